This is an optimization exercise on Yosys and OpenROAD, whose aim is small area, not a production implementation. RTL that was checked went through simulation tests only; none was proved equivalent to the original. The runs stand in the order in which they began. Some may have run side by side, so a run need not build on the results above it, and the first need not be the original design. Not every run is shown, and edits may drop behaviour that the tests do not exercise. For runs 3 to 5, only the layout was checked, not whether the RTL still works.

==> flow/design.v <==
module scankeyboard_debounce(clk,rst_n,r,c,keyvalue,keyfinish);
input              clk;
input              rst_n; 
input        [4:1] c;                   
output  reg  [4:1] r;                   
output  reg  [4:0] keyvalue;            
output             keyfinish;           
reg		    [25:0]	time_cnt;			 
reg		    [25:0]	time_cnt_n;			 
reg          [ 1:0]  q;                 
reg          [ 1:0]  q_n;               
reg          [ 4:1]  r_n;               
reg          [ 4:1]  c1;                
reg          [ 4:1]  c2;                
reg          [ 4:1]  c3;                
reg          [ 4:1]  c4;                
reg          [ 4:1]  c1_n;              
reg          [ 4:1]  c2_n;              
reg          [ 4:1]  c3_n;              
reg          [ 4:1]  c4_n;              
wire         [ 4:1]  c1_tmp;            
wire         [ 4:1]  c2_tmp;            
wire         [ 4:1]  c3_tmp;            
wire         [ 4:1]  c4_tmp;            
reg          [ 3:0]  keyflag;           
reg          [ 3:0]  keyflag_n;         
reg          [ 4:0]  keyvalue_n;        
parameter SET_TIME = 26'd4;  
always @ (posedge clk or negedge rst_n)  
begin
	if(!rst_n)									 
		time_cnt <= 26'h0;					 
	else
		time_cnt <= time_cnt_n;				 
end
always @ (*)  
begin
	if(time_cnt == SET_TIME-1)			    
		time_cnt_n = 26'h0;					 
	else
		time_cnt_n = time_cnt + 26'h1;	 
end
always @ (posedge clk or negedge rst_n)  
begin
	if(!rst_n)								    
		q <= 2'b0;					          
	else
		q <= q_n;				             
end
always @ (*)  
begin
	if(time_cnt == SET_TIME-1)           
		q_n = q+1'b1;                     
	else
	   q_n = q;                          
end
always @ (posedge clk or negedge rst_n)  
begin
	if(!rst_n)								    
		r <= 4'b1110;					       
	else
		r <= r_n;				             
end
always @ (*)  
begin
	case(q)
	  0:r_n=4'b1110;
	  1:r_n=4'b1101;
	  2:r_n=4'b1011;
	  3:r_n=4'b0111;
	endcase                        
end
always @ (posedge clk or negedge rst_n)
begin
	if(!rst_n) begin
		c1 <= 4'b1111; c1_n <= 4'b1111;
		c2 <= 4'b1111; c2_n <= 4'b1111;
		c3 <= 4'b1111; c3_n <= 4'b1111;
		c4 <= 4'b1111; c4_n <= 4'b1111;
	end
	else begin
		if(r_n[1] & ~r[1]) begin c1 <= c; c1_n <= c1; end
		if(r_n[2] & ~r[2]) begin c2 <= c; c2_n <= c2; end
		if(r_n[3] & ~r[3]) begin c3 <= c; c3_n <= c3; end
		if(r_n[4] & ~r[4]) begin c4 <= c; c4_n <= c4; end
	end
end
assign c1_tmp=c1|c1_n;
assign c2_tmp=c2|c2_n;
assign c3_tmp=c3|c3_n;
assign c4_tmp=c4|c4_n;
always @ (posedge clk or negedge rst_n)  
begin
	if(!rst_n)								    
		keyflag <= 4'b1111;					 
	else
		keyflag <= keyflag_n;				 
end
always @ (*)  
begin
	case(r)
	  4'b1110:if (c1_tmp==4'b1111)
					keyflag_n={keyflag[3:1],1'b1};
				 else
					keyflag_n={keyflag[3:1],1'b0};	 
	  4'b1101:if (c2_tmp==4'b1111)
					keyflag_n={keyflag[3:2],1'b1,keyflag[0]};
				 else
					keyflag_n={keyflag[3:2],1'b0,keyflag[0]};
	  4'b1011:if (c3_tmp==4'b1111)
					keyflag_n={keyflag[3],1'b1,keyflag[1:0]};
				 else
					keyflag_n={keyflag[3],1'b0,keyflag[1:0]}; 
	  4'b0111:if (c4_tmp==4'b1111)
					keyflag_n={1'b1,keyflag[2:0]}; 
				 else
					keyflag_n={1'b0,keyflag[2:0]}; 	 
	  default: keyflag_n=keyflag;	
	endcase                         
end
always @ (posedge clk or negedge rst_n)  
begin
	if(!rst_n)								    
		keyvalue <= 5'b10000;				 
	else
		keyvalue <= keyvalue_n;				 
end
always @ (*)  
begin	
   case(keyflag)
	4'b1110:
	  case(c1_tmp)
		  4'b1110:keyvalue_n= 5'b00000;
		  4'b1101:keyvalue_n= 5'b00001;
		  4'b1011:keyvalue_n= 5'b00010;
		  4'b0111:keyvalue_n= 5'b00011;
		  default:keyvalue_n= keyvalue;
	  endcase
	4'b1101:
	  case(c2_tmp)
		  4'b1110:keyvalue_n= 5'b00100;
		  4'b1101:keyvalue_n= 5'b00101;
		  4'b1011:keyvalue_n= 5'b00110;
		  4'b0111:keyvalue_n= 5'b00111;
		  default:keyvalue_n= keyvalue;
	  endcase	
	4'b1011:
	  case(c3_tmp)
		  4'b1110:keyvalue_n= 5'b01000;
		  4'b1101:keyvalue_n= 5'b01001;
		  4'b1011:keyvalue_n= 5'b01010;
		  4'b0111:keyvalue_n= 5'b01011;
		  default:keyvalue_n= keyvalue;
	  endcase
	4'b0111:
	  case(c4_tmp)
		  4'b1110:keyvalue_n= 5'b01100;
		  4'b1101:keyvalue_n= 5'b01101;
		  4'b1011:keyvalue_n= 5'b01110;
		  4'b0111:keyvalue_n= 5'b01111;
		  default:keyvalue_n= keyvalue;
	  endcase
	4'b1111: keyvalue_n= 5'b10000;
	default: keyvalue_n= keyvalue;
	endcase
end
assign keyfinish=&keyflag;      
endmodule
module smart_pill_box_ctl(
    input                   clk    ,         
    input                   rst_n  ,         
	input        [4:0]      keyvalue,        
	input                   keyfinish,       
	output	reg  [23:0]     time_din,        
	output  reg  [27:0]     pill_box_din,    
    output	reg  [63:0] 	r_dis  ,         
    output	reg  [63:0]     g_dis,           
	output	wire            beep,             
	output  wire [3:0]      mode_out,
	output  wire [3:0]      index_out         
    );
reg  [15:0] key,key_n1,key_n2;
wire [15:0] key_fin;
reg  [31:0] time1s_cnt;
reg  clk_1hz;
reg  [31:0] time500ms_cnt;
reg  clk_2hz;
reg  [31:0] time250ms_cnt;
reg  clk_4hz;
reg [7:0] hour; 
reg [7:0] min; 
reg [7:0] sec; 
wire [3:0] hour_bcd0;
wire [3:0] hour_bcd1;
wire [3:0] min_bcd0;
wire [3:0] min_bcd1;
wire [3:0] sec_bcd0;
wire [3:0] sec_bcd1;
reg [7:0] pill_box1_hour[2:0]; 
reg [7:0] pill_box1_min[2:0]; 
reg [7:0] pill_box1_sec[2:0]; 
reg pill_box1_on_flag[2:0]; 
reg pill_box1_alarm_flag[2:0]; 
wire [3:0] pill_box1_hour_bcd0[2:0];
wire [3:0] pill_box1_hour_bcd1[2:0];
wire [3:0] pill_box1_min_bcd0[2:0];
wire [3:0] pill_box1_min_bcd1[2:0];
wire [3:0] pill_box1_sec_bcd0[2:0];
wire [3:0] pill_box1_sec_bcd1[2:0];
reg [7:0] pill_box2_hour[2:0]; 
reg [7:0] pill_box2_min[2:0]; 
reg [7:0] pill_box2_sec[2:0]; 
reg pill_box2_on_flag[2:0]; 
reg pill_box2_alarm_flag[2:0]; 
wire [3:0] pill_box2_hour_bcd0[2:0];
wire [3:0] pill_box2_hour_bcd1[2:0];
wire [3:0] pill_box2_min_bcd0[2:0];
wire [3:0] pill_box2_min_bcd1[2:0];
wire [3:0] pill_box2_sec_bcd0[2:0];
wire [3:0] pill_box2_sec_bcd1[2:0];
reg [7:0] pill_box3_hour[2:0]; 
reg [7:0] pill_box3_min[2:0]; 
reg [7:0] pill_box3_sec[2:0]; 
reg pill_box3_on_flag[2:0]; 
reg pill_box3_alarm_flag[2:0]; 
wire [3:0] pill_box3_hour_bcd0[2:0];
wire [3:0] pill_box3_hour_bcd1[2:0];
wire [3:0] pill_box3_min_bcd0[2:0];
wire [3:0] pill_box3_min_bcd1[2:0];
wire [3:0] pill_box3_sec_bcd0[2:0];
wire [3:0] pill_box3_sec_bcd1[2:0];
reg  [7:0] recent_hour;
reg  [7:0] recent_min;
reg  [7:0] recent_sec;
wire [3:0] recent_hour_bcd0;
wire [3:0] recent_hour_bcd1;
wire [3:0] recent_min_bcd0;
wire [3:0] recent_min_bcd1;
wire [3:0] recent_sec_bcd0;
wire [3:0] recent_sec_bcd1;
reg  [2:0] box_flag_abc; 
reg [3:0] mode; 
reg [3:0] change; 
reg [3:0] index; 
reg beep_ctl; 
reg [31:0] beep_cnt; 
wire alarm_ctl;
parameter  FRE = 32'd16;  
parameter SET_TIME_1MS = 16'd50_000;
parameter SET_TIME_1S = 32'd1000;  
parameter SET_TIME_500MS = 32'd500;  
parameter SET_TIME_250MS = 32'd250;  
parameter TIME = 4'd0; 
parameter PILL_BOX1 = 4'd1;
parameter PILL_BOX2 = 4'd2;
parameter PILL_BOX3 = 4'd3;
assign mode_out=mode;
assign index_out=index;
always @ (posedge clk or negedge rst_n)  
begin
	if(!rst_n) begin						
		beep_ctl<=1'b0;
		beep_cnt<=0;
	end
	else begin
		if(beep_cnt>FRE) begin
			beep_ctl<=~ beep_ctl;
			beep_cnt<=0;
		end
		else begin
			beep_cnt<=beep_cnt+1'b1;
		end
	end	
end
assign   beep =~ (beep_ctl & alarm_ctl);
always @ (posedge clk or negedge rst_n)  
begin
	if(!rst_n) begin						
		pill_box1_alarm_flag[0]<=1'b0;
		pill_box1_alarm_flag[1]<=1'b0;
		pill_box1_alarm_flag[2]<=1'b0;
		pill_box2_alarm_flag[0]<=1'b0;
		pill_box2_alarm_flag[1]<=1'b0;
		pill_box2_alarm_flag[2]<=1'b0;
		pill_box3_alarm_flag[0]<=1'b0;
		pill_box3_alarm_flag[1]<=1'b0;
		pill_box3_alarm_flag[2]<=1'b0;
	end
	else begin
		if(pill_box1_alarm_flag[0]==1'b1) begin 
			if(key_fin[5]) begin
				pill_box1_alarm_flag[0]<=1'b0;
			end
		end
		else begin
			if(mode==PILL_BOX1 && index==4'd0 && change!=4'd0) begin 
				pill_box1_alarm_flag[0]<=1'b0;
			end
			else begin 
				if(pill_box1_on_flag[0]) begin 
					if(pill_box1_hour[0]==hour && pill_box1_min[0]==min && pill_box1_sec[0]==sec && time1s_cnt==0) begin
						pill_box1_alarm_flag[0]<=1'b1;
					end
					else begin
						pill_box1_alarm_flag[0]<=1'b0;
					end
				end
				else begin 
					pill_box1_alarm_flag[0]<=1'b0;
				end
			end
		end
		if(pill_box1_alarm_flag[1]==1'b1) begin 
			if(key_fin[5]) begin
				pill_box1_alarm_flag[1]<=1'b0;
			end
		end
		else begin
			if(mode==PILL_BOX1 && index==4'd1 && change!=4'd0) begin 
				pill_box1_alarm_flag[1]<=1'b0;
			end
			else begin 
				if(pill_box1_on_flag[1]) begin 
					if(pill_box1_hour[1]==hour && pill_box1_min[1]==min && pill_box1_sec[1]==sec && time1s_cnt==0) begin
						pill_box1_alarm_flag[1]<=1'b1;
					end
					else begin
						pill_box1_alarm_flag[1]<=1'b0;
					end
				end
				else begin 
					pill_box1_alarm_flag[1]<=1'b0;
				end
			end
		end
		if(pill_box1_alarm_flag[2]==1'b1) begin 
			if(key_fin[5]) begin
				pill_box1_alarm_flag[2]<=1'b0;
			end
		end
		else begin
			if(mode==PILL_BOX1 && index==4'd2 && change!=4'd0) begin 
				pill_box1_alarm_flag[2]<=1'b0;
			end
			else begin 
				if(pill_box1_on_flag[2]) begin 
					if(pill_box1_hour[2]==hour && pill_box1_min[2]==min && pill_box1_sec[2]==sec && time1s_cnt==0) begin
						pill_box1_alarm_flag[2]<=1'b1;
					end
					else begin
						pill_box1_alarm_flag[2]<=1'b0;
					end
				end
				else begin 
					pill_box1_alarm_flag[2]<=1'b0;
				end
			end
		end
		if(pill_box2_alarm_flag[0]==1'b1) begin 
			if(key_fin[5]) begin
				pill_box2_alarm_flag[0]<=1'b0;
			end
		end
		else begin
			if(mode==PILL_BOX2 && index==4'd0 && change!=4'd0) begin 
				pill_box2_alarm_flag[0]<=1'b0;
			end
			else begin 
				if(pill_box2_on_flag[0]) begin 
					if(pill_box2_hour[0]==hour && pill_box2_min[0]==min && pill_box2_sec[0]==sec && time1s_cnt==0) begin
						pill_box2_alarm_flag[0]<=1'b1;
					end
					else begin
						pill_box2_alarm_flag[0]<=1'b0;
					end
				end
				else begin 
					pill_box2_alarm_flag[0]<=1'b0;
				end
			end
		end
		if(pill_box2_alarm_flag[1]==1'b1) begin 
			if(key_fin[5]) begin
				pill_box2_alarm_flag[1]<=1'b0;
			end
		end
		else begin
			if(mode==PILL_BOX2 && index==4'd1 && change!=4'd0) begin 
				pill_box2_alarm_flag[1]<=1'b0;
			end
			else begin 
				if(pill_box2_on_flag[1]) begin 
					if(pill_box2_hour[1]==hour && pill_box2_min[1]==min && pill_box2_sec[1]==sec && time1s_cnt==0) begin
						pill_box2_alarm_flag[1]<=1'b1;
					end
					else begin
						pill_box2_alarm_flag[1]<=1'b0;
					end
				end
				else begin 
					pill_box2_alarm_flag[1]<=1'b0;
				end
			end
		end
		if(pill_box2_alarm_flag[2]==1'b1) begin 
			if(key_fin[5]) begin
				pill_box2_alarm_flag[2]<=1'b0;
			end
		end
		else begin
			if(mode==PILL_BOX2 && index==4'd2 && change!=4'd0) begin 
				pill_box2_alarm_flag[2]<=1'b0;
			end
			else begin 
				if(pill_box2_on_flag[2]) begin 
					if(pill_box2_hour[2]==hour && pill_box2_min[2]==min && pill_box2_sec[2]==sec && time1s_cnt==0) begin
						pill_box2_alarm_flag[2]<=1'b1;
					end
					else begin
						pill_box2_alarm_flag[2]<=1'b0;
					end
				end
				else begin 
					pill_box2_alarm_flag[2]<=1'b0;
				end
			end
		end
		if(pill_box3_alarm_flag[0]==1'b1) begin 
			if(key_fin[5]) begin
				pill_box3_alarm_flag[0]<=1'b0;
			end
		end
		else begin
			if(mode==PILL_BOX3 && index==4'd0 && change!=4'd0) begin 
				pill_box3_alarm_flag[0]<=1'b0;
			end
			else begin 
				if(pill_box3_on_flag[0]) begin 
					if(pill_box3_hour[0]==hour && pill_box3_min[0]==min && pill_box3_sec[0]==sec && time1s_cnt==0) begin
						pill_box3_alarm_flag[0]<=1'b1;
					end
					else begin
						pill_box3_alarm_flag[0]<=1'b0;
					end
				end
				else begin 
					pill_box3_alarm_flag[0]<=1'b0;
				end
			end
		end
		if(pill_box3_alarm_flag[1]==1'b1) begin 
			if(key_fin[5]) begin
				pill_box3_alarm_flag[1]<=1'b0;
			end
		end
		else begin
			if(mode==PILL_BOX3 && index==4'd1 && change!=4'd0) begin 
				pill_box3_alarm_flag[1]<=1'b0;
			end
			else begin 
				if(pill_box3_on_flag[1]) begin 
					if(pill_box3_hour[1]==hour && pill_box3_min[1]==min && pill_box3_sec[1]==sec && time1s_cnt==0) begin
						pill_box3_alarm_flag[1]<=1'b1;
					end
					else begin
						pill_box3_alarm_flag[1]<=1'b0;
					end
				end
				else begin 
					pill_box3_alarm_flag[1]<=1'b0;
				end
			end
		end
		if(pill_box3_alarm_flag[2]==1'b1) begin 
			if(key_fin[5]) begin
				pill_box3_alarm_flag[2]<=1'b0;
			end
		end
		else begin
			if(mode==PILL_BOX3 && index==4'd2 && change!=4'd0) begin 
				pill_box3_alarm_flag[2]<=1'b0;
			end
			else begin 
				if(pill_box3_on_flag[2]) begin 
					if(pill_box3_hour[2]==hour && pill_box3_min[2]==min && pill_box3_sec[2]==sec && time1s_cnt==0) begin
						pill_box3_alarm_flag[2]<=1'b1;
					end
					else begin
						pill_box3_alarm_flag[2]<=1'b0;
					end
				end
				else begin 
					pill_box3_alarm_flag[2]<=1'b0;
				end
			end
		end
	end	
end
assign alarm_ctl=pill_box1_alarm_flag[0]|pill_box1_alarm_flag[1]|pill_box1_alarm_flag[2]|
		pill_box2_alarm_flag[0]|pill_box2_alarm_flag[1]|pill_box2_alarm_flag[2]|
		pill_box3_alarm_flag[0]|pill_box3_alarm_flag[1]|pill_box3_alarm_flag[2];
always @ (posedge clk or negedge rst_n)  
begin
	if(!rst_n) begin						
		r_dis<=64'h00000000000000000;
		g_dis<=64'h00000000000000000;
	end
	else begin
		if(box_flag_abc[0]==1'b1) begin
			r_dis<=64'h0042427e42241800;
		end
		else if(box_flag_abc[1]==1'b1) begin
			r_dis<=64'h1C24241C24241C00;
		end
		else if(box_flag_abc[2]==1'b1) begin
			r_dis<=64'h001C220202221C00;
		end
		else if(mode==PILL_BOX1 && change!=4'd0) begin
			g_dis<=64'h00000000000000000; 
			if(clk_2hz) begin
				if(r_dis==64'h00000000000000000) begin
					r_dis<=64'h003c3c3c24183C00;
				end
				else begin
					r_dis<=64'h00000000000000000;	
				end
			end	
		end
		else if(mode==PILL_BOX2 && change!=4'd0) begin
			r_dis<=64'h00000000000000000; 
			if(clk_2hz) begin
				if(g_dis==64'h00000000000000000) begin
					g_dis<=64'h003c3c3c24183C00;
				end
				else begin
					g_dis<=64'h00000000000000000;	
				end
			end	
		end
		else if(mode==PILL_BOX3 && change!=4'd0) begin
			if(clk_2hz) begin
				if(g_dis==64'h00000000000000000) begin
					g_dis<=64'h003c3c3c24183C00;
					r_dis<=64'h003c3c3c24183C00;
				end
				else begin
					g_dis<=64'h00000000000000000;	
					r_dis<=64'h00000000000000000;
				end
			end	
		end
		else if(change==4'd0) begin 
			if(pill_box1_alarm_flag[0]|pill_box1_alarm_flag[1]|pill_box1_alarm_flag[2]) begin
				g_dis<=64'h00000000000000000; 
				if(clk_4hz) begin
					if(r_dis==64'h00000000000000000) begin
						r_dis<=64'h003c3c3c24183C00;
					end
					else begin
						r_dis<=64'h00000000000000000;	
					end
				end
			end
			else if(pill_box2_alarm_flag[0]|pill_box2_alarm_flag[1]|pill_box2_alarm_flag[2]) begin
				r_dis<=64'h00000000000000000; 
				if(clk_4hz) begin
					if(g_dis==64'h00000000000000000) begin
						g_dis<=64'h003c3c3c24183C00;
					end
					else begin
						g_dis<=64'h00000000000000000;	
					end
				end
			end
			else if(pill_box3_alarm_flag[0]|pill_box3_alarm_flag[1]|pill_box3_alarm_flag[2]) begin
				if(clk_4hz) begin
					if(g_dis==64'h00000000000000000) begin
						g_dis<=64'h003c3c3c24183C00;
						r_dis<=64'h003c3c3c24183C00;
					end
					else begin
						g_dis<=64'h00000000000000000;	
						r_dis<=64'h00000000000000000;
					end
				end
			end
			else begin
				r_dis<=64'h00000000000000000;
				g_dis<=64'h00000000000000000;
			end
		end
		else begin
			r_dis<=64'h00000000000000000;
			g_dis<=64'h00000000000000000;
		end
	end	
end
always @ (posedge clk or negedge rst_n)  
begin
	if(!rst_n) begin						
		key <= 16'b0000000000000000;
	end
	else begin
		case(keyvalue)
			5'b00000:key<=16'b0000000000000001;	 
			5'b00001:key<=16'b0000000000000010;		
			5'b00010:key<=16'b0000000000000100;	
			5'b00011:key<=16'b0000000000001000;		
			5'b00100:key<=16'b0000000000010000;	
			5'b00101:key<=16'b0000000000100000;		
			5'b00110:key<=16'b0000000001000000;		
			5'b00111:key<=16'b0000000010000000;	
			5'b01000:key<=16'b0000000100000000;		
			5'b01001:key<=16'b0000001000000000;		
			5'b01010:key<=16'b0000010000000000;		
			5'b01011:key<=16'b0000100000000000;		
			5'b01100:key<=16'b0001000000000000;		
			5'b01101:key<=16'b0010000000000000;		
			5'b01110:key<=16'b0100000000000000;	
			5'b01111:key<=16'b1000000000000000;	
			5'b10000:key<=16'b0000000000000000;
			default:key<=16'b0000000000000000;	 
		endcase         	 		 
	end	
end
always @ (posedge clk or negedge rst_n)  
begin
	if(!rst_n) begin						
		key_n1<=16'b0000000000000000;
		key_n2<=16'b0000000000000000;
	end
	else begin
		key_n1<=key;
		key_n2<=key_n1;
	end	
end
assign key_fin=key_n1 & (~ key_n2);  
always @ (posedge clk or negedge rst_n)  
begin
	if(!rst_n) begin						
		time1s_cnt<=0;
        clk_1hz<=1'b0;
	end
	else begin
		if((mode==TIME && change==4'd0) || mode==PILL_BOX1 || mode==PILL_BOX2 || mode==PILL_BOX3) begin
			if(time1s_cnt == SET_TIME_1S-1'b1) begin
				time1s_cnt<=0;
				clk_1hz<=1'b1;
			end
			else begin
				time1s_cnt<=time1s_cnt+1;
				clk_1hz<=1'b0;
			end
		end
		else begin
			time1s_cnt<=0;
			clk_1hz<=1'b0;
		end 
	end	
end
always @ (posedge clk or negedge rst_n)  
begin
	if(!rst_n) begin						
		time500ms_cnt<=0;
        clk_2hz<=1'b0;
	end
	else begin
		if(change!=4'd0) begin
			if(time500ms_cnt == SET_TIME_500MS-1'b1) begin
				time500ms_cnt<=0;
				clk_2hz<=1'b1;
			end
			else begin
				time500ms_cnt<=time500ms_cnt+1;
				clk_2hz<=1'b0;
			end
		end
		else begin
			time500ms_cnt<=0;
			clk_2hz<=1'b0;
		end 
	end	
end
always @ (posedge clk or negedge rst_n)  
begin
	if(!rst_n) begin						
		time250ms_cnt<=0;
        clk_4hz<=1'b0;
	end
	else begin
		if(mode==TIME && alarm_ctl==1'b1) begin
			if(time250ms_cnt == SET_TIME_250MS-1'b1) begin
				time250ms_cnt<=0;
				clk_4hz<=1'b1;
			end
			else begin
				time250ms_cnt<=time250ms_cnt+1;
				clk_4hz<=1'b0;
			end
		end
		else begin
			time250ms_cnt<=0;
			clk_4hz<=1'b0;
		end 
	end	
end
assign hour_bcd1 = hour/4'd10%4'd10; 
assign hour_bcd0 = hour%4'd10;
assign min_bcd1  = min/4'd10%4'd10;
assign min_bcd0  = min%4'd10;  
assign sec_bcd1  = sec/4'd10%4'd10;
assign sec_bcd0  = sec%4'd10;   
assign pill_box1_hour_bcd1[0] = pill_box1_hour[0]/4'd10%4'd10; 
assign pill_box1_hour_bcd0[0] = pill_box1_hour[0]%4'd10;
assign pill_box1_min_bcd1[0]  = pill_box1_min[0]/4'd10%4'd10;
assign pill_box1_min_bcd0[0]  = pill_box1_min[0]%4'd10;  
assign pill_box1_sec_bcd1[0]  = pill_box1_sec[0]/4'd10%4'd10;
assign pill_box1_sec_bcd0[0]  = pill_box1_sec[0]%4'd10;   
assign pill_box1_hour_bcd1[1] = pill_box1_hour[1]/4'd10%4'd10; 
assign pill_box1_hour_bcd0[1] = pill_box1_hour[1]%4'd10;
assign pill_box1_min_bcd1[1]  = pill_box1_min[1]/4'd10%4'd10;
assign pill_box1_min_bcd0[1]  = pill_box1_min[1]%4'd10;  
assign pill_box1_sec_bcd1[1]  = pill_box1_sec[1]/4'd10%4'd10;
assign pill_box1_sec_bcd0[1]  = pill_box1_sec[1]%4'd10;   
assign pill_box1_hour_bcd1[2] = pill_box1_hour[2]/4'd10%4'd10; 
assign pill_box1_hour_bcd0[2] = pill_box1_hour[2]%4'd10;
assign pill_box1_min_bcd1[2]  = pill_box1_min[2]/4'd10%4'd10;
assign pill_box1_min_bcd0[2]  = pill_box1_min[2]%4'd10;  
assign pill_box1_sec_bcd1[2]  = pill_box1_sec[2]/4'd10%4'd10;
assign pill_box1_sec_bcd0[2]  = pill_box1_sec[2]%4'd10;   
assign pill_box2_hour_bcd1[0] = pill_box2_hour[0]/4'd10%4'd10; 
assign pill_box2_hour_bcd0[0] = pill_box2_hour[0]%4'd10;
assign pill_box2_min_bcd1[0]  = pill_box2_min[0]/4'd10%4'd10;
assign pill_box2_min_bcd0[0]  = pill_box2_min[0]%4'd10;  
assign pill_box2_sec_bcd1[0]  = pill_box2_sec[0]/4'd10%4'd10;
assign pill_box2_sec_bcd0[0]  = pill_box2_sec[0]%4'd10;   
assign pill_box2_hour_bcd1[1] = pill_box2_hour[1]/4'd10%4'd10; 
assign pill_box2_hour_bcd0[1] = pill_box2_hour[1]%4'd10;
assign pill_box2_min_bcd1[1]  = pill_box2_min[1]/4'd10%4'd10;
assign pill_box2_min_bcd0[1]  = pill_box2_min[1]%4'd10;  
assign pill_box2_sec_bcd1[1]  = pill_box2_sec[1]/4'd10%4'd10;
assign pill_box2_sec_bcd0[1]  = pill_box2_sec[1]%4'd10;   
assign pill_box2_hour_bcd1[2] = pill_box2_hour[2]/4'd10%4'd10; 
assign pill_box2_hour_bcd0[2] = pill_box2_hour[2]%4'd10;
assign pill_box2_min_bcd1[2]  = pill_box2_min[2]/4'd10%4'd10;
assign pill_box2_min_bcd0[2]  = pill_box2_min[2]%4'd10;  
assign pill_box2_sec_bcd1[2]  = pill_box2_sec[2]/4'd10%4'd10;
assign pill_box2_sec_bcd0[2]  = pill_box2_sec[2]%4'd10;
assign pill_box3_hour_bcd1[0] = pill_box3_hour[0]/4'd10%4'd10; 
assign pill_box3_hour_bcd0[0] = pill_box3_hour[0]%4'd10;
assign pill_box3_min_bcd1[0]  = pill_box3_min[0]/4'd10%4'd10;
assign pill_box3_min_bcd0[0]  = pill_box3_min[0]%4'd10;  
assign pill_box3_sec_bcd1[0]  = pill_box3_sec[0]/4'd10%4'd10;
assign pill_box3_sec_bcd0[0]  = pill_box3_sec[0]%4'd10;   
assign pill_box3_hour_bcd1[1] = pill_box3_hour[1]/4'd10%4'd10; 
assign pill_box3_hour_bcd0[1] = pill_box3_hour[1]%4'd10;
assign pill_box3_min_bcd1[1]  = pill_box3_min[1]/4'd10%4'd10;
assign pill_box3_min_bcd0[1]  = pill_box3_min[1]%4'd10;  
assign pill_box3_sec_bcd1[1]  = pill_box3_sec[1]/4'd10%4'd10;
assign pill_box3_sec_bcd0[1]  = pill_box3_sec[1]%4'd10;   
assign pill_box3_hour_bcd1[2] = pill_box3_hour[2]/4'd10%4'd10; 
assign pill_box3_hour_bcd0[2] = pill_box3_hour[2]%4'd10;
assign pill_box3_min_bcd1[2]  = pill_box3_min[2]/4'd10%4'd10;
assign pill_box3_min_bcd0[2]  = pill_box3_min[2]%4'd10;  
assign pill_box3_sec_bcd1[2]  = pill_box3_sec[2]/4'd10%4'd10;
assign pill_box3_sec_bcd0[2]  = pill_box3_sec[2]%4'd10;
assign recent_hour_bcd1 = recent_hour/4'd10%4'd10; 
assign recent_hour_bcd0 = recent_hour%4'd10;
assign recent_min_bcd1  = recent_min/4'd10%4'd10;
assign recent_min_bcd0  = recent_min%4'd10;  
assign recent_sec_bcd1  = recent_sec/4'd10%4'd10;
assign recent_sec_bcd0  = recent_sec%4'd10;
always @ (posedge clk or negedge rst_n)  
begin
	if(!rst_n) begin						
		hour<=8'd0;
		min<=8'd0;
		sec<=8'd0;
		mode<=TIME; 
		change<=4'd0; 
		index<=4'd0; 
		pill_box1_hour[0]<=8'd0;
		pill_box1_min[0]<=8'd0;
		pill_box1_sec[0]<=8'd0;
		pill_box1_hour[1]<=8'd0;
		pill_box1_min[1]<=8'd0;
		pill_box1_sec[1]<=8'd0;
		pill_box1_hour[2]<=8'd0;
		pill_box1_min[2]<=8'd0;
		pill_box1_sec[2]<=8'd0;
		pill_box2_hour[0]<=8'd0;
		pill_box2_min[0]<=8'd0;
		pill_box2_sec[0]<=8'd0;
		pill_box2_hour[1]<=8'd0;
		pill_box2_min[1]<=8'd0;
		pill_box2_sec[1]<=8'd0;
		pill_box2_hour[2]<=8'd0;
		pill_box2_min[2]<=8'd0;
		pill_box2_sec[2]<=8'd0;
		pill_box3_hour[0]<=8'd0;
		pill_box3_min[0]<=8'd0;
		pill_box3_sec[0]<=8'd0;
		pill_box3_hour[1]<=8'd0;
		pill_box3_min[1]<=8'd0;
		pill_box3_sec[1]<=8'd0;
		pill_box3_hour[2]<=8'd0;
		pill_box3_min[2]<=8'd0;
		pill_box3_sec[2]<=8'd0;
		pill_box1_on_flag[0]<=1'b0;
		pill_box1_on_flag[1]<=1'b0;
		pill_box1_on_flag[2]<=1'b0;
		pill_box2_on_flag[0]<=1'b0;
		pill_box2_on_flag[1]<=1'b0;
		pill_box2_on_flag[2]<=1'b0;
		pill_box3_on_flag[0]<=1'b0;
		pill_box3_on_flag[1]<=1'b0;
		pill_box3_on_flag[2]<=1'b0;
	end
	else begin
		if(mode==TIME) begin 
			index<=4'd0;
			if(key_fin[0]==1'b1) begin
				if(change==4'd3) begin
					change<=4'd0;
				end
				else begin
					change<=change+1'b1;
				end
			end
			else if(key_fin[1]==1'b1) begin
				if(change==4'd1) begin
					if(hour==8'd23) hour<=8'd0;
					else hour<=hour+1'd1;
				end
				else if(change==4'd2) begin
					if(min==8'd59) min<=8'd0;
					else min<=min+1'd1;
				end
				else if(change==4'd3) begin
					if(sec==8'd59) sec<=8'd0;
					else sec<=sec+1'd1;
				end
			end
			else if(key_fin[2]==1'b1) begin
				if(change==4'd1) begin
					if(hour==8'd0) hour<=8'd23;
					else hour<=hour-1'd1;
				end
				else if(change==4'd2) begin
					if(min==8'd0) min<=8'd59;
					else min<=min-1'd1;
				end
				else if(change==4'd3) begin
					if(sec==8'd0) sec<=8'd59;
					else sec<=sec-1'd1;
				end
			end
			else if(key_fin[3]==1'b1) begin
				if(change==4'd0) begin
					mode<=PILL_BOX1;
				end
			end
		end
		else if(mode==PILL_BOX1) begin
			if(key_fin[0]==1'b1) begin
				if(change==4'd4) begin
					change<=4'd0;
				end
				else begin
					change<=change+1'b1;
				end
			end
			else if(key_fin[1]==1'b1) begin
				if(change==4'd1) begin
					if(pill_box1_hour[index]==8'd23) pill_box1_hour[index]<=8'd0;
					else pill_box1_hour[index]<=pill_box1_hour[index]+1'd1;
				end
				else if(change==4'd2) begin
					if(pill_box1_min[index]==8'd59) pill_box1_min[index]<=8'd0;
					else pill_box1_min[index]<=pill_box1_min[index]+1'd1;
				end
				else if(change==4'd3) begin
					if(pill_box1_sec[index]==8'd59) pill_box1_sec[index]<=8'd0;
					else pill_box1_sec[index]<=pill_box1_sec[index]+1'd1;
				end
				else if(change==4'd4) begin
					pill_box1_on_flag[index]<=~pill_box1_on_flag[index];
				end
			end
			else if(key_fin[2]==1'b1) begin
				if(change==4'd1) begin
					if(pill_box1_hour[index]==8'd0) pill_box1_hour[index]<=8'd23;
					else pill_box1_hour[index]<=pill_box1_hour[index]-1'd1;
				end
				else if(change==4'd2) begin
					if(pill_box1_min[index]==8'd0) pill_box1_min[index]<=8'd59;
					else pill_box1_min[index]<=pill_box1_min[index]-1'd1;
				end
				else if(change==4'd3) begin
					if(pill_box1_sec[index]==8'd0) pill_box1_sec[index]<=8'd59;
					else pill_box1_sec[index]<=pill_box1_sec[index]-1'd1;
				end
				else if(change==4'd4) begin
					pill_box1_on_flag[index]<=~pill_box1_on_flag[index];
				end
			end
			else if(key_fin[3]==1'b1) begin
				if(change==4'd0) begin
					mode<=PILL_BOX2;
					index<=4'd0;
				end
			end
			else if(key_fin[4]==1'b1) begin 
				if(change==4'd0) begin
					if(index==4'd2) begin
						index<=4'd0;
					end
					else begin
						index<=index+1'b1;
					end
				end
			end
		end
		else if(mode==PILL_BOX2) begin
			if(key_fin[0]==1'b1) begin
				if(change==4'd4) begin
					change<=4'd0;
				end
				else begin
					change<=change+1'b1;
				end
			end
			else if(key_fin[1]==1'b1) begin
				if(change==4'd1) begin
					if(pill_box2_hour[index]==8'd23) pill_box2_hour[index]<=8'd0;
					else pill_box2_hour[index]<=pill_box2_hour[index]+1'd1;
				end
				else if(change==4'd2) begin
					if(pill_box2_min[index]==8'd59) pill_box2_min[index]<=8'd0;
					else pill_box2_min[index]<=pill_box2_min[index]+1'd1;
				end
				else if(change==4'd3) begin
					if(pill_box2_sec[index]==8'd59) pill_box2_sec[index]<=8'd0;
					else pill_box2_sec[index]<=pill_box2_sec[index]+1'd1;
				end
				else if(change==4'd4) begin
					pill_box2_on_flag[index]<=~pill_box2_on_flag[index];
				end
			end
			else if(key_fin[2]==1'b1) begin
				if(change==4'd1) begin
					if(pill_box2_hour[index]==8'd0) pill_box2_hour[index]<=8'd23;
					else pill_box2_hour[index]<=pill_box2_hour[index]-1'd1;
				end
				else if(change==4'd2) begin
					if(pill_box2_min[index]==8'd0) pill_box2_min[index]<=8'd59;
					else pill_box2_min[index]<=pill_box2_min[index]-1'd1;
				end
				else if(change==4'd3) begin
					if(pill_box2_sec[index]==8'd0) pill_box2_sec[index]<=8'd59;
					else pill_box2_sec[index]<=pill_box2_sec[index]-1'd1;
				end
				else if(change==4'd4) begin
					pill_box2_on_flag[index]<=~pill_box2_on_flag[index];
				end
			end
			else if(key_fin[3]==1'b1) begin
				if(change==4'd0) begin
					mode<=PILL_BOX3;
					index<=4'd0;
				end
			end
			else if(key_fin[4]==1'b1) begin 
				if(change==4'd0) begin
					if(index==4'd2) begin
						index<=4'd0;
					end
					else begin
						index<=index+1'b1;
					end
				end
			end
		end
		else if(mode==PILL_BOX3) begin
			if(key_fin[0]==1'b1) begin
				if(change==4'd4) begin
					change<=4'd0;
				end
				else begin
					change<=change+1'b1;
				end
			end
			else if(key_fin[1]==1'b1) begin
				if(change==4'd1) begin
					if(pill_box3_hour[index]==8'd23) pill_box3_hour[index]<=8'd0;
					else pill_box3_hour[index]<=pill_box3_hour[index]+1'd1;
				end
				else if(change==4'd2) begin
					if(pill_box3_min[index]==8'd59) pill_box3_min[index]<=8'd0;
					else pill_box3_min[index]<=pill_box3_min[index]+1'd1;
				end
				else if(change==4'd3) begin
					if(pill_box3_sec[index]==8'd59) pill_box3_sec[index]<=8'd0;
					else pill_box3_sec[index]<=pill_box3_sec[index]+1'd1;
				end
				else if(change==4'd4) begin
					pill_box3_on_flag[index]<=~pill_box3_on_flag[index];
				end
			end
			else if(key_fin[2]==1'b1) begin
				if(change==4'd1) begin
					if(pill_box3_hour[index]==8'd0) pill_box3_hour[index]<=8'd23;
					else pill_box3_hour[index]<=pill_box3_hour[index]-1'd1;
				end
				else if(change==4'd2) begin
					if(pill_box3_min[index]==8'd0) pill_box3_min[index]<=8'd59;
					else pill_box3_min[index]<=pill_box3_min[index]-1'd1;
				end
				else if(change==4'd3) begin
					if(pill_box3_sec[index]==8'd0) pill_box3_sec[index]<=8'd59;
					else pill_box3_sec[index]<=pill_box3_sec[index]-1'd1;
				end
				else if(change==4'd4) begin
					pill_box3_on_flag[index]<=~pill_box3_on_flag[index];
				end
			end
			else if(key_fin[3]==1'b1) begin
				if(change==4'd0) begin
					mode<=TIME;
					index<=4'd0;
				end
			end
			else if(key_fin[4]==1'b1) begin 
				if(change==4'd0) begin
					if(index==4'd2) begin
						index<=4'd0;
					end
					else begin
						index<=index+1'b1;
					end
				end
			end		
		end
		if(((change==4'd0&&mode==TIME))||mode==PILL_BOX1||mode==PILL_BOX2||mode==PILL_BOX3) begin
			if(clk_1hz==1'b1) begin
				if(sec==8'd59) begin
					sec<=8'd0;
					if(min==8'd59)begin
						min<=8'd0;
						if (hour==8'd23) begin
							hour<=8'd0;
						end
						else begin
							hour<=hour+1'b1;
						end 
					end
					else begin
						min<=min+1'b1;
					end 
				end	
				else begin
					sec<=sec+1'b1;
				end
			end	
		end
	end	
end
always @ (posedge clk or negedge rst_n)  
begin
	if(!rst_n) begin						
		time_din<=24'h000000;
	end
	else begin
		if(mode==TIME) begin
			if(change==4'd0) begin
				time_din<={hour_bcd1,hour_bcd0,min_bcd1,min_bcd0,sec_bcd1,sec_bcd0};
			end
			else if(change==4'd1) begin
				time_din[7:0]<={sec_bcd1,sec_bcd0};
				time_din[15:8]<={min_bcd1,min_bcd0};
				if(clk_2hz==1'b1) begin
					if(time_din[23:16]==8'hff) begin
						time_din[23:16]<={hour_bcd1,hour_bcd0};
					end
					else begin
						time_din[23:16]<=8'hff;
					end
				end
			end
			else if(change==4'd2) begin
				time_din[7:0]<={sec_bcd1,sec_bcd0};
				time_din[23:16]<={hour_bcd1,hour_bcd0};
				if(clk_2hz==1'b1) begin
					if(time_din[15:8]==8'hff) begin
						time_din[15:8]<={min_bcd1,min_bcd0};
					end
					else begin
						time_din[15:8]<=8'hff;
					end
				end
			end
			else if(change==4'd3) begin
				time_din[15:8]<={min_bcd1,min_bcd0};
				time_din[23:16]<={hour_bcd1,hour_bcd0};
				if(clk_2hz==1'b1) begin
					if(time_din[7:0]==8'hff) begin
						time_din[7:0]<={sec_bcd1,sec_bcd0};
					end
					else begin
						time_din[7:0]<=8'hff;
					end
				end
			end
		end 
		else begin
			time_din<={hour_bcd1,hour_bcd0,min_bcd1,min_bcd0,sec_bcd1,sec_bcd0};
		end
	end	
end
always @ (posedge clk or negedge rst_n)  
begin
	if(!rst_n) begin						 
		box_flag_abc<=3'b000;
	end
	else begin
		if(box_flag_abc==3'b000) begin
			if(key_fin[6]==1'b1) begin
				box_flag_abc<=3'b001;
			end
			else if(key_fin[7]==1'b1) begin
				box_flag_abc<=3'b010;
			end
			else if(key_fin[8]==1'b1) begin
				box_flag_abc<=3'b100;
			end
		end
		else if(box_flag_abc==3'b001) begin
			if(key_fin[6]==1'b1) begin
				box_flag_abc<=3'b000;
			end
			else if(key_fin[7]==1'b1) begin
				box_flag_abc<=3'b010;
			end
			else if(key_fin[8]==1'b1) begin
				box_flag_abc<=3'b100;
			end
		end
		else if(box_flag_abc==3'b010) begin
			if(key_fin[6]==1'b1) begin
				box_flag_abc<=3'b001;
			end
			else if(key_fin[7]==1'b1) begin
				box_flag_abc<=3'b000;
			end
			else if(key_fin[8]==1'b1) begin
				box_flag_abc<=3'b100;
			end
		end
		else if(box_flag_abc==3'b100) begin
			if(key_fin[6]==1'b1) begin
				box_flag_abc<=3'b001;
			end
			else if(key_fin[7]==1'b1) begin
				box_flag_abc<=3'b010;
			end
			else if(key_fin[8]==1'b1) begin
				box_flag_abc<=3'b000;
			end
		end
	end	
end
always @ (posedge clk or negedge rst_n)  
begin
	if(!rst_n) begin						
		pill_box_din<=28'h0000000;
	end
	else begin
		if(mode==TIME) begin 
			pill_box_din<=28'hFFFFFF;
		end
		else if(mode==PILL_BOX1) begin
			if(change==4'd0) begin
				pill_box_din[27:4]<={pill_box1_hour_bcd1[index],pill_box1_hour_bcd0[index],pill_box1_min_bcd1[index],pill_box1_min_bcd0[index],pill_box1_sec_bcd1[index],pill_box1_sec_bcd0[index]};
				pill_box_din[3:0]<={3'b000,pill_box1_on_flag[index]};
			end
			else if(change==4'd1) begin
				pill_box_din[19:4]<={pill_box1_min_bcd1[index],pill_box1_min_bcd0[index],pill_box1_sec_bcd1[index],pill_box1_sec_bcd0[index]};
				pill_box_din[3:0]<={3'b000,pill_box1_on_flag[index]};
				if(clk_2hz==1'b1) begin
					if(pill_box_din[27:20]==8'hff) begin
						pill_box_din[27:20]<={pill_box1_hour_bcd1[index],pill_box1_hour_bcd0[index]};
					end
					else begin
						pill_box_din[27:20]<=8'hff;
					end
				end
			end
			else if(change==4'd2) begin
				pill_box_din[27:20]<={pill_box1_hour_bcd1[index],pill_box1_hour_bcd0[index]};
				pill_box_din[11:4]<={pill_box1_sec_bcd1[index],pill_box1_sec_bcd0[index]};
				pill_box_din[3:0]<={3'b000,pill_box1_on_flag[index]};
				if(clk_2hz==1'b1) begin
					if(pill_box_din[19:12]==8'hff) begin
						pill_box_din[19:12]<={pill_box1_min_bcd1[index],pill_box1_min_bcd0[index]};
					end
					else begin
						pill_box_din[19:12]<=8'hff;
					end
				end
			end
			else if(change==4'd3) begin
				pill_box_din[27:12]<={pill_box1_hour_bcd1[index],pill_box1_hour_bcd0[index],pill_box1_min_bcd1[index],pill_box1_min_bcd0[index]};
				pill_box_din[3:0]<={3'b000,pill_box1_on_flag[index]};
				if(clk_2hz==1'b1) begin
					if(pill_box_din[11:4]==8'hff) begin
						pill_box_din[11:4]<={pill_box1_sec_bcd1[index],pill_box1_sec_bcd0[index]};
					end
					else begin
						pill_box_din[11:4]<=8'hff;
					end
				end
			end
			else if(change==4'd4) begin
				pill_box_din[27:4]<={pill_box1_hour_bcd1[index],pill_box1_hour_bcd0[index],pill_box1_min_bcd1[index],pill_box1_min_bcd0[index],pill_box1_sec_bcd1[index],pill_box1_sec_bcd0[index]};
				if(clk_2hz==1'b1) begin
					if(pill_box_din[3:0]==4'hf) begin
						pill_box_din[3:0]<={3'b000,pill_box1_on_flag[index]};
					end
					else begin
						pill_box_din[3:0]<=4'hf;
					end
				end		
			end
		end
		else if(mode==PILL_BOX2) begin
			if(change==4'd0) begin
				pill_box_din[27:4]<={pill_box2_hour_bcd1[index],pill_box2_hour_bcd0[index],pill_box2_min_bcd1[index],pill_box2_min_bcd0[index],pill_box2_sec_bcd1[index],pill_box2_sec_bcd0[index]};
				pill_box_din[3:0]<={3'b000,pill_box2_on_flag[index]};
			end
			else if(change==4'd1) begin
				pill_box_din[19:4]<={pill_box2_min_bcd1[index],pill_box2_min_bcd0[index],pill_box2_sec_bcd1[index],pill_box2_sec_bcd0[index]};
				pill_box_din[3:0]<={3'b000,pill_box2_on_flag[index]};
				if(clk_2hz==1'b1) begin
					if(pill_box_din[27:20]==8'hff) begin
						pill_box_din[27:20]<={pill_box2_hour_bcd1[index],pill_box2_hour_bcd0[index]};
					end
					else begin
						pill_box_din[27:20]<=8'hff;
					end
				end
			end
			else if(change==4'd2) begin
				pill_box_din[27:20]<={pill_box2_hour_bcd1[index],pill_box2_hour_bcd0[index]};
				pill_box_din[11:4]<={pill_box2_sec_bcd1[index],pill_box2_sec_bcd0[index]};
				pill_box_din[3:0]<={3'b000,pill_box2_on_flag[index]};
				if(clk_2hz==1'b1) begin
					if(pill_box_din[19:12]==8'hff) begin
						pill_box_din[19:12]<={pill_box2_min_bcd1[index],pill_box2_min_bcd0[index]};
					end
					else begin
						pill_box_din[19:12]<=8'hff;
					end
				end
			end
			else if(change==4'd3) begin
				pill_box_din[27:12]<={pill_box2_hour_bcd1[index],pill_box2_hour_bcd0[index],pill_box2_min_bcd1[index],pill_box2_min_bcd0[index]};
				pill_box_din[3:0]<={3'b000,pill_box2_on_flag[index]};
				if(clk_2hz==1'b1) begin
					if(pill_box_din[11:4]==8'hff) begin
						pill_box_din[11:4]<={pill_box2_sec_bcd1[index],pill_box2_sec_bcd0[index]};
					end
					else begin
						pill_box_din[11:4]<=8'hff;
					end
				end
			end
			else if(change==4'd4) begin
				pill_box_din[27:4]<={pill_box2_hour_bcd1[index],pill_box2_hour_bcd0[index],pill_box2_min_bcd1[index],pill_box2_min_bcd0[index],pill_box2_sec_bcd1[index],pill_box2_sec_bcd0[index]};
				if(clk_2hz==1'b1) begin
					if(pill_box_din[3:0]==4'hf) begin
						pill_box_din[3:0]<={3'b000,pill_box2_on_flag[index]};
					end
					else begin
						pill_box_din[3:0]<=4'hf;
					end
				end		
			end
		end
		else if(mode==PILL_BOX3) begin
			if(change==4'd0) begin
				pill_box_din[27:4]<={pill_box3_hour_bcd1[index],pill_box3_hour_bcd0[index],pill_box3_min_bcd1[index],pill_box3_min_bcd0[index],pill_box3_sec_bcd1[index],pill_box3_sec_bcd0[index]};
				pill_box_din[3:0]<={3'b000,pill_box3_on_flag[index]};
			end
			else if(change==4'd1) begin
				pill_box_din[19:4]<={pill_box3_min_bcd1[index],pill_box3_min_bcd0[index],pill_box3_sec_bcd1[index],pill_box3_sec_bcd0[index]};
				pill_box_din[3:0]<={3'b000,pill_box3_on_flag[index]};
				if(clk_2hz==1'b1) begin
					if(pill_box_din[27:20]==8'hff) begin
						pill_box_din[27:20]<={pill_box3_hour_bcd1[index],pill_box3_hour_bcd0[index]};
					end
					else begin
						pill_box_din[27:20]<=8'hff;
					end
				end
			end
			else if(change==4'd2) begin
				pill_box_din[27:20]<={pill_box3_hour_bcd1[index],pill_box3_hour_bcd0[index]};
				pill_box_din[11:4]<={pill_box3_sec_bcd1[index],pill_box3_sec_bcd0[index]};
				pill_box_din[3:0]<={3'b000,pill_box3_on_flag[index]};
				if(clk_2hz==1'b1) begin
					if(pill_box_din[19:12]==8'hff) begin
						pill_box_din[19:12]<={pill_box3_min_bcd1[index],pill_box3_min_bcd0[index]};
					end
					else begin
						pill_box_din[19:12]<=8'hff;
					end
				end
			end
			else if(change==4'd3) begin
				pill_box_din[27:12]<={pill_box3_hour_bcd1[index],pill_box3_hour_bcd0[index],pill_box3_min_bcd1[index],pill_box3_min_bcd0[index]};
				pill_box_din[3:0]<={3'b000,pill_box3_on_flag[index]};
				if(clk_2hz==1'b1) begin
					if(pill_box_din[11:4]==8'hff) begin
						pill_box_din[11:4]<={pill_box3_sec_bcd1[index],pill_box3_sec_bcd0[index]};
					end
					else begin
						pill_box_din[11:4]<=8'hff;
					end
				end
			end
			else if(change==4'd4) begin
				pill_box_din[27:4]<={pill_box3_hour_bcd1[index],pill_box3_hour_bcd0[index],pill_box3_min_bcd1[index],pill_box3_min_bcd0[index],pill_box3_sec_bcd1[index],pill_box3_sec_bcd0[index]};
				if(clk_2hz==1'b1) begin
					if(pill_box_din[3:0]==4'hf) begin
						pill_box_din[3:0]<={3'b000,pill_box3_on_flag[index]};
					end
					else begin
						pill_box_din[3:0]<=4'hf;
					end
				end		
			end
		end
	end	
end
endmodule               
module lattic(
    input                   clk    ,         
    input                   rst_n  ,         
    input        [63:0] 	r_dis  ,         
    input        [63:0]     g_dis  ,         
    output	reg  [ 7:0]     row    ,         
    output  reg	 [ 7:0]     r_col  ,       
    output  reg	 [ 7:0]     g_col
    );
parameter SET_TIME_1MS = 16'd8;  
reg			[15:0]	time_cnt;			 
reg			[2:0]	cnt;			 
always @ (posedge clk or negedge rst_n)  
begin
	if(!rst_n) begin						 
		time_cnt <= 16'd0;					 
		cnt <= 3'd0;
	end
	else begin
		if(time_cnt==SET_TIME_1MS) begin
			time_cnt<=16'd0;
			if(cnt==3'd7) cnt<=3'd0;
			else cnt<=cnt+1'b1;
		end
		else time_cnt<=time_cnt+1'b1;
	end	
end
always @ (*)
begin
	case (cnt)  
		3'b000 : r_col = ~r_dis[ 7:0 ];  
		3'b001 : r_col = ~r_dis[15:8 ];  
		3'b010 : r_col = ~r_dis[23:16];  
		3'b011 : r_col = ~r_dis[31:24];  
		3'b100 : r_col = ~r_dis[39:32];  
		3'b101 : r_col = ~r_dis[47:40];  
		3'b110 : r_col = ~r_dis[55:48];  
		3'b111 : r_col = ~r_dis[63:56];  		
		default: r_col = ~r_dis[ 7:0 ]; 	
	endcase 	
end
always @ (*)
begin
	case (cnt)  
		3'b000 : g_col = ~g_dis[ 7:0 ];  
		3'b001 : g_col = ~g_dis[15:8 ];  
		3'b010 : g_col = ~g_dis[23:16];  
		3'b011 : g_col = ~g_dis[31:24];  
		3'b100 : g_col = ~g_dis[39:32];  
		3'b101 : g_col = ~g_dis[47:40];  
		3'b110 : g_col = ~g_dis[55:48];  
		3'b111 : g_col = ~g_dis[63:56];  		
		default: g_col = ~g_dis[ 7:0 ];  	
	endcase 	
end
always @ (*)
begin
	case (cnt)  
		3'b000 : row = ~8'b11111110; 
		3'b001 : row = ~8'b11111101; 
		3'b010 : row = ~8'b11111011; 
		3'b011 : row = ~8'b11110111; 
		3'b100 : row = ~8'b11101111; 
		3'b101 : row = ~8'b11011111; 
		3'b110 : row = ~8'b10111111; 
		3'b111 : row = ~8'b01111111; 		
		default: row = ~8'b11111110;   
	endcase 	       
end                    
endmodule               
module lcd1602_driver(
	input				clk			, 
	input				rst_n		, 
	input	[255:0]		dis_data    , 
	output	reg			lcd_rs		, 
	output	wire		lcd_rw		, 
	output	reg			lcd_en		, 
	output	reg	[7:0]	lcd_data	  
	);
parameter SET_TIME_1MS = 32'd50_000; 
parameter SET_TIME_5MS = 32'd250_000; 
parameter INIT_CMD_NUM = 4'd5; 
reg	[31:0]	cnt				; 
reg	[3:0]	state_f			; 
reg	[3:0]	state_s		    ; 
reg	[3:0]	init_cnt		; 
reg [7:0]   init_cmd[4:0]  	; 
reg [7:0]   pos_cmd[31:0]  	; 
reg [255:0] dis_cache	   	; 
reg	[4:0]	refresh_pos		; 
reg	[7:0]	refresh_date    ; 
reg	[4:0]	local_pos           ; 
localparam
INIT			= 4'd0	, 
CHECK 			= 4'd1	, 
REFRESH		    = 4'd2	;
localparam
S0			= 4'd0	, 
S1 			= 4'd1	,
S2		    = 4'd2	,
S3		    = 4'd3	, 
S4		    = 4'd4	, 
S5		    = 4'd5	; 
localparam
S0_TIME			    = 10	, 
S1_TIME	 			= 24	, 
S2_TIME			    = 10	,
S3_TIME			    = 10	,
S4_TIME			    = 24	, 
S5_TIME			    = 10	;
assign lcd_rw = 1'b0; 
always @ (posedge clk)   
begin
	init_cmd[0]<=8'h38; 
	init_cmd[1]<=8'h0c;
	init_cmd[2]<=8'h06;
	init_cmd[3]<=8'h01;
	init_cmd[4]<=8'h80;
	pos_cmd[ 0]<=8'h80+8'h00;
	pos_cmd[ 1]<=8'h80+8'h01;
	pos_cmd[ 2]<=8'h80+8'h02;
	pos_cmd[ 3]<=8'h80+8'h03;
	pos_cmd[ 4]<=8'h80+8'h04;
	pos_cmd[ 5]<=8'h80+8'h05;
	pos_cmd[ 6]<=8'h80+8'h06;
	pos_cmd[ 7]<=8'h80+8'h07;
	pos_cmd[ 8]<=8'h80+8'h08;
	pos_cmd[ 9]<=8'h80+8'h09;
	pos_cmd[10]<=8'h80+8'h0A;
	pos_cmd[11]<=8'h80+8'h0B;
	pos_cmd[12]<=8'h80+8'h0C;
	pos_cmd[13]<=8'h80+8'h0D;
	pos_cmd[14]<=8'h80+8'h0E;
	pos_cmd[15]<=8'h80+8'h0F;
	pos_cmd[16]<=8'h80+8'h40+8'h00;
	pos_cmd[17]<=8'h80+8'h40+8'h01;
	pos_cmd[18]<=8'h80+8'h40+8'h02;
	pos_cmd[19]<=8'h80+8'h40+8'h03;	
	pos_cmd[20]<=8'h80+8'h40+8'h04;
	pos_cmd[21]<=8'h80+8'h40+8'h05;
	pos_cmd[22]<=8'h80+8'h40+8'h06;
	pos_cmd[23]<=8'h80+8'h40+8'h07;
	pos_cmd[24]<=8'h80+8'h40+8'h08;
	pos_cmd[25]<=8'h80+8'h40+8'h09;
	pos_cmd[26]<=8'h80+8'h40+8'h0A;
	pos_cmd[27]<=8'h80+8'h40+8'h0B;
	pos_cmd[28]<=8'h80+8'h40+8'h0C;
	pos_cmd[29]<=8'h80+8'h40+8'h0D;
	pos_cmd[30]<=8'h80+8'h40+8'h0E;
	pos_cmd[31]<=8'h80+8'h40+8'h0F;	
end
always @ (posedge clk or negedge rst_n)  
begin
	if(!rst_n) begin	
		state_f <= INIT; 
		state_s <= S0; 
		cnt <= 0;	
		refresh_pos<=5'd0; 
		init_cnt <= 4'd0; 
		lcd_rs <= 1'b0;
		lcd_en <= 1'b0;
		lcd_data <= 8'd0;
		refresh_date<=" ";
		local_pos<=5'd0; 
		dis_cache <= "                                ";
	end
	else begin
		if(state_f==INIT) begin
			if(init_cnt<INIT_CMD_NUM) begin
				if(state_s==S0) begin
					if(cnt==S0_TIME) begin
						cnt<=0;
						state_s<=S1;
					end
					else begin  
						cnt<=cnt+1;
						lcd_rs<=1'b0;
						lcd_en <= 1'b0;
						lcd_data<=init_cmd[init_cnt];
					end
				end
				else if(state_s==S1)begin
					if(cnt==S1_TIME) begin
						cnt<=0;
						state_s<=S2;
					end
					else begin  
						cnt<=cnt+1;
						lcd_en <= 1'b1;
					end
				end
				else if(state_s==S2)begin
					if(cnt==S2_TIME) begin
						cnt<=0;
						state_s<=S0;
						init_cnt<=init_cnt+4'd1;
					end
					else begin  
						cnt<=cnt+1;
						lcd_en <= 1'b0;
					end
				end
			end
			else begin
				state_f<=CHECK;
			end
		end
		else if(state_f==CHECK) begin
			if(dis_cache[7:0]!=dis_data[7:0]) begin 
				refresh_pos<=5'd0;
				refresh_date<=dis_data[7:0];
				state_f <= REFRESH; 
				if(local_pos==5'd0) state_s <= S3;
				else state_s <= S0; 
				dis_cache[7:0]<=dis_data[7:0];
			end
			else if(dis_cache[15:8]!=dis_data[15:8]) begin
				refresh_pos<=5'd1;
				refresh_date<=dis_data[15:8];
				state_f <= REFRESH; 
				if(local_pos==5'd1) state_s <= S3;
				else state_s <= S0; 
				dis_cache[15:8]<=dis_data[15:8];
			end
			else if(dis_cache[23:16]!=dis_data[23:16]) begin
				refresh_pos<=5'd2;
				refresh_date<=dis_data[23:16];
				state_f <= REFRESH; 
				if(local_pos==5'd2) state_s <= S3;
				else state_s <= S0; 
				dis_cache[23:16]<=dis_data[23:16];
			end
			else if(dis_cache[31:24]!=dis_data[31:24]) begin
				refresh_pos<=5'd3;
				refresh_date<=dis_data[31:24];
				state_f <= REFRESH; 
				if(local_pos==5'd3) state_s <= S3;
				else state_s <= S0; 
				dis_cache[31:24]<=dis_data[31:24];
			end
			else if(dis_cache[39:32]!=dis_data[39:32]) begin
				refresh_pos<=5'd4;
				refresh_date<=dis_data[39:32];
				state_f <= REFRESH; 
				if(local_pos==5'd4) state_s <= S3;
				else state_s <= S0; 
				dis_cache[39:32]<=dis_data[39:32];
			end
			else if(dis_cache[47:40]!=dis_data[47:40]) begin
				refresh_pos<=5'd5;
				refresh_date<=dis_data[47:40];
				state_f <= REFRESH; 
				if(local_pos==5'd5) state_s <= S3;
				else state_s <= S0; 
				dis_cache[47:40]<=dis_data[47:40];
			end
			else if(dis_cache[55:48]!=dis_data[55:48]) begin
				refresh_pos<=5'd6;
				refresh_date<=dis_data[55:48];
				state_f <= REFRESH; 
				if(local_pos==5'd6) state_s <= S3;
				else state_s <= S0; 
				dis_cache[55:48]<=dis_data[55:48];
			end
			else if(dis_cache[63:56]!=dis_data[63:56]) begin
				refresh_pos<=5'd7;
				refresh_date<=dis_data[63:56];
				state_f <= REFRESH; 
				if(local_pos==5'd7) state_s <= S3;
				else state_s <= S0; 
				dis_cache[63:56]<=dis_data[63:56];
			end
			else if(dis_cache[71:64]!=dis_data[71:64]) begin
				refresh_pos<=5'd8;
				refresh_date<=dis_data[71:64];
				state_f <= REFRESH; 
				if(local_pos==5'd8) state_s <= S3;
				else state_s <= S0; 
				dis_cache[71:64]<=dis_data[71:64];
			end
			else if(dis_cache[79:72]!=dis_data[79:72]) begin
				refresh_pos<=5'd9;
				refresh_date<=dis_data[79:72];
				state_f <= REFRESH; 
				if(local_pos==5'd9) state_s <= S3;
				else state_s <= S0; 
				dis_cache[79:72]<=dis_data[79:72];
			end
			else if(dis_cache[87:80]!=dis_data[87:80]) begin
				refresh_pos<=5'd10;
				refresh_date<=dis_data[87:80];
				state_f <= REFRESH; 
				if(local_pos==5'd10) state_s <= S3;
				else state_s <= S0; 
				dis_cache[87:80]<=dis_data[87:80];
			end
			else if(dis_cache[95:88]!=dis_data[95:88]) begin
				refresh_pos<=5'd11;
				refresh_date<=dis_data[95:88];
				state_f <= REFRESH; 
				if(local_pos==5'd11) state_s <= S3;
				else state_s <= S0; 
				dis_cache[95:88]<=dis_data[95:88];
			end
			else if(dis_cache[103:96]!=dis_data[103:96]) begin
				refresh_pos<=5'd12;
				refresh_date<=dis_data[103:96];
				state_f <= REFRESH; 
				if(local_pos==5'd12) state_s <= S3;
				else state_s <= S0; 
				dis_cache[103:96]<=dis_data[103:96];
			end
			else if(dis_cache[111:104]!=dis_data[111:104]) begin
				refresh_pos<=5'd13;
				refresh_date<=dis_data[111:104];
				state_f <= REFRESH; 
				if(local_pos==5'd13) state_s <= S3;
				else state_s <= S0; 
				dis_cache[111:104]<=dis_data[111:104];
			end
			else if(dis_cache[119:112]!=dis_data[119:112]) begin
				refresh_pos<=5'd14;
				refresh_date<=dis_data[119:112];
				state_f <= REFRESH; 
				if(local_pos==5'd14) state_s <= S3;
				else state_s <= S0; 
				dis_cache[119:112]<=dis_data[119:112];
			end
			else if(dis_cache[127:120]!=dis_data[127:120]) begin
				refresh_pos<=5'd15;
				refresh_date<=dis_data[127:120];
				state_f <= REFRESH; 
				if(local_pos==5'd15) state_s <= S3;
				else state_s <= S0; 
				dis_cache[127:120]<=dis_data[127:120];
			end
			else if(dis_cache[135:128]!=dis_data[135:128]) begin
				refresh_pos<=5'd16;
				refresh_date<=dis_data[135:128];
				state_f <= REFRESH; 
				if(local_pos==5'd16) state_s <= S3;
				else state_s <= S0; 
				dis_cache[135:128]<=dis_data[135:128];
			end
			else if(dis_cache[143:136]!=dis_data[143:136]) begin
				refresh_pos<=5'd17;
				refresh_date<=dis_data[143:136];
				state_f <= REFRESH; 
				if(local_pos==5'd17) state_s <= S3;
				else state_s <= S0; 
				dis_cache[143:136]<=dis_data[143:136];
			end
			else if(dis_cache[151:144]!=dis_data[151:144]) begin
				refresh_pos<=5'd18;
				refresh_date<=dis_data[151:144];
				state_f <= REFRESH; 
				if(local_pos==5'd18) state_s <= S3;
				else state_s <= S0; 
				dis_cache[151:144]<=dis_data[151:144];
			end
			else if(dis_cache[159:152]!=dis_data[159:152]) begin
				refresh_pos<=5'd19;
				refresh_date<=dis_data[159:152];
				state_f <= REFRESH; 
				if(local_pos==5'd19) state_s <= S3;
				else state_s <= S0; 
				dis_cache[159:152]<=dis_data[159:152];
			end
			else if(dis_cache[167:160]!=dis_data[167:160]) begin
				refresh_pos<=5'd20;
				refresh_date<=dis_data[167:160];
				state_f <= REFRESH; 
				if(local_pos==5'd20) state_s <= S3;
				else state_s <= S0; 
				dis_cache[167:160]<=dis_data[167:160];
			end
			else if(dis_cache[175:168]!=dis_data[175:168]) begin
				refresh_pos<=5'd21;
				refresh_date<=dis_data[175:168];
				state_f <= REFRESH; 
				if(local_pos==5'd21) state_s <= S3;
				else state_s <= S0; 
				dis_cache[175:168]<=dis_data[175:168];
			end
			else if(dis_cache[183:176]!=dis_data[183:176]) begin
				refresh_pos<=5'd22;
				refresh_date<=dis_data[183:176];
				state_f <= REFRESH; 
				if(local_pos==5'd22) state_s <= S3;
				else state_s <= S0; 
				dis_cache[183:176]<=dis_data[183:176];
			end
			else if(dis_cache[191:184]!=dis_data[191:184]) begin
				refresh_pos<=5'd23;
				refresh_date<=dis_data[191:184];
				state_f <= REFRESH; 
				if(local_pos==5'd23) state_s <= S3;
				else state_s <= S0; 
				dis_cache[191:184]<=dis_data[191:184];
			end
			else if(dis_cache[199:192]!=dis_data[199:192]) begin
				refresh_pos<=5'd24;
				refresh_date<=dis_data[199:192];
				state_f <= REFRESH; 
				if(local_pos==5'd24) state_s <= S3;
				else state_s <= S0; 
				dis_cache[199:192]<=dis_data[199:192];
			end
			else if(dis_cache[207:200]!=dis_data[207:200]) begin
				refresh_pos<=5'd25;
				refresh_date<=dis_data[207:200];
				state_f <= REFRESH; 
				if(local_pos==5'd25) state_s <= S3;
				else state_s <= S0; 
				dis_cache[207:200]<=dis_data[207:200];
			end
			else if(dis_cache[215:208]!=dis_data[215:208]) begin
				refresh_pos<=5'd26;
				refresh_date<=dis_data[215:208];
				state_f <= REFRESH; 
				if(local_pos==5'd26) state_s <= S3;
				else state_s <= S0; 
				dis_cache[215:208]<=dis_data[215:208];
			end
			else if(dis_cache[223:216]!=dis_data[223:216]) begin
				refresh_pos<=5'd27;
				refresh_date<=dis_data[223:216];
				state_f <= REFRESH; 
				if(local_pos==5'd27) state_s <= S3;
				else state_s <= S0; 
				dis_cache[223:216]<=dis_data[223:216];
			end
			else if(dis_cache[231:224]!=dis_data[231:224]) begin
				refresh_pos<=5'd28;
				refresh_date<=dis_data[231:224];
				state_f <= REFRESH; 
				if(local_pos==5'd28) state_s <= S3;
				else state_s <= S0; 
				dis_cache[231:224]<=dis_data[231:224];
			end
			else if(dis_cache[239:232]!=dis_data[239:232]) begin
				refresh_pos<=5'd29;
				refresh_date<=dis_data[239:232];
				state_f <= REFRESH; 
				if(local_pos==5'd29) state_s <= S3;
				else state_s <= S0; 
				dis_cache[239:232]<=dis_data[239:232];
			end
			else if(dis_cache[247:240]!=dis_data[247:240]) begin
				refresh_pos<=5'd30;
				refresh_date<=dis_data[247:240];
				state_f <= REFRESH; 
				if(local_pos==5'd30) state_s <= S3;
				else state_s <= S0; 
				dis_cache[247:240]<=dis_data[247:240];
			end
			else if(dis_cache[255:248]!=dis_data[255:248]) begin
				refresh_pos<=5'd31;
				refresh_date<=dis_data[255:248];
				state_f <= REFRESH; 
				if(local_pos==5'd31) state_s <= S3;
				else state_s <= S0; 
				dis_cache[255:248]<=dis_data[255:248];
			end
			else begin
				state_f<=CHECK;
			end
		end
		else if(state_f==REFRESH) begin
			if(state_s==S0) begin
				if(cnt==S0_TIME) begin
					cnt<=0;
					state_s<=S1;
				end
				else begin  
					cnt<=cnt+1;
					lcd_rs<=1'b0;
					lcd_en <= 1'b0;
					lcd_data<=pos_cmd[refresh_pos];
				end	
			end
			else if(state_s==S1)begin
				if(cnt==S1_TIME) begin
					cnt<=0;
					state_s<=S2;
				end
				else begin  
					cnt<=cnt+1;
					lcd_en <= 1'b1;
				end
			end
			else if(state_s==S2)begin
				if(cnt==S2_TIME) begin
					cnt<=0;
					state_s<=S3;
				end
				else begin  
					cnt<=cnt+1;
					lcd_en <= 1'b0;
				end
			end
			else if(state_s==S3) begin
				if(cnt==S3_TIME) begin
					cnt<=0;
					state_s<=S4;
				end
				else begin  
					cnt<=cnt+1;
					lcd_rs<=1'b1;
					lcd_en <= 1'b0;
					lcd_data<=refresh_date;
				end	
			end
			else if(state_s==S4)begin
				if(cnt==S4_TIME) begin
					cnt<=0;
					state_s<=S5;
				end
				else begin  
					cnt<=cnt+1;
					lcd_en <= 1'b1;
				end
			end
			else if(state_s==S5)begin
				if(cnt==S5_TIME) begin
					cnt<=0;
					state_s<=S0;
					state_f<=CHECK;
					local_pos<=refresh_pos+1'b1;
				end
				else begin  
					cnt<=cnt+1;
					lcd_en <= 1'b0;
				end
			end
		end
	end	
end
endmodule
module lcd1602_display(
	input				clk			, 
	input				rst_n		, 
	input   [3:0]       mode_out    , 
	input   [3:0]       index_out    , 
    input	[23:0]      time_din,        
	input   [27:0]      pill_box_din,    
	output	reg [255:0]		dis_data    
	); 
parameter TIME = 4'd0; 
parameter PILL_BOX1 = 4'd1;
parameter PILL_BOX2 = 4'd2;
parameter PILL_BOX3 = 4'd3;
always @ (posedge clk or negedge rst_n)  
begin
	if(!rst_n) begin						
		dis_data <= "                                ";					
	end
	else begin
		if(mode_out==TIME) begin
			dis_data[ 7: 0]<=" "; 
			dis_data[15: 8]<="s";
			dis_data[23:16]<="m";
			dis_data[31:24]<="a";
			dis_data[39:32]<="r";
			dis_data[47:40]<="t";
			dis_data[55:48]<=" ";
			dis_data[63:56]<="p";
			dis_data[71:64]<="i";
			dis_data[79:72]<="l";
			dis_data[87:80]<="l";
			dis_data[95:88]<=" ";
			dis_data[103:96]<="b";
			dis_data[111:104]<="o";
			dis_data[119:112]<="x";
			dis_data[127:120]<=" ";
			dis_data[135:128]<=" "; 
			dis_data[143:136]<=" ";
			dis_data[151:144]<=" ";
			dis_data[159:152]<=" ";
			dis_data[167:160]<=to_char(time_din[23:20]);
			dis_data[175:168]<=to_char(time_din[19:16]);
			dis_data[183:176]<=":";
			dis_data[192:184]<=to_char(time_din[15:12]);
			dis_data[199:192]<=to_char(time_din[11: 8]);
			dis_data[207:200]<=":";
			dis_data[215:208]<=to_char(time_din[ 7: 4]);
			dis_data[223:216]<=to_char(time_din[ 3: 0]);	
			dis_data[231:224]<=" ";
			dis_data[239:232]<=" ";
			dis_data[247:240]<=" ";
			dis_data[255:248]<=" ";
		end
		else if(mode_out==PILL_BOX1||mode_out==PILL_BOX2||mode_out==PILL_BOX3) begin
			dis_data[ 7: 0]<=" "; 
			dis_data[15: 8]<=" ";
			dis_data[23:16]<=" ";
			dis_data[31:24]<=" ";
			dis_data[39:32]<=" ";
			dis_data[47:40]<="b";
			dis_data[55:48]<="o";
			dis_data[63:56]<="x";
			dis_data[71:64]<=to_char(mode_out);
			dis_data[79:72]<=":";
			dis_data[87:80]<=to_char(index_out)+"1"-"0";
			dis_data[95:88]<=" ";
			dis_data[103:96]<=" ";
			dis_data[111:104]<=" ";
			dis_data[119:112]<=" ";
			dis_data[127:120]<=" ";
			dis_data[135:128]<=" ";
			dis_data[143:136]<=" ";
			dis_data[151:144]<=" ";
			dis_data[159:152]<=" ";
			dis_data[167:160]<=to_char(pill_box_din[27:24]);
			dis_data[175:168]<=to_char(pill_box_din[23:20]);
			dis_data[183:176]<=":";
			dis_data[192:184]<=to_char(pill_box_din[19:16]);
			dis_data[199:192]<=to_char(pill_box_din[15: 12]);
			dis_data[207:200]<=":";
			dis_data[215:208]<=to_char(pill_box_din[ 11: 8]);
			dis_data[223:216]<=to_char(pill_box_din[ 7: 4]);
			dis_data[231:224]<=" ";
			if(pill_box_din[3:0]==4'd1) begin
				dis_data[239:232]<="o";
				dis_data[247:240]<="n";
				dis_data[255:248]<=" ";
			end
			else if(pill_box_din[3:0]==4'd0) begin
				dis_data[239:232]<="o";
				dis_data[247:240]<="f";
				dis_data[255:248]<="f";
			end
			else begin
				dis_data[239:232]<=" ";
				dis_data[247:240]<=" ";
				dis_data[255:248]<=" ";
			end
		end
	end	
end	
function [7:0] to_char; 
    input [3:0] char;
		begin
			case (char)  
				4'b0000 : to_char = "0";	
				4'b0001 : to_char = "1";
				4'b0010 : to_char = "2";	
				4'b0011 : to_char = "3";	
				4'b0100 : to_char = "4";	
				4'b0101 : to_char = "5";		
				4'b0110 : to_char = "6";	
				4'b0111 : to_char = "7";	
				4'b1000 : to_char = "8";	
				4'b1001 : to_char = "9";	
			default:  to_char =" "; 
			endcase	
		end
	endfunction
endmodule
module smart_pill_box(
    input                   clk    ,         
    input                   rst_n  ,         
	input        [4:1] 		c,                   
	output       [4:1] 		r,                   
	output				    lcd_rs		, 
	output			        lcd_rw		, 
	output				    lcd_en		, 
	output		  [7:0]	    lcd_data,	  
	output                  beep,
	output	     [ 7:0]     row    ,         
    output   	 [ 7:0]     r_col  ,       
    output   	 [ 7:0]     g_col
    );
wire      	[4:0]       keyvalue;           
wire             		keyfinish;          
wire        [63:0] 	    r_dis;         
wire        [63:0]      g_dis;         
wire        [3:0]       mode_out;
wire  		[23:0]      time_din;       
wire  		[27:0]      pill_box_din;    
wire	    [255:0]		dis_data    ; 
wire        [3:0]       index_out;         
scankeyboard_debounce scankeyboard_debounce_inst(
	.clk(clk),
	.rst_n(rst_n),
	.r(r),
	.c(c),
	.keyvalue(keyvalue),
	.keyfinish(keyfinish)
	);	
smart_pill_box_ctl smart_pill_box_ctl_inst(
    .clk(clk)    ,         
    .rst_n(rst_n)  ,         
	.keyvalue(keyvalue),        
	.keyfinish(keyfinish),       
	.time_din(time_din),        
	.pill_box_din(pill_box_din),    
    .r_dis(r_dis)  ,         
    .g_dis(g_dis),           
	.beep(beep),             
	.mode_out(mode_out),
	.index_out(index_out)
    );	
lattic lattic_inst(
    .clk(clk)    ,         
    .rst_n(rst_n)  ,         
    .r_dis(r_dis)  ,         
    .g_dis(g_dis)  ,         
    .row(row)    ,         
    .r_col(r_col)  ,       
    .g_col(g_col)
    );
lcd1602_driver lcd1602_driver_inst(
	.clk(clk)			, 
	.rst_n(rst_n)		, 
	.dis_data(dis_data)    , 
	.lcd_rs(lcd_rs)		, 
	.lcd_rw(lcd_rw)		, 
	.lcd_en(lcd_en)		, 
	.lcd_data(lcd_data)	  
	);
lcd1602_display lcd1602_display_inst(
	.clk(clk)			, 
	.rst_n(rst_n)		, 
	.mode_out(mode_out)    , 
	.index_out(index_out)    , 
    .time_din(time_din),        
	.pill_box_din(pill_box_din),    
	.dis_data(dis_data)     
	); 
endmodule
==> flow/run.sh <==
#!/bin/bash
# synth_recipe.tcl (not shown) runs the flow's synth.tcl, then flattens the netlist and writes it again
# the make line also repeats each setting of config.mk as NAME=value (left out here)
make -C /OpenROAD-flow-scripts/flow DESIGN_CONFIG=/design/flow/config.mk WORK_HOME=/design/flow/orfs CLKGATE_MAP_FILE= SYNTH_SCRIPT=/design/flow/synth_recipe.tcl finish
==> flow/config.mk <==
export PLATFORM = sky130hd
export DESIGN_NAME = smart_pill_box
export DESIGN_NICKNAME = smart_pill_box
export VERILOG_FILES = /design/flow/design.v
export SDC_FILE = /design/flow/constraint.sdc
export NUM_CORES = 4
export LEC_CHECK = 0
export CAP_MARGIN = 20
export CORE_MARGIN = 2
export CORE_UTILIZATION = 30
export SLEW_MARGIN = 20
==> flow/constraint.sdc <==
create_clock -name core_clock -period 12.0 [get_ports {clk}]
set_input_delay 2.4000 -clock core_clock [delete_from_list [all_inputs] [get_ports {clk}]]
set_output_delay 2.4000 -clock core_clock [all_outputs]
set_load 0.01 [all_outputs]
==> flow_summary_export.csv, run 1 <==
group,metric,value,unit
job,maxCapViolCount,0,
setup_path,critPathLaunchType,"register",
setup_path,slowest_stage,"a21oi_2",
grt,grt_overflow_total,0,
min_path,hp-class,"register to register",
setup_path,worstPathArrival,6.66,ns
clock_network,cts_buffers,94,
floorplan,dieArea,187000,um^2
finish,flow.area_growth_from_synthesis,10.8,%
finish,nets,6331,
timing,min_period,6.03,ns
timing,fin_setup_tns,0,ns
grt,grt_pass1_vias,46000,
route,drc,0,
setup_path,crit_fanout,37,
route,first_iter_violations,4911,
floorplan,die_y,432,um
timing,maxSlewHeadroom,26.4,%
yosys,synth_async_sr_flop_share,100,%
placed_design,dp_hpwl,124000,um
route,drt-pass1-iter-count,8,
clock_network,post_cts_resized,0,
floorplan,initial_core_util,30.1,%
clock_network,clock-sinks,826,
outcome,status,"complete, no violations",
timing,finalCritPeriodShare,50.3,%
yosys,ys_ff_latch,826,
floorplan,die_width,432,um
grt,grt_pass1_wl,271000,um
timing,tightest_slew,1.10,ns
setup_path,path_buf_inv,3,
route,routed-via-count,48600,
floorplan,core-area,182000,um^2
clock_network,root_buffer,"clkbuf_16",
clock_network,clk_pin_slew,0.06,ns
yosys,synth_top_area_cell,"dfrtp_1",
clock_network,post-cts-setup-buffer-count,0,
timing,rsz0062_at_grt,"no",
timing,clock_skew,0.0326,ns
clock_network,cts.htree.levels,3,
timing,timing.fmax,166,MHz
yosys,avgSynthCellArea,8.76,um^2
route,wl_per_cell,20.1,um
clock_network,cts_tree,"yes",
route,via_per_inst,5.63,
placed_design,portBuffers,42,
yosys,yosysSeqAreaShare,37.7,%
yosys,yosysMostFrequentCell,"dfrtp_1",
setup_path,crit_required,12.63,ns
yosys,synth_area_leaders,"dfrtp_1 (36%), xnor2_1 (5.1%), mux2_2 (5.0%), nor2_1 (4.9%), nand2_1 (3.8%)",
finish,drive_gt1_share,10.6,%
timing,hold_viol_final,0,
placed_design,place_congestion,0.971,
yosys,synth_flop_cell,"dfrtp_1",
floorplan,io-pin-count,46,
timing,setup_violations,0,
clock_network,clk_latency,0.72,ns
yosys,syn-instance-count,6269,
yosys,synth_cell_type_count,110,
setup_path,crit_chain,"inv_1, ha_4, buf_4, buf_4, a22oi_1, a21oi_2, nand2_1, nor3b_1, a211oi_2, ha_1, nand2_1, a311oi_1, o221ai_1, o21ai_1, xnor2_1, ha_1, or3_1, a31o_1, a31oi_1",
timing,slew_violations,0,
yosys,synth_warnings,22,
yosys,synth_edf_count,0,
setup_path,crit_family,"compound AO/OA/AOI/OAI gates",
floorplan,rows,157,
setup_path,setup.worst_path.class,"register to register",
yosys,yosysTopAreaCellShare,35.7,%
clock_network,holdBufCountCts,0,
grt,grt_usage,18.1,%
grt,grt_max_degree,178,
route,routed_wl,173000,um
setup_path,cpPeakStageDelay,0.63,ns
finish,fillers,18700,
setup_path,endpoint_kind,"register",
grt,antenna_found_initial,0,
clock_network,cts_buffer_depth,3,
yosys,synth_commonest_cells,"dfrtp_1 (783), nor2_1 (719), nand2_1 (562)",
yosys,netlist_area,54900,um^2
route,postRouteAntennaNets,0,
[path summary, 6_finish.rpt]
path / startpoint / end / slack (ns) / cells after the start
worst max-delay path: smart_pill_box_ctl_inst.index[0] / smart_pill_box_ctl_inst.pill_box_din[10] / 5.97 / 19
worst min-delay path: smart_pill_box_ctl_inst.key[0] / smart_pill_box_ctl_inst.key_n1[0] / 0.35 / 0
worst max register to register: smart_pill_box_ctl_inst.index[0] / smart_pill_box_ctl_inst.pill_box_din[10] / 5.97 / 19
worst min register to register: smart_pill_box_ctl_inst.key[0] / smart_pill_box_ctl_inst.key_n1[0] / 0.35 / 0
max in group asynchronous: rst_n / smart_pill_box_ctl_inst.time1s_cnt[20] / 7.95 / 3
min in group asynchronous: rst_n / lcd1602_driver_inst.cnt[31] / 1.66 / 1
[logic make-up (layout without fill, tap and decap cells)]
group,Yosys count,count (layout),synth area share (%)
buffers and inverters,512,470,4.12
and+or+nand+nor,2287,2287,19.7
DFF,826,826,37.7
AOI/OAI and AO/OA,1627,1627,20.0
adders and majority gates,157,157,3.52
xor gates and xnor gates,547,547,8.72
muxes,311,311,6.22
other,2,31,0.0137
[layer usage]
metal  GRT usage (%)  share of wire (%)  vias to the layer above  wire length (um)
li1                -                  -                    22500                 -
met1            24.6                 44                    23800             75900
met2            27.9                 45                     1892             77200
met3            3.15                7.0                      362             12100
met4            7.82                4.7                        0              8170
met5               0                  0                        -                 0
[layout make-up]
| class | instances | area, um^2 | share of cell area (%) |
|---|---|---|---|
| clock buffers | 133 | 2730 | 4.49 |
| inverters | 174 | 653 | 1.07 |
| clock inverters | 37 | 528 | 0.867 |
| flip-flops and latches | 826 | 20700 | 34.0 |
| multi-input cells | 4959 | 32200 | 52.8 |
| diodes | 1 | 2.50 | 0.00411 |
| repair buffers | 126 | 1090 | 1.79 |
| well taps | 2385 | 2980 | 4.90 |
[per-stage QoR]
step / utilization, % / hold WS, ns / setup slack, ns / instance area, um^2 / std cells
finish: 33.4 / 0.349 / 5.97 / 60900 / 8641
floorplan: - / 0.331 / 7.67 / 55000 / 6297
detailed placement: 31.6 / 0.336 / 6.11 / 57600 / 8470
CTS: 33.3 / 0.349 / 5.89 / 60900 / 8640
global route: 33.4 / 0.359 / 5.60 / 60900 / 8640
global placement: 31.6 / 0.333 / 6.22 / 57600 / 8469
[worst reg2reg max path: cells and delay by family (launching register included)]
kind	cells	cell delay, ns
AOI/OAI and AO/OA	8	2.27
buffers and inverters	3	1.25
and+or+nand+nor	4	0.92
adders and majority gates	3	0.87
DFF	1	0.48
xor gates and xnor gates	1	0.18
[layout by cell type (no fill, tap or decap), types with 22 or more instances in the layout]
| master | instances |
|---|---|
| dfstp_2 | 43 |
| dfrtp_1 | 781 |
| clkbuf_16 | 96 |
| o22ai_1 | 82 |
| nand3_1 | 217 |
| mux2i_1 | 67 |
| nor2b_1 | 43 |
| o21ai_1 | 25 |
| xnor2_1 | 318 |
| xor2_1 | 229 |
| nor3_1 | 169 |
| buf_4 | 80 |
| and3_1 | 67 |
| ha_1 | 138 |
| or3_1 | 41 |
| mux2_2 | 242 |
| a221oi_1 | 30 |
| a21oi_2 | 28 |
| a32oi_1 | 23 |
| nand4_1 | 117 |
| o21ai_0 | 336 |
| o31ai_1 | 42 |
| clkdlybuf4s50_1 | 41 |
| conb_1 | 30 |
| a22oi_1 | 81 |
| a31oi_1 | 78 |
| nand2b_1 | 38 |
| a211oi_1 | 45 |
| inv_1 | 162 |
| o22a_1 | 35 |
| o211ai_1 | 40 |
| and2_1 | 80 |
| nor2_1 | 719 |
| a21oi_1 | 367 |
| nor4_1 | 117 |
| a21o_1 | 105 |
| o21bai_1 | 22 |
| nand2_1 | 561 |
[registers in the layout (all words and copies together), names as in the netlist, 13 cells and up]
register and count:
lattic_inst.time_cnt 16, lcd1602_display_inst.dis_data 45, lcd1602_driver_inst.cnt 32, lcd1602_driver_inst.dis_cache 63, scankeyboard_debounce_inst.time_cnt 26, smart_pill_box_ctl_inst.beep_cnt 32
smart_pill_box_ctl_inst.g_dis 64, smart_pill_box_ctl_inst.pill_box1_hour 24, smart_pill_box_ctl_inst.pill_box1_min 24, smart_pill_box_ctl_inst.pill_box1_sec 24, smart_pill_box_ctl_inst.pill_box2_hour 24, smart_pill_box_ctl_inst.pill_box2_min 24
smart_pill_box_ctl_inst.pill_box2_sec 24, smart_pill_box_ctl_inst.pill_box3_hour 24, smart_pill_box_ctl_inst.pill_box3_min 24, smart_pill_box_ctl_inst.pill_box3_sec 24, smart_pill_box_ctl_inst.pill_box_din 26, smart_pill_box_ctl_inst.r_dis 13
smart_pill_box_ctl_inst.time1s_cnt 32, smart_pill_box_ctl_inst.time250ms_cnt 32, smart_pill_box_ctl_inst.time500ms_cnt 32, smart_pill_box_ctl_inst.time_din 24
Power of run 1 is not shown: the default activity estimate is doubtful for this run.
==> inputs of run 2 (changes only) <==
==> flow/design.v (replaced) <==
module scankeyboard_debounce(
	input              clk,
	input              rst_n,
	output reg  [4:1]  r,
	input       [4:1]  c,
	output reg  [3:0]  kcode,
	output             kev
	);
reg  [3:0] cnt;           
reg  [4:1] c1, c2, c3, c4;
reg  [4:1] c1_n, c2_n, c3_n, c4_n;
reg  [3:0] keyflag;
reg  [2:0] ch;            
wire [4:1] r_n = ~(4'b0001 << cnt[3:2]);
wire [4:1] c1_tmp = c1 | c1_n;
wire [4:1] c2_tmp = c2 | c2_n;
wire [4:1] c3_tmp = c3 | c3_n;
wire [4:1] c4_tmp = c4 | c4_n;
always @(posedge clk or negedge rst_n)
	if (!rst_n) begin
		cnt <= 4'd0;
		r <= 4'b1110;
	end else begin
		cnt <= cnt + 4'd1;
		r <= r_n;
	end
always @(posedge clk or negedge rst_n)
	if (!rst_n) begin
		c1 <= 4'b1111; c1_n <= 4'b1111;
		c2 <= 4'b1111; c2_n <= 4'b1111;
		c3 <= 4'b1111; c3_n <= 4'b1111;
		c4 <= 4'b1111; c4_n <= 4'b1111;
	end else begin
		if (r_n[1] & ~r[1]) begin c1 <= c; c1_n <= c1; end
		if (r_n[2] & ~r[2]) begin c2 <= c; c2_n <= c2; end
		if (r_n[3] & ~r[3]) begin c3 <= c; c3_n <= c3; end
		if (r_n[4] & ~r[4]) begin c4 <= c; c4_n <= c4; end
	end
always @(posedge clk or negedge rst_n)
	if (!rst_n)
		keyflag <= 4'b1111;
	else begin
		if (~r[1]) keyflag[0] <= &c1_tmp;
		if (~r[2]) keyflag[1] <= &c2_tmp;
		if (~r[3]) keyflag[2] <= &c3_tmp;
		if (~r[4]) keyflag[3] <= &c4_tmp;
	end
reg [3:0] kcode_n;
reg       hold;
always @(*) begin
	hold = 1'b0;
	kcode_n = 4'd15;
	case (keyflag)
	4'b1110:
		case (c1_tmp)
		4'b1110: kcode_n = 4'd0;
		4'b1101: kcode_n = 4'd1;
		4'b1011: kcode_n = 4'd2;
		4'b0111: kcode_n = 4'd3;
		default: hold = 1'b1;
		endcase
	4'b1101:
		case (c2_tmp)
		4'b1110: kcode_n = 4'd4;
		4'b1101: kcode_n = 4'd5;
		4'b1011: kcode_n = 4'd6;
		4'b0111: kcode_n = 4'd7;
		default: hold = 1'b1;
		endcase
	4'b1011:
		case (c3_tmp)
		4'b1110: kcode_n = 4'd8;
		4'b1101, 4'b1011, 4'b0111: kcode_n = 4'd15;
		default: hold = 1'b1;
		endcase
	4'b0111:
		case (c4_tmp)
		4'b1110, 4'b1101, 4'b1011, 4'b0111: kcode_n = 4'd15;
		default: hold = 1'b1;
		endcase
	4'b1111: kcode_n = 4'd15;
	default: hold = 1'b1;
	endcase
end
always @(posedge clk or negedge rst_n)
	if (!rst_n) begin
		kcode <= 4'd15;
		ch <= 3'b000;
	end else begin
		if (!hold) kcode <= kcode_n;
		ch <= {ch[1:0], ~hold & (kcode_n != kcode)};
	end
assign kev = ch[2];
endmodule
module smart_pill_box_ctl(
	input              clk,
	input              rst_n,
	input      [3:0]   kcode,
	input              kev,
	output reg [1:0]   mode,
	output reg [1:0]   index,
	output reg [19:0]  xd,        
	output reg         xd_bl,
	output reg         xd_on,
	output reg [2:0]   rstate,    
	output reg         gstate,    
	output             alarm_ctl
	);
localparam [19:0] BLANK_H = {2'd3, 4'd15};
localparam [19:0] BLANK_M = {3'd7, 4'd15};
wire [8:0] kf = {9{kev}} & (9'd1 << kcode);    
reg  [2:0] change;
reg  [4:0] hour;
reg  [5:0] min, sec;
reg  [4:0] ah [0:8];
reg  [5:0] am [0:8];
reg  [5:0] as [0:8];
reg  [8:0] on, af;
reg  [1:0] abc;
reg  [9:0] t1s;  reg clk_1hz;
reg  [8:0] t500; reg clk_2hz;
reg  [7:0] t250; reg clk_4hz;
assign alarm_ctl = |af;
wire [3:0] aidx = {2'b00, index} + (mode == 2'd2 ? 4'd3 : mode == 2'd3 ? 4'd6 : 4'd0);
wire [4:0] sel_h  = ah[aidx];
wire [5:0] sel_m  = am[aidx];
wire [5:0] sel_s  = as[aidx];
wire       sel_on = on[aidx];
wire [8:0] asel = (mode == 2'd0) ? 9'd0 : (9'd1 << aidx);
wire time_mode = (mode == 2'd0);
wire chg0 = (change == 3'd0);
wire [1:0] mode_n = (kf[3] & chg0) ? mode + 2'd1 : mode;
wire to_time = (mode_n == 2'd0);
wire [4:0] src_h = to_time ? hour : sel_h;
wire [5:0] src_m = to_time ? min  : sel_m;
wire [5:0] src_s = to_time ? sec  : sel_s;
wire [5:0] fv   = (change == 3'd1) ? {1'b0, src_h} : (change == 3'd2) ? src_m : src_s;
wire [5:0] fmax = (change == 3'd1) ? 6'd23 : 6'd59;
wire [5:0] fnew = kf[1] ? ((fv == fmax) ? 6'd0 : fv + 6'd1)
                        : ((fv == 6'd0) ? fmax : fv - 6'd1);
wire kud = kf[1] | kf[2];
wire run1s = ~time_mode | chg0;
wire tick  = run1s & clk_1hz;
integer a;
always @(posedge clk or negedge rst_n)
	if (!rst_n) begin
		mode <= 2'd0; change <= 3'd0; index <= 2'd0;
		hour <= 5'd0; min <= 6'd0; sec <= 6'd0;
		on <= 9'd0;
		for (a = 0; a < 9; a = a + 1) begin
			ah[a] <= 5'd0; am[a] <= 6'd0; as[a] <= 6'd0;
		end
	end else begin
		mode <= mode_n;
		if (kf[0])
			change <= (change == (time_mode ? 3'd3 : 3'd4)) ? 3'd0 : change + 3'd1;
		if (time_mode | (kf[3] & chg0))
			index <= 2'd0;
		else if (kf[4] & chg0)
			index <= (index == 2'd2) ? 2'd0 : index + 2'd1;
		if (time_mode & kud) begin
			if (change == 3'd1) hour <= fnew[4:0];
			if (change == 3'd2) min  <= fnew;
			if (change == 3'd3) sec  <= fnew;
		end
		if (tick) begin
			if (sec == 6'd59) begin
				sec <= 6'd0;
				if (min == 6'd59) begin
					min <= 6'd0;
					hour <= (hour == 5'd23) ? 5'd0 : hour + 5'd1;
				end else
					min <= min + 6'd1;
			end else
				sec <= sec + 6'd1;
		end
		for (a = 0; a < 9; a = a + 1)
			if (asel[a] & kud) begin
				if (change == 3'd1) ah[a] <= fnew[4:0];
				if (change == 3'd2) am[a] <= fnew;
				if (change == 3'd3) as[a] <= fnew;
				if (change == 3'd4) on[a] <= ~on[a];
			end
	end
reg [8:0] match;
always @(*)
	for (a = 0; a < 9; a = a + 1)
		match[a] = (ah[a] == hour) & (am[a] == min) & (as[a] == sec);
wire t1s0 = (t1s == 10'd0);
wire [8:0] editing = asel & {9{~chg0}};
always @(posedge clk or negedge rst_n)
	if (!rst_n)
		af <= 9'd0;
	else
		af <= (af & ~{9{kf[5]}}) | (~af & ~editing & on & match & {9{t1s0}});
always @(posedge clk or negedge rst_n)
	if (!rst_n) begin
		t1s <= 10'd0; clk_1hz <= 1'b0;
		t500 <= 9'd0; clk_2hz <= 1'b0;
		t250 <= 8'd0; clk_4hz <= 1'b0;
	end else begin
		if (run1s) begin
			clk_1hz <= (t1s == 10'd999);
			t1s <= (t1s == 10'd999) ? 10'd0 : t1s + 10'd1;
		end else begin
			clk_1hz <= 1'b0; t1s <= 10'd0;
		end
		if (!chg0) begin
			clk_2hz <= (t500 == 9'd499);
			t500 <= (t500 == 9'd499) ? 9'd0 : t500 + 9'd1;
		end else begin
			clk_2hz <= 1'b0; t500 <= 9'd0;
		end
		if (time_mode & alarm_ctl) begin
			clk_4hz <= (t250 == 8'd249);
			t250 <= (t250 == 8'd249) ? 8'd0 : t250 + 8'd1;
		end else begin
			clk_4hz <= 1'b0; t250 <= 8'd0;
		end
	end
always @(posedge clk or negedge rst_n)
	if (!rst_n)
		abc <= 2'd0;
	else if (kf[6])
		abc <= (abc == 2'd1) ? 2'd0 : 2'd1;
	else if (kf[7])
		abc <= (abc == 2'd2) ? 2'd0 : 2'd2;
	else if (kf[8])
		abc <= (abc == 2'd3) ? 2'd0 : 2'd3;
wire [2:0] r_tog = (rstate == 3'd0) ? 3'd4 : 3'd0;
always @(posedge clk or negedge rst_n)
	if (!rst_n) begin
		rstate <= 3'd0; gstate <= 1'b0;
	end else if (abc != 2'd0)
		rstate <= {1'b0, abc};
	else if (!chg0) begin
		case (mode)
		2'd1: begin gstate <= 1'b0; if (clk_2hz) rstate <= r_tog; end
		2'd2: begin rstate <= 3'd0; if (clk_2hz) gstate <= ~gstate; end
		2'd3: if (clk_2hz) begin gstate <= ~gstate; rstate <= gstate ? 3'd0 : 3'd4; end
		default: begin rstate <= 3'd0; gstate <= 1'b0; end
		endcase
	end else if (|af[2:0]) begin
		gstate <= 1'b0; if (clk_4hz) rstate <= r_tog;
	end else if (|af[5:3]) begin
		rstate <= 3'd0; if (clk_4hz) gstate <= ~gstate;
	end else if (|af[8:6]) begin
		if (clk_4hz) begin gstate <= ~gstate; rstate <= gstate ? 3'd0 : 3'd4; end
	end else begin
		rstate <= 3'd0; gstate <= 1'b0;
	end
function [5:0] bcd_h;   
	input [4:0] v;
	begin
		if (v >= 5'd20)      bcd_h = {2'd2, v[3:0] - 4'd4};
		else if (v >= 5'd10) bcd_h = {2'd1, v[3:0] - 4'd10};
		else                 bcd_h = {2'd0, v[3:0]};
	end
endfunction
function [6:0] bcd_ms;  
	input [5:0] v;
	begin
		if (v >= 6'd50)      bcd_ms = {3'd5, v[3:0] - 4'd2};
		else if (v >= 6'd40) bcd_ms = {3'd4, v[3:0] - 4'd8};
		else if (v >= 6'd30) bcd_ms = {3'd3, v[3:0] - 4'd14};
		else if (v >= 6'd20) bcd_ms = {3'd2, v[3:0] - 4'd4};
		else if (v >= 6'd10) bcd_ms = {3'd1, v[3:0] - 4'd10};
		else                 bcd_ms = {3'd0, v[3:0]};
	end
endfunction
wire [5:0] bh = bcd_h(src_h);
wire [6:0] bm = bcd_ms(src_m);
wire [6:0] bs = bcd_ms(src_s);
wire [5:0] xh = xd[19:14];
wire [6:0] xm = xd[13:7];
wire [6:0] xs = xd[6:0];
wire hbl = (xh == BLANK_H[5:0]);
wire mbl = (xm == BLANK_M[6:0]);
wire sbl = (xs == BLANK_M[6:0]);
always @(posedge clk or negedge rst_n)
	if (!rst_n) begin
		xd <= 20'd0; xd_bl <= 1'b0; xd_on <= 1'b0;
	end else if (time_mode & ~to_time) begin
		xd <= {2'd0, 4'd15, BLANK_M[6:0], BLANK_M[6:0]};
		xd_bl <= 1'b1;
	end else begin
		case (change)
		3'd0: begin xd <= {bh, bm, bs}; xd_bl <= 1'b0; xd_on <= sel_on; end
		3'd1: begin
			xd[13:0] <= {bm, bs}; xd_bl <= 1'b0; xd_on <= sel_on;
			if (clk_2hz) xd[19:14] <= hbl ? bh : BLANK_H[5:0];
		end
		3'd2: begin
			xd[19:14] <= bh; xd[6:0] <= bs; xd_bl <= 1'b0; xd_on <= sel_on;
			if (clk_2hz) xd[13:7] <= mbl ? bm : BLANK_M[6:0];
		end
		3'd3: begin
			xd[19:7] <= {bh, bm}; xd_bl <= 1'b0; xd_on <= sel_on;
			if (clk_2hz) xd[6:0] <= sbl ? bs : BLANK_M[6:0];
		end
		3'd4: begin
			xd <= {bh, bm, bs};
			if (clk_2hz) begin
				xd_bl <= ~xd_bl; xd_on <= sel_on;
			end
		end
		default: ;
		endcase
	end
endmodule
module lattic(
	input              clk,
	input              rst_n,
	input      [2:0]   rstate,
	input              gstate,
	input              alarm_ctl,
	output     [7:0]   row,
	output reg [7:0]   r_col,
	output     [7:0]   g_col,
	output             beep
	);
reg [3:0] tc;
reg [2:0] cnt;
always @(posedge clk or negedge rst_n)
	if (!rst_n) begin
		tc <= 4'd0; cnt <= 3'd0;
	end else if (tc == 4'd8) begin
		tc <= 4'd0; cnt <= cnt + 3'd1;
	end else
		tc <= tc + 4'd1;
assign beep = ~(cnt[1] & alarm_ctl);
assign row = 8'd1 << cnt;
reg [7:0] heart;
always @(*)
	case (cnt)
	3'd1: heart = 8'h3c;
	3'd2: heart = 8'h18;
	3'd3: heart = 8'h24;
	3'd4, 3'd5, 3'd6: heart = 8'h3c;
	default: heart = 8'h00;
	endcase
assign g_col = ~(gstate ? heart : 8'h00);
always @(*)
	case (rstate)
	3'd1:
		case (cnt)
		3'd1: r_col = ~8'h18;
		3'd2: r_col = ~8'h24;
		3'd3, 3'd5, 3'd6: r_col = ~8'h42;
		3'd4: r_col = ~8'h7e;
		default: r_col = ~8'h00;
		endcase
	3'd2:
		case (cnt)
		3'd0: r_col = ~8'h00;
		3'd1, 3'd4, 3'd7: r_col = ~8'h1c;
		default: r_col = ~8'h24;
		endcase
	3'd3:
		case (cnt)
		3'd1, 3'd6: r_col = ~8'h1c;
		3'd2, 3'd5: r_col = ~8'h22;
		3'd3, 3'd4: r_col = ~8'h02;
		default: r_col = ~8'h00;
		endcase
	3'd4: r_col = ~heart;
	default: r_col = ~8'h00;
	endcase
endmodule
module lcd1602_driver(
	input              clk,
	input              rst_n,
	input      [1:0]   dmode,
	input      [1:0]   didx,
	input      [19:0]  dd,
	input              dbl,
	input              don,
	output reg         lcd_rs,
	output             lcd_rw,
	output reg         lcd_en,
	output reg [7:0]   lcd_data
	);
assign lcd_rw = 1'b0;
localparam INIT = 2'd0, CHECK = 2'd1, REFRESH = 2'd2;
localparam S0 = 3'd0, S1 = 3'd1, S2 = 3'd2, S3 = 3'd3, S4 = 3'd4, S5 = 3'd5;
wire T = (dmode == 2'd0) & (didx != 2'd3);    
wire B = (dmode != 2'd0);                     
wire Z = (dmode == 2'd0) & (didx == 2'd3);    
wire onf = B & ~dbl;                          
reg [3:0] newc [0:31];
integer p;
always @(*) begin
	for (p = 0; p < 32; p = p + 1) newc[p] = 4'd0;
	newc[1] = {3'd0, T}; newc[2] = {3'd0, T}; newc[3] = {3'd0, T}; newc[4] = {3'd0, T};
	newc[5] = {2'd0, T, B};
	newc[6] = {3'd0, B};
	newc[7] = {2'd0, T, B};
	newc[8] = {1'b0, T, dmode};
	newc[9] = {2'd0, T, B};
	newc[10] = {1'b0, T, didx};
	newc[12] = {3'd0, T}; newc[13] = {3'd0, T}; newc[14] = {3'd0, T};
	newc[20] = {2'd0, dd[19:18]};
	newc[21] = dd[17:14];
	newc[22] = {3'd0, ~Z};
	newc[23] = {1'b0, dd[13:11]};
	newc[24] = dd[10:7];
	newc[25] = {3'd0, ~Z};
	newc[26] = {1'b0, dd[6:4]};
	newc[27] = dd[3:0];
	newc[29] = {3'd0, onf};
	newc[30] = {2'd0, onf & don, onf & ~don};
	newc[31] = {3'd0, onf & ~don};
end
function [7:0] digit;
	input [3:0] v;
	digit = (v >= 4'd10) ? " " : "0" + {4'd0, v};
endfunction
function [7:0] to_char;
	input [4:0] pos;
	input [3:0] c;
	case (pos)
	5'd1:  to_char = c[0] ? "s" : " ";
	5'd2:  to_char = c[0] ? "m" : " ";
	5'd3:  to_char = c[0] ? "a" : " ";
	5'd4:  to_char = c[0] ? "r" : " ";
	5'd5:  to_char = c[1] ? "t" : c[0] ? "b" : " ";
	5'd6:  to_char = c[0] ? "o" : " ";
	5'd7:  to_char = c[1] ? "p" : c[0] ? "x" : " ";
	5'd8:  to_char = c[2] ? "i" : (c[1:0] == 2'd0) ? " " : "0" + {6'd0, c[1:0]};
	5'd9:  to_char = c[1] ? "l" : c[0] ? ":" : " ";
	5'd10: to_char = c[2] ? "l" : (c[1:0] == 2'd3) ? " " : "1" + {6'd0, c[1:0]};
	5'd12: to_char = c[0] ? "b" : " ";
	5'd13: to_char = c[0] ? "o" : " ";
	5'd14: to_char = c[0] ? "x" : " ";
	5'd20: to_char = (c[1:0] == 2'd3) ? " " : "0" + {6'd0, c[1:0]};
	5'd21, 5'd24, 5'd27: to_char = digit(c);
	5'd23, 5'd26: to_char = (c[2:0] >= 3'd6) ? " " : "0" + {5'd0, c[2:0]};
	5'd22, 5'd25: to_char = c[0] ? ":" : " ";
	5'd29: to_char = c[0] ? "o" : " ";
	5'd30: to_char = c[1] ? "n" : c[0] ? "f" : " ";
	5'd31: to_char = c[0] ? "f" : " ";
	default: to_char = " ";
	endcase
endfunction
reg [1:0] state_f;
reg [2:0] state_s;
reg [4:0] cnt;
reg [4:0] refresh_pos;    
reg [4:0] local_pos;
reg [3:0] cache [0:31];
reg       found;
reg [4:0] fpos;
always @(*) begin
	found = 1'b0;
	fpos = 5'd0;
	for (p = 31; p >= 0; p = p - 1)
		if (cache[p] != newc[p]) begin
			found = 1'b1;
			fpos = p[4:0];
		end
end
reg [7:0] init_cmd;
always @(*)
	case (refresh_pos[2:0])
	3'd0: init_cmd = 8'h38;
	3'd1: init_cmd = 8'h0c;
	3'd2: init_cmd = 8'h06;
	3'd3: init_cmd = 8'h01;
	default: init_cmd = 8'h80;
	endcase
wire [4:0] tlim = (state_s == S1 || state_s == S4) ? 5'd24 : 5'd10;
wire tdone = (cnt == tlim);
always @(posedge clk or negedge rst_n)
	if (!rst_n) begin
		state_f <= INIT;
		state_s <= S0;
		cnt <= 5'd0;
		refresh_pos <= 5'd0;
		local_pos <= 5'd0;
		lcd_rs <= 1'b0;
		lcd_en <= 1'b0;
		lcd_data <= 8'd0;
		for (p = 0; p < 32; p = p + 1) cache[p] <= 4'd0;
		cache[10] <= 4'd3;
		cache[20] <= 4'd3; cache[21] <= 4'd15;
		cache[23] <= 4'd7; cache[24] <= 4'd15;
		cache[26] <= 4'd7; cache[27] <= 4'd15;
	end else begin
		case (state_f)
		INIT:
			if (refresh_pos[2:0] < 3'd5) begin
				cnt <= tdone ? 5'd0 : cnt + 5'd1;
				case (state_s)
				S0: if (tdone) state_s <= S1;
				    else begin lcd_rs <= 1'b0; lcd_en <= 1'b0; lcd_data <= init_cmd; end
				S1: if (tdone) state_s <= S2;
				    else lcd_en <= 1'b1;
				default:
				    if (tdone) begin state_s <= S0; refresh_pos <= refresh_pos + 5'd1; end
				    else lcd_en <= 1'b0;
				endcase
			end else
				state_f <= CHECK;
		CHECK:
			if (found) begin
				refresh_pos <= fpos;
				state_f <= REFRESH;
				state_s <= (local_pos == fpos) ? S3 : S0;
				cache[fpos] <= newc[fpos];
			end
		default: begin
			cnt <= tdone ? 5'd0 : cnt + 5'd1;
			case (state_s)
			S0: if (tdone) state_s <= S1;
			    else begin
			        lcd_rs <= 1'b0; lcd_en <= 1'b0;
			        lcd_data <= {1'b1, refresh_pos[4], 2'b00, refresh_pos[3:0]};
			    end
			S1: if (tdone) state_s <= S2;
			    else lcd_en <= 1'b1;
			S2: if (tdone) state_s <= S3;
			    else lcd_en <= 1'b0;
			S3: if (tdone) state_s <= S4;
			    else begin
			        lcd_rs <= 1'b1; lcd_en <= 1'b0;
			        lcd_data <= to_char(refresh_pos, cache[refresh_pos]);
			    end
			S4: if (tdone) state_s <= S5;
			    else lcd_en <= 1'b1;
			default:
			    if (tdone) begin
			        state_s <= S0; state_f <= CHECK;
			        local_pos <= refresh_pos + 5'd1;
			    end else lcd_en <= 1'b0;
			endcase
		end
		endcase
	end
endmodule
module lcd1602_display(
	input              clk,
	input              rst_n,
	input      [1:0]   mode,
	input      [1:0]   index,
	input      [19:0]  xd,
	input              xd_bl,
	input              xd_on,
	output reg [1:0]   dmode,
	output reg [1:0]   didx,
	output reg [19:0]  dd,
	output reg         dbl,
	output reg         don
	);
always @(posedge clk or negedge rst_n)
	if (!rst_n) begin
		dmode <= 2'd0;
		didx  <= 2'd3;
		dd    <= {2'd3, 4'd15, 3'd7, 4'd15, 3'd7, 4'd15};
		dbl   <= 1'b1;
		don   <= 1'b0;
	end else begin
		dmode <= mode;
		didx  <= index;
		dd    <= xd;
		dbl   <= xd_bl;
		don   <= xd_on;
	end
endmodule
module smart_pill_box(
	input              clk,
	input              rst_n,
	input      [4:1]   c,
	output     [4:1]   r,
	output             lcd_rs,
	output             lcd_rw,
	output             lcd_en,
	output     [7:0]   lcd_data,
	output             beep,
	output     [7:0]   row,
	output     [7:0]   r_col,
	output     [7:0]   g_col
	);
wire [3:0]  kcode;
wire        kev;
wire [1:0]  mode, index;
wire [19:0] xd;
wire        xd_bl, xd_on;
wire [2:0]  rstate;
wire        gstate;
wire        alarm_ctl;
wire [1:0]  dmode, didx;
wire [19:0] dd;
wire        dbl, don;
scankeyboard_debounce scankeyboard_debounce_inst(
	.clk(clk), .rst_n(rst_n), .r(r), .c(c), .kcode(kcode), .kev(kev));
smart_pill_box_ctl smart_pill_box_ctl_inst(
	.clk(clk), .rst_n(rst_n), .kcode(kcode), .kev(kev),
	.mode(mode), .index(index), .xd(xd), .xd_bl(xd_bl), .xd_on(xd_on),
	.rstate(rstate), .gstate(gstate), .alarm_ctl(alarm_ctl));
lattic lattic_inst(
	.clk(clk), .rst_n(rst_n), .rstate(rstate), .gstate(gstate),
	.alarm_ctl(alarm_ctl), .row(row), .r_col(r_col), .g_col(g_col), .beep(beep));
lcd1602_display lcd1602_display_inst(
	.clk(clk), .rst_n(rst_n), .mode(mode), .index(index), .xd(xd),
	.xd_bl(xd_bl), .xd_on(xd_on), .dmode(dmode), .didx(didx), .dd(dd),
	.dbl(dbl), .don(don));
lcd1602_driver lcd1602_driver_inst(
	.clk(clk), .rst_n(rst_n), .dmode(dmode), .didx(didx), .dd(dd),
	.dbl(dbl), .don(don), .lcd_rs(lcd_rs), .lcd_rw(lcd_rw), .lcd_en(lcd_en),
	.lcd_data(lcd_data));
endmodule
==> run 2 against run 1 <==
Net effect:
- still clean on timing, DRC and antenna
- die area decreased by 46%
- final cell count decreased by 49%
- clock-buffer cell count decreased by 65
- synthesized cell count decreased by 51%
- flip-flop and latch count decreased by 331
- worst hold slack improved by 0.0020 ns
- non-clock buffer count decreased by 29
- clock skew decreased by 0.0041 ns
- first-iteration DRC count decreased by 50%
- routed wire length decreased by 44%
- critical path depth increased by 2
- register-to-register slack got worse by 0.61 ns
==> flow_summary_export.csv, run 2 <==
group,metric,value,unit
yosys,yosysMostFrequentCell,"dfrtp_1",
setup_path,worstPathArrival,7.17,ns
floorplan,die_width,316,um
yosys,yosysTopAreaCellShare,34.8,%
clock_network,clk_pin_slew,0.06,ns
timing,hold_viol_final,0,
timing,setup_violations,0,
route,drc,0,
floorplan,die_y,316,um
outcome,status,"complete, no violations",
clock_network,cts_buffers,53,
clock_network,post_cts_resized,0,
finish,nets,3152,
finish,flow.area_growth_from_synthesis,12.7,%
floorplan,io-pin-count,46,
timing,slew_violations,0,
timing,min_period,6.64,ns
route,routed-via-count,24500,
setup_path,setup.worst_path.start,"smart_pill_box_ctl_inst.mode[0]",
clock_network,root_buffer,"clkbuf_16",
placed_design,dp_hpwl,70100,um
clock_network,holdBufCountCts,0,
route,drt-pass1-iter-count,6,
setup_path,cpPeakStageDelay,0.76,ns
timing,finalCritPeriodShare,55.3,%
grt,grt_overflow_total,0,
timing,tightest_slew,1.25,ns
route,routed_wl,97600,um
yosys,synth_flop_cell,"dfrtp_1",
yosys,syn-instance-count,3085,
finish,largest_register,"lcd1602_driver_inst.cache",
route,via_per_inst,5.57,
setup_path,critPathLaunchType,"register",
setup_path,crit_fanout,58,
floorplan,initial_core_util,30.3,%
finish,antenna_cells,0,
grt,grt_pass1_wl,149000,um
job,maxCapViolCount,0,
placed_design,portBuffers,38,
clock_network,clk_latency,0.64,ns
yosys,synth_top_area_cell,"dfrtp_1",
setup_path,crit_required,12.53,ns
timing,rsz0062_at_grt,"no",
setup_path,slowest_stage,"a21bo_2",
clock_network,clock-sinks,495,
yosys,synth_cell_type_count,93,
yosys,ys_ff_latch,495,
timing,setup_ws,5.36,ns
timing,maxSlewHeadroom,16.0,%
finish,final_common_cell,"dfrtp_1",
grt,grt_usage,19.2,%
grt,grt_pass1_vias,23600,
timing,clock_skew,0.0285,ns
setup_path,rr_startpoint,"smart_pill_box_ctl_inst.mode[0]",
clock_network,cts_buffer_depth,3,
route,wl_per_cell,22.2,um
route,postRouteAntennaNets,0,
yosys,synth_edf_count,0,
yosys,synth_warnings,10,
clock_network,post-cts-setup-buffer-count,0,
yosys,avgSynthCellArea,9.48,um^2
yosys,synth_commonest_cells,"dfrtp_1 (407), nand2_1 (309), nor2_1 (242)",
grt,grt_max_degree,158,
setup_path,endpoint_kind,"register",
yosys,yosysSeqAreaShare,42.7,%
timing,fin_setup_tns,0,ns
min_path,hp-class,"register to register",
placed_design,place_congestion,0.982,
setup_path,setup.worst_path.class,"register to register",
floorplan,dieArea,100000,um^2
yosys,synth_async_sr_flop_share,100,%
setup_path,crit_chain,"inv_1, ha_1, ha_1, inv_1, fa_2, buf_4, nor2b_1, a211oi_1, nor2_1, o22ai_1, o21ai_1, a22o_1, or2_2, inv_1, ha_1, o221a_2, nand4_4, o21ai_0, a21bo_2, o21ai_0, and2_1",
yosys,synth_area_leaders,"dfrtp_1 (35%), dfstp_2 (7.9%), mux2_2 (6.5%), xnor2_1 (5.2%), nand2_1 (4.0%)",
yosys,netlist_area,29300,um^2
finish,layout_common_cells,"dfrtp_1 (405), nand2_1 (309), nor2_1 (242)",
grt,antenna_found_initial,1,
floorplan,rows,114,
finish,largest_register_ffs,128,
finish,drive_gt1_share,14.7,%
min_path,min-delay-start,"scankeyboard_debounce_inst.ch[0]",
placed_design,dp_slack,5.46,ns
clock_network,cts.htree.levels,2,
floorplan,core-area,96700,um^2
route,first_iter_violations,2441,
clock_network,cts_tree,"yes",
timing,timing.fmax,151,MHz
finish,reg_top3,"lcd1602_driver_inst.cache (128), smart_pill_box_ctl_inst.am (54), smart_pill_box_ctl_inst.as (54)",
-- run 2: changes by cell type after synthesis, sizes merged, moves of 80 or more --
| cell | before | now |
|---|---|---|
| xnor2 | 318 | 173 |
| inv | 167 | 66 |
| nor2 | 724 | 243 |
| ha | 144 | 64 |
| nand3 | 218 | 114 |
| buf | 170 | 71 |
| nor4 | 119 | 36 |
| xor2 | 229 | 80 |
| a21oi | 402 | 121 |
| nand2 | 563 | 309 |
| o21ai | 362 | 201 |
| dfrtp | 783 | 407 |
| nor3 | 172 | 83 |
| a21o | 106 | 12 |
-- run 2: cell type report --
class                           instances  area (um^2)
Sequential cell                       495        12500
Multi-Input combinational cell       2367        15900
Clock inverter                         31          430
Timing Repair Buffer                   97          838
Clock buffer                           68         1470
Tap cell                             1276         1600
Fill cell                            9910        63700
Inverter                               67          251
-- run 2: layer usage --
layer | wire length [um] | up-vias | global-route usage [%]
li1 | - | 11100 | -
met1 | 42900 | 12100 | 26.5
met5 | 9 | - | 0
met2 | 43300 | 1001 | 29.9
met4 | 5010 | 2 | 8.92
met3 | 6350 | 268 | 2.54
-- run 2: critical path, delay by kind of cell (launching register included) --
family	cells	cell delay [ns]
compound gates	8	2.31
simple gates	5	1.68
fa+ha+maj	4	1.16
buf+inv	4	0.90
flops	1	0.43
-- run 2: worst paths after layout --
| kind | cells past startpoint | slack (ns) | endpoint |
|---|---|---|---|
| max | 21 | 5.36 | smart_pill_box_ctl_inst.hour[0] |
| min reg2reg | 0 | 0.35 | scankeyboard_debounce_inst.ch[1] |
| max reg2reg | 21 | 5.36 | smart_pill_box_ctl_inst.hour[0] |
| min | 0 | 0.35 | scankeyboard_debounce_inst.ch[1] |
| max in group asynchronous | 3 | 7.92 | smart_pill_box_ctl_inst.as[3][5] |
| min in group asynchronous | 1 | 1.78 | lcd1602_driver_inst.cnt[4] |
-- run 2: through the flow --
| step | cell area [um^2] | hold WS (ns) | util (%) | std cells |
|---|---|---|---|---|
| CTS | 33000 | 0.357 | 34.1 | 4401 |
| detailed placement | 31100 | 0.342 | 32.1 | 4302 |
| finish | 33000 | 0.351 | 34.1 | 4401 |
| global route | 33000 | 0.367 | 34.1 | 4401 |
| floorplan | 29300 | 0.331 | - | 3090 |
| global placement | 31100 | 0.334 | 32.1 | 4301 |
-- run 2: kinds of logic (layout without fill, tap and decap cells) --
family,Yosys count,in the layout,synth area share (%)
AO/OA/AOI/OAI,684,684,15.7
XOR/XNOR,253,253,7.60
adder cells (fa/ha/maj),65,65,2.81
buffers and inverters,228,263,3.21
flip-flops,495,495,42.7
multiplexers,220,220,8.59
other,2,7,0.0257
AND/OR/NAND/NOR,1138,1138,19.3
Power of run 2 is not shown: the default activity estimate is doubtful for this run.
==> inputs of run 3 (changes only) <==
--- a/flow/design.v
+++ b/flow/design.v
@@ -370,11 +370,7 @@
 module lcd1602_driver(
 	input              clk,
 	input              rst_n,
-	input      [1:0]   dmode,
-	input      [1:0]   didx,
-	input      [19:0]  dd,
-	input              dbl,
-	input              don,
+	input      [127:0] codes,
 	output reg         lcd_rs,
 	output             lcd_rw,
 	output reg         lcd_en,
@@ -383,34 +379,10 @@
 assign lcd_rw = 1'b0;
 localparam INIT = 2'd0, CHECK = 2'd1, REFRESH = 2'd2;
 localparam S0 = 3'd0, S1 = 3'd1, S2 = 3'd2, S3 = 3'd3, S4 = 3'd4, S5 = 3'd5;
-wire T = (dmode == 2'd0) & (didx != 2'd3);    
-wire B = (dmode != 2'd0);                     
-wire Z = (dmode == 2'd0) & (didx == 2'd3);    
-wire onf = B & ~dbl;                          
-reg [3:0] newc [0:31];
-integer p;
-always @(*) begin
-	for (p = 0; p < 32; p = p + 1) newc[p] = 4'd0;
-	newc[1] = {3'd0, T}; newc[2] = {3'd0, T}; newc[3] = {3'd0, T}; newc[4] = {3'd0, T};
-	newc[5] = {2'd0, T, B};
-	newc[6] = {3'd0, B};
-	newc[7] = {2'd0, T, B};
-	newc[8] = {1'b0, T, dmode};
-	newc[9] = {2'd0, T, B};
-	newc[10] = {1'b0, T, didx};
-	newc[12] = {3'd0, T}; newc[13] = {3'd0, T}; newc[14] = {3'd0, T};
-	newc[20] = {2'd0, dd[19:18]};
-	newc[21] = dd[17:14];
-	newc[22] = {3'd0, ~Z};
-	newc[23] = {1'b0, dd[13:11]};
-	newc[24] = dd[10:7];
-	newc[25] = {3'd0, ~Z};
-	newc[26] = {1'b0, dd[6:4]};
-	newc[27] = dd[3:0];
-	newc[29] = {3'd0, onf};
-	newc[30] = {2'd0, onf & don, onf & ~don};
-	newc[31] = {3'd0, onf & ~don};
-end
+localparam [127:0] SP = {4'd0, 4'd0, 4'd0, 4'd0, 4'd15, 4'd7, 4'd0, 4'd15,
+                         4'd7, 4'd0, 4'd15, 4'd3, 4'd0, 4'd0, 4'd0, 4'd0,
+                         4'd0, 4'd0, 4'd0, 4'd0, 4'd0, 4'd3, 4'd0, 4'd0,
+                         4'd0, 4'd0, 4'd0, 4'd0, 4'd0, 4'd0, 4'd0, 4'd0};
 function [7:0] digit;
 	input [3:0] v;
 	digit = (v >= 4'd10) ? " " : "0" + {4'd0, v};
@@ -442,22 +414,26 @@
 	default: to_char = " ";
 	endcase
 endfunction
-reg [1:0] state_f;
-reg [2:0] state_s;
-reg [4:0] cnt;
-reg [4:0] refresh_pos;    
-reg [4:0] local_pos;
-reg [3:0] cache [0:31];
-reg       found;
-reg [4:0] fpos;
+reg [1:0]   state_f;
+reg [2:0]   state_s;
+reg [4:0]   cnt;
+reg [4:0]   refresh_pos;    
+reg [4:0]   local_pos;
+reg [127:0] cache;
+wire [127:0] ncx = codes ^ SP;
+reg [31:0] diff, first;
+reg        found;
+reg [4:0]  fpos;
+integer p;
 always @(*) begin
-	found = 1'b0;
 	fpos = 5'd0;
-	for (p = 31; p >= 0; p = p - 1)
-		if (cache[p] != newc[p]) begin
-			found = 1'b1;
-			fpos = p[4:0];
-		end
+	found = 1'b0;
+	for (p = 0; p < 32; p = p + 1) begin
+		diff[p] = (cache[p*4 +: 4] != ncx[p*4 +: 4]);
+		first[p] = diff[p] & ~found;
+		found = found | diff[p];
+		if (first[p]) fpos = fpos | p[4:0];
+	end
 end
 reg [7:0] init_cmd;
 always @(*)
@@ -468,37 +444,51 @@
 	3'd3: init_cmd = 8'h01;
 	default: init_cmd = 8'h80;
 	endcase
+wire [3:0] rcode = cache[refresh_pos*4 +: 4] ^ SP[refresh_pos*4 +: 4];
 wire [4:0] tlim = (state_s == S1 || state_s == S4) ? 5'd24 : 5'd10;
 wire tdone = (cnt == tlim);
+wire win = (cnt != 5'd0);           
+wire init_run = (state_f == INIT) & (refresh_pos[2:0] < 3'd5);
+wire busy = init_run | (state_f == REFRESH);
+always @(posedge clk or negedge rst_n)
+	if (!rst_n) begin
+		lcd_rs <= 1'b0;
+		lcd_en <= 1'b0;
+		lcd_data <= 8'd0;
+	end else if (busy & win) begin
+		case (state_s)
+		S0: begin
+			lcd_rs <= 1'b0; lcd_en <= 1'b0;
+			lcd_data <= init_run ? init_cmd
+			                     : {1'b1, refresh_pos[4], 2'b00, refresh_pos[3:0]};
+		end
+		S1, S4: lcd_en <= 1'b1;
+		S3: begin
+			lcd_rs <= 1'b1; lcd_en <= 1'b0;
+			lcd_data <= to_char(refresh_pos, rcode);
+		end
+		default: lcd_en <= 1'b0;
+		endcase
+	end
 always @(posedge clk or negedge rst_n)
 	if (!rst_n) begin
 		state_f <= INIT;
 		state_s <= S0;
-		cnt <= 5'd0;
+		cnt <= 5'd1;
 		refresh_pos <= 5'd0;
 		local_pos <= 5'd0;
-		lcd_rs <= 1'b0;
-		lcd_en <= 1'b0;
-		lcd_data <= 8'd0;
-		for (p = 0; p < 32; p = p + 1) cache[p] <= 4'd0;
-		cache[10] <= 4'd3;
-		cache[20] <= 4'd3; cache[21] <= 4'd15;
-		cache[23] <= 4'd7; cache[24] <= 4'd15;
-		cache[26] <= 4'd7; cache[27] <= 4'd15;
+		cache <= 128'd0;
 	end else begin
 		case (state_f)
 		INIT:
-			if (refresh_pos[2:0] < 3'd5) begin
+			if (init_run) begin
 				cnt <= tdone ? 5'd0 : cnt + 5'd1;
-				case (state_s)
-				S0: if (tdone) state_s <= S1;
-				    else begin lcd_rs <= 1'b0; lcd_en <= 1'b0; lcd_data <= init_cmd; end
-				S1: if (tdone) state_s <= S2;
-				    else lcd_en <= 1'b1;
-				default:
-				    if (tdone) begin state_s <= S0; refresh_pos <= refresh_pos + 5'd1; end
-				    else lcd_en <= 1'b0;
-				endcase
+				if (tdone)
+					case (state_s)
+					S0: state_s <= S1;
+					S1: state_s <= S2;
+					default: begin state_s <= S0; refresh_pos <= refresh_pos + 5'd1; end
+					endcase
 			end else
 				state_f <= CHECK;
 		CHECK:
@@ -506,65 +496,59 @@
 				refresh_pos <= fpos;
 				state_f <= REFRESH;
 				state_s <= (local_pos == fpos) ? S3 : S0;
-				cache[fpos] <= newc[fpos];
+				for (p = 0; p < 32; p = p + 1)
+					if (first[p]) cache[p*4 +: 4] <= ncx[p*4 +: 4];
 			end
 		default: begin
 			cnt <= tdone ? 5'd0 : cnt + 5'd1;
-			case (state_s)
-			S0: if (tdone) state_s <= S1;
-			    else begin
-			        lcd_rs <= 1'b0; lcd_en <= 1'b0;
-			        lcd_data <= {1'b1, refresh_pos[4], 2'b00, refresh_pos[3:0]};
-			    end
-			S1: if (tdone) state_s <= S2;
-			    else lcd_en <= 1'b1;
-			S2: if (tdone) state_s <= S3;
-			    else lcd_en <= 1'b0;
-			S3: if (tdone) state_s <= S4;
-			    else begin
-			        lcd_rs <= 1'b1; lcd_en <= 1'b0;
-			        lcd_data <= to_char(refresh_pos, cache[refresh_pos]);
-			    end
-			S4: if (tdone) state_s <= S5;
-			    else lcd_en <= 1'b1;
-			default:
-			    if (tdone) begin
-			        state_s <= S0; state_f <= CHECK;
-			        local_pos <= refresh_pos + 5'd1;
-			    end else lcd_en <= 1'b0;
-			endcase
+			if (tdone) begin
+				if (state_s == S5) begin
+					state_s <= S0; state_f <= CHECK;
+					local_pos <= refresh_pos + 5'd1;
+				end else
+					state_s <= state_s + 3'd1;
+			end
 		end
 		endcase
 	end
 endmodule
 module lcd1602_display(
-	input              clk,
-	input              rst_n,
 	input      [1:0]   mode,
 	input      [1:0]   index,
 	input      [19:0]  xd,
 	input              xd_bl,
 	input              xd_on,
-	output reg [1:0]   dmode,
-	output reg [1:0]   didx,
-	output reg [19:0]  dd,
-	output reg         dbl,
-	output reg         don
+	output reg [127:0] codes     
 	);
-always @(posedge clk or negedge rst_n)
-	if (!rst_n) begin
-		dmode <= 2'd0;
-		didx  <= 2'd3;
-		dd    <= {2'd3, 4'd15, 3'd7, 4'd15, 3'd7, 4'd15};
-		dbl   <= 1'b1;
-		don   <= 1'b0;
-	end else begin
-		dmode <= mode;
-		didx  <= index;
-		dd    <= xd;
-		dbl   <= xd_bl;
-		don   <= xd_on;
-	end
+wire T = (mode == 2'd0);
+wire onf = ~T & ~xd_bl;
+always @(*) begin
+	codes = 128'd0;
+	codes[1*4 +: 4] = {3'd0, T};
+	codes[2*4 +: 4] = {3'd0, T};
+	codes[3*4 +: 4] = {3'd0, T};
+	codes[4*4 +: 4] = {3'd0, T};
+	codes[5*4 +: 4] = {2'd0, T, ~T};
+	codes[6*4 +: 4] = {3'd0, ~T};
+	codes[7*4 +: 4] = {2'd0, T, ~T};
+	codes[8*4 +: 4] = {1'b0, T, mode};
+	codes[9*4 +: 4] = {2'd0, T, ~T};
+	codes[10*4 +: 4] = {1'b0, T, index};
+	codes[12*4 +: 4] = {3'd0, T};
+	codes[13*4 +: 4] = {3'd0, T};
+	codes[14*4 +: 4] = {3'd0, T};
+	codes[20*4 +: 4] = {2'd0, xd[19:18]};
+	codes[21*4 +: 4] = xd[17:14];
+	codes[22*4 +: 4] = 4'd1;
+	codes[23*4 +: 4] = {1'b0, xd[13:11]};
+	codes[24*4 +: 4] = xd[10:7];
+	codes[25*4 +: 4] = 4'd1;
+	codes[26*4 +: 4] = {1'b0, xd[6:4]};
+	codes[27*4 +: 4] = xd[3:0];
+	codes[29*4 +: 4] = {3'd0, onf};
+	codes[30*4 +: 4] = {2'd0, onf & xd_on, onf & ~xd_on};
+	codes[31*4 +: 4] = {3'd0, onf & ~xd_on};
+end
 endmodule
 module smart_pill_box(
 	input              clk,
@@ -588,9 +572,7 @@
 wire [2:0]  rstate;
 wire        gstate;
 wire        alarm_ctl;
-wire [1:0]  dmode, didx;
-wire [19:0] dd;
-wire        dbl, don;
+wire [127:0] codes;
 scankeyboard_debounce scankeyboard_debounce_inst(
 	.clk(clk), .rst_n(rst_n), .r(r), .c(c), .kcode(kcode), .kev(kev));
 smart_pill_box_ctl smart_pill_box_ctl_inst(
@@ -601,11 +583,9 @@
 	.clk(clk), .rst_n(rst_n), .rstate(rstate), .gstate(gstate),
 	.alarm_ctl(alarm_ctl), .row(row), .r_col(r_col), .g_col(g_col), .beep(beep));
 lcd1602_display lcd1602_display_inst(
-	.clk(clk), .rst_n(rst_n), .mode(mode), .index(index), .xd(xd),
-	.xd_bl(xd_bl), .xd_on(xd_on), .dmode(dmode), .didx(didx), .dd(dd),
-	.dbl(dbl), .don(don));
+	.mode(mode), .index(index), .xd(xd), .xd_bl(xd_bl), .xd_on(xd_on),
+	.codes(codes));
 lcd1602_driver lcd1602_driver_inst(
-	.clk(clk), .rst_n(rst_n), .dmode(dmode), .didx(didx), .dd(dd),
-	.dbl(dbl), .don(don), .lcd_rs(lcd_rs), .lcd_rw(lcd_rw), .lcd_en(lcd_en),
+	.clk(clk), .rst_n(rst_n), .codes(codes), .lcd_rs(lcd_rs), .lcd_rw(lcd_rw), .lcd_en(lcd_en),
 	.lcd_data(lcd_data));
 endmodule
--- a/flow/config.mk
+++ b/flow/config.mk
@@ -5,6 +5,7 @@
 export SDC_FILE = /design/flow/constraint.sdc
 export NUM_CORES = 4
 export LEC_CHECK = 0
+export ABC_AREA = 1
 export CAP_MARGIN = 20
 export CORE_MARGIN = 2
 export CORE_UTILIZATION = 30
==> run 3 against run 2 <==
Net effect:
- critical endpoint is now smart_pill_box_ctl_inst.min[5]
- die area is 17% lower
- critical path depth increased by 7
- flip-flop and latch count shrank 108
- routed wire length down 24%
- first-iteration DRC count is 10% lower
==> flow_summary_export.csv, run 3 <==
group,metric,value,unit
finish,nets,3301,
route,highest_layer,"met4",
finish,drive_gt1_share,7.85,%
clock_network,holdBufCountCts,0,
route,met1_length,32900,um
route,met2_length,32600,um
placed_design,dp_slack,6.38,ns
setup_path,slowest_stage,"nand2_1",
setup_path,critPathLaunchType,"register",
timing,finalCritPeriodShare,48.0,%
yosys,netlist_area,24100,um^2
clock_network,clock-sinks,387,
timing,hold_viol_final,0,
clock_network,cts_tree,"yes",
floorplan,core-area,79300,um^2
floorplan,die_y,287,um
setup_path,cpPeakStageDelay,0.79,ns
floorplan,dieArea,82700,um^2
route,postRouteAntennaNets,0,
placed_design,dp.cells,4229,
route,routed_wl,73900,um
setup_path,crit_family,"simple AND/OR/NAND/NOR gates",
finish,antenna_cells,0,
grt,grt_usage,17.9,%
finish,fin_area,27000,um^2
clock_network,post_cts_resized,0,
route,dr_wl_met3,5390,um
grt,grt_overflow_total,0,
setup_path,crit_required,12.55,ns
finish,flow.area_growth_from_synthesis,12.2,%
yosys,synth_area_leaders,"dfrtp_1 (36%), nand2_1 (11%), inv_1 (6.3%), o21ai_0 (5.9%), nor2_1 (4.9%)",
grt,grt_pass1_vias,21000,
timing,maxSlewHeadroom,27.2,%
grt,grt_pass1_wl,118000,um
setup_path,worstPathArrival,6.30,ns
floorplan,io-pin-count,46,
timing,setup_violations,0,
setup_path,reg2reg_slack,6.25,ns
setup_path,endpoint_kind,"register",
placed_design,dp_hpwl,53500,um
finish,layout_common_cells,"nand2_1 (729), inv_1 (403), dfrtp_1 (343)",
job,maxCapViolCount,0,
setup_path,path_buf_inv,5,
yosys,synth_async_sr_flop_share,100,%
finish,reg_top3,"smart_pill_box_ctl_inst.am (54), smart_pill_box_ctl_inst.as (54), lcd1602_driver_inst.cache (46)",
floorplan,die_width,287,um
yosys,yosysSeqAreaShare,40.4,%
clock_network,clk_latency,0.62,ns
floorplan,rows,103,
yosys,synth_commonest_cells,"nand2_1 (730), inv_1 (403), dfrtp_1 (343)",
finish,final_common_cell,"nand2_1",
route,wl_per_cell,17.1,um
timing,min_period,5.75,ns
min_path,hp-class,"register to register",
route,drc,0,
yosys,yosysTopAreaCellShare,35.6,%
outcome,status,"complete, no violations",
yosys,avgSynthCellArea,7.52,um^2
floorplan,initial_core_util,30.4,%
timing,tightest_slew,1.09,ns
grt,antenna_found_initial,1,
finish,multi_input_area,12200,um^2
placed_design,portBuffers,38,
setup_path,crit_end,"smart_pill_box_ctl_inst.min[5]",
clock_network,cts_buffer_depth,3,
clock_network,post-cts-setup-buffer-count,0,
clock_network,clk_pin_slew,0.06,ns
setup_path,rr_startpoint,"smart_pill_box_ctl_inst.mode[0]",
finish,seq_area,9740,um^2
yosys,synth_warnings,8,
setup_path,crit_fanout,22,
timing,slew_violations,0,
yosys,synth_top_area_cell,"dfrtp_1",
timing,timing.fmax,174,MHz
yosys,synth_edf_count,0,
clock_network,root_buffer,"clkbuf_16",
route,routed-via-count,22100,
finish,final_cells,4313,
setup_path,setup.worst_path.start,"smart_pill_box_ctl_inst.mode[0]",
setup_path,rr_endpoint,"smart_pill_box_ctl_inst.min[5]",
setup_path,worst-path-stages,28,
placed_design,place_congestion,0.940,
timing,setup_ws,6.25,ns
yosys,syn-instance-count,3206,
yosys,ys_ff_latch,387,
clock_network,cts.htree.levels,2,
clock_network,cts_buffers,46,
yosys,yosysMostFrequentCell,"nand2_1",
timing,clock_skew,0.0511,ns
finish,fillers,8367,
setup_path,setup.worst_path.class,"register to register",
route,drt-pass1-iter-count,6,
route,via_per_inst,5.12,
yosys,synth_cell_type_count,73,
timing,rsz0062_at_grt,"no",
grt,grt_max_degree,107,
timing,fin_setup_tns,0,ns
setup_path,reg2reg_depth,28,
route,first_iter_violations,2193,
placed_design,place_area,25500,um^2
setup_path,crit_top_cell,"nand2_1",
yosys,synth_flop_cell,"dfrtp_1",
run 3: layout make-up:
class,count,share of cell area [%]
timing repair buffer,66,2.20
tap,1050,4.86
inverter,437,6.07
multi-input combinational,2289,45.3
clock buffer,71,5.01
sequential,387,36.0
clock inverter,13,0.606
run 3: cell families after synthesis:
kind of cell | synth area share, %
simple gates | 24.2
buf+inv | 8.94
mux | 0.882
fa+ha+maj | 3.56
compound gates | 17.1
flops | 40.4
xor+xnor | 4.87
other cells | 0.0311
run 3: layer usage:
layer	GRT usage (%)	vias up
met2	27.6	804
met1	24.5	10400
met5	0	-
met4	7.32	0
li1	-	10700
met3	3.19	153
run 3: stage by stage:
step / utilization [%] / hold slack, ns
6_report: 34.1 / 0.354
3_5_place_dp: 32.2 / 0.342
4_1_cts: 34.1 / 0.360
3_3_place_gp: 32.2 / 0.333
5_1_grt: 34.1 / 0.359
2_1_floorplan: - / 0.331
run 3: worst min-delay path by stage:
stage | start | endpoint | slack (ns) | cells after the start
finish | scankeyboard_debounce_inst.ch[1] | scankeyboard_debounce_inst.ch[2] | 0.35 | 0
global route | scankeyboard_debounce_inst.ch[1] | scankeyboard_debounce_inst.ch[2] | 0.36 | 0
CTS | scankeyboard_debounce_inst.ch[1] | scankeyboard_debounce_inst.ch[2] | 0.36 | 0
detailed placement | scankeyboard_debounce_inst.ch[1] | scankeyboard_debounce_inst.ch[2] | 0.34 | 0
global placement | scankeyboard_debounce_inst.ch[0] | scankeyboard_debounce_inst.ch[1] | 0.33 | 0
floorplan | scankeyboard_debounce_inst.ch[0] | scankeyboard_debounce_inst.ch[1] | 0.33 | 0
Power of run 3 is not shown: the default activity estimate is doubtful for this run.
==> inputs of run 4 (changes only) <==
--- a/flow/design.v
+++ b/flow/design.v
@@ -3,19 +3,18 @@
 	input              rst_n,
 	output reg  [4:1]  r,
 	input       [4:1]  c,
-	output reg  [3:0]  kcode,
+	output      [3:0]  kcode,
 	output             kev
 	);
 reg  [3:0] cnt;           
-reg  [4:1] c1, c2, c3, c4;
-reg  [4:1] c1_n, c2_n, c3_n, c4_n;
-reg  [3:0] keyflag;
+reg  [4:1] n1, n2, n3, n4;    
+reg  [2:0] cls1, cls2;    
+reg  [1:0] cls3;          
+reg  [1:0] cls4;          
+reg  [3:0] kf;            
+reg  [3:0] kx;            
 reg  [2:0] ch;            
 wire [4:1] r_n = ~(4'b0001 << cnt[3:2]);
-wire [4:1] c1_tmp = c1 | c1_n;
-wire [4:1] c2_tmp = c2 | c2_n;
-wire [4:1] c3_tmp = c3 | c3_n;
-wire [4:1] c4_tmp = c4 | c4_n;
 always @(posedge clk or negedge rst_n)
 	if (!rst_n) begin
 		cnt <= 4'd0;
@@ -24,72 +23,69 @@
 		cnt <= cnt + 4'd1;
 		r <= r_n;
 	end
+function [2:0] classify;
+	input [4:1] p;    
+	case (p)
+	4'b0000: classify = 3'b000;
+	4'b0001: classify = 3'b100;
+	4'b0010: classify = 3'b101;
+	4'b0100: classify = 3'b110;
+	4'b1000: classify = 3'b111;
+	default: classify = 3'b001;
+	endcase
+endfunction
+wire [2:0] k1 = classify(~c & n1);
+wire [2:0] k2 = classify(~c & n2);
+wire [2:0] k3 = classify(~c & n3);
+wire [2:0] k4 = classify(~c & n4);
 always @(posedge clk or negedge rst_n)
 	if (!rst_n) begin
-		c1 <= 4'b1111; c1_n <= 4'b1111;
-		c2 <= 4'b1111; c2_n <= 4'b1111;
-		c3 <= 4'b1111; c3_n <= 4'b1111;
-		c4 <= 4'b1111; c4_n <= 4'b1111;
+		n1 <= 4'd0; n2 <= 4'd0; n3 <= 4'd0; n4 <= 4'd0;
+		cls1 <= 3'd0; cls2 <= 3'd0; cls3 <= 2'd0; cls4 <= 2'd0;
 	end else begin
-		if (r_n[1] & ~r[1]) begin c1 <= c; c1_n <= c1; end
-		if (r_n[2] & ~r[2]) begin c2 <= c; c2_n <= c2; end
-		if (r_n[3] & ~r[3]) begin c3 <= c; c3_n <= c3; end
-		if (r_n[4] & ~r[4]) begin c4 <= c; c4_n <= c4; end
+		if (r_n[1] & ~r[1]) begin n1 <= ~c; cls1 <= k1; end
+		if (r_n[2] & ~r[2]) begin n2 <= ~c; cls2 <= k2; end
+		if (r_n[3] & ~r[3]) begin
+			n3 <= ~c;
+			cls3 <= k3[2] ? ((k3[1:0] == 2'd0) ? 2'd1 : 2'd2) : {k3[0], k3[0]};
+		end
+		if (r_n[4] & ~r[4]) begin
+			n4 <= ~c;
+			cls4 <= k4[2] ? 2'd1 : {k4[0], k4[0]};
+		end
 	end
 always @(posedge clk or negedge rst_n)
 	if (!rst_n)
-		keyflag <= 4'b1111;
+		kf <= 4'b0000;
 	else begin
-		if (~r[1]) keyflag[0] <= &c1_tmp;
-		if (~r[2]) keyflag[1] <= &c2_tmp;
-		if (~r[3]) keyflag[2] <= &c3_tmp;
-		if (~r[4]) keyflag[3] <= &c4_tmp;
+		if (~r[1]) kf[0] <= (cls1 != 3'd0);
+		if (~r[2]) kf[1] <= (cls2 != 3'd0);
+		if (~r[3]) kf[2] <= (cls3 != 2'd0);
+		if (~r[4]) kf[3] <= (cls4 != 2'd0);
 	end
 reg [3:0] kcode_n;
 reg       hold;
 always @(*) begin
 	hold = 1'b0;
 	kcode_n = 4'd15;
-	case (keyflag)
-	4'b1110:
-		case (c1_tmp)
-		4'b1110: kcode_n = 4'd0;
-		4'b1101: kcode_n = 4'd1;
-		4'b1011: kcode_n = 4'd2;
-		4'b0111: kcode_n = 4'd3;
-		default: hold = 1'b1;
-		endcase
-	4'b1101:
-		case (c2_tmp)
-		4'b1110: kcode_n = 4'd4;
-		4'b1101: kcode_n = 4'd5;
-		4'b1011: kcode_n = 4'd6;
-		4'b0111: kcode_n = 4'd7;
-		default: hold = 1'b1;
-		endcase
-	4'b1011:
-		case (c3_tmp)
-		4'b1110: kcode_n = 4'd8;
-		4'b1101, 4'b1011, 4'b0111: kcode_n = 4'd15;
-		default: hold = 1'b1;
-		endcase
-	4'b0111:
-		case (c4_tmp)
-		4'b1110, 4'b1101, 4'b1011, 4'b0111: kcode_n = 4'd15;
-		default: hold = 1'b1;
-		endcase
-	4'b1111: kcode_n = 4'd15;
+	case (kf)
+	4'b0001: if (cls1[2]) kcode_n = {2'b00, cls1[1:0]}; else hold = 1'b1;
+	4'b0010: if (cls2[2]) kcode_n = {2'b01, cls2[1:0]}; else hold = 1'b1;
+	4'b0100: if (cls3 == 2'd1) kcode_n = 4'd8; else if (cls3 != 2'd2) hold = 1'b1;
+	4'b1000: if (cls4 != 2'd1) hold = 1'b1;
+	4'b0000: ;
 	default: hold = 1'b1;
 	endcase
 end
 always @(posedge clk or negedge rst_n)
 	if (!rst_n) begin
-		kcode <= 4'd15;
+		kx <= 4'd0;
 		ch <= 3'b000;
 	end else begin
-		if (!hold) kcode <= kcode_n;
-		ch <= {ch[1:0], ~hold & (kcode_n != kcode)};
+		if (!hold) kx <= ~kcode_n;
+		ch <= {ch[1:0], ~hold & (~kcode_n != kx)};
 	end
+assign kcode = ~kx;
 assign kev = ch[2];
 endmodule
 module smart_pill_box_ctl(
@@ -117,9 +113,12 @@
 reg  [5:0] as [0:8];
 reg  [8:0] on, af;
 reg  [1:0] abc;
-reg  [9:0] t1s;  reg clk_1hz;
-reg  [8:0] t500; reg clk_2hz;
-reg  [7:0] t250; reg clk_4hz;
+reg  [9:0] t1s;
+reg  [8:0] t500;
+reg  [7:0] t250;
+wire clk_1hz = (t1s == 10'd1000);
+wire clk_2hz = (t500 == 9'd500);
+wire clk_4hz = (t250 == 8'd250);
 assign alarm_ctl = |af;
 wire [3:0] aidx = {2'b00, index} + (mode == 2'd2 ? 4'd3 : mode == 2'd3 ? 4'd6 : 4'd0);
 wire [4:0] sel_h  = ah[aidx];
@@ -186,7 +185,7 @@
 always @(*)
 	for (a = 0; a < 9; a = a + 1)
 		match[a] = (ah[a] == hour) & (am[a] == min) & (as[a] == sec);
-wire t1s0 = (t1s == 10'd0);
+wire t1s0 = (t1s == 10'd0) | clk_1hz;
 wire [8:0] editing = asel & {9{~chg0}};
 always @(posedge clk or negedge rst_n)
 	if (!rst_n)
@@ -195,28 +194,11 @@
 		af <= (af & ~{9{kf[5]}}) | (~af & ~editing & on & match & {9{t1s0}});
 always @(posedge clk or negedge rst_n)
 	if (!rst_n) begin
-		t1s <= 10'd0; clk_1hz <= 1'b0;
-		t500 <= 9'd0; clk_2hz <= 1'b0;
-		t250 <= 8'd0; clk_4hz <= 1'b0;
+		t1s <= 10'd0; t500 <= 9'd0; t250 <= 8'd0;
 	end else begin
-		if (run1s) begin
-			clk_1hz <= (t1s == 10'd999);
-			t1s <= (t1s == 10'd999) ? 10'd0 : t1s + 10'd1;
-		end else begin
-			clk_1hz <= 1'b0; t1s <= 10'd0;
-		end
-		if (!chg0) begin
-			clk_2hz <= (t500 == 9'd499);
-			t500 <= (t500 == 9'd499) ? 9'd0 : t500 + 9'd1;
-		end else begin
-			clk_2hz <= 1'b0; t500 <= 9'd0;
-		end
-		if (time_mode & alarm_ctl) begin
-			clk_4hz <= (t250 == 8'd249);
-			t250 <= (t250 == 8'd249) ? 8'd0 : t250 + 8'd1;
-		end else begin
-			clk_4hz <= 1'b0; t250 <= 8'd0;
-		end
+		t1s  <= ~run1s ? 10'd0 : clk_1hz ? 10'd1 : t1s + 10'd1;
+		t500 <= chg0 ? 9'd0 : clk_2hz ? 9'd1 : t500 + 9'd1;
+		t250 <= ~(time_mode & alarm_ctl) ? 8'd0 : clk_4hz ? 8'd1 : t250 + 8'd1;
 	end
 always @(posedge clk or negedge rst_n)
 	if (!rst_n)
==> flow/flow/run.sh (new file) <==
#!/bin/bash
# Layout flow: the standard synthesis, then the combinational logic of
# that netlist is mapped again with a stronger ABC script (the registers,
# their names and cell types are kept as they are), then the standard
# layout from floorplan to finish on the new netlist.
set -euo pipefail
W=$(pwd)
F=$W/flow
R=$W/orfs/results/$FLOW_PLATFORM/smart_pill_box/base
LIB=$FLOW_HOME/platforms/sky130hd/lib/sky130_fd_sc_hd__tt_025C_1v80.lib

bash standard.sh synth > $W/synth.log 2>&1

cp $R/1_2_yosys.v $W/std_synth.v
# register cell types of the standard synthesis, kept as black boxes
FLOPS=$(grep -o 'sky130_fd_sc_hd__[a-z0-9_]*' $W/std_synth.v | sort -u | grep -E '__(df|sdf|edf|dl)' | tr '\n' ' ')
DONT_USE=$(sed -n '/DONT_USE_CELLS/,/^$/p' $FLOW_HOME/platforms/sky130hd/config.mk | tr -d '\\' | tr ' \t' '\n\n' | grep '^sky130' | sed 's/^/-dont_use /' | tr '\n' ' ')
cat > $W/remap.ys <<EOT
read_liberty -ignore_miss_func $LIB
read_verilog $W/std_synth.v
hierarchy -top $FLOW_TOP
setattr -mod -set keep_hierarchy 1 $FLOPS
flatten
opt_clean
tee -o $W/remap_before.txt stat -liberty $LIB
abc -liberty $LIB $DONT_USE -script $F/remap.abc
opt_clean -purge
splitnets
opt_clean -purge
hilomap -singleton -hicell sky130_fd_sc_hd__conb_1 HI -locell sky130_fd_sc_hd__conb_1 LO
insbuf -buf sky130_fd_sc_hd__buf_4 A X
select $FLOW_TOP
tee -o $W/remap_after.txt stat -liberty $LIB
write_verilog -noattr -nohex -nodec -selected $W/remapped.v
EOT
yosys -s $W/remap.ys > $W/remap.log 2>&1

cp $W/remapped.v $R/1_2_yosys.v
rm -f $R/1_synth.odb $R/1_synth.sdc
bash standard.sh finish > $W/finish.log 2>&1
==> flow/flow/remap.abc (new file) <==
strash
&get -n
&fraig -x
&put
scorr
dc2
strash
&get -n
&dch -f
&nf -a -R 1000
&put
strash
&get -n
&dch -f
&nf -a -R 1000
&put
==> flow/standard.sh (new file) <==
#!/bin/bash
# synth_recipe.tcl (not shown) runs the flow's synth.tcl, then flattens the netlist and writes it again
# the make line also repeats each setting of config.mk as NAME=value (left out here)
make -C /OpenROAD-flow-scripts/flow DESIGN_CONFIG=/design/flow/config.mk WORK_HOME=/design/flow/orfs CLKGATE_MAP_FILE= SYNTH_SCRIPT=/design/flow/synth_recipe.tcl "${@:-finish}"
--- a/flow/config.mk
+++ b/flow/config.mk
@@ -8,5 +8,8 @@
 export ABC_AREA = 1
 export CAP_MARGIN = 20
 export CORE_MARGIN = 2
-export CORE_UTILIZATION = 30
+export CORE_UTILIZATION = 50
+export CTS_BUF_LIST = sky130_fd_sc_hd__clkbuf_8
+export CTS_CLUSTER_DIAMETER = 60
+export CTS_CLUSTER_SIZE = 16
 export SLEW_MARGIN = 20
removed: flow/run.sh
==> run 4 against run 3 <==
Net effect:
- still clean on timing, DRC and antenna
- register-to-register slack worse by 0.21 ns
- area after synthesis is 15% lower
- critical path depth is 9 lower
- die area is 48% lower
- core utilization is 22 points higher
- fmax is 3.5% lower
- clock skew is 0.011 ns higher
- first-iteration DRC count is 28% higher
- via count is 11% lower
- final cell count is 30% lower
- global-route usage is 18 points higher
- largest cell class unchanged
- highest routed layer unchanged
==> flow_summary_export.csv, run 4 <==
group,metric,value,unit
setup_path,critPathLaunchType,"register",
floorplan,rows,74,
finish,fin_area,22700,um^2
placed_design,dp.cells,2940,
floorplan,io-pin-count,46,
setup_path,crit_required,12.53,ns
timing,clock_skew,0.0619,ns
yosys,netlist_area,20600,um^2
route,wl_per_cell,25.6,um
finish,layout_common_cells,"dfrtp_1 (374), nand2_1 (312), nor2_1 (278)",
setup_path,worstPathArrival,6.50,ns
grt,grt_pass1_vias,18500,
route,drc,0,
route,drt-pass1-iter-count,14,
grt,antenna_found_initial,0,
finish,nets,2455,
grt,grt_pass1_wl,116000,um
route,routed_wl,77000,um
placed_design,portBuffers,38,
finish,final_cells,3009,
timing,hold_viol_final,0,
route,via_per_inst,6.54,
route,routed-via-count,19700,
timing,finalCritPeriodShare,49.7,%
finish,antenna_cells,0,
route,first_iter_violations,2798,
clock_network,holdBufCountCts,0,
yosys,synth_warnings,8,
finish,fillers,3798,
clock_network,cts_buffers,39,
setup_path,endpoint_kind,"register",
timing,maxSlewHeadroom,29.3,%
floorplan,initial_core_util,50.5,%
clock_network,post-cts-setup-buffer-count,0,
finish,flow.area_growth_from_synthesis,10.4,%
clock_network,clk_pin_slew,0.10,ns
timing,slew_violations,0,
setup_path,setup.worst_path.class,"register to register",
yosys,avgSynthCellArea,8.80,um^2
clock_network,post_cts_resized,0,
floorplan,core-area,40700,um^2
grt,grt_max_degree,83,
timing,rsz0062_at_grt,"no",
floorplan,dieArea,42800,um^2
yosys,syn-instance-count,2340,
clock_network,cts_tree,"yes",
finish,seq_area,9460,um^2
grt,grt_usage,36.2,%
outcome,status,"complete, no violations",
timing,tightest_slew,1.06,ns
floorplan,die_y,207,um
grt,grt_overflow_total,0,
clock_network,cts.htree.levels,2,
finish,drive_gt1_share,4.93,%
timing,timing.fmax,168,MHz
timing,setup_violations,0,
clock_network,root_buffer,"clkbuf_8",
clock_network,clock-sinks,378,
placed_design,place_congestion,1.02,
clock_network,clk_latency,0.67,ns
clock_network,cts_buffer_depth,3,
finish,reg_top3,"smart_pill_box_ctl_inst.am (54), smart_pill_box_ctl_inst.as (54), lcd1602_driver_inst.cache (46)",
floorplan,die_width,207,um
job,maxCapViolCount,0,
setup_path,crit_fanout,30,
placed_design,place_area,21900,um^2
timing,min_period,5.96,ns
timing,fin_setup_tns,0,ns
route,postRouteAntennaNets,0,
min_path,hp-class,"register to register",
finish,final_common_cell,"dfrtp_1",
setup_path,reg2reg_slack,6.04,ns
finish,multi_input_area,10700,um^2
placed_design,dp_hpwl,55600,um
## run 4: cell type report
class                      instances  share of cell area, %
timing repair buffer              85                   3.28
clock inverter                    26                   1.10
sequential                       378                   41.6
clock buffer                      43                   2.60
tap                              532                   2.93
multi-input combinational       1868                   47.2
inverter                          77                   1.27
## run 4: worst paths after layout
kind / startpoint / to / cells after the start
hold reg to reg: scankeyboard_debounce_inst.ch[0] / scankeyboard_debounce_inst.ch[1] / 0
hold / removal: scankeyboard_debounce_inst.ch[0] / scankeyboard_debounce_inst.ch[1] / 0
setup reg to reg: smart_pill_box_ctl_inst.change[2] / smart_pill_box_ctl_inst.min[2] / 19
min in group asynchronous: rst_n / smart_pill_box_ctl_inst.xd[12] / 1
max in group asynchronous: rst_n / smart_pill_box_ctl_inst.index[1] / 3
setup / recovery: smart_pill_box_ctl_inst.change[2] / smart_pill_box_ctl_inst.min[2] / 19
## run 4: through the flow
stage	hold slack [ns]	util, %	worst slack (ns)
2_1_floorplan	0.331	-	5.38
4_1_cts	0.366	55.8	6.20
5_1_grt	0.385	55.8	5.51
6_report	0.364	55.8	6.04
3_5_place_dp	0.336	53.7	6.25
3_3_place_gp	0.335	53.7	6.34
## run 4: metal layers
layer | share of wire [%] | vias to the layer above | GRT usage, %
met5 | 0 | - | 0
met4 | 4.5 | 0 | 14.9
met3 | 11 | 218 | 9.81
met2 | 42 | 1091 | 51.7
met1 | 43 | 9544 | 51.8
li1 | - | 8826 | -
## run 4: worst max-delay path, cell delays in order (launching register included)
cell and delay (ns):
dfrtp_1 0.59, or3_1 0.69, nor3_1 0.54, nand2_1 0.13, xor2_1 0.20, clkinv_1 0.11
nor2_1 0.11, buf_4 0.31, a21oi_1 0.15, a21oi_1 0.70, o21ai_0 0.28, o21ai_0 0.29
nand4_1 0.23, nor3_1 0.34, a21oi_1 0.10, a32oi_2 0.16, buf_4 0.44, nor2_1 0.10
a211oi_1 0.23, a211oi_1 0.08
Power of run 4 is not shown: the default activity estimate is doubtful for this run.
==> inputs of run 5 (changes only) <==
==> flow/run.sh (new file) <==
#!/bin/bash
# synth_recipe.tcl (not shown) runs the flow's synth.tcl, then flattens the netlist and writes it again
# the make line also repeats each setting of config.mk as NAME=value (left out here)
make -C /OpenROAD-flow-scripts/flow DESIGN_CONFIG=/design/flow/config.mk WORK_HOME=/design/flow/orfs CLKGATE_MAP_FILE= SYNTH_SCRIPT=/design/flow/synth_recipe.tcl finish
--- a/flow/config.mk
+++ b/flow/config.mk
@@ -9,7 +9,7 @@
 export CAP_MARGIN = 20
 export CORE_MARGIN = 2
 export CORE_UTILIZATION = 50
-export CTS_BUF_LIST = sky130_fd_sc_hd__clkbuf_8
-export CTS_CLUSTER_DIAMETER = 60
-export CTS_CLUSTER_SIZE = 16
+export CTS_BUF_LIST = sky130_fd_sc_hd__clkbuf_16
+export CTS_CLUSTER_DIAMETER = 100
+export CTS_CLUSTER_SIZE = 30
 export SLEW_MARGIN = 20
removed: flow/flow/run.sh
removed: flow/flow/remap.abc
removed: flow/standard.sh
==> run 5 against run 4 <==
Net effect:
- still clean
- fmax down 0.18%
- core utilization shrank 1.8 points
- via count up 14%
- highest routed layer is now met5
==> flow_summary_export.csv, run 5 <==
group,metric,value,unit
yosys,synth_area_leaders,"dfrtp_1 (39%), nand2_1 (11%), inv_1 (7.0%), o21ai_0 (6.8%), nor2_1 (4.4%)",
yosys,yosysTopAreaCellShare,39.3,%
finish,fillers,4532,
setup_path,crit_family,"simple AND/OR/NAND/NOR gates",
yosys,synth_top_area_cell,"dfrtp_1",
job,maxCapViolCount,0,
clock_network,cts_buffers,19,
yosys,yosysSeqAreaShare,39.8,%
clock_network,clk_pin_slew,0.12,ns
placed_design,place_congestion,1.02,
grt,top_usage_layer,"met2",
timing,rsz0062_at_grt,"no",
finish,nets,3255,
placed_design,portBuffers,38,
grt,gr-usage-met1,44.9,%
clock_network,clock-sinks,378,
finish,final_cells,3796,
yosys,synth_flop_cell,"dfrtp_1",
finish,reg_top3,"smart_pill_box_ctl_inst.am (54), smart_pill_box_ctl_inst.as (54), lcd1602_driver_inst.cache (46)",
yosys,avgSynthCellArea,7.45,um^2
route,first_iter_violations,2407,
finish,layout_common_cells,"nand2_1 (682), inv_1 (442), dfrtp_1 (374)",
timing,clock_skew,0.0303,ns
timing,fin_setup_tns,0,ns
grt,grt_usage,32.7,%
grt,grt_max_degree,169,
setup_path,crit_top_cell,"nand2_1",
setup_path,slowest_stage,"nand3_2",
placed_design,dp.cells,3764,
yosys,synth_async_sr_flop_share,100,%
clock_network,post_cts_resized,0,
grt,use_met3,5.51,%
grt,antenna_found_initial,1,
route,via_per_inst,5.89,
clock_network,holdBufCountCts,0,
setup_path,path_buf_inv,5,
setup_path,endpoint_kind,"register",
timing,timing.fmax,167,MHz
yosys,netlist_area,23800,um^2
yosys,synth_cell_type_count,73,
floorplan,die_width,222,um
floorplan,initial_core_util,50.9,%
clock_network,root_buffer,"clkbuf_16",
yosys,ys_ff_latch,378,
floorplan,dieArea,49400,um^2
yosys,yosysMostFrequentCell,"nand2_1",
setup_path,cpPeakStageDelay,0.77,ns
clock_network,cts.htree.levels,1,
placed_design,dp_hpwl,59900,um
floorplan,rows,79,
route,postRouteAntennaNets,0,
clock_network,post-cts-setup-buffer-count,0,
yosys,synth_commonest_cells,"nand2_1 (683), inv_1 (442), dfrtp_1 (374)",
grt,grt_pass1_wl,126000,um
finish,flow.area_growth_from_synthesis,6.12,%
setup_path,worstPathArrival,6.41,ns
grt,grt_pass1_vias,21400,
grt,grt_overflow_total,0,
route,routed_wl,81400,um
timing,setup_violations,0,
min_path,hp-class,"register to register",
yosys,synth_edf_count,0,
timing,tightest_slew,1.03,ns
setup_path,crit_required,12.44,ns
finish,drive_gt1_share,4.71,%
clock_network,cts_buffer_depth,3,
clock_network,cts_tree,"yes",
outcome,status,"complete, no violations",
timing,min_period,5.98,ns
setup_path,crit_fanout,30,
timing,hold_viol_final,0,
timing,finalCritPeriodShare,49.8,%
finish,final_common_cell,"nand2_1",
route,drt-pass1-iter-count,6,
grt,met2_usage,52.1,%
floorplan,io-pin-count,46,
timing,maxSlewHeadroom,31.5,%
route,drc,0,
timing,slew_violations,0,
floorplan,core-area,46800,um^2
route,routed-via-count,22400,
finish,final_util,54.0,%
clock_network,clk_latency,0.58,ns
yosys,synth_warnings,8,
setup_path,setup.worst_path.class,"register to register",
floorplan,die_y,222,um
yosys,syn-instance-count,3195,
setup_path,critPathLaunchType,"register",
route,wl_per_cell,21.4,um
==> run 5: worst paths after layout <==
path / slack [ns] / to / from / cells after the start
setup / recovery: 6.02 / smart_pill_box_ctl_inst.ah[0][4] / smart_pill_box_ctl_inst.mode[0] / 26
hold reg to reg: 0.37 / scankeyboard_debounce_inst.ch[1] / scankeyboard_debounce_inst.ch[0] / 0
hold / removal: 0.37 / scankeyboard_debounce_inst.ch[1] / scankeyboard_debounce_inst.ch[0] / 0
max in group asynchronous: 7.97 / smart_pill_box_ctl_inst.hour[0] / rst_n / 3
setup reg to reg: 6.02 / smart_pill_box_ctl_inst.ah[0][4] / smart_pill_box_ctl_inst.mode[0] / 26
min in group asynchronous: 1.79 / lcd1602_driver_inst.cnt[1] / rst_n / 1
==> run 5: per-stage QoR <==
stage                     hold WS [ns]  setup WS [ns]  area [um^2]
after floorplan                  0.331           7.85        23800
after global placement           0.338           6.33        24600
after detailed placement         0.342           6.22        24600
after CTS                        0.369           6.16        25200
after global routing             0.385           5.71        25200
final                            0.365           6.02        25300
==> run 5: metal layers <==
layer / vias to the layer above / share of wire (%)
met5: - / 0.016
met4: 2 / 4.1
met3: 178 / 8.3
met2: 940 / 45
met1: 10700 / 43
li1: 10500 / -
==> run 5: cells by family after synthesis <==
kind of cell | share of synthesized area [%]
fa+ha+maj | 3.76
mux | 0.505
flops | 39.8
simple gates | 23.7
xor+xnor | 4.27
other cells | 0.0316
buf+inv | 9.61
compound gates | 18.3
==> run 5: final cells by class <==
class                           instances  area (um^2)  share of cell area (%)
Sequential cell                       378         9460                    37.5
Multi-Input combinational cell       2253        12100                    47.8
Inverter                              462         1740                    6.88
Tap cell                              607          759                    3.01
Clock buffer                           19          475                    1.88
Timing Repair Buffer                   64          593                    2.35
Antenna cell                            1         2.50                 0.00991
Clock inverter                         12          148                   0.585
Power of run 5 is not shown: the default activity estimate is doubtful for this run.
==> inputs of run 6 (changes only) <==
--- a/flow/design.v
+++ b/flow/design.v
@@ -113,12 +113,18 @@
 reg  [5:0] as [0:8];
 reg  [8:0] on, af;
 reg  [1:0] abc;
+localparam [9:0] T1_END = 10'h081;
+localparam [8:0] T2_END = 9'h087;
+localparam [7:0] T4_END = 8'ha8;
 reg  [9:0] t1s;
 reg  [8:0] t500;
 reg  [7:0] t250;
-wire clk_1hz = (t1s == 10'd1000);
-wire clk_2hz = (t500 == 9'd500);
-wire clk_4hz = (t250 == 8'd250);
+wire clk_1hz = (t1s == T1_END);
+wire clk_2hz = (t500 == T2_END);
+wire clk_4hz = (t250 == T4_END);
+wire [9:0] t1s_nx  = {t1s[8:0], ~(t1s[2] ^ t1s[9])};
+wire [8:0] t500_nx = {t500[7:0], ~(t500[3] ^ t500[8])};
+wire [7:0] t250_nx = {t250[6:0], ~(t250[0] ^ t250[1] ^ t250[6] ^ t250[7])};
 assign alarm_ctl = |af;
 wire [3:0] aidx = {2'b00, index} + (mode == 2'd2 ? 4'd3 : mode == 2'd3 ? 4'd6 : 4'd0);
 wire [4:0] sel_h  = ah[aidx];
@@ -196,9 +202,9 @@
 	if (!rst_n) begin
 		t1s <= 10'd0; t500 <= 9'd0; t250 <= 8'd0;
 	end else begin
-		t1s  <= ~run1s ? 10'd0 : clk_1hz ? 10'd1 : t1s + 10'd1;
-		t500 <= chg0 ? 9'd0 : clk_2hz ? 9'd1 : t500 + 9'd1;
-		t250 <= ~(time_mode & alarm_ctl) ? 8'd0 : clk_4hz ? 8'd1 : t250 + 8'd1;
+		t1s  <= ~run1s ? 10'd0 : clk_1hz ? 10'd1 : t1s_nx;
+		t500 <= chg0 ? 9'd0 : clk_2hz ? 9'd1 : t500_nx;
+		t250 <= ~(time_mode & alarm_ctl) ? 8'd0 : clk_4hz ? 8'd1 : t250_nx;
 	end
 always @(posedge clk or negedge rst_n)
 	if (!rst_n)
@@ -306,10 +312,10 @@
 always @(posedge clk or negedge rst_n)
 	if (!rst_n) begin
 		tc <= 4'd0; cnt <= 3'd0;
-	end else if (tc == 4'd8) begin
+	end else if (tc == 4'd6) begin        
 		tc <= 4'd0; cnt <= cnt + 3'd1;
 	end else
-		tc <= tc + 4'd1;
+		tc <= {tc[2:0], ~(tc[0] ^ tc[3])};
 assign beep = ~(cnt[1] & alarm_ctl);
 assign row = 8'd1 << cnt;
 reg [7:0] heart;
@@ -399,8 +405,8 @@
 reg [1:0]   state_f;
 reg [2:0]   state_s;
 reg [4:0]   cnt;
-reg [4:0]   refresh_pos;    
-reg [4:0]   local_pos;
+reg [4:0]   refresh_pos;
+wire [4:0]  local_pos = refresh_pos + 5'd1;
 reg [127:0] cache;
 wire [127:0] ncx = codes ^ SP;
 reg [31:0] diff, first;
@@ -420,17 +426,19 @@
 reg [7:0] init_cmd;
 always @(*)
 	case (refresh_pos[2:0])
-	3'd0: init_cmd = 8'h38;
-	3'd1: init_cmd = 8'h0c;
-	3'd2: init_cmd = 8'h06;
-	3'd3: init_cmd = 8'h01;
+	3'd2: init_cmd = 8'h38;    
+	3'd3: init_cmd = 8'h0c;
+	3'd4: init_cmd = 8'h06;
+	3'd5: init_cmd = 8'h01;
 	default: init_cmd = 8'h80;
 	endcase
 wire [3:0] rcode = cache[refresh_pos*4 +: 4] ^ SP[refresh_pos*4 +: 4];
-wire [4:0] tlim = (state_s == S1 || state_s == S4) ? 5'd24 : 5'd10;
+localparam [4:0] T10 = 5'd13, T24 = 5'd9;
+wire [4:0] cnt_nx = {cnt[3:0], ~(cnt[1] ^ cnt[4])};
+wire [4:0] tlim = (state_s == S1 || state_s == S4) ? T24 : T10;
 wire tdone = (cnt == tlim);
 wire win = (cnt != 5'd0);           
-wire init_run = (state_f == INIT) & (refresh_pos[2:0] < 3'd5);
+wire init_run = (state_f == INIT) & (refresh_pos != 5'd31);
 wire busy = init_run | (state_f == REFRESH);
 always @(posedge clk or negedge rst_n)
 	if (!rst_n) begin
@@ -457,14 +465,13 @@
 		state_f <= INIT;
 		state_s <= S0;
 		cnt <= 5'd1;
-		refresh_pos <= 5'd0;
-		local_pos <= 5'd0;
+		refresh_pos <= 5'd26;
 		cache <= 128'd0;
 	end else begin
 		case (state_f)
 		INIT:
 			if (init_run) begin
-				cnt <= tdone ? 5'd0 : cnt + 5'd1;
+				cnt <= tdone ? 5'd0 : cnt_nx;
 				if (tdone)
 					case (state_s)
 					S0: state_s <= S1;
@@ -482,11 +489,10 @@
 					if (first[p]) cache[p*4 +: 4] <= ncx[p*4 +: 4];
 			end
 		default: begin
-			cnt <= tdone ? 5'd0 : cnt + 5'd1;
+			cnt <= tdone ? 5'd0 : cnt_nx;
 			if (tdone) begin
 				if (state_s == S5) begin
 					state_s <= S0; state_f <= CHECK;
-					local_pos <= refresh_pos + 5'd1;
 				end else
 					state_s <= state_s + 3'd1;
 			end
==> flow/flow/run.sh (new file) <==
#!/bin/bash
# Layout flow: the standard synthesis, then the combinational logic of
# that netlist is mapped again with a stronger ABC script (the registers,
# their names and cell types are kept as they are), then the standard
# layout from floorplan to finish on the new netlist.
set -euo pipefail
W=$(pwd)
F=$W/flow
R=$W/orfs/results/$FLOW_PLATFORM/smart_pill_box/base
LIB=$FLOW_HOME/platforms/sky130hd/lib/sky130_fd_sc_hd__tt_025C_1v80.lib

bash standard.sh synth > $W/synth.log 2>&1

cp $R/1_2_yosys.v $W/std_synth.v
# register cell types of the standard synthesis, kept as black boxes
FLOPS=$(grep -o 'sky130_fd_sc_hd__[a-z0-9_]*' $W/std_synth.v | sort -u | grep -E '__(df|sdf|edf|dl)' | tr '\n' ' ')
DONT_USE=$(sed -n '/DONT_USE_CELLS/,/^$/p' $FLOW_HOME/platforms/sky130hd/config.mk | tr -d '\\' | tr ' \t' '\n\n' | grep '^sky130' | sed 's/^/-dont_use /' | tr '\n' ' ')
cat > $W/remap.ys <<EOT
read_liberty -ignore_miss_func $LIB
read_verilog $W/std_synth.v
hierarchy -top $FLOW_TOP
setattr -mod -set keep_hierarchy 1 $FLOPS
flatten
opt_clean
tee -o $W/remap_before.txt stat -liberty $LIB
abc -liberty $LIB $DONT_USE -script $F/remap.abc
opt_clean -purge
splitnets
opt_clean -purge
hilomap -singleton -hicell sky130_fd_sc_hd__conb_1 HI -locell sky130_fd_sc_hd__conb_1 LO
insbuf -buf sky130_fd_sc_hd__buf_4 A X
select $FLOW_TOP
tee -o $W/remap_after.txt stat -liberty $LIB
write_verilog -noattr -nohex -nodec -selected $W/remapped.v
EOT
yosys -s $W/remap.ys > $W/remap.log 2>&1

cp $W/remapped.v $R/1_2_yosys.v
rm -f $R/1_synth.odb $R/1_synth.sdc
bash standard.sh finish > $W/finish.log 2>&1
==> flow/flow/remap.abc (new file) <==
strash
&get -n
&fraig -x
&put
scorr
dc2
strash
&get -n
&dch -f
&nf -a -R 1000
&put
strash
&get -n
&dch -f
&nf -a -R 1000
&put
==> flow/standard.sh (new file) <==
#!/bin/bash
# synth_recipe.tcl (not shown) runs the flow's synth.tcl, then flattens the netlist and writes it again
# the make line also repeats each setting of config.mk as NAME=value (left out here)
make -C /OpenROAD-flow-scripts/flow DESIGN_CONFIG=/design/flow/config.mk WORK_HOME=/design/flow/orfs CLKGATE_MAP_FILE= SYNTH_SCRIPT=/design/flow/synth_recipe.tcl "${@:-finish}"
--- a/flow/config.mk
+++ b/flow/config.mk
@@ -9,7 +9,7 @@
 export CAP_MARGIN = 20
 export CORE_MARGIN = 2
 export CORE_UTILIZATION = 50
-export CTS_BUF_LIST = sky130_fd_sc_hd__clkbuf_16
-export CTS_CLUSTER_DIAMETER = 100
-export CTS_CLUSTER_SIZE = 30
+export CTS_BUF_LIST = sky130_fd_sc_hd__clkbuf_8
+export CTS_CLUSTER_DIAMETER = 60
+export CTS_CLUSTER_SIZE = 16
 export SLEW_MARGIN = 20
removed: flow/run.sh
==> run 6 against run 5 <==
Net effect:
- routed wire length fell by 7.9%
- final cell count shrank 23%
- still clean
- fmax is 11% higher
- critical path depth fell by 3
- area after synthesis shrank 15%
- register-to-register slack better by 0.58 ns
- die area is 15% lower
- first-iteration DRC count is 14% higher
- sequential share of layout area grew 4.6 points
- critical endpoint is now smart_pill_box_ctl_inst.sec[3]
- clock skew is 0.016 ns higher
- final area is 12% lower
- setup slack gained 0.58 ns
==> flow_summary_export.csv, run 6 <==
group,metric,value,unit
outcome,status,"complete, no violations",
clock_network,post-cts-setup-buffer-count,0,
route,routed_wl,75000,um
setup_path,setup.worst_path.class,"register to register",
clock_network,cts_buffers,36,
clock_network,clock-sinks,373,
setup_path,crit_required,12.53,ns
setup_path,worstPathArrival,5.93,ns
floorplan,initial_core_util,50.8,%
route,postRouteAntennaNets,0,
min_path,min-delay-start,"scankeyboard_debounce_inst.ch[1]",
timing,tightest_slew,1.14,ns
setup_path,crit_top_cell,"nand2_1",
timing,fin_setup_tns,0,ns
finish,final_cells,2937,
setup_path,reg2reg_depth,23,
finish,multi_input_area,10500,um^2
grt,grt_pass1_wl,115000,um
timing,clock_skew,0.0465,ns
clock_network,post_cts_resized,0,
finish,drive_gt1_share,5.02,%
min_path,hp-class,"register to register",
timing,slew_violations,0,
clock_network,cts_buffer_depth,3,
grt,grt_overflow_total,0,
grt,grt_pass1_vias,18200,
clock_network,holdBufCountCts,0,
clock_network,clk_pin_slew,0.11,ns
finish,antenna_cells,0,
floorplan,dieArea,42000,um^2
finish,fillers,3639,
floorplan,die_y,205,um
setup_path,rr_endpoint,"smart_pill_box_ctl_inst.sec[3]",
job,maxCapViolCount,0,
min_path,hold_path_depth,0,
finish,flow.area_growth_from_synthesis,10.1,%
setup_path,slowest_stage,"dfrtp_1",
timing,hold_viol_final,0,
floorplan,io-pin-count,46,
placed_design,dp.cells,2874,
route,drt-pass1-iter-count,7,
route,wl_per_cell,25.5,um
clock_network,clk_latency,0.67,ns
placed_design,portBuffers,38,
grt,grt_usage,36.4,%
grt,antenna_found_initial,1,
floorplan,rows,73,
clock_network,cts_tree,"yes",
floorplan,die_width,205,um
placed_design,place_congestion,1.05,
setup_path,crit_family,"compound AO/OA/AOI/OAI gates",
setup_path,reg2reg_slack,6.60,ns
setup_path,endpoint_kind,"register",
setup_path,crit_chain,"nor2b_1, nand2_1, nand2_1, xor2_1, nor3_2, buf_4, a222oi_1, nand2_1, a21oi_1, a22oi_1, nor2_1, a211oi_4, a31oi_1, nand2_1, nor2_1, and2_0, nand2_1, o21ai_0, nand2_1, a21oi_2, buf_4, o32a_1, a21oi_1",
yosys,synth_warnings,8,
finish,final_util,55.9,%
setup_path,cpPeakStageDelay,0.60,ns
route,drc,0,
finish,final_common_cell,"dfrtp_1",
setup_path,critPathLaunchType,"register",
placed_design,dp_hpwl,55100,um
route,routed-via-count,19100,
timing,timing.fmax,185,MHz
setup_path,rr_startpoint,"smart_pill_box_ctl_inst.mode[1]",
timing,setup_violations,0,
timing,rsz0062_at_grt,"no",
finish,layout_common_cells,"dfrtp_1 (366), nor2_1 (316), nand2_1 (277)",
finish,seq_area,9340,um^2
setup_path,crit_fanout,30,
timing,maxSlewHeadroom,23.7,%
grt,gr-usage-met1,51.7,%
yosys,netlist_area,20200,um^2
timing,min_period,5.40,ns
setup_path,setup.worst_path.start,"smart_pill_box_ctl_inst.mode[1]",
floorplan,core-area,39700,um^2
route,first_iter_violations,2737,
grt,top_usage_layer,"met2",
route,via_per_inst,6.50,
min_path,hold_end,"scankeyboard_debounce_inst.ch[2]",
clock_network,cts.htree.levels,2,
grt,use_met3,8.38,%
grt,met2_usage,54.0,%
finish,reg_top3,"smart_pill_box_ctl_inst.am (54), smart_pill_box_ctl_inst.as (54), lcd1602_driver_inst.cache (46)",
yosys,syn-instance-count,2284,
grt,grt_max_degree,107,
timing,hold_slack,0.355,ns
setup_path,path_buf_inv,2,
yosys,avgSynthCellArea,8.83,um^2
finish,nets,2393,
timing,finalCritPeriodShare,45.0,%
clock_network,root_buffer,"clkbuf_8",
==> run 6: area by class of cell <==
cell class              instances  share of cell area, %
repair buffers                 82                   3.22
well taps                     525                   2.96
inverters                      75                   1.27
clock inverters                22                  0.806
multi-input cells            1819                   47.1
clock buffers                  41                   2.54
flip-flops and latches        373                   42.1
==> run 6: worst max-delay path by stage <==
stage,slack (ns),endpoint,cells past startpoint
5_1_grt,6.05,smart_pill_box_ctl_inst.sec[2],20
3_3_place_gp,6.67,smart_pill_box_ctl_inst.am[1][5],21
2_1_floorplan,5.01,smart_pill_box_ctl_inst.sec[4],16
3_5_place_dp,6.44,smart_pill_box_ctl_inst.am[2][5],17
4_1_cts,6.41,smart_pill_box_ctl_inst.am[2][5],17
6_report,6.60,smart_pill_box_ctl_inst.sec[3],23
==> run 6: metrics by stage <==
step / worst slack (ns) / cell area [um^2]
after detailed placement: 6.44 / 21500
final: 6.60 / 22200
after floorplan: 5.01 / 20200
after global routing: 6.05 / 22200
after CTS: 6.41 / 22200
after global placement: 6.67 / 21500
==> run 6: routing by layer <==
layer  part of all wire, %  wire (um)  vias to the layer above
li1                      -          -                     8594
met1                    43      32000                     9359
met2                    43      32200                      949
met3                    10       7510                      199
met4                   4.3       3260                        2
met5                 0.015         11                        -
Power of run 6 is not shown: the default activity estimate is doubtful for this run.
==> inputs of run 7 (changes only) <==
==> flow/flow/remap.abc (replaced) <==
strash
&get -n
&fraig -x
&deepsyn -T 60
&put
strash
&get -n
&dch -f
&nf -a -R 1000
&put
strash
&get -n
&dch -f
&nf -a -R 1000
&put
--- a/flow/config.mk
+++ b/flow/config.mk
@@ -12,4 +12,5 @@
 export CTS_BUF_LIST = sky130_fd_sc_hd__clkbuf_8
 export CTS_CLUSTER_DIAMETER = 60
 export CTS_CLUSTER_SIZE = 16
+export GPL_TIMING_DRIVEN = 0
 export SLEW_MARGIN = 20
==> run 7 against run 6 <==
Net effect:
- still clean on timing, DRC and antenna
- synthesized cell count down 4.2%
- sequential share of layout area up 0.56 points
- routed wire length down 10%
- final cell count down 3.5%
- via count down 3.8%
==> flow_summary_export.csv, run 7 <==
group,metric,value,unit
job,maxCapViolCount,0,
floorplan,die_y,202,um
placed_design,dp_hpwl,47900,um
timing,hold_viol_final,0,
setup_path,crit_required,12.50,ns
yosys,avgSynthCellArea,8.96,um^2
setup_path,critPathLaunchType,"register",
finish,final_common_cell,"dfrtp_1",
setup_path,worstPathArrival,7.43,ns
placed_design,portBuffers,38,
timing,finalCritPeriodShare,57.8,%
route,drt-pass1-iter-count,10,
clock_network,clk_latency,0.64,ns
timing,min_period,6.94,ns
finish,flow.area_growth_from_synthesis,11.8,%
setup_path,endpoint_kind,"register",
timing,hold_slack,0.358,ns
floorplan,die_width,202,um
placed_design,place_congestion,1.00,
clock_network,cts.htree.levels,2,
route,drc,0,
outcome,status,"complete, no violations",
min_path,hold_path_depth,0,
setup_path,setup.worst_path.class,"register to register",
clock_network,clk_pin_slew,0.10,ns
route,via_per_inst,6.48,
route,routed-via-count,18400,
finish,antenna_cells,0,
floorplan,core-area,38600,um^2
finish,final_util,56.7,%
floorplan,rows,72,
clock_network,post_cts_resized,0,
setup_path,reg2reg_depth,17,
route,routed_wl,67100,um
timing,maxSlewHeadroom,24.0,%
timing,tightest_slew,1.13,ns
grt,grt_pass1_vias,17500,
finish,drive_gt1_share,5.75,%
timing,setup_violations,0,
floorplan,io-pin-count,46,
finish,fin_area,21900,um^2
floorplan,dieArea,40800,um^2
clock_network,root_buffer,"clkbuf_8",
yosys,netlist_area,19600,um^2
floorplan,initial_core_util,50.7,%
clock_network,cts_buffer_depth,3,
clock_network,holdBufCountCts,0,
route,postRouteAntennaNets,0,
clock_network,clock-sinks,373,
placed_design,dp_slack,5.32,ns
clock_network,cts_tree,"yes",
grt,grt_overflow_total,0,
grt,grt_pass1_wl,104000,um
timing,rsz0062_at_grt,"no",
timing,clock_skew,0.0303,ns
route,wl_per_cell,23.7,um
yosys,syn-instance-count,2187,
grt,grt_max_degree,97,
min_path,hp-class,"register to register",
clock_network,cts_buffers,37,
grt,antenna_found_initial,1,
finish,nets,2295,
finish,layout_common_cells,"dfrtp_1 (366), nand2_1 (274), nor2_1 (242)",
placed_design,place_area,21100,um^2
grt,grt_usage,33.0,%
clock_network,post-cts-setup-buffer-count,0,
timing,timing.fmax,144,MHz
timing,setup_ws,5.06,ns
timing,slew_violations,0,
finish,reg_top3,"smart_pill_box_ctl_inst.am (54), smart_pill_box_ctl_inst.as (54), lcd1602_driver_inst.cache (46)",
route,first_iter_violations,2408,
setup_path,crit_fanout,23,
yosys,synth_warnings,8,
## run 7: routing by layer
| layer | share of wire [%] | vias up | GRT usage (%) | routed length, um |
|---|---|---|---|---|
| li1 | - | 8277 | - | - |
| met1 | 40 | 8781 | 43.5 | 27100 |
| met2 | 44 | 1023 | 50.7 | 29400 |
| met3 | 10 | 286 | 8.40 | 6820 |
| met4 | 5.6 | 2 | 16.5 | 3780 |
| met5 | 0.019 | - | 0.119 | 13 |
## run 7: critical path: stages (launching register included)
cell and delay [ns]:
dfrtp_1 0.58, or3_1 0.92, nor4_1 1.05, nand2_1 0.11
a22o_1 0.28, or2_1 0.53, buf_6 0.29, o21ai_0 0.66
clkinv_1 0.28, o221ai_1 0.42, nand2_1 0.17, nor2_1 0.22
or2_0 0.14, a21oi_1 0.10, a21oi_4 0.57, buf_16 0.24
o22a_1 0.16, o31ai_1 0.06
## run 7: metrics by stage
stage          setup TNS, ns  instances
2_1_floorplan              0       2192
3_3_place_gp        -2871.94       2748
3_5_place_dp               0       2768
4_1_cts                    0       2833
5_1_grt                    0       2833
6_report                   0       2833
## run 7: final timing paths
check | startpoint | end | slack (ns)
max reg2reg | smart_pill_box_ctl_inst.change[1] | smart_pill_box_ctl_inst.hour[4] | 5.06
max in group asynchronous | rst_n | smart_pill_box_ctl_inst.ah[1][3] | 9.22
min in group asynchronous | rst_n | lcd1602_driver_inst.state_s[0] | 1.67
max | smart_pill_box_ctl_inst.change[1] | smart_pill_box_ctl_inst.hour[4] | 5.06
min reg2reg | scankeyboard_debounce_inst.ch[1] | scankeyboard_debounce_inst.ch[2] | 0.36
min | scankeyboard_debounce_inst.ch[1] | scankeyboard_debounce_inst.ch[2] | 0.36
## run 7: final cells by class
cell class / count / area [um^2]
well taps: 518 / 648
fillers: 3485 / 16700
inverters: 88 / 330
plain buffers: 22 / 165
clock inverters: 25 / 223
multi-input cells: 1709 / 9910
clock buffers: 40 / 551
flip-flops and latches: 373 / 9340
repair buffers: 58 / 751
Power of run 7 is not shown: the default activity estimate is doubtful for this run.
==> inputs of run 8 (changes only) <==
--- a/flow/config.mk
+++ b/flow/config.mk
@@ -9,8 +9,7 @@
 export CAP_MARGIN = 20
 export CORE_MARGIN = 2
 export CORE_UTILIZATION = 50
-export CTS_BUF_LIST = sky130_fd_sc_hd__clkbuf_8
-export CTS_CLUSTER_DIAMETER = 60
-export CTS_CLUSTER_SIZE = 16
-export GPL_TIMING_DRIVEN = 0
+export CTS_BUF_LIST = sky130_fd_sc_hd__clkbuf_16
+export CTS_CLUSTER_DIAMETER = 80
+export CTS_CLUSTER_SIZE = 24
 export SLEW_MARGIN = 20
==> run 8 against run 7 <==
Net effect:
- still clean
- final area down 1.4%
- clock skew up 0.010 ns
- die area unchanged
- critical path depth down 4
- setup slack better by 1.1 ns
- via count about the same
- routed wire length up 3.8%
- area after synthesis unchanged
- non-clock buffer count down 6
- register-to-register slack better by 1.1 ns
- critical endpoint is now smart_pill_box_ctl_inst.am[2][4]
- highest routed layer unchanged
==> flow_summary_export.csv, run 8 <==
group,metric,value,unit
floorplan,initial_core_util,50.7,%
setup_path,setup.worst_path.class,"register to register",
finish,antenna_cells,0,
route,postRouteAntennaNets,0,
setup_path,critPathLaunchType,"register",
setup_path,endpoint_kind,"register",
yosys,synth_warnings,8,
grt,grt_pass1_vias,17000,
clock_network,clock-sinks,373,
finish,drive_gt1_share,4.20,%
floorplan,core-area,38600,um^2
grt,grt_overflow_total,0,
clock_network,cts_tree,"yes",
clock_network,cts_buffers,24,
setup_path,crit_chain,"or3_1, nor4_1, nand2_1, a22o_1, or2_2, a21oi_1, nor2_1, a221o_1, o41ai_1, nor2_1, a21oi_2, buf_4, o21ai_0",
floorplan,io-pin-count,46,
min_path,hp-class,"register to register",
timing,slew_violations,0,
yosys,avgSynthCellArea,8.96,um^2
timing,finalCritPeriodShare,49.0,%
clock_network,cts.htree.levels,1,
finish,final_common_cell,"dfrtp_1",
outcome,status,"complete, no violations",
job,maxCapViolCount,0,
grt,antenna_found_initial,2,
setup_path,worstPathArrival,6.35,ns
timing,fin_setup_tns,0,ns
setup_path,slowest_stage,"o41ai_1",
finish,layout_common_cells,"dfrtp_1 (366), nand2_1 (274), nor2_1 (248)",
clock_network,post-cts-setup-buffer-count,0,
route,routed-via-count,18400,
placed_design,portBuffers,38,
clock_network,root_buffer,"clkbuf_16",
setup_path,crit_fanout,38,
grt,grt_pass1_wl,106000,um
finish,nets,2276,
clock_network,post_cts_resized,0,
grt,grt_max_degree,119,
floorplan,dieArea,40800,um^2
route,drt-pass1-iter-count,9,
timing,setup_violations,0,
setup_path,crit_family,"compound AO/OA/AOI/OAI gates",
yosys,netlist_area,19600,um^2
setup_path,crit_required,12.48,ns
timing,tightest_slew,1.04,ns
setup_path,crit_top_cell,"nor2_1",
clock_network,holdBufCountCts,0,
timing,rsz0062_at_grt,"no",
floorplan,die_width,202,um
timing,min_period,5.87,ns
grt,grt_usage,33.9,%
route,drc,0,
placed_design,dp_hpwl,49800,um
timing,timing.fmax,170,MHz
floorplan,die_y,202,um
route,wl_per_cell,24.8,um
timing,clock_skew,0.0405,ns
finish,flow.area_growth_from_synthesis,10.3,%
route,via_per_inst,6.55,
timing,maxSlewHeadroom,29.9,%
setup_path,cpPeakStageDelay,0.72,ns
route,first_iter_violations,2375,
route,routed_wl,69700,um
clock_network,clk_pin_slew,0.09,ns
setup_path,path_buf_inv,1,
yosys,syn-instance-count,2187,
clock_network,clk_latency,0.60,ns
timing,hold_viol_final,0,
placed_design,place_congestion,1.07,
floorplan,rows,72,
finish,reg_top3,"smart_pill_box_ctl_inst.am (54), smart_pill_box_ctl_inst.as (54), lcd1602_driver_inst.cache (46)",
clock_network,cts_buffer_depth,3,
-- run 8: path summary, 6_finish.rpt --
| path | depth (start not counted) | slack (ns) | from | to |
|---|---|---|---|---|
| worst max register to register | 13 | 6.13 | smart_pill_box_ctl_inst.change[1] | smart_pill_box_ctl_inst.am[2][4] |
| worst max-delay path | 13 | 6.13 | smart_pill_box_ctl_inst.change[1] | smart_pill_box_ctl_inst.am[2][4] |
| max in group asynchronous | 3 | 7.95 | rst_n | smart_pill_box_ctl_inst.am[5][0] |
| min in group asynchronous | 1 | 1.89 | rst_n | lcd1602_driver_inst.lcd_rs |
| worst min-delay path | 0 | 0.33 | scankeyboard_debounce_inst.ch[1] | scankeyboard_debounce_inst.ch[2] |
| worst min register to register | 0 | 0.33 | scankeyboard_debounce_inst.ch[1] | scankeyboard_debounce_inst.ch[2] |
-- run 8: worst register-to-register path: cells and delay by family, from the launching register on --
kind | cells | cell delay (ns)
AO/OA/AOI/OAI | 6 | 2.76
AND/OR/NAND/NOR | 6 | 2.02
flip-flops | 1 | 0.55
buffers and inverters | 1 | 0.44
-- run 8: routing by layer --
metal  share of wire (%)  routed length, um  up-vias  global-route usage (%)
li1                    -                  -     8230                       -
met1                  42              29500     8840                    49.3
met2                  42              29300     1038                    50.3
met3                  11               7360      270                    6.37
met4                 4.9               3430        2                    13.4
met5               0.017                 12        -                       0
-- run 8: cell type report --
type | instances | area, um^2
clock buffers | 24 | 601
repair buffers | 74 | 656
flip-flops and latches | 373 | 9340
well taps | 518 | 648
clock inverters | 19 | 188
fillers | 3543 | 17000
multi-input cells | 1709 | 9850
inverters | 88 | 330
-- run 8: per-stage QoR --
stage / util [%] / hold WS [ns] / worst slack [ns] / std cells / cell area [um^2]
finish: 55.9 / 0.329 / 6.13 / 2805 / 21600
global route: 55.9 / 0.336 / 5.75 / 2805 / 21600
CTS: 55.9 / 0.331 / 5.96 / 2805 / 21600
detailed placement: 53.9 / 0.336 / 5.95 / 2762 / 20800
global placement: 53.8 / 0.334 / 6.04 / 2762 / 20800
floorplan: - / 0.331 / 6.09 / 2192 / 19600
Power of run 8 is not shown: the default activity estimate is doubtful for this run.
==> inputs of run 9 (changes only) <==
--- a/flow/config.mk
+++ b/flow/config.mk
@@ -8,7 +8,7 @@
 export ABC_AREA = 1
 export CAP_MARGIN = 20
 export CORE_MARGIN = 2
-export CORE_UTILIZATION = 50
+export CORE_UTILIZATION = 60
 export CTS_BUF_LIST = sky130_fd_sc_hd__clkbuf_16
 export CTS_CLUSTER_DIAMETER = 80
 export CTS_CLUSTER_SIZE = 24
==> run 9 against run 8 <==
Net effect:
- setup slack improved by 0.11 ns
- final cell count decreased by 3.4%
- first-iteration DRC count increased by 23%
- register-to-register slack improved by 0.11 ns
- highest routed layer unchanged
- sequential share of layout area increased by 0.62 points
==> flow_summary_export.csv, run 9 <==
group,metric,value,unit
outcome,status,"complete, no violations",
setup_path,crit_family,"compound AO/OA/AOI/OAI gates",
grt,grt_pass1_vias,17300,
yosys,avgSynthCellArea,8.96,um^2
setup_path,setup.worst_path.class,"register to register",
finish,flow.area_growth_from_synthesis,8.75,%
clock_network,root_buffer,"clkbuf_16",
yosys,netlist_area,19600,um^2
clock_network,post_cts_resized,0,
setup_path,crit_fanout,38,
grt,grt_max_degree,186,
timing,timing.fmax,174,MHz
job,maxCapViolCount,0,
setup_path,crit_required,12.40,ns
floorplan,rows,66,
timing,clock_skew,0.0316,ns
setup_path,critPathLaunchType,"register",
timing,rsz0062_at_grt,"no",
timing,hold_viol_final,0,
floorplan,die_y,185,um
setup_path,endpoint_kind,"register",
clock_network,clk_pin_slew,0.09,ns
timing,maxSlewHeadroom,15.3,%
clock_network,cts.htree.levels,1,
finish,drive_gt1_share,3.31,%
route,routed_wl,66600,um
route,met2_length,28100,um
clock_network,cts_tree,"yes",
route,wl_per_cell,24.6,um
finish,final_util,65.8,%
route,met1_length,26500,um
finish,multi_input_area,9830,um^2
timing,tightest_slew,1.26,ns
setup_path,cpPeakStageDelay,0.98,ns
timing,slew_violations,0,
timing,min_period,5.76,ns
route,drt-pass1-iter-count,10,
finish,layout_common_cells,"dfrtp_1 (366), nand2_1 (274), nor2_1 (250)",
floorplan,initial_core_util,60.5,%
setup_path,path_buf_inv,0,
setup_path,worstPathArrival,6.16,ns
finish,fillers,2701,
finish,antenna_cells,0,
clock_network,cts_buffer_depth,3,
yosys,synth_warnings,8,
route,highest_layer,"met5",
floorplan,core-area,32400,um^2
route,drc,0,
floorplan,dieArea,34100,um^2
route,first_iter_violations,2928,
route,via_per_inst,6.92,
placed_design,dp.cells,2679,
grt,grt_pass1_wl,102000,um
clock_network,clock-sinks,373,
clock_network,clk_latency,0.57,ns
finish,reg_top3,"smart_pill_box_ctl_inst.am (54), smart_pill_box_ctl_inst.as (54), lcd1602_driver_inst.cache (46)",
yosys,syn-instance-count,2187,
route,postRouteAntennaNets,0,
grt,grt_usage,39.3,%
finish,final_cells,2711,
route,routed-via-count,18700,
clock_network,cts_buffers,21,
placed_design,portBuffers,38,
floorplan,io-pin-count,46,
finish,seq_area,9340,um^2
min_path,hp-class,"register to register",
grt,antenna_found_initial,4,
floorplan,die_width,185,um
timing,fin_setup_tns,0,ns
timing,finalCritPeriodShare,48.0,%
clock_network,holdBufCountCts,0,
finish,nets,2266,
finish,final_common_cell,"dfrtp_1",
route,dr_wl_met3,8420,um
placed_design,place_congestion,1.10,
setup_path,crit_chain,"or3_1, nor4_1, nand2_1, a22o_1, or2_2, nand2_1, o21ai_0, a221o_1, o41ai_1, o22a_1, o21ai_0",
placed_design,dp_hpwl,47100,um
timing,setup_violations,0,
clock_network,post-cts-setup-buffer-count,0,
grt,grt_overflow_total,0,
setup_path,slowest_stage,"o22a_1",
[run 9: metal layers]
metal | GRT usage, % | up-vias
met4 | 15.7 | 6
li1 | - | 8202
met5 | 0 | -
met1 | 55.1 | 8988
met3 | 11.0 | 324
met2 | 57.7 | 1229
[run 9: worst paths after layout]
check | startpoint | end | slack (ns) | cells past startpoint
worst max-delay path | smart_pill_box_ctl_inst.change[0] | smart_pill_box_ctl_inst.am[1][5] | 6.24 | 11
worst min-delay path | scankeyboard_debounce_inst.ch[0] | scankeyboard_debounce_inst.ch[1] | 0.36 | 0
worst max register to register | smart_pill_box_ctl_inst.change[0] | smart_pill_box_ctl_inst.am[1][5] | 6.24 | 11
worst min register to register | scankeyboard_debounce_inst.ch[0] | scankeyboard_debounce_inst.ch[1] | 0.36 | 0
max in group asynchronous | rst_n | smart_pill_box_ctl_inst.sec[3] | 8.52 | 2
min in group asynchronous | rst_n | lcd1602_driver_inst.lcd_data[7] | 1.90 | 1
[run 9: final cells by class]
type | count | share of cell area, %
Clock buffer | 21 | 2.47
Clock inverter | 11 | 0.528
Inverter | 88 | 1.55
Multi-Input combinational cell | 1709 | 46.1
Sequential cell | 373 | 43.8
Tap cell | 442 | 2.59
Timing Repair Buffer | 67 | 2.91
[run 9: per-stage QoR]
stage	worst slack, ns	instance area, um^2	hold slack (ns)
finish	6.24	21300	0.358
detailed placement	6.21	20700	0.350
global route	5.91	21300	0.368
global placement	6.43	20700	0.334
floorplan	6.09	19600	0.331
CTS	6.19	21300	0.369
Power of run 9 is not shown: the default activity estimate is doubtful for this run.
==> inputs of run 10 (changes only) <==
--- a/flow/flow/run.sh
+++ b/flow/flow/run.sh
@@ -2,7 +2,8 @@
 # Layout flow: the standard synthesis, then the combinational logic of
 # that netlist is mapped again with a stronger ABC script (the registers,
 # their names and cell types are kept as they are), then the standard
-# layout from floorplan to finish on the new netlist.
+# layout from floorplan to finish on the new netlist. Clock tree synthesis
+# takes its options from flow/cts_args (ORFS's CTS_ARGS) when that exists.
 set -euo pipefail
 W=$(pwd)
 F=$W/flow
@@ -37,4 +38,7 @@
 
 cp $W/remapped.v $R/1_2_yosys.v
 rm -f $R/1_synth.odb $R/1_synth.sdc
+if [[ -f $F/cts_args ]]; then
+  export CTS_ARGS="$(cat $F/cts_args)"
+fi
 bash standard.sh finish > $W/finish.log 2>&1
==> flow/flow/cts_args (new file) <==
-sink_clustering_enable -repair_clock_nets -sink_clustering_size 24 -sink_clustering_max_diameter 80 -buf_list sky130_fd_sc_hd__clkbuf_16 -tree_buf sky130_fd_sc_hd__clkbuf_8 -dont_use_dummy_load
==> run 10 against run 9 <==
Net effect:
- global-route usage about the same
- clock skew increased by 0.020 ns
- core utilization decreased by 0.35 points
- highest routed layer unchanged
- register-to-register slack improved by 0.08 ns
- flip-flop and latch count unchanged
- worst hold slack got worse by 0.0018 ns
- area after synthesis unchanged
- largest cell class unchanged
- clock-buffer cell count unchanged
- synthesized cell count unchanged
==> flow_summary_export.csv, run 10 <==
group,metric,value,unit
setup_path,crit_required,12.40,ns
yosys,netlist_area,19600,um^2
clock_network,cts_tree,"yes",
grt,grt_max_degree,186,
yosys,syn-instance-count,2187,
setup_path,rr_endpoint,"smart_pill_box_ctl_inst.am[1][5]",
setup_path,crit_fanout,38,
grt,grt_pass1_vias,17300,
timing,clock_skew,0.0512,ns
grt,antenna_found_initial,1,
setup_path,critPathLaunchType,"register",
floorplan,core-area,32400,um^2
finish,final_util,65.5,%
finish,final_common_cell,"dfrtp_1",
timing,fin_setup_tns,0,ns
timing,min_period,5.68,ns
finish,flow.area_growth_from_synthesis,8.17,%
clock_network,cts_buffer_depth,3,
clock_network,cts.htree.levels,1,
timing,maxSlewHeadroom,14.4,%
clock_network,root_buffer,"clkbuf_16",
yosys,avgSynthCellArea,8.96,um^2
floorplan,die_width,185,um
grt,grt_usage,39.2,%
finish,multi_input_area,9830,um^2
setup_path,rr_startpoint,"smart_pill_box_ctl_inst.change[0]",
floorplan,initial_core_util,60.5,%
route,via_per_inst,6.94,
setup_path,reg2reg_slack,6.32,ns
route,first_iter_violations,2935,
timing,tightest_slew,1.28,ns
finish,antenna_cells,0,
clock_network,clk_pin_slew,0.10,ns
route,drt-pass1-iter-count,9,
job,maxCapViolCount,0,
min_path,hold_end,"scankeyboard_debounce_inst.ch[1]",
setup_path,endpoint_kind,"register",
finish,drive_gt1_share,2.97,%
clock_network,post-cts-setup-buffer-count,0,
outcome,status,"complete, no violations",
timing,setup_violations,0,
timing,timing.fmax,176,MHz
route,drc,0,
yosys,synth_warnings,8,
finish,seq_area,9340,um^2
setup_path,setup.worst_path.class,"register to register",
floorplan,die_y,185,um
clock_network,cts_buffers,21,
clock_network,clk_latency,0.56,ns
timing,rsz0062_at_grt,"no",
placed_design,place_congestion,1.10,
floorplan,io-pin-count,46,
timing,hold_viol_final,0,
timing,slew_violations,0,
finish,nets,2266,
route,routed-via-count,18700,
min_path,hp-class,"register to register",
timing,finalCritPeriodShare,47.3,%
min_path,min-delay-start,"scankeyboard_debounce_inst.ch[0]",
timing,hold_slack,0.356,ns
min_path,hold_path_depth,0,
finish,reg_top3,"smart_pill_box_ctl_inst.am (54), smart_pill_box_ctl_inst.as (54), lcd1602_driver_inst.cache (46)",
route,postRouteAntennaNets,0,
placed_design,dp_hpwl,47100,um
setup_path,worstPathArrival,6.08,ns
setup_path,reg2reg_depth,14,
grt,grt_pass1_wl,102000,um
floorplan,rows,66,
placed_design,portBuffers,38,
route,wl_per_cell,24.6,um
clock_network,post_cts_resized,0,
finish,fillers,2715,
route,routed_wl,66500,um
clock_network,clock-sinks,373,
floorplan,dieArea,34100,um^2
grt,grt_overflow_total,0,
finish,layout_common_cells,"dfrtp_1 (366), nand2_1 (274), nor2_1 (250)",
clock_network,holdBufCountCts,0,
-- run 10: how the worst max path moves through the flow --
stage          depth (start not counted)  slack (ns)                         startpoint                            endpoint
3_5_place_dp                           9        6.21  smart_pill_box_ctl_inst.change[1]    smart_pill_box_ctl_inst.am[1][5]
5_1_grt                               23        5.93    smart_pill_box_ctl_inst.mode[0]  lcd1602_driver_inst.refresh_pos[3]
3_3_place_gp                          11        6.43  smart_pill_box_ctl_inst.change[1]    smart_pill_box_ctl_inst.am[7][5]
4_1_cts                                9        6.23  smart_pill_box_ctl_inst.change[1]    smart_pill_box_ctl_inst.am[5][5]
6_report                              14        6.32  smart_pill_box_ctl_inst.change[0]    smart_pill_box_ctl_inst.am[1][5]
2_1_floorplan                         11        6.09  smart_pill_box_ctl_inst.change[1]     smart_pill_box_ctl_inst.hour[4]
-- run 10: worst max-delay path, stage by stage (launching register included) --
cell	delay, ns
dfrtp_1	0.55
or3_1	0.45
nor4_1	0.68
nand2_1	0.12
a22o_1	0.28
or2_2	0.53
o21ai_0	0.66
nand2_1	0.22
a31oi_1	0.36
nand2_1	0.15
nor2_1	0.18
nand2_1	0.11
xor2_1	0.15
o22a_1	0.89
o21ai_0	0.23
-- run 10: cell type report --
cell class,count,area share [%]
timing repair buffer,67,2.92
sequential,373,44.1
tap,442,2.61
clock buffer,21,2.48
multi-input combinational,1709,46.4
inverter,88,1.56
-- run 10: metal layers --
layer	up-vias	track usage (%)	wire length [um]
met5	-	0	13
met4	2	16.2	3790
met3	341	9.58	8320
met2	1274	57.9	27900
met1	8932	55.6	26500
li1	8191	-	-
-- run 10: stage by stage --
step / std cells / cell area (um^2) / setup slack, ns
detailed placement: 2679 / 20700 / 6.21
floorplan: 2192 / 19600 / 6.09
CTS: 2700 / 21200 / 6.23
global route: 2700 / 21200 / 5.93
global placement: 2679 / 20700 / 6.43
finish: 2700 / 21200 / 6.32
Power of run 10 is not shown: the default activity estimate is doubtful for this run.
==> inputs of run 11 (changes only) <==
==> flow/flow/cts_args (replaced) <==
-sink_clustering_enable -repair_clock_nets -sink_clustering_size 24 -sink_clustering_max_diameter 80 -buf_list sky130_fd_sc_hd__clkbuf_16 -dont_use_dummy_load
==> run 11 against run 10 <==
Net effect:
- still clean
- synthesized cell count stayed put
- final cell count stayed put
- non-clock buffer count stayed put
- die area stayed put
- final area stayed put
- global-route usage stayed put
- via count stayed put
- clock skew stayed put
==> flow_summary_export.csv, run 11 <==
group,metric,value,unit
outcome,status,"complete, no violations",
timing,rsz0062_at_grt,"no",
timing,timing.fmax,176,MHz
min_path,hold_path_depth,0,
setup_path,crit_family,"simple AND/OR/NAND/NOR gates",
floorplan,rows,66,
grt,antenna_found_initial,1,
floorplan,dieArea,34100,um^2
finish,nets,2266,
setup_path,crit_fanout,38,
timing,maxSlewHeadroom,14.4,%
route,first_iter_violations,2935,
finish,drive_gt1_share,2.97,%
grt,grt_max_degree,186,
setup_path,rr_startpoint,"smart_pill_box_ctl_inst.change[0]",
route,routed-via-count,18700,
setup_path,reg2reg_slack,6.32,ns
clock_network,post-cts-setup-buffer-count,0,
clock_network,cts_buffer_depth,3,
grt,grt_pass1_wl,102000,um
placed_design,place_congestion,1.10,
setup_path,crit_top_cell,"nand2_1",
finish,final_util,65.5,%
clock_network,clk_pin_slew,0.10,ns
min_path,min-delay-start,"scankeyboard_debounce_inst.ch[0]",
route,drt-pass1-iter-count,9,
timing,finalCritPeriodShare,47.3,%
setup_path,endpoint_kind,"register",
timing,fin_setup_tns,0,ns
job,maxCapViolCount,0,
setup_path,reg2reg_depth,14,
setup_path,critPathLaunchType,"register",
timing,slew_violations,0,
setup_path,worstPathArrival,6.08,ns
route,via_per_inst,6.94,
grt,grt_usage,39.2,%
yosys,synth_warnings,8,
timing,tightest_slew,1.28,ns
clock_network,cts_tree,"yes",
setup_path,path_buf_inv,0,
grt,grt_pass1_vias,17300,
finish,reg_top3,"smart_pill_box_ctl_inst.am (54), smart_pill_box_ctl_inst.as (54), lcd1602_driver_inst.cache (46)",
setup_path,slowest_stage,"o22a_1",
yosys,syn-instance-count,2187,
floorplan,die_width,185,um
finish,final_common_cell,"dfrtp_1",
clock_network,holdBufCountCts,0,
route,wl_per_cell,24.6,um
timing,hold_viol_final,0,
route,postRouteAntennaNets,0,
timing,min_period,5.68,ns
setup_path,setup.worst_path.class,"register to register",
floorplan,io-pin-count,46,
finish,layout_common_cells,"dfrtp_1 (366), nand2_1 (274), nor2_1 (250)",
finish,flow.area_growth_from_synthesis,8.17,%
min_path,hp-class,"register to register",
route,drc,0,
setup_path,crit_chain,"or3_1, nor4_1, nand2_1, a22o_1, or2_2, o21ai_0, nand2_1, a31oi_1, nand2_1, nor2_1, nand2_1, xor2_1, o22a_1, o21ai_0",
floorplan,die_y,185,um
placed_design,portBuffers,38,
placed_design,dp_hpwl,47100,um
yosys,avgSynthCellArea,8.96,um^2
finish,antenna_cells,0,
setup_path,crit_required,12.40,ns
setup_path,rr_endpoint,"smart_pill_box_ctl_inst.am[1][5]",
clock_network,cts.htree.levels,1,
clock_network,post_cts_resized,0,
finish,fillers,2715,
grt,grt_overflow_total,0,
clock_network,cts_buffers,21,
min_path,hold_end,"scankeyboard_debounce_inst.ch[1]",
setup_path,cpPeakStageDelay,0.89,ns
route,routed_wl,66500,um
timing,clock_skew,0.0512,ns
clock_network,root_buffer,"clkbuf_16",
timing,setup_violations,0,
clock_network,clk_latency,0.56,ns
floorplan,core-area,32400,um^2
yosys,netlist_area,19600,um^2
clock_network,clock-sinks,373,
floorplan,initial_core_util,60.5,%
[run 11: worst max path at each step]
stage                                       from  slack, ns  cells after the start                            endpoint
6_report       smart_pill_box_ctl_inst.change[0]       6.32                     14    smart_pill_box_ctl_inst.am[1][5]
5_1_grt          smart_pill_box_ctl_inst.mode[0]       5.93                     23  lcd1602_driver_inst.refresh_pos[3]
4_1_cts        smart_pill_box_ctl_inst.change[1]       6.23                      9    smart_pill_box_ctl_inst.am[5][5]
3_5_place_dp   smart_pill_box_ctl_inst.change[1]       6.21                      9    smart_pill_box_ctl_inst.am[1][5]
3_3_place_gp   smart_pill_box_ctl_inst.change[1]       6.43                     11    smart_pill_box_ctl_inst.am[7][5]
2_1_floorplan  smart_pill_box_ctl_inst.change[1]       6.09                     11     smart_pill_box_ctl_inst.hour[4]
[run 11: final cells by class]
class                      instances  area, um^2  share of cell area [%]
sequential                       373        9340                    44.1
multi-input combinational       1709        9830                    46.4
tap                              442         553                    2.61
clock buffer                      21         526                    2.48
inverter                          88         330                    1.56
timing repair buffer              67         619                    2.92
[run 11: metal layers]
metal	part of all wire (%)	wire length, um	GRT usage, %
met1	40	26500	55.6
met2	42	27900	57.9
met3	13	8320	9.58
met4	5.7	3790	16.2
met5	0.020	13	0
[run 11: through the flow]
| stage | setup slack, ns | hold slack [ns] | instance area (um^2) | std cells |
|---|---|---|---|---|
| global placement | 6.43 | 0.334 | 20700 | 2679 |
| finish | 6.32 | 0.356 | 21200 | 2700 |
| global route | 5.93 | 0.364 | 21200 | 2700 |
| CTS | 6.23 | 0.365 | 21200 | 2700 |
| floorplan | 6.09 | 0.331 | 19600 | 2192 |
| detailed placement | 6.21 | 0.350 | 20700 | 2679 |
Power of run 11 is not shown: the default activity estimate is doubtful for this run.
==> inputs of run 12 (changes only) <==
--- a/flow/flow/run.sh
+++ b/flow/flow/run.sh
@@ -3,7 +3,8 @@
 # that netlist is mapped again with a stronger ABC script (the registers,
 # their names and cell types are kept as they are), then the standard
 # layout from floorplan to finish on the new netlist. Clock tree synthesis
-# takes its options from flow/cts_args (ORFS's CTS_ARGS) when that exists.
+# takes its options from flow/cts_args (ORFS's CTS_ARGS) and port buffering
+# from flow/buffer_ports_args (ORFS's BUFFER_PORTS_ARGS) when they exist.
 set -euo pipefail
 W=$(pwd)
 F=$W/flow
@@ -41,4 +42,7 @@
 if [[ -f $F/cts_args ]]; then
   export CTS_ARGS="$(cat $F/cts_args)"
 fi
+if [[ -f $F/buffer_ports_args ]]; then
+  export BUFFER_PORTS_ARGS="$(cat $F/buffer_ports_args)"
+fi
 bash standard.sh finish > $W/finish.log 2>&1
==> run 12 against run 11 <==
Net effect:
- die area unchanged
- synthesized cell count unchanged
- register-to-register slack about the same
- worst hold slack unchanged
- global-route usage unchanged
- final cell count unchanged
- still clean
- fmax unchanged
- flip-flop and latch count unchanged
==> flow_summary_export.csv, run 12 <==
group,metric,value,unit
outcome,status,"complete, no violations",
clock_network,cts_tree,"yes",
grt,grt_pass1_wl,102000,um
yosys,avgSynthCellArea,8.96,um^2
floorplan,die_width,185,um
clock_network,cts_buffers,21,
setup_path,crit_required,12.40,ns
timing,setup_violations,0,
timing,maxSlewHeadroom,14.4,%
finish,nets,2266,
clock_network,cts.htree.levels,1,
clock_network,post_cts_resized,0,
placed_design,portBuffers,38,
setup_path,crit_end,"smart_pill_box_ctl_inst.am[1][5]",
grt,grt_pass1_vias,17300,
clock_network,cts_buffer_depth,3,
timing,fin_setup_tns,0,ns
floorplan,initial_core_util,60.5,%
min_path,hp-class,"register to register",
floorplan,io-pin-count,46,
floorplan,die_y,185,um
yosys,netlist_area,19600,um^2
job,maxCapViolCount,0,
floorplan,core-area,32400,um^2
finish,final_common_cell,"dfrtp_1",
grt,antenna_found_initial,1,
finish,flow.area_growth_from_synthesis,8.17,%
floorplan,dieArea,34100,um^2
route,routed_wl,66500,um
placed_design,place_congestion,1.10,
setup_path,setup.worst_path.class,"register to register",
timing,clock_skew,0.0512,ns
floorplan,rows,66,
route,wl_per_cell,24.6,um
grt,grt_overflow_total,0,
finish,reg_top3,"smart_pill_box_ctl_inst.am (54), smart_pill_box_ctl_inst.as (54), lcd1602_driver_inst.cache (46)",
route,routed-via-count,18700,
setup_path,rr_endpoint,"smart_pill_box_ctl_inst.am[1][5]",
yosys,synth_warnings,8,
setup_path,endpoint_kind,"register",
setup_path,reg2reg_depth,14,
setup_path,worstPathArrival,6.08,ns
grt,grt_max_degree,186,
finish,layout_common_cells,"dfrtp_1 (366), nand2_1 (274), nor2_1 (250)",
clock_network,clk_latency,0.56,ns
setup_path,setup.worst_path.start,"smart_pill_box_ctl_inst.change[0]",
timing,timing.fmax,176,MHz
clock_network,root_buffer,"clkbuf_16",
setup_path,crit_fanout,38,
route,via_per_inst,6.94,
setup_path,critPathLaunchType,"register",
clock_network,post-cts-setup-buffer-count,0,
clock_network,clock-sinks,373,
timing,finalCritPeriodShare,47.3,%
finish,antenna_cells,0,
placed_design,place_area,20700,um^2
route,first_iter_violations,2935,
finish,drive_gt1_share,2.97,%
yosys,syn-instance-count,2187,
timing,tightest_slew,1.28,ns
grt,grt_usage,39.2,%
setup_path,rr_startpoint,"smart_pill_box_ctl_inst.change[0]",
timing,slew_violations,0,
clock_network,holdBufCountCts,0,
timing,hold_viol_final,0,
route,drt-pass1-iter-count,9,
timing,rsz0062_at_grt,"no",
route,postRouteAntennaNets,0,
placed_design,dp_hpwl,47100,um
finish,fin_area,21200,um^2
timing,min_period,5.68,ns
clock_network,clk_pin_slew,0.10,ns
timing,hold_slack,0.356,ns
route,drc,0,
setup_path,reg2reg_slack,6.32,ns
-- run 12: stage by stage --
step | setup WS, ns | util (%) | std cells
2_1_floorplan | 6.09 | - | 2192
3_5_place_dp | 6.21 | 63.8 | 2679
3_3_place_gp | 6.43 | 63.8 | 2679
6_report | 6.32 | 65.5 | 2700
5_1_grt | 5.93 | 65.5 | 2700
4_1_cts | 6.23 | 65.5 | 2700
-- run 12: per-layer routing --
| metal | part of all wire, % | global-route usage (%) | wire, um |
|---|---|---|---|
| met1 | 40 | 55.6 | 26500 |
| met5 | 0.020 | 0 | 13 |
| met3 | 13 | 9.58 | 8320 |
| met4 | 5.7 | 16.2 | 3790 |
| met2 | 42 | 57.9 | 27900 |
-- run 12: area by class of cell --
type	count	area, um^2
clock buffers	21	526
repair buffers	67	619
well taps	442	553
inverters	88	330
flip-flops and latches	373	9340
multi-input cells	1709	9830
fillers	2715	11200
-- run 12: worst max-delay path, stage by stage, from the launching register on --
cell and delay [ns]:
dfrtp_1 0.55, or3_1 0.45, nor4_1 0.68, nand2_1 0.12, a22o_1 0.28, or2_2 0.53, o21ai_0 0.66, nand2_1 0.22
a31oi_1 0.36, nand2_1 0.15, nor2_1 0.18, nand2_1 0.11, xor2_1 0.15, o22a_1 0.89, o21ai_0 0.23
-- run 12: worst min path at each step --
| stage | to | depth (start not counted) | slack [ns] | startpoint |
|---|---|---|---|---|
| 2_1_floorplan | scankeyboard_debounce_inst.ch[1] | 0 | 0.33 | scankeyboard_debounce_inst.ch[0] |
| 3_3_place_gp | scankeyboard_debounce_inst.ch[2] | 0 | 0.33 | scankeyboard_debounce_inst.ch[1] |
| 3_5_place_dp | scankeyboard_debounce_inst.ch[2] | 0 | 0.35 | scankeyboard_debounce_inst.ch[1] |
| 4_1_cts | scankeyboard_debounce_inst.ch[1] | 0 | 0.37 | scankeyboard_debounce_inst.ch[0] |
| 5_1_grt | scankeyboard_debounce_inst.ch[1] | 0 | 0.36 | scankeyboard_debounce_inst.ch[0] |
| 6_report | scankeyboard_debounce_inst.ch[1] | 0 | 0.36 | scankeyboard_debounce_inst.ch[0] |
Power of run 12 is not shown: the default activity estimate is doubtful for this run.
==> inputs of run 13 (changes only) <==
==> flow/flow/buffer_ports_args (new file) <==
-buffer_cell sky130_fd_sc_hd__buf_1
==> run 13 against run 12 <==
Net effect:
- still clean
- worst hold slack worse by 0.0011 ns
- via count is 0.37% lower
- core utilization is 0.47 points lower
- register-to-register slack worse by 0.49 ns
- routed wire length is 0.14% higher
- non-clock buffer count is 2 higher
- global-route usage is 0.12 points lower
- synthesized cell count stayed put
- critical path type unchanged
==> flow_summary_export.csv, run 13 <==
group,metric,value,unit
outcome,status,"complete, no violations",
route,wl_per_cell,24.6,um
timing,hold_viol_final,0,
timing,fin_setup_tns,0,ns
grt,grt_overflow_total,0,
setup_path,endpoint_kind,"register",
timing,slew_violations,0,
clock_network,clk_pin_slew,0.09,ns
floorplan,rows,66,
placed_design,dp_hpwl,47300,um
grt,antenna_found_initial,4,
route,drt-pass1-iter-count,10,
route,first_iter_violations,2597,
route,drc,0,
clock_network,cts.htree.levels,1,
placed_design,place_congestion,1.03,
clock_network,holdBufCountCts,0,
clock_network,clk_latency,0.58,ns
finish,nets,2270,
setup_path,crit_required,12.40,ns
floorplan,dieArea,34100,um^2
finish,final_common_cell,"dfrtp_1",
yosys,avgSynthCellArea,8.96,um^2
setup_path,crit_fanout,38,
timing,setup_violations,0,
timing,min_period,6.17,ns
finish,flow.area_growth_from_synthesis,7.39,%
route,routed-via-count,18700,
clock_network,post-cts-setup-buffer-count,0,
clock_network,root_buffer,"clkbuf_16",
floorplan,die_y,185,um
route,routed_wl,66600,um
grt,grt_pass1_vias,17600,
placed_design,portBuffers,38,
route,postRouteAntennaNets,0,
route,via_per_inst,6.90,
grt,grt_usage,39.1,%
floorplan,initial_core_util,60.5,%
clock_network,post_cts_resized,0,
timing,tightest_slew,1.15,ns
timing,finalCritPeriodShare,51.4,%
finish,fillers,2752,
floorplan,die_width,185,um
setup_path,setup.worst_path.class,"register to register",
finish,reg_top3,"smart_pill_box_ctl_inst.am (54), smart_pill_box_ctl_inst.as (54), lcd1602_driver_inst.cache (46)",
yosys,synth_warnings,8,
timing,maxSlewHeadroom,23.5,%
yosys,syn-instance-count,2187,
timing,timing.fmax,162,MHz
timing,rsz0062_at_grt,"no",
clock_network,cts_buffers,23,
setup_path,worstPathArrival,6.57,ns
clock_network,cts_buffer_depth,3,
yosys,netlist_area,19600,um^2
job,maxCapViolCount,0,
floorplan,core-area,32400,um^2
setup_path,critPathLaunchType,"register",
finish,drive_gt1_share,3.27,%
clock_network,cts_tree,"yes",
finish,layout_common_cells,"dfrtp_1 (366), nand2_1 (274), nor2_1 (249)",
timing,clock_skew,0.0570,ns
floorplan,io-pin-count,46,
grt,grt_max_degree,168,
clock_network,clock-sinks,373,
grt,grt_pass1_wl,102000,um
min_path,hp-class,"register to register",
==> run 13: routing by layer <==
layer  track usage (%)  vias to the layer above  wire, um
met5                 0                        -        35
met4              15.8                        4      3260
met3              9.96                      304      7240
met2              62.5                     1160     30200
met1              51.1                     8997     25900
li1                  -                     8205         -
==> run 13: path summary, 6_finish.rpt <==
path                                                   start                                to  slack, ns  depth (start not counted)
setup / recovery           smart_pill_box_ctl_inst.change[1]  smart_pill_box_ctl_inst.am[5][5]       5.83                         15
max in group asynchronous                              rst_n  scankeyboard_debounce_inst.n3[4]       8.24                          3
hold reg to reg             scankeyboard_debounce_inst.ch[0]  scankeyboard_debounce_inst.ch[1]       0.35                          0
setup reg to reg           smart_pill_box_ctl_inst.change[1]  smart_pill_box_ctl_inst.am[5][5]       5.83                         15
hold / removal              scankeyboard_debounce_inst.ch[0]  scankeyboard_debounce_inst.ch[1]       0.35                          0
min in group asynchronous                              rst_n   lcd1602_driver_inst.lcd_data[1]       1.92                          1
==> run 13: area by class of cell <==
class | instances | area (um^2) | area share [%]
clock buffer | 23 | 576 | 2.73
antenna | 1 | 2.50 | 0.0119
multi-input combinational | 1709 | 9850 | 46.8
timing repair buffer | 69 | 395 | 1.88
tap | 442 | 553 | 2.63
sequential | 373 | 9340 | 44.4
inverter | 88 | 330 | 1.57
==> run 13: critical path, cell delays in order (launching register included) <==
cell	delay [ns]
dfrtp_1	0.56
or3_1	0.46
buf_4	0.25
nor4_1	0.78
nand2_1	0.12
a22o_1	0.27
or2_2	0.54
o21ai_0	0.56
clkinv_1	0.23
o221ai_1	0.44
nand2_1	0.17
nor2_1	0.18
nand2_1	0.11
xor2_1	0.16
o22a_1	0.93
o21ai_0	0.24
==> run 13: per-stage QoR <==
step	utilization, %	hold WS (ns)	cell area [um^2]	worst slack (ns)	instances
2_1_floorplan	-	0.331	19600	6.09	2192
3_3_place_gp	63.1	0.336	20400	6.07	2681
3_5_place_dp	63.1	0.335	20400	5.89	2681
4_1_cts	64.9	0.356	21000	5.83	2704
5_1_grt	65.0	0.367	21000	5.51	2704
6_report	65.0	0.355	21000	5.83	2705
Power of run 13 is not shown: the default activity estimate is doubtful for this run.
==> inputs of run 14 (changes only) <==
--- a/flow/design.v
+++ b/flow/design.v
@@ -34,24 +34,23 @@
 	default: classify = 3'b001;
 	endcase
 endfunction
-wire [2:0] k1 = classify(~c & n1);
-wire [2:0] k2 = classify(~c & n2);
-wire [2:0] k3 = classify(~c & n3);
-wire [2:0] k4 = classify(~c & n4);
+wire [4:1] smp = r_n & ~r;
+wire [4:1] nsel = ({4{smp[1]}} & n1) | ({4{smp[2]}} & n2) | ({4{smp[3]}} & n3) | ({4{smp[4]}} & n4);
+wire [2:0] k = classify(~c & nsel);
 always @(posedge clk or negedge rst_n)
 	if (!rst_n) begin
 		n1 <= 4'd0; n2 <= 4'd0; n3 <= 4'd0; n4 <= 4'd0;
 		cls1 <= 3'd0; cls2 <= 3'd0; cls3 <= 2'd0; cls4 <= 2'd0;
 	end else begin
-		if (r_n[1] & ~r[1]) begin n1 <= ~c; cls1 <= k1; end
-		if (r_n[2] & ~r[2]) begin n2 <= ~c; cls2 <= k2; end
-		if (r_n[3] & ~r[3]) begin
+		if (smp[1]) begin n1 <= ~c; cls1 <= k; end
+		if (smp[2]) begin n2 <= ~c; cls2 <= k; end
+		if (smp[3]) begin
 			n3 <= ~c;
-			cls3 <= k3[2] ? ((k3[1:0] == 2'd0) ? 2'd1 : 2'd2) : {k3[0], k3[0]};
+			cls3 <= k[2] ? ((k[1:0] == 2'd0) ? 2'd1 : 2'd2) : {k[0], k[0]};
 		end
-		if (r_n[4] & ~r[4]) begin
+		if (smp[4]) begin
 			n4 <= ~c;
-			cls4 <= k4[2] ? 2'd1 : {k4[0], k4[0]};
+			cls4 <= k[2] ? 2'd1 : {k[0], k[0]};
 		end
 	end
 always @(posedge clk or negedge rst_n)
@@ -126,12 +125,21 @@
 wire [8:0] t500_nx = {t500[7:0], ~(t500[3] ^ t500[8])};
 wire [7:0] t250_nx = {t250[6:0], ~(t250[0] ^ t250[1] ^ t250[6] ^ t250[7])};
 assign alarm_ctl = |af;
-wire [3:0] aidx = {2'b00, index} + (mode == 2'd2 ? 4'd3 : mode == 2'd3 ? 4'd6 : 4'd0);
-wire [4:0] sel_h  = ah[aidx];
-wire [5:0] sel_m  = am[aidx];
-wire [5:0] sel_s  = as[aidx];
-wire       sel_on = on[aidx];
-wire [8:0] asel = (mode == 2'd0) ? 9'd0 : (9'd1 << aidx);
+wire [17:0] bx [0:2];
+genvar gb;
+generate for (gb = 0; gb < 3; gb = gb + 1) begin : rd
+	assign bx[gb] = (index == 2'd0) ? {on[3*gb],   ah[3*gb],   am[3*gb],   as[3*gb]} :
+	                (index == 2'd1) ? {on[3*gb+1], ah[3*gb+1], am[3*gb+1], as[3*gb+1]} :
+	                                  {on[3*gb+2], ah[3*gb+2], am[3*gb+2], as[3*gb+2]};
+end endgenerate
+wire [17:0] selv = (mode == 2'd2) ? bx[1] : (mode == 2'd3) ? bx[2] : bx[0];
+wire [4:0] sel_h  = selv[16:12];
+wire [5:0] sel_m  = selv[11:6];
+wire [5:0] sel_s  = selv[5:0];
+wire       sel_on = selv[17];
+wire [2:0] mdec = {mode == 2'd3, mode == 2'd2, mode == 2'd1};
+wire [2:0] idec = {index == 2'd2, index == 2'd1, index == 2'd0};
+wire [8:0] asel = {{3{mdec[2]}} & idec, {3{mdec[1]}} & idec, {3{mdec[0]}} & idec};
 wire time_mode = (mode == 2'd0);
 wire chg0 = (change == 3'd0);
 wire [1:0] mode_n = (kf[3] & chg0) ? mode + 2'd1 : mode;
==> run 14 against run 13 <==
Net effect:
- still clean on timing, DRC and antenna
- synthesized cell count decreased by 2.0%
- final area decreased by 1.3%
- sequential share of layout area increased by 0.59 points
- area after synthesis decreased by 1.0%
- critical path depth unchanged
- flip-flop and latch count unchanged
- core utilization increased by 0.47 points
==> flow_summary_export.csv, run 14 <==
group,metric,value,unit
grt,grt_usage,40.3,%
route,via_per_inst,7.03,
timing,min_period,6.62,ns
placed_design,dp_hpwl,48700,um
outcome,status,"complete, no violations",
timing,setup_ws,5.38,ns
timing,hold_viol_final,0,
finish,nets,2224,
finish,drive_gt1_share,3.25,%
finish,fillers,2657,
yosys,avgSynthCellArea,9.05,um^2
clock_network,clk_latency,0.57,ns
timing,finalCritPeriodShare,55.2,%
floorplan,die_width,184,um
route,routed-via-count,18400,
yosys,netlist_area,19400,um^2
floorplan,initial_core_util,61.2,%
clock_network,post_cts_resized,0,
placed_design,place_congestion,1.07,
finish,antenna_cells,0,
finish,final_util,65.5,%
floorplan,io-pin-count,46,
setup_path,setup.worst_path.class,"register to register",
floorplan,core-area,31700,um^2
timing,clock_skew,0.0579,ns
floorplan,die_y,184,um
route,highest_layer,"met4",
grt,antenna_found_initial,0,
route,met2_length,29200,um
placed_design,dp_slack,5.66,ns
timing,maxSlewHeadroom,23.3,%
route,first_iter_violations,3085,
grt,grt_pass1_wl,104000,um
route,drt-pass1-iter-count,13,
setup_path,worstPathArrival,6.97,ns
route,dr_wl_met3,7350,um
route,met1_length,27200,um
route,drc,0,
clock_network,root_buffer,"clkbuf_16",
min_path,hp-class,"register to register",
finish,final_common_cell,"dfrtp_1",
setup_path,crit_chain,"nor2_1, nand2_1, nor3_1, nand2_1, xnor2_1, nand2_1, a21oi_1, o22ai_1, a21oi_1, or3_1, o41a_1, o21a_1, nor2_1, xor2_4, o21ai_0",
clock_network,clk_pin_slew,0.09,ns
grt,grt_pass1_vias,17400,
clock_network,cts_buffers,23,
finish,flow.area_growth_from_synthesis,7.08,%
timing,rsz0062_at_grt,"no",
clock_network,cts.htree.levels,1,
timing,hold_slack,0.355,ns
timing,slew_violations,0,
yosys,synth_warnings,8,
setup_path,crit_fanout,34,
clock_network,cts_buffer_depth,3,
setup_path,crit_top_cell,"nand2_1",
timing,tightest_slew,1.15,ns
grt,grt_max_degree,79,
clock_network,clock-sinks,373,
timing,timing.fmax,151,MHz
timing,fin_setup_tns,0,ns
timing,setup_violations,0,
floorplan,rows,65,
placed_design,portBuffers,38,
setup_path,path_buf_inv,0,
grt,grt_overflow_total,0,
finish,reg_top3,"smart_pill_box_ctl_inst.am (54), smart_pill_box_ctl_inst.as (54), lcd1602_driver_inst.cache (46)",
route,wl_per_cell,25.8,um
setup_path,crit_required,12.35,ns
setup_path,cpPeakStageDelay,0.84,ns
clock_network,post-cts-setup-buffer-count,0,
job,maxCapViolCount,0,
setup_path,slowest_stage,"xor2_4",
floorplan,dieArea,33800,um^2
setup_path,critPathLaunchType,"register",
setup_path,crit_family,"simple AND/OR/NAND/NOR gates",
route,routed_wl,67600,um
route,postRouteAntennaNets,0,
setup_path,endpoint_kind,"register",
yosys,syn-instance-count,2143,
finish,layout_common_cells,"dfrtp_1 (366), nand2_1 (332), o21ai_0 (251)",
clock_network,holdBufCountCts,0,
clock_network,cts_tree,"yes",
[run 14: cell count changes in the layout (fill, tap and decap cells not counted), sizes merged, moves of 20 or more]
cell,delta
a222oi,+28
o21ai,+56
a22oi,-20
xnor2,+23
nand2,+58
nor2,-69
a21oi,-63
[run 14: per-stage QoR]
stage	instance area, um^2	std cells
2_1_floorplan	19400	2148
3_3_place_gp	20200	2595
3_5_place_dp	20200	2595
4_1_cts	20800	2618
5_1_grt	20800	2618
6_report	20800	2618
[run 14: area by class of cell]
cell class	count	area, um^2	area share [%]
Inverter	84	315	1.52
Timing Repair Buffer	67	364	1.75
Clock buffer	23	576	2.77
Sequential cell	373	9340	45.0
Tap cell	402	503	2.42
Multi-Input combinational cell	1669	9670	46.6
[run 14: per-layer routing]
metal	vias up	global-route usage [%]
met5	-	0
met4	0	18.5
met3	252	8.85
met2	1229	61.3
met1	8876	55.5
li1	8058	-
[run 14: worst register-to-register path: stages, from the launching register on]
cell and delay [ns]:
dfrtp_1 0.53, nor2_1 0.32, nand2_1 0.57, nor3_1 0.64, nand2_1 0.14, xnor2_1 0.19
nand2_1 0.77, a21oi_1 0.48, o22ai_1 0.28, a21oi_1 0.07, or3_1 0.44, o41a_1 0.43
o21a_1 0.16, nor2_1 0.30, xor2_4 0.85, o21ai_0 0.24
[run 14: path summary, 6_finish.rpt]
kind,endpoint,slack [ns],startpoint,cells after the start
min reg2reg,scankeyboard_debounce_inst.ch[1],0.36,scankeyboard_debounce_inst.ch[0],0
min in group asynchronous,lattic_inst.tc[1],1.91,rst_n,1
max reg2reg,smart_pill_box_ctl_inst.as[7][4],5.38,smart_pill_box_ctl_inst.change[1],15
max,smart_pill_box_ctl_inst.as[7][4],5.38,smart_pill_box_ctl_inst.change[1],15
max in group asynchronous,smart_pill_box_ctl_inst.sec[1],7.84,rst_n,3
min,scankeyboard_debounce_inst.ch[1],0.36,scankeyboard_debounce_inst.ch[0],0
Power of run 14 is not shown: the default activity estimate is doubtful for this run.
==> inputs of run 15 (changes only) <==
--- a/flow/config.mk
+++ b/flow/config.mk
@@ -8,7 +8,7 @@
 export ABC_AREA = 1
 export CAP_MARGIN = 20
 export CORE_MARGIN = 2
-export CORE_UTILIZATION = 60
+export CORE_UTILIZATION = 70
 export CTS_BUF_LIST = sky130_fd_sc_hd__clkbuf_16
 export CTS_CLUSTER_DIAMETER = 80
 export CTS_CLUSTER_SIZE = 24
==> run 15 against run 14 <==
Net effect:
- still clean on timing, DRC and antenna
- clock skew is 0.033 ns lower
- synthesized cell count did not move
- final cell count decreased by 1.3%
- via count increased by 4.9%
- fmax is 0.77% higher
- routed wire length is 1.5% higher
- critical path type unchanged
- critical endpoint is now smart_pill_box_ctl_inst.ah[0][2]
==> flow_summary_export.csv, run 15 <==
group,metric,value,unit
yosys,synth_warnings,8,
placed_design,place_congestion,1.14,
route,wl_per_cell,26.5,um
clock_network,post_cts_resized,0,
route,drc,0,
finish,multi_input_area,9690,um^2
finish,seq_area,9340,um^2
clock_network,clock-sinks,373,
timing,fin_setup_tns,0,ns
clock_network,clk_pin_slew,0.09,ns
floorplan,die_width,170,um
finish,final_util,76.4,%
yosys,syn-instance-count,2143,
finish,layout_common_cells,"dfrtp_1 (366), nand2_1 (332), o21ai_0 (251)",
clock_network,cts_buffers,20,
outcome,status,"complete, no violations",
clock_network,holdBufCountCts,0,
finish,drive_gt1_share,3.12,%
finish,reg_top3,"smart_pill_box_ctl_inst.am (54), smart_pill_box_ctl_inst.as (54), lcd1602_driver_inst.cache (46)",
clock_network,clk_latency,0.55,ns
grt,grt_max_degree,167,
yosys,avgSynthCellArea,9.05,um^2
setup_path,setup.worst_path.class,"register to register",
setup_path,worstPathArrival,6.98,ns
floorplan,initial_core_util,71.6,%
setup_path,reg2reg_slack,5.43,ns
route,drt-pass1-iter-count,9,
timing,setup_violations,0,
grt,grt_overflow_total,0,
finish,antenna_cells,0,
timing,rsz0062_at_grt,"no",
placed_design,dp_hpwl,48400,um
floorplan,io-pin-count,46,
setup_path,crit_fanout,25,
clock_network,post-cts-setup-buffer-count,0,
grt,grt_pass1_wl,105000,um
finish,final_common_cell,"dfrtp_1",
route,routed_wl,68500,um
setup_path,crit_required,12.41,ns
job,maxCapViolCount,0,
finish,final_cells,2585,
route,routed-via-count,19300,
floorplan,die_y,170,um
clock_network,cts.htree.levels,1,
route,first_iter_violations,3654,
floorplan,core-area,27100,um^2
floorplan,dieArea,29100,um^2
clock_network,cts_buffer_depth,3,
timing,hold_viol_final,0,
timing,finalCritPeriodShare,54.8,%
min_path,hp-class,"register to register",
clock_network,root_buffer,"clkbuf_16",
timing,min_period,6.57,ns
finish,fillers,1807,
timing,tightest_slew,1.15,ns
route,via_per_inst,7.47,
clock_network,cts_tree,"yes",
placed_design,dp.cells,2562,
floorplan,rows,60,
yosys,netlist_area,19400,um^2
finish,flow.area_growth_from_synthesis,6.77,%
timing,clock_skew,0.0246,ns
grt,grt_pass1_vias,18100,
placed_design,dp_slack,5.51,ns
grt,antenna_found_initial,1,
setup_path,endpoint_kind,"register",
timing,maxSlewHeadroom,22.5,%
grt,grt_usage,47.5,%
timing,timing.fmax,152,MHz
setup_path,critPathLaunchType,"register",
timing,slew_violations,0,
finish,nets,2221,
route,postRouteAntennaNets,0,
placed_design,portBuffers,38,
timing,setup_ws,5.43,ns
[run 15: layer usage]
layer	global-route usage, %	routed length (um)
met5	0	0
met3	14.2	9740
met1	61.6	24100
met4	26.5	4960
met2	71.7	29700
[run 15: path summary, 6_finish.rpt]
check                                             startpoint                          endpoint  cells past startpoint
max                        smart_pill_box_ctl_inst.change[1]  smart_pill_box_ctl_inst.ah[0][2]                     17
min                         scankeyboard_debounce_inst.ch[1]  scankeyboard_debounce_inst.ch[2]                      0
max reg2reg                smart_pill_box_ctl_inst.change[1]  smart_pill_box_ctl_inst.ah[0][2]                     17
min reg2reg                 scankeyboard_debounce_inst.ch[1]  scankeyboard_debounce_inst.ch[2]                      0
max in group asynchronous                              rst_n  scankeyboard_debounce_inst.n4[2]                      3
min in group asynchronous                              rst_n                 lattic_inst.tc[0]                      1
[run 15: metrics by stage]
stage                     hold slack (ns)  cell area, um^2
after floorplan                     0.331            19400
after global placement              0.334            20100
after detailed placement            0.344            20100
after CTS                           0.364            20600
after global routing                0.367            20700
final                               0.359            20700
[run 15: cell type report]
cell class,instances,area share (%)
clock buffer,20,2.42
multi-input combinational,1669,46.8
inverter,84,1.52
sequential,373,45.1
tap,372,2.25
timing repair buffer,67,1.95
[run 15: critical path, cell delays in order (launching register included)]
cell and delay [ns]:
dfrtp_1 0.57, nor2_1 0.33, nand2_1 0.60, nor3_1 0.80
nand2_1 0.16, xnor2_1 0.27, nand2_1 0.32, buf_8 0.27
o21ai_0 0.65, o22ai_1 0.19, o21ai_0 0.35, nand2b_1 0.26
a31oi_1 0.07, a21oi_1 0.13, nor2_1 0.06, a31oi_2 0.81
buf_4 0.41, o21ai_0 0.15
Power of run 15 is not shown: the default activity estimate is doubtful for this run.
==> inputs of run 16 (changes only) <==
--- a/flow/design.v
+++ b/flow/design.v
@@ -76,14 +76,13 @@
 	default: hold = 1'b1;
 	endcase
 end
+always @(posedge clk)
+	if (!hold) kx <= ~kcode_n;
 always @(posedge clk or negedge rst_n)
-	if (!rst_n) begin
-		kx <= 4'd0;
+	if (!rst_n)
 		ch <= 3'b000;
-	end else begin
-		if (!hold) kx <= ~kcode_n;
+	else
 		ch <= {ch[1:0], ~hold & (~kcode_n != kx)};
-	end
 assign kcode = ~kx;
 assign kev = ch[2];
 endmodule
@@ -207,13 +206,14 @@
 	else
 		af <= (af & ~{9{kf[5]}}) | (~af & ~editing & on & match & {9{t1s0}});
 always @(posedge clk or negedge rst_n)
-	if (!rst_n) begin
-		t1s <= 10'd0; t500 <= 9'd0; t250 <= 8'd0;
-	end else begin
+	if (!rst_n)
+		t1s <= 10'd0;
+	else
 		t1s  <= ~run1s ? 10'd0 : clk_1hz ? 10'd1 : t1s_nx;
-		t500 <= chg0 ? 9'd0 : clk_2hz ? 9'd1 : t500_nx;
-		t250 <= ~(time_mode & alarm_ctl) ? 8'd0 : clk_4hz ? 8'd1 : t250_nx;
-	end
+always @(posedge clk) begin
+	t500 <= chg0 ? 9'd0 : clk_2hz ? 9'd1 : t500_nx;
+	t250 <= ~(time_mode & alarm_ctl) ? 8'd0 : clk_4hz ? 8'd1 : t250_nx;
+end
 always @(posedge clk or negedge rst_n)
 	if (!rst_n)
 		abc <= 2'd0;
@@ -273,10 +273,8 @@
 wire hbl = (xh == BLANK_H[5:0]);
 wire mbl = (xm == BLANK_M[6:0]);
 wire sbl = (xs == BLANK_M[6:0]);
-always @(posedge clk or negedge rst_n)
-	if (!rst_n) begin
-		xd <= 20'd0; xd_bl <= 1'b0; xd_on <= 1'b0;
-	end else if (time_mode & ~to_time) begin
+always @(posedge clk)
+	if (time_mode & ~to_time) begin
 		xd <= {2'd0, 4'd15, BLANK_M[6:0], BLANK_M[6:0]};
 		xd_bl <= 1'b1;
 	end else begin
--- a/flow/config.mk
+++ b/flow/config.mk
@@ -8,7 +8,7 @@
 export ABC_AREA = 1
 export CAP_MARGIN = 20
 export CORE_MARGIN = 2
-export CORE_UTILIZATION = 70
+export CORE_UTILIZATION = 60
 export CTS_BUF_LIST = sky130_fd_sc_hd__clkbuf_16
 export CTS_CLUSTER_DIAMETER = 80
 export CTS_CLUSTER_SIZE = 24
==> run 16 against run 15 <==
Net effect:
- register-to-register slack better by 0.08 ns
- synthesized cell count up 1.2%
- worst hold slack worse by 0.0080 ns
- flip-flop and latch count unchanged
- critical endpoint is now lcd1602_driver_inst.state_s[2]
- final cell count up 2.5%
- routed wire length down 1.8%
- still clean on timing, DRC and antenna
- global-route usage down 7.2 points
- critical path depth up 3
==> flow_summary_export.csv, run 16 <==
group,metric,value,unit
finish,flow.area_growth_from_synthesis,7.17,%
finish,drive_gt1_share,3.34,%
setup_path,cpPeakStageDelay,0.93,ns
setup_path,rr_startpoint,"smart_pill_box_ctl_inst.mode[1]",
floorplan,dieArea,33600,um^2
grt,grt_pass1_vias,17500,
clock_network,clk_pin_slew,0.09,ns
timing,maxSlewHeadroom,25.3,%
clock_network,root_buffer,"clkbuf_16",
finish,nets,2255,
timing,tightest_slew,1.12,ns
min_path,min-delay-start,"scankeyboard_debounce_inst.ch[0]",
yosys,avgSynthCellArea,8.89,um^2
floorplan,die_width,183,um
finish,fillers,2682,
outcome,status,"complete, no violations",
route,first_iter_violations,2878,
route,drt-pass1-iter-count,13,
grt,grt_max_degree,140,
min_path,hp-class,"register to register",
floorplan,core-area,31600,um^2
setup_path,crit_chain,"or2_0, nand2_1, nor2_1, o211ai_1, nor2_1, o2111ai_1, a21oi_1, clkinv_1, nor3b_1, nand3_1, nor2_1, and3_1, and2_0, nand2_1, nor2_1, nand3_1, nor2_1, or2_0, o21ai_0, a32o_1",
finish,final_common_cell,"dfrtp_1",
grt,grt_usage,40.2,%
timing,fin_setup_tns,0,ns
setup_path,critPathLaunchType,"register",
finish,multi_input_area,9710,um^2
finish,layout_common_cells,"dfrtp_1 (323), nand2_1 (285), nor2_1 (261)",
timing,timing.fmax,154,MHz
clock_network,clk_latency,0.56,ns
timing,min_period,6.49,ns
min_path,hold_end,"scankeyboard_debounce_inst.ch[1]",
setup_path,reg2reg_slack,5.51,ns
setup_path,setup.worst_path.class,"register to register",
setup_path,path_buf_inv,1,
timing,hold_viol_final,0,
grt,antenna_found_initial,0,
placed_design,place_congestion,1.13,
setup_path,crit_required,12.44,ns
setup_path,crit_top_cell,"nor2_1",
placed_design,portBuffers,38,
route,via_per_inst,7.00,
setup_path,reg2reg_depth,20,
setup_path,crit_fanout,26,
floorplan,initial_core_util,61.1,%
setup_path,worstPathArrival,6.93,ns
route,wl_per_cell,25.4,um
timing,rsz0062_at_grt,"no",
yosys,netlist_area,19300,um^2
route,routed_wl,67300,um
floorplan,rows,65,
clock_network,cts_buffers,22,
setup_path,slowest_stage,"dfrtp_1",
floorplan,io-pin-count,46,
clock_network,cts_buffer_depth,3,
route,drc,0,
yosys,syn-instance-count,2169,
timing,slew_violations,0,
finish,seq_area,9180,um^2
clock_network,cts_tree,"yes",
timing,clock_skew,0.0487,ns
clock_network,cts.htree.levels,1,
route,routed-via-count,18500,
floorplan,die_y,183,um
yosys,synth_warnings,8,
job,maxCapViolCount,0,
finish,reg_top3,"smart_pill_box_ctl_inst.am (54), smart_pill_box_ctl_inst.as (54), lcd1602_driver_inst.cache (46)",
timing,setup_violations,0,
setup_path,crit_family,"simple AND/OR/NAND/NOR gates",
clock_network,clock-sinks,373,
clock_network,post-cts-setup-buffer-count,0,
clock_network,holdBufCountCts,0,
setup_path,rr_endpoint,"lcd1602_driver_inst.state_s[2]",
clock_network,post_cts_resized,0,
placed_design,dp_hpwl,48700,um
timing,finalCritPeriodShare,54.1,%
setup_path,endpoint_kind,"register",
grt,grt_overflow_total,0,
grt,grt_pass1_wl,104000,um
route,postRouteAntennaNets,0,
min_path,hold_path_depth,0,
[run 16: how the worst max path moves through the flow]
stage / start / end / depth (start not counted)
final: smart_pill_box_ctl_inst.mode[1] / lcd1602_driver_inst.state_s[2] / 20
after detailed placement: smart_pill_box_ctl_inst.mode[1] / lcd1602_driver_inst.state_s[2] / 20
after global routing: smart_pill_box_ctl_inst.mode[1] / lcd1602_driver_inst.state_s[2] / 20
after CTS: smart_pill_box_ctl_inst.mode[1] / lcd1602_driver_inst.state_s[2] / 20
after global placement: smart_pill_box_ctl_inst.change[1] / smart_pill_box_ctl_inst.am[6][4] / 18
after floorplan: smart_pill_box_ctl_inst.mode[1] / lcd1602_driver_inst.state_s[2] / 21
[run 16: routing by layer]
| metal | up-vias | wire [um] | global-route usage, % |
|---|---|---|---|
| li1 | 8111 | - | - |
| met2 | 1242 | 29100 | 61.4 |
| met1 | 8879 | 25800 | 53.8 |
| met4 | 0 | 4310 | 20.3 |
| met5 | - | 0 | 0 |
| met3 | 310 | 8050 | 9.71 |
[run 16: per-stage QoR]
step,cell area (um^2),hold WS (ns),util (%),instances,setup slack (ns)
2_1_floorplan,19300,0.331,-,2174,6.56
3_3_place_gp,20100,0.337,63.7,2627,6.09
3_5_place_dp,20100,0.337,63.7,2627,5.77
4_1_cts,20700,0.354,65.4,2649,5.77
5_1_grt,20700,0.351,65.4,2649,5.00
6_report,20700,0.351,65.5,2650,5.51
[run 16: layout make-up]
cell class                 count  share of cell area (%)
antenna                        1                  0.0121
inverter                      76                    1.38
clock buffer                  22                    2.67
tap                          402                    2.44
timing repair buffer          73                    2.04
multi-input combinational   1703                    47.0
sequential                   373                    44.4
[run 16: worst reg2reg max path, cell delays in order (launching register included)]
cell and delay [ns]:
dfrtp_1 0.93, or2_0 0.74, nand2_1 0.11, nor2_1 0.26
o211ai_1 0.19, nor2_1 0.19, o2111ai_1 0.18, a21oi_1 0.23
clkinv_1 0.13, nor3b_1 0.66, nand3_1 0.18, nor2_1 0.31
and3_1 0.26, and2_0 0.22, nand2_1 0.13, nor2_1 0.19
nand3_1 0.14, nor2_1 0.14, or2_0 0.51, o21ai_0 0.36
a32o_1 0.35
Power of run 16 is not shown: the default activity estimate is doubtful for this run.
==> inputs of run 17 (changes only) <==
--- a/flow/flow/run.sh
+++ b/flow/flow/run.sh
@@ -17,25 +17,42 @@
 # register cell types of the standard synthesis, kept as black boxes
 FLOPS=$(grep -o 'sky130_fd_sc_hd__[a-z0-9_]*' $W/std_synth.v | sort -u | grep -E '__(df|sdf|edf|dl)' | tr '\n' ' ')
 DONT_USE=$(sed -n '/DONT_USE_CELLS/,/^$/p' $FLOW_HOME/platforms/sky130hd/config.mk | tr -d '\\' | tr ' \t' '\n\n' | grep '^sky130' | sed 's/^/-dont_use /' | tr '\n' ' ')
-cat > $W/remap.ys <<EOT
+# four runs of the ABC script with different random seeds, in parallel;
+# the smallest result is kept
+for S in 0 1 2 3; do
+  sed "s/@SEED@/$S/" $F/remap.abc > $W/remap_$S.abc
+  cat > $W/remap_$S.ys <<EOT
 read_liberty -ignore_miss_func $LIB
 read_verilog $W/std_synth.v
 hierarchy -top $FLOW_TOP
 setattr -mod -set keep_hierarchy 1 $FLOPS
 flatten
 opt_clean
-tee -o $W/remap_before.txt stat -liberty $LIB
-abc -liberty $LIB $DONT_USE -script $F/remap.abc
+tee -o $W/remap_before_$S.txt stat -liberty $LIB
+abc -liberty $LIB $DONT_USE -script $W/remap_$S.abc
 opt_clean -purge
 splitnets
 opt_clean -purge
 hilomap -singleton -hicell sky130_fd_sc_hd__conb_1 HI -locell sky130_fd_sc_hd__conb_1 LO
 insbuf -buf sky130_fd_sc_hd__buf_4 A X
 select $FLOW_TOP
-tee -o $W/remap_after.txt stat -liberty $LIB
-write_verilog -noattr -nohex -nodec -selected $W/remapped.v
+tee -o $W/remap_after_$S.txt stat -liberty $LIB
+write_verilog -noattr -nohex -nodec -selected $W/remapped_$S.v
 EOT
-yosys -s $W/remap.ys > $W/remap.log 2>&1
+  yosys -s $W/remap_$S.ys > $W/remap_$S.log 2>&1 &
+done
+wait
+BEST=""; BEST_AREA=""
+for S in 0 1 2 3; do
+  A=$( (grep "Chip area for module" $W/remap_after_$S.txt || true) | awk '{print $NF}')
+  if [[ -n "$A" && -s $W/remapped_$S.v ]]; then
+    if [[ -z "$BEST" ]] || awk -v a="$A" -v b="$BEST_AREA" 'BEGIN{exit !(a < b)}'; then
+      BEST=$S; BEST_AREA=$A
+    fi
+  fi
+done
+echo "remap: kept seed $BEST, area $BEST_AREA" > $W/remap_choice.txt
+cp $W/remapped_$BEST.v $W/remapped.v
 
 cp $W/remapped.v $R/1_2_yosys.v
 rm -f $R/1_synth.odb $R/1_synth.sdc
==> flow/flow/remap.abc (replaced) <==
strash
&get -n
&fraig -x
&deepsyn -T 90 -S @SEED@
&put
strash
&get -n
&dch -f
&nf -a -R 1000
&put
strash
&get -n
&dch -f
&nf -a -R 1000
&put
--- a/flow/config.mk
+++ b/flow/config.mk
@@ -6,10 +6,10 @@
 export NUM_CORES = 4
 export LEC_CHECK = 0
 export ABC_AREA = 1
-export CAP_MARGIN = 20
+export CAP_MARGIN = 10
 export CORE_MARGIN = 2
 export CORE_UTILIZATION = 60
 export CTS_BUF_LIST = sky130_fd_sc_hd__clkbuf_16
 export CTS_CLUSTER_DIAMETER = 80
 export CTS_CLUSTER_SIZE = 24
-export SLEW_MARGIN = 20
+export SLEW_MARGIN = 10
==> run 17 against run 16 <==
Net effect:
- core utilization shrank 0.11 points
- register-to-register slack worse by 0.14 ns
- clock-buffer cell count unchanged
- non-clock buffer count unchanged
- first-iteration DRC count is 0.24% higher
- flip-flop and latch count did not move
- largest cell class unchanged
- via count is 1.1% lower
- die area decreased by 0.53%
- global-route usage grew 0.90 points
- critical path depth decreased by 5
- final area fell by 0.42%
==> flow_summary_export.csv, run 17 <==
group,metric,value,unit
outcome,status,"complete, no violations",
setup_path,crit_fanout,36,
clock_network,cts_buffers,22,
min_path,min-delay-start,"scankeyboard_debounce_inst.ch[0]",
grt,grt_usage,41.1,%
clock_network,cts_tree,"yes",
finish,layout_common_cells,"nand2_1 (326), dfrtp_1 (323), o21ai_0 (255)",
route,routed-via-count,18300,
clock_network,holdBufCountCts,0,
floorplan,dieArea,33400,um^2
finish,fillers,2643,
setup_path,rr_startpoint,"smart_pill_box_ctl_inst.change[1]",
setup_path,crit_required,12.39,ns
setup_path,reg2reg_depth,15,
placed_design,place_congestion,1.05,
yosys,syn-instance-count,2127,
min_path,hp-class,"register to register",
min_path,hold_end,"scankeyboard_debounce_inst.ch[1]",
grt,grt_pass1_wl,105000,um
route,via_per_inst,7.03,
clock_network,root_buffer,"clkbuf_16",
route,routed_wl,68300,um
route,drt-pass1-iter-count,8,
clock_network,post-cts-setup-buffer-count,0,
clock_network,cts_buffer_depth,3,
grt,grt_pass1_vias,17400,
route,postRouteAntennaNets,0,
clock_network,cts.htree.levels,1,
floorplan,rows,65,
yosys,synth_warnings,8,
finish,final_cells,2608,
finish,final_common_cell,"nand2_1",
finish,fin_area,20600,um^2
finish,flow.area_growth_from_synthesis,7.30,%
placed_design,dp_hpwl,48500,um
finish,drive_gt1_share,3.40,%
placed_design,portBuffers,38,
floorplan,initial_core_util,60.9,%
clock_network,clock-sinks,373,
timing,slew_violations,0,
setup_path,reg2reg_slack,5.37,ns
setup_path,worstPathArrival,7.02,ns
timing,setup_violations,0,
grt,grt_overflow_total,0,
finish,reg_top3,"smart_pill_box_ctl_inst.am (54), smart_pill_box_ctl_inst.as (54), lcd1602_driver_inst.cache (46)",
grt,antenna_found_initial,1,
placed_design,place_area,20000,um^2
timing,finalCritPeriodShare,55.2,%
floorplan,die_width,183,um
finish,multi_input_area,9620,um^2
timing,maxSlewHeadroom,12.7,%
clock_network,clk_pin_slew,0.09,ns
setup_path,critPathLaunchType,"register",
timing,hold_viol_final,0,
floorplan,core-area,31500,um^2
route,drc,0,
timing,min_period,6.63,ns
clock_network,post_cts_resized,0,
setup_path,rr_endpoint,"smart_pill_box_ctl_inst.as[8][5]",
route,first_iter_violations,2885,
route,wl_per_cell,26.2,um
clock_network,clk_latency,0.57,ns
floorplan,io-pin-count,46,
timing,tightest_slew,1.30,ns
job,maxCapViolCount,0,
yosys,netlist_area,19200,um^2
timing,fin_setup_tns,0,ns
placed_design,dp.cells,2585,
timing,clock_skew,0.0604,ns
timing,timing.fmax,151,MHz
timing,rsz0062_at_grt,"no",
min_path,hold_path_depth,0,
finish,seq_area,9180,um^2
grt,grt_max_degree,70,
finish,nets,2213,
setup_path,endpoint_kind,"register",
yosys,avgSynthCellArea,9.01,um^2
finish,final_util,65.3,%
setup_path,setup.worst_path.class,"register to register",
floorplan,die_y,183,um
[run 17: routing by layer]
layer | GRT usage, % | share of wire [%] | vias up
li1 | - | - | 8023
met1 | 52.2 | 37 | 8748
met2 | 64.9 | 45 | 1215
met3 | 8.64 | 11 | 352
met4 | 25.4 | 7.1 | 2
met5 | 0 | 0.019 | -
[run 17: per-stage QoR]
step | setup WS (ns) | hold WS, ns
floorplan | 6.26 | 0.331
global placement | 5.97 | 0.332
detailed placement | 5.68 | 0.335
CTS | 5.62 | 0.355
global route | 4.85 | 0.374
finish | 5.37 | 0.356
[run 17: worst max path at each step]
stage                                       from  cells past startpoint  slack [ns]                          endpoint
2_1_floorplan  smart_pill_box_ctl_inst.change[1]                     13        6.26   smart_pill_box_ctl_inst.hour[4]
3_3_place_gp   smart_pill_box_ctl_inst.change[1]                     15        5.97  smart_pill_box_ctl_inst.am[3][5]
3_5_place_dp   smart_pill_box_ctl_inst.change[1]                     15        5.68  smart_pill_box_ctl_inst.as[3][5]
4_1_cts        smart_pill_box_ctl_inst.change[1]                     15        5.62  smart_pill_box_ctl_inst.as[8][5]
5_1_grt          smart_pill_box_ctl_inst.mode[1]                     23        4.85     lcd1602_driver_inst.cache[94]
6_report       smart_pill_box_ctl_inst.change[1]                     15        5.37  smart_pill_box_ctl_inst.as[8][5]
[run 17: final cells by class]
cell class	instances	share of cell area, %
Antenna cell	1	0.0122
Timing Repair Buffer	73	1.99
Multi-Input combinational cell	1656	46.8
Inverter	81	1.48
Clock buffer	22	2.68
Tap cell	402	2.45
Sequential cell	373	44.6
[run 17: critical path, stage by stage, from the launching register on]
cell     delay, ns
dfrtp_1       0.55
nor2_1        0.49
nand2_1       0.67
or4_1         0.70
xnor2_1       0.17
or2_1         0.25
buf_4         0.24
o21ai_0       0.85
o22ai_1       0.26
a21oi_1       0.38
o41ai_1       0.18
a31oi_1       0.36
nor2_1        0.11
xor2_1        0.74
buf_4         0.39
o21ai_0       0.12
Power of run 17 is not shown: the default activity estimate is doubtful for this run.
==> inputs of run 18 (changes only) <==
--- a/flow/config.mk
+++ b/flow/config.mk
@@ -6,10 +6,10 @@
 export NUM_CORES = 4
 export LEC_CHECK = 0
 export ABC_AREA = 1
-export CAP_MARGIN = 10
+export CAP_MARGIN = 0
 export CORE_MARGIN = 2
 export CORE_UTILIZATION = 60
 export CTS_BUF_LIST = sky130_fd_sc_hd__clkbuf_16
 export CTS_CLUSTER_DIAMETER = 80
 export CTS_CLUSTER_SIZE = 24
-export SLEW_MARGIN = 10
+export SLEW_MARGIN = 0
==> run 18 against run 17 <==
Net effect:
- routed wire length stayed put
- highest routed layer unchanged
- non-clock buffer count stayed put
- flip-flop and latch count stayed put
==> flow_summary_export.csv, run 18 <==
group,metric,value,unit
finish,nets,2213,
min_path,hp-class,"register to register",
route,drc,0,
timing,setup_violations,0,
timing,slew_violations,0,
timing,rsz0062_at_grt,"no",
yosys,syn-instance-count,2127,
route,routed_wl,68300,um
placed_design,dp_slack,5.68,ns
timing,min_period,6.63,ns
timing,maxSlewHeadroom,12.7,%
timing,finalCritPeriodShare,55.2,%
placed_design,dp_hpwl,48500,um
floorplan,core-area,31500,um^2
setup_path,worstPathArrival,7.02,ns
grt,grt_usage,41.1,%
setup_path,crit_family,"simple AND/OR/NAND/NOR gates",
timing,timing.fmax,151,MHz
yosys,netlist_area,19200,um^2
clock_network,post-cts-setup-buffer-count,0,
clock_network,clk_pin_slew,0.09,ns
floorplan,rows,65,
route,via_per_inst,7.03,
placed_design,portBuffers,38,
setup_path,slowest_stage,"o21ai_0",
grt,antenna_found_initial,1,
finish,drive_gt1_share,3.40,%
finish,seq_area,9180,um^2
grt,grt_max_degree,70,
setup_path,crit_required,12.39,ns
setup_path,setup.worst_path.class,"register to register",
floorplan,io-pin-count,46,
setup_path,path_buf_inv,2,
setup_path,crit_chain,"nor2_1, nand2_1, or4_1, xnor2_1, or2_1, buf_4, o21ai_0, o22ai_1, a21oi_1, o41ai_1, a31oi_1, nor2_1, xor2_1, buf_4, o21ai_0",
route,routed-via-count,18300,
clock_network,cts_buffer_depth,3,
timing,tightest_slew,1.30,ns
route,drt-pass1-iter-count,8,
floorplan,die_width,183,um
clock_network,cts_buffers,22,
route,wl_per_cell,26.2,um
finish,fillers,2643,
yosys,synth_warnings,8,
floorplan,die_y,183,um
finish,multi_input_area,9620,um^2
grt,grt_pass1_wl,105000,um
timing,hold_viol_final,0,
clock_network,holdBufCountCts,0,
yosys,avgSynthCellArea,9.01,um^2
timing,clock_skew,0.0604,ns
clock_network,cts.htree.levels,1,
clock_network,clock-sinks,373,
clock_network,root_buffer,"clkbuf_16",
setup_path,cpPeakStageDelay,0.85,ns
setup_path,critPathLaunchType,"register",
finish,layout_common_cells,"nand2_1 (326), dfrtp_1 (323), o21ai_0 (255)",
setup_path,crit_fanout,36,
grt,grt_overflow_total,0,
timing,setup_ws,5.37,ns
finish,final_common_cell,"nand2_1",
floorplan,initial_core_util,60.9,%
placed_design,place_congestion,1.05,
clock_network,post_cts_resized,0,
setup_path,endpoint_kind,"register",
route,postRouteAntennaNets,0,
finish,final_cells,2608,
finish,reg_top3,"smart_pill_box_ctl_inst.am (54), smart_pill_box_ctl_inst.as (54), lcd1602_driver_inst.cache (46)",
floorplan,dieArea,33400,um^2
placed_design,dp.cells,2585,
grt,grt_pass1_vias,17400,
route,first_iter_violations,2885,
outcome,status,"complete, no violations",
job,maxCapViolCount,0,
clock_network,cts_tree,"yes",
timing,fin_setup_tns,0,ns
finish,flow.area_growth_from_synthesis,7.30,%
clock_network,clk_latency,0.57,ns
-- run 18: metal layers --
layer / share of wire (%) / track usage [%]
met1: 37 / 52.2
met2: 45 / 64.9
met3: 11 / 8.64
met4: 7.1 / 25.4
met5: 0.019 / 0
-- run 18: through the flow --
| stage | utilization (%) | area [um^2] | hold WS, ns |
|---|---|---|---|
| floorplan | - | 19200 | 0.331 |
| global placement | 63.6 | 20000 | 0.332 |
| detailed placement | 63.6 | 20000 | 0.335 |
| CTS | 65.3 | 20600 | 0.355 |
| global route | 65.3 | 20600 | 0.374 |
| finish | 65.3 | 20600 | 0.356 |
-- run 18: worst paths after layout --
path                                                    from                          endpoint  slack (ns)  depth (start not counted)
setup / recovery           smart_pill_box_ctl_inst.change[1]  smart_pill_box_ctl_inst.as[8][5]        5.37                         15
hold / removal              scankeyboard_debounce_inst.ch[0]  scankeyboard_debounce_inst.ch[1]        0.36                          0
setup reg to reg           smart_pill_box_ctl_inst.change[1]  smart_pill_box_ctl_inst.as[8][5]        5.37                         15
hold reg to reg             scankeyboard_debounce_inst.ch[0]  scankeyboard_debounce_inst.ch[1]        0.36                          0
max in group asynchronous                              rst_n   smart_pill_box_ctl_inst.hour[0]        8.16                          3
min in group asynchronous                              rst_n                lattic_inst.cnt[1]        1.83                          1
-- run 18: cell type report --
class,instances,area share [%]
Multi-Input combinational cell,1656,46.8
Timing Repair Buffer,73,1.99
Antenna cell,1,0.0122
Clock buffer,22,2.68
Tap cell,402,2.45
Sequential cell,373,44.6
Inverter,81,1.48
Power of run 18 is not shown: the default activity estimate is doubtful for this run.
==> inputs of run 19 (changes only) <==
--- a/flow/config.mk
+++ b/flow/config.mk
@@ -6,10 +6,10 @@
 export NUM_CORES = 4
 export LEC_CHECK = 0
 export ABC_AREA = 1
-export CAP_MARGIN = 0
+export CAP_MARGIN = 20
 export CORE_MARGIN = 2
 export CORE_UTILIZATION = 60
 export CTS_BUF_LIST = sky130_fd_sc_hd__clkbuf_16
 export CTS_CLUSTER_DIAMETER = 80
 export CTS_CLUSTER_SIZE = 24
-export SLEW_MARGIN = 0
+export SLEW_MARGIN = 20
==> run 19 against run 18 <==
Net effect:
- synthesized cell count unchanged
- clock skew about the same
- non-clock buffer count is 2 higher
- register-to-register slack improved by 0.06 ns
- routed wire length about the same
- sequential share of layout area hardly changed
- area after synthesis unchanged
==> flow_summary_export.csv, run 19 <==
group,metric,value,unit
outcome,status,"complete, no violations",
yosys,netlist_area,19200,um^2
timing,min_period,6.57,ns
clock_network,cts.htree.levels,1,
timing,finalCritPeriodShare,54.7,%
clock_network,cts_buffer_depth,3,
route,drc,0,
timing,slew_violations,0,
clock_network,root_buffer,"clkbuf_16",
timing,setup_violations,0,
floorplan,die_y,183,um
finish,seq_area,9180,um^2
grt,grt_max_degree,70,
finish,nets,2215,
clock_network,post_cts_resized,0,
route,first_iter_violations,2867,
floorplan,io-pin-count,46,
finish,flow.area_growth_from_synthesis,7.40,%
grt,grt_usage,41.1,%
timing,hold_slack,0.355,ns
placed_design,portBuffers,38,
route,routed-via-count,18300,
setup_path,critPathLaunchType,"register",
floorplan,rows,65,
route,wl_per_cell,26.2,um
route,via_per_inst,7.02,
setup_path,endpoint_kind,"register",
grt,grt_pass1_vias,17400,
placed_design,place_congestion,1.05,
clock_network,post-cts-setup-buffer-count,0,
yosys,avgSynthCellArea,9.01,um^2
min_path,hold_path_depth,0,
timing,rsz0062_at_grt,"no",
clock_network,clk_latency,0.57,ns
route,postRouteAntennaNets,0,
setup_path,reg2reg_slack,5.43,ns
floorplan,die_width,183,um
finish,final_common_cell,"nand2_1",
placed_design,dp_hpwl,48500,um
finish,reg_top3,"smart_pill_box_ctl_inst.am (54), smart_pill_box_ctl_inst.as (54), lcd1602_driver_inst.cache (46)",
route,drt-pass1-iter-count,13,
setup_path,setup.worst_path.class,"register to register",
setup_path,crit_required,12.43,ns
clock_network,cts_buffers,22,
yosys,syn-instance-count,2127,
setup_path,worstPathArrival,7.00,ns
finish,fillers,2641,
floorplan,dieArea,33400,um^2
grt,grt_overflow_total,0,
clock_network,cts_tree,"yes",
timing,fin_setup_tns,0,ns
finish,layout_common_cells,"nand2_1 (326), dfrtp_1 (323), o21ai_0 (255)",
finish,multi_input_area,9620,um^2
floorplan,initial_core_util,60.9,%
setup_path,setup.worst_path.start,"smart_pill_box_ctl_inst.mode[1]",
timing,clock_skew,0.0609,ns
clock_network,clock-sinks,373,
floorplan,core-area,31500,um^2
timing,tightest_slew,1.25,ns
min_path,hp-class,"register to register",
grt,antenna_found_initial,1,
job,maxCapViolCount,0,
route,routed_wl,68400,um
grt,grt_pass1_wl,105000,um
setup_path,rr_startpoint,"smart_pill_box_ctl_inst.mode[1]",
setup_path,crit_end,"lcd1602_driver_inst.cache[94]",
timing,maxSlewHeadroom,16.3,%
timing,timing.fmax,152,MHz
setup_path,rr_endpoint,"lcd1602_driver_inst.cache[94]",
timing,hold_viol_final,0,
yosys,synth_warnings,8,
clock_network,holdBufCountCts,0,
setup_path,reg2reg_depth,23,
setup_path,crit_fanout,28,
clock_network,clk_pin_slew,0.09,ns
finish,drive_gt1_share,3.49,%
==> run 19: cell types whose count changed in the layout (fill, tap and decap cells not counted), sizes merged <==
cell and delta:
buf +2
==> run 19: metal layers <==
layer  part of all wire, %  up-vias  wire length, um  global-route usage [%]
li1                      -     8028                -                       -
met1                    38     8692            25700                    52.2
met2                    44     1226            30300                    64.9
met3                    11      368             7180                    8.64
met4                   7.6        2             5220                    25.4
met5                 0.019        -               13                       0
==> run 19: how the worst min path moves through the flow <==
stage,from,to
after floorplan,scankeyboard_debounce_inst.ch[0],scankeyboard_debounce_inst.ch[1]
after global placement,scankeyboard_debounce_inst.ch[1],scankeyboard_debounce_inst.ch[2]
after detailed placement,scankeyboard_debounce_inst.ch[0],scankeyboard_debounce_inst.ch[1]
after CTS,scankeyboard_debounce_inst.ch[0],scankeyboard_debounce_inst.ch[1]
after global routing,scankeyboard_debounce_inst.ch[1],scankeyboard_debounce_inst.ch[2]
final,scankeyboard_debounce_inst.ch[0],scankeyboard_debounce_inst.ch[1]
==> run 19: layout make-up <==
type,count,share of cell area (%)
repair buffers,75,2.07
clock buffers,22,2.67
inverters,81,1.48
diodes,1,0.0122
flip-flops and latches,373,44.6
multi-input cells,1656,46.7
well taps,402,2.44
==> run 19: stage by stage <==
step	instance area, um^2	utilization (%)	std cells	worst slack, ns
global route	20600	65.4	2609	4.85
global placement	20000	63.6	2585	5.97
CTS	20600	65.3	2607	5.62
floorplan	19200	-	2132	6.26
finish	20600	65.4	2610	5.43
detailed placement	20000	63.6	2585	5.68
==> run 19: critical path: stages, from the launching register on <==
cell	delay [ns]
dfrtp_1	0.59
nor2_2	0.28
buf_4	0.35
xnor2_1	0.21
o211ai_1	0.15
a221oi_1	0.30
o21ai_0	0.22
nor3_1	0.47
o2111ai_1	0.26
nand2b_1	0.23
nand3b_1	0.29
nor3_1	0.34
nand2_1	0.15
nor4_1	0.43
and2_0	0.23
nand2b_1	0.12
nand2b_1	0.22
a21oi_1	0.29
a21oi_1	0.38
nand2b_1	0.33
nor3_1	0.20
nand3_1	0.22
nand2_1	0.09
o21ai_0	0.07
Power of run 19 is not shown: the default activity estimate is doubtful for this run.
==> inputs of run 20 (changes only) <==
==> flow/flow/cts_args (replaced) <==
-sink_clustering_enable -repair_clock_nets -sink_clustering_size 28 -sink_clustering_max_diameter 80 -buf_list sky130_fd_sc_hd__clkbuf_16 -dont_use_dummy_load
==> run 20 against run 19 <==
Net effect:
- highest routed layer unchanged
- critical path type unchanged
- worst hold slack improved by 0.0046 ns
- global-route usage about the same
- setup slack got worse by 0.055 ns
- final area decreased by 0.24%
- flip-flop and latch count unchanged
- final cell count decreased by 0.11%
- die area unchanged
- largest cell class unchanged
==> flow_summary_export.csv, run 20 <==
group,metric,value,unit
clock_network,cts_tree,"yes",
route,drc,0,
setup_path,path_buf_inv,2,
grt,antenna_found_initial,2,
timing,tightest_slew,1.19,ns
route,highest_layer,"met5",
timing,finalCritPeriodShare,55.2,%
timing,clock_skew,0.0414,ns
clock_network,post_cts_resized,0,
timing,slew_violations,0,
setup_path,critPathLaunchType,"register",
clock_network,clk_latency,0.56,ns
floorplan,die_y,183,um
timing,hold_viol_final,0,
outcome,status,"complete, no violations",
placed_design,dp_hpwl,48500,um
grt,grt_pass1_vias,17500,
clock_network,clk_pin_slew,0.11,ns
grt,grt_usage,41.1,%
finish,nets,2213,
clock_network,clock-sinks,373,
route,met2_length,30600,um
clock_network,cts_buffer_depth,3,
finish,drive_gt1_share,3.40,%
placed_design,place_congestion,1.05,
route,first_iter_violations,3002,
setup_path,crit_family,"simple AND/OR/NAND/NOR gates",
clock_network,post-cts-setup-buffer-count,0,
setup_path,endpoint_kind,"register",
finish,fin_area,20500,um^2
grt,grt_overflow_total,0,
placed_design,dp_slack,5.68,ns
route,routed-via-count,18400,
setup_path,cpPeakStageDelay,0.73,ns
floorplan,io-pin-count,46,
floorplan,core-area,31500,um^2
setup_path,slowest_stage,"xor2_1",
yosys,syn-instance-count,2127,
timing,rsz0062_at_grt,"no",
floorplan,dieArea,33400,um^2
setup_path,setup.worst_path.class,"register to register",
route,dr_wl_met3,7090,um
grt,grt_pass1_wl,105000,um
floorplan,die_width,183,um
yosys,avgSynthCellArea,9.01,um^2
setup_path,crit_top_cell,"o21ai_0",
setup_path,crit_required,12.39,ns
route,postRouteAntennaNets,0,
clock_network,cts_buffers,20,
route,routed_wl,68400,um
job,maxCapViolCount,0,
setup_path,worstPathArrival,7.01,ns
finish,reg_top3,"smart_pill_box_ctl_inst.am (54), smart_pill_box_ctl_inst.as (54), lcd1602_driver_inst.cache (46)",
route,met1_length,25400,um
timing,maxSlewHeadroom,20.1,%
timing,min_period,6.62,ns
clock_network,holdBufCountCts,0,
finish,flow.area_growth_from_synthesis,7.13,%
placed_design,place_area,20000,um^2
setup_path,crit_fanout,36,
timing,setup_violations,0,
route,wl_per_cell,26.2,um
clock_network,cts.htree.levels,1,
finish,fillers,2631,
setup_path,crit_chain,"nor2_1, nand2_1, or4_1, xnor2_1, or2_1, buf_4, o21ai_0, o21ai_0, or2_0, o41ai_1, a31oi_1, nor2_1, xor2_1, buf_4, o21ai_0",
floorplan,rows,65,
route,via_per_inst,7.05,
timing,setup_ws,5.38,ns
clock_network,root_buffer,"clkbuf_16",
yosys,synth_warnings,8,
timing,fin_setup_tns,0,ns
min_path,hp-class,"register to register",
yosys,netlist_area,19200,um^2
finish,final_common_cell,"nand2_1",
finish,antenna_cells,0,
floorplan,initial_core_util,60.9,%
route,drt-pass1-iter-count,9,
timing,timing.fmax,151,MHz
placed_design,portBuffers,38,
finish,layout_common_cells,"nand2_1 (326), dfrtp_1 (323), o21ai_0 (255)",
grt,grt_max_degree,70,
==> run 20: final cells by class <==
| cell class | instances | area [um^2] | area share (%) |
|---|---|---|---|
| multi-input combinational | 1656 | 9620 | 46.9 |
| clock buffer | 20 | 500 | 2.44 |
| tap | 402 | 503 | 2.45 |
| inverter | 81 | 304 | 1.48 |
| sequential | 373 | 9180 | 44.7 |
| timing repair buffer | 75 | 428 | 2.08 |
==> run 20: per-layer routing <==
metal | up-vias | track usage (%)
li1 | 8011 | -
met1 | 8804 | 52.1
met2 | 1191 | 64.6
met3 | 365 | 8.84
met4 | 4 | 25.8
met5 | - | 0
==> run 20: worst reg2reg max path, delay by kind of cell (launching register included) <==
kind	cells	cell delay, ns
AO/OA/AOI/OAI	5	1.74
XOR/XNOR	2	0.90
buffers and inverters	2	0.62
flip-flops	1	0.57
AND/OR/NAND/NOR	6	2.65
==> run 20: path summary, 6_finish.rpt <==
check | startpoint | cells after the start | to | slack, ns
max reg2reg | smart_pill_box_ctl_inst.change[1] | 15 | smart_pill_box_ctl_inst.am[3][5] | 5.38
max in group asynchronous | rst_n | 3 | smart_pill_box_ctl_inst.min[0] | 8.16
min | scankeyboard_debounce_inst.ch[0] | 0 | scankeyboard_debounce_inst.ch[1] | 0.36
min in group asynchronous | rst_n | 1 | lattic_inst.cnt[1] | 1.85
min reg2reg | scankeyboard_debounce_inst.ch[0] | 0 | scankeyboard_debounce_inst.ch[1] | 0.36
max | smart_pill_box_ctl_inst.change[1] | 15 | smart_pill_box_ctl_inst.am[3][5] | 5.38
==> run 20: stage by stage <==
stage | util, % | instances | hold WS, ns
2_1_floorplan | - | 2132 | 0.331
3_3_place_gp | 63.6 | 2585 | 0.332
3_5_place_dp | 63.6 | 2585 | 0.335
4_1_cts | 65.2 | 2605 | 0.359
5_1_grt | 65.2 | 2607 | 0.378
6_report | 65.2 | 2607 | 0.360
Power of run 20 is not shown: the default activity estimate is doubtful for this run.
==> inputs of run 21 (changes only) <==
==> flow/flow/remap.abc (replaced) <==
strash
&get -n
&fraig -x
&deepsyn -T 120 -S @SEED@
&put
strash
&get -n
&dch -f
&nf -a -R 1000
&put
strash
&get -n
&dch -f
&nf -a -R 1000
&put
==> run 21 against run 20 <==
Net effect:
- still clean on timing, DRC and antenna
- flip-flop and latch count stayed put
- final cell count did not move
- critical path depth did not move
- via count stayed put
- fmax did not move
- routed wire length unchanged
- clock-buffer cell count did not move
- core utilization stayed put
- global-route usage is the same
- register-to-register slack is essentially flat
- synthesized cell count did not move
==> flow_summary_export.csv, run 21 <==
group,metric,value,unit
route,first_iter_violations,3002,
floorplan,rows,65,
grt,antenna_found_initial,2,
job,maxCapViolCount,0,
setup_path,crit_fanout,36,
grt,grt_max_degree,70,
clock_network,cts_tree,"yes",
min_path,hp-class,"register to register",
setup_path,critPathLaunchType,"register",
setup_path,worstPathArrival,7.01,ns
timing,finalCritPeriodShare,55.2,%
yosys,avgSynthCellArea,9.01,um^2
floorplan,die_width,183,um
finish,final_common_cell,"nand2_1",
floorplan,initial_core_util,60.9,%
timing,maxSlewHeadroom,20.1,%
timing,setup_violations,0,
timing,slew_violations,0,
route,routed-via-count,18400,
timing,timing.fmax,151,MHz
placed_design,portBuffers,38,
yosys,netlist_area,19200,um^2
floorplan,dieArea,33400,um^2
timing,tightest_slew,1.19,ns
finish,flow.area_growth_from_synthesis,7.13,%
clock_network,cts_buffer_depth,3,
floorplan,die_y,183,um
setup_path,reg2reg_depth,15,
clock_network,post_cts_resized,0,
setup_path,setup.worst_path.class,"register to register",
yosys,synth_warnings,8,
clock_network,cts.htree.levels,1,
timing,hold_viol_final,0,
grt,grt_usage,41.1,%
timing,fin_setup_tns,0,ns
route,via_per_inst,7.05,
floorplan,core-area,31500,um^2
placed_design,dp_hpwl,48500,um
clock_network,holdBufCountCts,0,
grt,grt_overflow_total,0,
finish,nets,2213,
finish,antenna_cells,0,
clock_network,clk_pin_slew,0.11,ns
route,wl_per_cell,26.2,um
clock_network,root_buffer,"clkbuf_16",
route,postRouteAntennaNets,0,
timing,rsz0062_at_grt,"no",
finish,reg_top3,"smart_pill_box_ctl_inst.am (54), smart_pill_box_ctl_inst.as (54), lcd1602_driver_inst.cache (46)",
yosys,syn-instance-count,2127,
clock_network,post-cts-setup-buffer-count,0,
min_path,hold_path_depth,0,
timing,min_period,6.62,ns
grt,grt_pass1_vias,17500,
clock_network,clock-sinks,373,
clock_network,clk_latency,0.56,ns
timing,clock_skew,0.0414,ns
setup_path,endpoint_kind,"register",
clock_network,cts_buffers,20,
placed_design,place_congestion,1.05,
grt,grt_pass1_wl,105000,um
route,routed_wl,68400,um
outcome,status,"complete, no violations",
finish,drive_gt1_share,3.40,%
floorplan,io-pin-count,46,
finish,layout_common_cells,"nand2_1 (326), dfrtp_1 (323), o21ai_0 (255)",
setup_path,crit_required,12.39,ns
route,drt-pass1-iter-count,9,
route,drc,0,
-- run 21: path summary, 6_finish.rpt --
kind	startpoint	end	slack (ns)
setup reg to reg	smart_pill_box_ctl_inst.change[1]	smart_pill_box_ctl_inst.am[3][5]	5.38
min in group asynchronous	rst_n	lattic_inst.cnt[1]	1.85
hold reg to reg	scankeyboard_debounce_inst.ch[0]	scankeyboard_debounce_inst.ch[1]	0.36
setup / recovery	smart_pill_box_ctl_inst.change[1]	smart_pill_box_ctl_inst.am[3][5]	5.38
max in group asynchronous	rst_n	smart_pill_box_ctl_inst.min[0]	8.16
hold / removal	scankeyboard_debounce_inst.ch[0]	scankeyboard_debounce_inst.ch[1]	0.36
-- run 21: per-layer routing --
metal  global-route usage [%]  wire length [um]  part of all wire (%)
met1                     52.1             25400                    37
met2                     64.6             30600                    45
met3                     8.84              7090                    10
met4                     25.8              5290                   7.7
met5                        0                54                 0.079
-- run 21: area by class of cell --
type / instances / area, um^2
timing repair buffer: 75 / 428
sequential: 373 / 9180
inverter: 81 / 304
clock buffer: 20 / 500
tap: 402 / 503
fill: 2631 / 10900
multi-input combinational: 1656 / 9620
-- run 21: critical path, cell delays in order (launching register included) --
cell and delay [ns]:
dfrtp_1 0.57, nor2_1 0.51, nand2_1 0.68, or4_1 0.70, xnor2_1 0.17, or2_1 0.25
buf_4 0.24, o21ai_0 0.55, o21ai_0 0.26, or2_0 0.34, o41ai_1 0.60, a31oi_1 0.18
nor2_1 0.17, xor2_1 0.73, buf_4 0.38, o21ai_0 0.13
-- run 21: stage by stage --
step           utilization (%)  instances  setup slack (ns)  hold WS, ns  cell area (um^2)
3_5_place_dp              63.6       2585              5.68        0.335             20000
5_1_grt                   65.2       2607              4.91        0.378             20500
2_1_floorplan                -       2132              6.26        0.331             19200
4_1_cts                   65.2       2605              5.63        0.359             20500
3_3_place_gp              63.6       2585              5.97        0.332             20000
6_report                  65.2       2607              5.38        0.360             20500
Power of run 21 is not shown: the default activity estimate is doubtful for this run.

==> what the ideal ports hide <==
The results above use ideal ports. As a check the final layouts listed here were re-extracted and re-timed, cells and wires unchanged.
Step 1: set_driving_cell puts a clkbuf_16 on clk and a buf_2 on each other input, an assumption about the parent block.
Step 2, shift: input delay + t, output delay - t, t = (earliest + latest rising clock arrival at the registers) / 2. This alone moves slack from input paths to output paths.
Three values: no drivers, after step 1, after step 2; two values: the first two.
| run | t, ns | slack for setup (ns) | worst setup path after step 2 | slew at the worst register clock pin (ns) |
|---|---|---|---|---|
| run 1 | 0.789 | 5.969 / 5.969 / 5.969 | register to register | 0.07 / 0.07 |
| run 2 | 0.691 | 5.359 / 5.359 / 5.359 | register to register | 0.07 / 0.07 |
| run 3 | 0.661 | 6.246 / 6.246 / 6.246 | register to register | 0.07 / 0.07 |
| run 4 | 0.695 | 6.035 / 6.035 / 6.035 | register to register | 0.11 / 0.11 |
| run 5 | 0.623 | 6.025 / 6.025 / 6.025 | register to register | 0.12 / 0.12 |
| run 6 | 0.696 | 6.603 / 6.603 / 6.603 | register to register | 0.11 / 0.11 |
| run 7 | 0.681 | 5.064 / 5.064 / 5.064 | register to register | 0.11 / 0.11 |
| run 8 | 0.639 | 6.126 / 6.126 / 6.126 | register to register | 0.10 / 0.10 |
| run 9 | 0.609 | 6.238 / 6.238 / 6.238 | register to register | 0.11 / 0.11 |
| run 10 | 0.591 | 6.319 / 6.319 / 6.319 | register to register | 0.11 / 0.11 |
| run 11 | 0.591 | 6.319 / 6.319 / 6.319 | register to register | 0.11 / 0.11 |
| run 12 | 0.591 | 6.319 / 6.319 / 6.319 | register to register | 0.11 / 0.11 |
| run 13 | 0.601 | 5.829 / 5.829 / 5.829 | register to register | 0.10 / 0.10 |
| run 14 | 0.597 | 5.379 / 5.379 / 5.379 | register to register | 0.10 / 0.10 |
| run 15 | 0.595 | 5.429 / 5.429 / 5.429 | register to register | 0.10 / 0.10 |
| run 16 | 0.589 | 5.508 / 5.508 / 5.508 | register to register | 0.10 / 0.10 |
| run 17 | 0.589 | 5.372 / 5.372 / 5.372 | register to register | 0.09 / 0.09 |
| run 18 | 0.589 | 5.372 / 5.372 / 5.372 | register to register | 0.09 / 0.09 |
| run 19 | 0.590 | 5.432 / 5.432 / 5.432 | register to register | 0.10 / 0.10 |
| run 20 | 0.591 | 5.378 / 5.378 / 5.378 | register to register | 0.11 / 0.11 |
| run 21 | 0.591 | 5.378 / 5.378 / 5.378 | register to register | 0.11 / 0.11 |
After both steps setup and hold are still met in every run listed.
